Context: an optimization exercise on an open-source flow, tuned for small area. The choices shown serve that exercise and are no tape-out recipe. RTL that was checked went through simulation tests only; none was proved equivalent to the original. Order is by start time. A run may have started before the one above it ended, and the first run may already hold edits. The series may have gaps, and a smaller design here may also do less where the tests do not look. For runs 2 to 5, only the layout was checked, not whether the RTL still works.

### flow/config.mk
export PLATFORM = sky130hd
export DESIGN_NAME = EF_TCC32_apb
export DESIGN_NICKNAME = EF_TCC32_apb
export VERILOG_FILES = /design/flow/design.v
export SDC_FILE = /design/flow/constraint.sdc
export NUM_CORES = 4
export LEC_CHECK = 0
export CAP_MARGIN = 20
export CORE_MARGIN = 2
export CORE_UTILIZATION = 40
export SLEW_MARGIN = 20
### flow/constraint.sdc
create_clock -name core_clock -period 10.0 [get_ports {PCLK}]
set_input_delay 2.0000 -clock core_clock [delete_from_list [all_inputs] [get_ports {PCLK}]]
set_output_delay 2.0000 -clock core_clock [all_outputs]
set_load 0.01 [all_outputs]
### flow/design.v
`timescale          1ns/1ns
`default_nettype    none
module EF_TCC32 (		
    input   wire            clk,
    input   wire	        rst_n,
    input	wire	        ctr_in,
    input   wire [31:0]     period,
    input   wire [31:0]     ctr_match,
    output  reg  [31:0]     tmr,
    output  reg  [31:0]     cp_count,
    input   wire [ 3:0]     clk_src,
    output  wire	        to_flag,
    output  wire            match_flag,
    input	wire	        tmr_en,
    input	wire	        one_shot,
    input	wire	        up,
    input   wire            cp_en,
    input   wire [1:0]      cp_event,
    output  wire            cp_flag,
    input   wire            en
);
    wire            ctr_clk;
    reg			    stop;
    reg			    pwm_out;
    assign to_flag = up ? (tmr == period) : (tmr == 32'b0);
    reg	ctr_in_sync [1:0];
    always @(posedge clk) begin
        ctr_in_sync[0] <= ctr_in;
        ctr_in_sync[1] <= ctr_in_sync[0];
    end
    assign ctr_clk = ctr_in_sync[1];
    reg [7:0] pre;
    always @(posedge clk or negedge rst_n)
        if(!rst_n)
            pre <= 8'd0;
        else
            if(en)
                pre <= pre + 1'd1;
    wire        tmr_clk;
    wire        tmr_clk_src;
    assign tmr_clk_src =    (clk_src[3] == 1'b0)    ? pre[clk_src[2:0]] :
                            (clk_src == 4'd9)       ? ctr_clk           : 1'b1;
    reg         tmr_clk_src_delayed;
    always @(posedge clk or negedge rst_n)
        if(!rst_n)
            tmr_clk_src_delayed <= 1'b0;
        else
            tmr_clk_src_delayed <= tmr_clk_src;
    assign tmr_clk =    (clk_src == 4'd8)   ? 1'b1 : ~tmr_clk_src_delayed & tmr_clk_src;
    always @ (posedge clk or negedge rst_n) begin
        if(!rst_n)
            tmr <= 32'b0;
        else
            if(~tmr_en)
                tmr <= up ? 32'b0 : period;
            else if(to_flag)
                tmr <= up ? 32'b0 : period;
            else if(~stop & tmr_clk)
                tmr <= up ? (tmr + 32'b1) : (tmr - 32'b1);
    end
    always @ (posedge clk or negedge rst_n)
        if(!rst_n)
            stop <= 1'b0;
        else if(~tmr_en)
            stop <= 1'b0;
        else if(to_flag & one_shot)
            stop <= 1'b1;
    reg [31:0]  cp_ctr;
    reg         cp_counting;
    wire        cp_pos, cp_neg;
    reg         ctr_in_sync_delayed;
    always @(posedge clk)
        ctr_in_sync_delayed <= ctr_in_sync[1];
    assign cp_pos = ~ctr_in_sync_delayed & ctr_in_sync[1];
    assign cp_neg = ctr_in_sync_delayed & ~ctr_in_sync[1];
    always @(posedge clk or negedge rst_n)
        if(!rst_n)
            cp_counting <= 1'b0;
        else if(!cp_en)
            cp_counting <= 1'b0;
        else if(cp_event[0] & cp_pos) 
            cp_counting <= ~cp_counting;
        else if(cp_event[1] & cp_neg)
            cp_counting <= ~cp_counting;
    always @(posedge clk or negedge rst_n)
        if(!rst_n)
            cp_ctr <= 32'd0;
        else if(!cp_counting)
            cp_ctr <= 32'd0;
        else if(tmr_clk)
            cp_ctr <= cp_ctr + 1'b1;
    reg cp_counting_delayed;
    always @(posedge clk or negedge rst_n)
        if(!rst_n)
            cp_counting_delayed <= 1'b0;
        else
            cp_counting_delayed <= cp_counting;
    assign cp_flag = cp_counting_delayed & ~cp_counting;
    always @(posedge clk or negedge rst_n)
    if(!rst_n)
        cp_count <= 32'd0;
    else if(cp_flag) 
        cp_count <= cp_ctr;
    reg     match;
    wire    ctr_mode = (clk_src == 4'd9);
    always @(posedge clk or negedge rst_n)
    if(!rst_n)
        match <= 1'b0;    
    else
        if(tmr == ctr_match && ctr_mode == 1'b1)
            match <= 1'b1;
        else
            match <= 1'b0;
    reg match_delayed;
    always @(posedge clk or negedge rst_n)
        if(!rst_n)
            match_delayed <= 1'b0;
        else
            match_delayed <= match;
    assign match_flag = match & ~match_delayed;
endmodule
`timescale			1ns/1ns
`default_nettype	none
module EF_TCC32_apb (
	input	wire 		ext_clk,
	input	wire 		PCLK,
	input	wire 		PRESETn,
	input	wire [31:0]	PADDR,
	input	wire 		PWRITE,
	input	wire 		PSEL,
	input	wire 		PENABLE,
	input	wire [31:0]	PWDATA,
	output	wire [31:0]	PRDATA,
	output	wire 		PREADY,
	output	wire 		irq
);
	localparam[15:0] TIMER_REG_ADDR = 16'h0000;
	localparam[15:0] PERIOD_REG_ADDR = 16'h0004;
	localparam[15:0] COUNTER_REG_ADDR = 16'h0008;
	localparam[15:0] COUNTER_MATCH_REG_ADDR = 16'h000c;
	localparam[15:0] CONTROL_REG_ADDR = 16'h0010;
	localparam[15:0] ICR_REG_ADDR = 16'h0f00;
	localparam[15:0] RIS_REG_ADDR = 16'h0f04;
	localparam[15:0] IM_REG_ADDR = 16'h0f08;
	localparam[15:0] MIS_REG_ADDR = 16'h0f0c;
	reg	[31:0]	PERIOD_REG;
	reg	[31:0]	COUNTER_MATCH_REG;
	reg	[31:0]	CONTROL_REG;
	reg	[2:0]	RIS_REG;
	reg	[2:0]	ICR_REG;
	reg	[2:0]	IM_REG;
	wire[31:0]	tmr;
	wire[31:0]	TIMER_REG	= tmr;
	wire[31:0]	period	= PERIOD_REG[31:0];
	wire[31:0]	cp_count;
	wire[31:0]	COUNTER_REG	= cp_count;
	wire[31:0]	ctr_match	= COUNTER_MATCH_REG[31:0];
	wire		en	= CONTROL_REG[0:0];
	wire		tmr_en	= CONTROL_REG[1:1];
	wire		cp_en	= CONTROL_REG[3:3];
	wire[3:0]	clk_src	= CONTROL_REG[11:8];
	wire		up	= CONTROL_REG[16:16];
	wire		one_shot	= CONTROL_REG[17:17];
	wire[1:0]	cp_event	= CONTROL_REG[25:24];
	wire		to_flag;
	wire		_TO_FLAG_	= to_flag;
	wire		cp_flag;
	wire		_CP_FLAG_	= cp_flag;
	wire		match_flag;
	wire		_MATCH_FLAG_	= match_flag;
	wire[2:0]	MIS_REG	= RIS_REG & IM_REG;
	wire		ctr_in	= ext_clk;
	wire		apb_valid	= PSEL & PENABLE;
	wire		apb_we	= PWRITE & apb_valid;
	wire		apb_re	= ~PWRITE & apb_valid;
	wire		_clk_	= PCLK;
	wire		_rst_	= ~PRESETn;
	EF_TCC32 inst_to_wrap (
		.clk(_clk_),
		.rst_n(~_rst_),
		.ctr_in(ctr_in),
		.period(period),
		.ctr_match(ctr_match),
		.tmr(tmr),
		.cp_count(cp_count),
		.clk_src(clk_src),
		.to_flag(to_flag),
		.match_flag(match_flag),
		.tmr_en(tmr_en),
		.one_shot(one_shot),
		.up(up),
		.cp_en(cp_en),
		.cp_event(cp_event),
		.cp_flag(cp_flag),
		.en(en)
	);
	always @(posedge PCLK or negedge PRESETn) if(~PRESETn) PERIOD_REG <= 0; else if(apb_we & (PADDR[15:0]==PERIOD_REG_ADDR)) PERIOD_REG <= PWDATA[32-1:0];
	always @(posedge PCLK or negedge PRESETn) if(~PRESETn) COUNTER_MATCH_REG <= 0; else if(apb_we & (PADDR[15:0]==COUNTER_MATCH_REG_ADDR)) COUNTER_MATCH_REG <= PWDATA[32-1:0];
	always @(posedge PCLK or negedge PRESETn) if(~PRESETn) CONTROL_REG <= 0; else if(apb_we & (PADDR[15:0]==CONTROL_REG_ADDR)) CONTROL_REG <= PWDATA[32-1:0];
	always @(posedge PCLK or negedge PRESETn) if(~PRESETn) IM_REG <= 0; else if(apb_we & (PADDR[15:0]==IM_REG_ADDR)) IM_REG <= PWDATA[3-1:0];
	always @(posedge PCLK or negedge PRESETn) if(~PRESETn) ICR_REG <= 3'b0; else if(apb_we & (PADDR[15:0]==ICR_REG_ADDR)) ICR_REG <= PWDATA[3-1:0]; else ICR_REG <= 3'd0;
	always @(posedge PCLK or negedge PRESETn)
		if(~PRESETn) RIS_REG <= 3'd0;
		else begin
			if(_TO_FLAG_) RIS_REG[0] <= 1'b1; else if(ICR_REG[0]) RIS_REG[0] <= 1'b0;
			if(_CP_FLAG_) RIS_REG[1] <= 1'b1; else if(ICR_REG[1]) RIS_REG[1] <= 1'b0;
			if(_MATCH_FLAG_) RIS_REG[2] <= 1'b1; else if(ICR_REG[2]) RIS_REG[2] <= 1'b0;
		end
	assign irq = |MIS_REG;
	assign	PRDATA = 
			(PADDR[15:0] == PERIOD_REG_ADDR) ? PERIOD_REG :
			(PADDR[15:0] == COUNTER_MATCH_REG_ADDR) ? COUNTER_MATCH_REG :
			(PADDR[15:0] == CONTROL_REG_ADDR) ? CONTROL_REG :
			(PADDR[15:0] == RIS_REG_ADDR) ? RIS_REG :
			(PADDR[15:0] == ICR_REG_ADDR) ? ICR_REG :
			(PADDR[15:0] == IM_REG_ADDR) ? IM_REG :
			(PADDR[15:0] == TIMER_REG_ADDR) ? TIMER_REG :
			(PADDR[15:0] == COUNTER_REG_ADDR) ? COUNTER_REG :
			(PADDR[15:0] == MIS_REG_ADDR) ? MIS_REG :
			32'hDEADBEEF;
	assign PREADY = 1'b1;
endmodule
### flow/run.sh
#!/bin/bash
# synth_recipe.tcl (not shown) runs the flow's synth.tcl, then flattens the netlist and writes it again
# the make line also repeats each setting of config.mk as NAME=value (left out here)
make -C /OpenROAD-flow-scripts/flow DESIGN_CONFIG=/design/flow/config.mk WORK_HOME=/design/flow/orfs CLKGATE_MAP_FILE= SYNTH_SCRIPT=/design/flow/synth_recipe.tcl finish
==> metrics.md, run 1 <==
| Metric | Value |
|---|---|
| Crit Path Max Fanout | 34 |
| Slew margin rel. | 24.8% |
| Most used DFF post-synth | dfrtp_1 |
| Synthesis-stage register bit count | around 220 |
| HP Class | register to register |
| Final #Nets | approximately 1400 |
| Total die area | 33000 um2 |
| Port bufs | 86 |
| H-Tree Depth | 1 |
| Ports | around 100 |
| Vias post-DR | ~10000 |
| Die Span Y | between 150 and 200 um |
| Critical path arrival | about 6.2 ns |
| Drt first pass iters | 5 |
| Top layer in use | met4 |
| Count leader, synth | dfrtp_1 |
| Top cells by count, synth | dfrtp_1, mux2_2, o21ai_0 |
| Kind of critical path | input port to primary output |
| Post-synth EDFFs | 0 |
| DRT iter0 DRCs | ~600 |
| Status | timing/DRC/antenna clean |
| Gr usage total | a little over a fifth |
| Slew Limit Fails | 0 |
| Cell taking the most area after synthesis | dfrtp_1 |
| Antenna diode count | 0 |
| Synthesized netlist net count | between 1000 and 1500 |
| Cell Rows | 65 |
| Final period utilization | between 80% and 90% |
| Cts bufs inserted | 23 |
| Crit path largest cell delay | around 0.86 ns |
| Fin worst setup slack | approximately 1.9 ns |
| Pre-CTS setup slack | approximately 2 ns |
| Clock transition at path regs | about 0.060 ns |
| Avg WL per Cell | 20.6 um |
| Setup_tns | 0 ns |
| CTS tree | done |
| Critical path required time | about 8.0 ns |
| Highest clock rate | about 120 MHz |
| GRT Residual Overflow | 0 |
| Vias in the first global route | 9759 |
| Async set-or-reset flop fraction in the synthesized netlist | between 90% and 100% |
| MaxCap Viol Count | 0 |
| Slowest CP cell | nand2b_1 |
| Antenna viol nets, final | 0 |
| WL met3 | roughly 1.5 mm |
| # setup viols final | 0 |
| Synthesized cell area | ~13000 um2 |
| Largest cells by area after synthesis | dfrtp_1, mux2_2, xnor2_1 |
| Post-CTS Setup Bufs | 0 |
| Startpoint Class | input port |
| Synthesized instance count | between 1000 and 1500 |
| Area of the core | between 30000 and 40000 um2 |
| DP Wirelength | ~25 mm |
| Initial Util | about 40% |
| First-pass GRT wire length | about 57 mm |
| Largest net degree at the start of global routing | 140 |
| Top cell by count, worst path | o21ai_0 |
| Post-DR vias/cell | 5.67 |
| Root Buffer | clkbuf_16 |
| Clk buf depth | 3 |
| Synth unique cells | between 60 and 70 |
| Setup crit end kind | primary output |
| Routed wl met2 | 16.3 mm |
| Die width | 182 um |
| Cts hold-fix bufs | 0 |
| Post_cts resized | 0 |
| Clock latency on the worst-skew pair | 0.53 ns |
| Synth warn | 3 |
| Endpoints failing hold | 0 |
| Layout cells sized above 1 | roughly 15% |
| Antenna violations before repair | 0 |
| RSZ-0062 raised after global routing | false |
| Final RePlAce weighted congestion | roughly 0.85 |
| Post-synthesis sequential area ratio | 43.1% |
| Syn-to-layout area delta | 16.0% |
| Final WL | 36.2 mm |
| Least-Margin Pin Slew | 1.13 ns |
| Worst path cell trace | clkdlybuf4s50_1, nor4_2, nand2_1, nor2_1, and4_1, buf_4, or2_2, nand2b_1, o21ai_0, o21ai_0, o21ai_0, clkdlybuf4s50_1 |
| Finished Layout Cells | roughly 1800 |
| Syn_area_per_cell | 9.80 um2 |
| Area share of the largest cell type after synthesis | 42.6% |
| Residual DRC count | 0 |
| Dpl cells | about 1700 |
| Skew final | approximately 0.028 ns |
| Clock period minus worst slack | ~8.1 ns |
| Metal1 wirelength | 17.0 mm |
| CTS sink count | approximately 220 |
registers in the layout, indices dropped and copies added, names as in the netlist, 8 cells and up:
signal and flops:
inst_to_wrap.cp_ctr 32, inst_to_wrap.cp_count 32, PERIOD_REG 32, inst_to_wrap.pre 8, COUNTER_MATCH_REG 32, CONTROL_REG 32
inst_to_wrap.tmr 32
per-stage QoR:
stage / hold slack (ns) / utilization (%) / area [um2]
detailed placement: 0.323 / 44.2 / 13800
finish: 0.334 / 46.8 / 14700
global route: 0.352 / 46.8 / 14700
CTS: 0.337 / 46.7 / 14600
global placement: 0.312 / 44.2 / 13800
floorplan: 0.310 / - / 12600
cells by family after synthesis:
kind of cell / count (synthesis) / share of synthesized area (%)
buffers and inverters: 88 / 2.84
multiplexers: 144 / 12.9
adder cells (fa/ha/maj): 33 / 3.33
AND/OR/NAND/NOR: 394 / 15.4
other: 1 / 0.0297
XOR/XNOR: 126 / 8.73
flip-flops: 218 / 43.1
AO/OA/AOI/OAI: 285 / 13.8
final cells by class:
class	instances	area, um2
Fill cell	2917	16700
Multi-Input combinational cell	983	6870
Sequential cell	218	5440
Timing Repair Buffer	101	998
Clock buffer	32	679
Tap cell	402	503
Clock inverter	9	98.8
Inverter	17	63.8
worst paths after layout:
path                                                   from                          end  slack [ns]  cells after the start
worst min-delay path            inst_to_wrap.ctr_in_sync[0]  inst_to_wrap.ctr_in_sync[1]        0.33                      0
worst max-delay path                              PADDR[13]                   PRDATA[31]        1.85                     12
worst min register to register  inst_to_wrap.ctr_in_sync[0]  inst_to_wrap.ctr_in_sync[1]        0.33                      0
max in group asynchronous                           PRESETn    inst_to_wrap.cp_count[28]        6.81                      3
min in group asynchronous                           PRESETn          inst_to_wrap.pre[1]        1.41                      1
worst max register to register              CONTROL_REG[16]         inst_to_wrap.tmr[31]        5.67                     13
critical path: cells and delay by family:
kind            cells  cell delay, ns
buf+inv             3            1.38
simple gates        6            2.23
compound gates      3            0.54
cell usage in the layout, fill, tap and decap left out, types with 16 or more instances in the layout:
cell type	n
a21oi_1	69
a21o_1	21
a22oi_1	20
nor4_1	17
nand2_1	94
o21ai_0	100
dfrtp_1	215
nand4_1	24
xnor2_1	92
xor2_1	34
ha_1	32
mux2_2	130
nor2_1	80
and2_1	32
clkdlybuf4s50_1	85
nor3_1	36
clkbuf_16	23
inv_1	16
nand3_1	56
routing by layer:
layer,up-vias,global-route usage (%)
li1,4752,-
met1,4928,31.3
met2,242,34.2
met3,64,2.39
met4,0,8.65
met5,-,0
Power of run 1 is not shown: the default activity estimate is doubtful for this run.
==> run 2, diff against run 1 <==
==> flow/design.v (replaced) <==
`timescale          1ns/1ns
`default_nettype    none
module EF_TCC32 (
    input   wire            clk,
    input   wire            rst_n,
    input   wire            ctr_in,
    input   wire [31:0]     period,
    input   wire [31:0]     ctr_match,
    output  reg  [31:0]     tmr,
    output  reg  [31:0]     cp_count,
    input   wire [ 3:0]     clk_src,
    output  wire            to_flag,
    output  wire            match_flag,
    input   wire            tmr_en,
    input   wire            one_shot,
    input   wire            up,
    input   wire            cp_en,
    input   wire [1:0]      cp_event,
    output  wire            cp_flag,
    input   wire            en
);
    reg ctr_in_sync0, ctr_in_sync1, ctr_in_sync_delayed;
    always @(posedge clk) begin
        ctr_in_sync0        <= ctr_in;
        ctr_in_sync1        <= ctr_in_sync0;
        ctr_in_sync_delayed <= ctr_in_sync1;
    end
    reg [7:0] pre;
    wire [8:0] pre_c;
    assign pre_c[0] = en;
    genvar gi;
    generate for (gi = 0; gi < 8; gi = gi + 1) begin : g_pre
        assign pre_c[gi+1] = pre_c[gi] & pre[gi];
    end endgenerate
    always @(posedge clk)
        pre <= (pre ^ pre_c[7:0]) & {8{rst_n}};
    wire ctr_mode    = (clk_src == 4'd9);
    wire tmr_clk_src = ~clk_src[3] ? pre[clk_src[2:0]] :
                       ctr_mode    ? ctr_in_sync1      : 1'b1;
    reg tmr_clk_src_delayed;
    always @(posedge clk)
        tmr_clk_src_delayed <= tmr_clk_src;
    wire tmr_clk = (clk_src == 4'd8) | (~tmr_clk_src_delayed & tmr_clk_src);
    reg stop;
    assign to_flag = up ? (tmr == period) : (tmr == 32'b0);
    wire        tmr_cnt = ~stop & tmr_clk;
    wire [31:0] tmr_y   = up ? tmr : ~tmr;
    wire [32:0] tmr_t;
    assign tmr_t[0] = tmr_cnt;
    generate for (gi = 0; gi < 32; gi = gi + 1) begin : g_tmr
        assign tmr_t[gi+1] = tmr_t[gi] & tmr_y[gi];
    end endgenerate
    wire reload = ~tmr_en | to_flag;
    always @(posedge clk)
        tmr <= reload ? (period & {32{~up}}) : (tmr ^ tmr_t[31:0]);
    always @(posedge clk)
        if (~tmr_en)
            stop <= 1'b0;
        else if (to_flag & one_shot)
            stop <= 1'b1;
    reg [31:0] cp_ctr;
    reg        cp_counting, cp_counting_delayed;
    wire cp_pos = ~ctr_in_sync_delayed &  ctr_in_sync1;
    wire cp_neg =  ctr_in_sync_delayed & ~ctr_in_sync1;
    always @(posedge clk)
        if (!cp_en)
            cp_counting <= 1'b0;
        else if ((cp_event[0] & cp_pos) | (cp_event[1] & cp_neg))
            cp_counting <= ~cp_counting;
    wire [32:0] cp_t;
    assign cp_t[0] = tmr_clk;
    generate for (gi = 0; gi < 32; gi = gi + 1) begin : g_cp
        assign cp_t[gi+1] = cp_t[gi] & cp_ctr[gi];
    end endgenerate
    always @(posedge clk)
        cp_ctr <= (cp_ctr ^ cp_t[31:0]) & {32{cp_counting & rst_n}};
    always @(posedge clk)
        cp_counting_delayed <= cp_counting;
    assign cp_flag = cp_counting_delayed & ~cp_counting;
    always @(posedge clk)
        if (cp_flag | ~rst_n)
            cp_count <= cp_ctr;
    reg match, match_delayed;
    always @(posedge clk) begin
        match         <= (tmr == ctr_match) & ctr_mode;
        match_delayed <= match;
    end
    assign match_flag = match & ~match_delayed;
endmodule
`timescale			1ns/1ns
`default_nettype	none
module EF_TCC32_apb (
	input	wire 		ext_clk,
	input	wire 		PCLK,
	input	wire 		PRESETn,
	input	wire [31:0]	PADDR,
	input	wire 		PWRITE,
	input	wire 		PSEL,
	input	wire 		PENABLE,
	input	wire [31:0]	PWDATA,
	output	wire [31:0]	PRDATA,
	output	wire 		PREADY,
	output	wire 		irq
);
	localparam[15:0] TIMER_REG_ADDR = 16'h0000;
	localparam[15:0] PERIOD_REG_ADDR = 16'h0004;
	localparam[15:0] COUNTER_REG_ADDR = 16'h0008;
	localparam[15:0] COUNTER_MATCH_REG_ADDR = 16'h000c;
	localparam[15:0] CONTROL_REG_ADDR = 16'h0010;
	localparam[15:0] ICR_REG_ADDR = 16'h0f00;
	localparam[15:0] RIS_REG_ADDR = 16'h0f04;
	localparam[15:0] IM_REG_ADDR = 16'h0f08;
	localparam[15:0] MIS_REG_ADDR = 16'h0f0c;
	reg	[31:0]	PERIOD_REG;
	reg	[31:0]	COUNTER_MATCH_REG;
	reg	[31:0]	CONTROL_REG;
	reg	[2:0]	IM_REG;
	reg	[2:0]	RIS_REG;
	reg		irq_pend;
	wire[31:0]	tmr;
	wire[31:0]	cp_count;
	wire		to_flag, cp_flag, match_flag;
	wire[2:0]	flags	= {match_flag, cp_flag, to_flag};
	wire		apb_we	= PWRITE & PSEL & PENABLE;
	wire[15:0]	addr	= PADDR[15:0];
	EF_TCC32 inst_to_wrap (
		.clk(PCLK),
		.rst_n(PRESETn),
		.ctr_in(ext_clk),
		.period(PERIOD_REG),
		.ctr_match(COUNTER_MATCH_REG),
		.tmr(tmr),
		.cp_count(cp_count),
		.clk_src(CONTROL_REG[11:8]),
		.to_flag(to_flag),
		.match_flag(match_flag),
		.tmr_en(CONTROL_REG[1]),
		.one_shot(CONTROL_REG[17]),
		.up(CONTROL_REG[16]),
		.cp_en(CONTROL_REG[3]),
		.cp_event(CONTROL_REG[25:24]),
		.cp_flag(cp_flag),
		.en(CONTROL_REG[0])
	);
	wire[31:0]	wdata	= PWDATA & {32{PRESETn}};
	always @(posedge PCLK) if((apb_we & (addr==PERIOD_REG_ADDR)) | ~PRESETn) PERIOD_REG <= wdata;
	always @(posedge PCLK) if((apb_we & (addr==COUNTER_MATCH_REG_ADDR)) | ~PRESETn) COUNTER_MATCH_REG <= wdata;
	always @(posedge PCLK) if((apb_we & (addr==CONTROL_REG_ADDR)) | ~PRESETn) CONTROL_REG <= wdata;
	always @(posedge PCLK) if((apb_we & (addr==IM_REG_ADDR)) | ~PRESETn) IM_REG <= wdata[2:0];
	wire[2:0]	icr	= (apb_we & (addr==ICR_REG_ADDR)) ? PWDATA[2:0] : 3'd0;
	wire[2:0]	ris_set	= flags | RIS_REG;
	always @(posedge PCLK or negedge PRESETn)
		if(~PRESETn) begin
			RIS_REG  <= 3'd0;
			irq_pend <= 1'b0;
		end else begin
			RIS_REG  <= ris_set & ~icr;
			irq_pend <= |(ris_set & icr & IM_REG);
		end
	wire[2:0]	MIS_REG	= RIS_REG & IM_REG;
	assign irq = (|MIS_REG) | irq_pend;
	assign	PRDATA =
			(addr == PERIOD_REG_ADDR) ? PERIOD_REG :
			(addr == COUNTER_MATCH_REG_ADDR) ? COUNTER_MATCH_REG :
			(addr == CONTROL_REG_ADDR) ? CONTROL_REG :
			(addr == RIS_REG_ADDR) ? {29'd0, RIS_REG} :
			(addr == ICR_REG_ADDR) ? 32'd0 :
			(addr == IM_REG_ADDR) ? {29'd0, IM_REG} :
			(addr == TIMER_REG_ADDR) ? tmr :
			(addr == COUNTER_REG_ADDR) ? cp_count :
			(addr == MIS_REG_ADDR) ? {29'd0, MIS_REG} :
			32'hDEADBEEF;
	assign PREADY = 1'b1;
endmodule
==> run 2 against run 1 <==
Synthesized cell count down 23%. Critical path depth increased by 26. Setup slack better by 0.25 ns. Via count decreased by 21%. Sequential cell count is 2 lower. Cell count fell by 21%. Non-clock buffer count fell by 2. Core utilization increased by 0.30 points. Worst hold slack gained 0.0032 ns. Area after synthesis fell by 14%.
==> metrics.md, run 2 <==
| Metric | Value |
|---|---|
| Status | timing/DRC/antenna clean |
| Slew Limit Fails | 0 |
| Least-Margin Pin Slew | 1.11 ns |
| Cell taking the most area after synthesis | edfxtp_1 |
| MaxCap Viol Count | 0 |
| Avg WL per Cell | roughly 22 um |
| Synth warn | 2 |
| FF/Latch Area | around 5700 um2 |
| RSZ-0062 raised after global routing | false |
| Clk buf depth | 3 |
| Cell Rows | 60 |
| HP Class | register to register |
| Post-synthesis sequential area ratio | 52.2% |
| Highest clock rate | 127 MHz |
| Setup crit end kind | register |
| GRT Residual Overflow | 0 |
| Clock latency on the worst-skew pair | between 0.5 and 0.6 ns |
| Post-DR vias/cell | 5.70 |
| Final period utilization | about four fifths |
| Largest cells by area after synthesis | edfxtp_1, dfxtp_1, xnor2_1 |
| R2R cell count | 38 |
| Hold Path Sink | inst_to_wrap.ctr_in_sync1 |
| Startpoint Class | register |
| Ports | approximately 100 |
| Most used DFF post-synth | edfxtp_1 |
| Multi-input logic area | around 4800 um2 |
| Top cells by count, synth | edfxtp_1, a21oi_1, dfxtp_1 |
| Skew final | 0.00718 ns |
| # setup viols final | 0 |
| Clock transition at path regs | 0.06 ns |
| Vias in the first global route | 7572 |
| Die width | roughly 170 um |
| Crit path largest cell delay | slightly below 0.7 ns |
| Clock period minus worst slack | between 7 and 8 ns |
| First-pass GRT wire length | 45.9 mm |
| Antenna viol nets, final | 0 |
| CTS tree | done |
| Post_cts resized | 0 |
| Die Span Y | 169 um |
| Final #Nets | ~1100 |
| Synthesis-stage register bit count | ~220 |
| Reg2Reg Setup Slack | roughly 2.1 ns |
| Setup_tns | 0 ns |
| Cts hold-fix bufs | 0 |
| CTS sink count | about 220 |
| Critical path arrival | around 8.3 ns |
| Critical path required time | around 10 ns |
| Slew margin rel. | 26.1% |
| Synth unique cells | 56 |
| Layout fillers | about 2400 |
| Drt first pass iters | 5 |
| Antenna diode count | 0 |
| Top cell by count, worst path | ha_1 |
| Async set-or-reset flop fraction in the synthesized netlist | under 10% |
| Crit Path Max Fanout | 9 |
| Commonest non-fill, non-tap cell in the layout | edfxtp_1 |
| Post-synth EDFFs | approximately 130 |
| Worst reg2reg path startpoint | CONTROL_REG[8] |
| Endpoints failing hold | 0 |
| Slowest CP cell | edfxtp_1 |
| Post-CTS Setup Bufs | 0 |
| Synthesized netlist net count | 1100 |
| Most frequent cells in the layout | edfxtp_1, clkdlybuf4s50_1, a21oi_1, dfxtp_1, xnor2_1 |
| Area share of the largest cell type after synthesis | 36.3% |
| Port bufs | 86 |
| Synthesized cell area | ~11000 um2 |
| Total die area | between 20000 and 30000 um2 |
| Final RePlAce weighted congestion | 0.873 |
| Residual DRC count | 0 |
| Syn-to-layout area delta | 16.6% |
| Initial Util | about two fifths |
| Hold path depth | 0 |
| Hold Crit Start | inst_to_wrap.ctr_in_sync0 |
| Cts bufs inserted | 23 |
| Gr usage total | between 20% and 30% |
| Vias post-DR | between 7000 and 8000 |
| R2R Path End | inst_to_wrap.cp_ctr[31] |
| Antenna violations before repair | 0 |
| Area of the core | around 27000 um2 |
| Root Buffer | clkbuf_16 |
| Syn_area_per_cell | 10.9 um2 |
| Kind of critical path | register to register |
| Count leader, synth | edfxtp_1 |
| DRT iter0 DRCs | 692 |
| H-Tree Depth | 1 |
| Final WL | 30.2 mm |
| DP Wirelength | approximately 21 mm |
| Synthesized instance count | between 900 and 1000 |
| Layout cells sized above 1 | 6.89% |
| Largest net degree at the start of global routing | slightly above 80 |
==> run 2: changes by cell type after synthesis, sizes merged, moves of 33 or more <==
cell | before | now
and3 | 8 | 41
nand2 | 95 | 62
edfxtp | 0 | 131
nor2 | 81 | 36
dfxtp | 3 | 81
mux2 | 130 | 0
o21ai | 114 | 8
nand3 | 56 | 19
dfrtp | 215 | 4
==> run 2: worst max path at each step <==
stage	from	to	slack, ns	cells past startpoint
6_report	CONTROL_REG[8]	inst_to_wrap.cp_ctr[31]	2.10	38
5_1_grt	CONTROL_REG[8]	inst_to_wrap.cp_ctr[31]	1.74	38
4_1_cts	PADDR[7]	PRDATA[10]	1.95	8
3_5_place_dp	PADDR[7]	PRDATA[10]	1.96	8
3_3_place_gp	PADDR[7]	PRDATA[10]	1.99	8
2_1_floorplan	CONTROL_REG[8]	inst_to_wrap.cp_ctr[31]	3.03	39
==> run 2: worst max-delay path: cells and delay by family (launching register included) <==
kind / cells / cell delay, ns
compound gates: 3 / 0.52
mux: 1 / 0.25
fa+ha+maj: 31 / 5.75
flops: 1 / 0.69
simple gates: 2 / 0.41
xor+xnor: 1 / 0.15
==> run 2: area by class of cell <==
cell class,count,share of cell area (%)
multi-input cells,679,38.1
flip-flops and latches,216,44.8
well taps,341,3.38
clock inverters,8,0.545
clock buffers,33,5.26
inverters,10,0.297
repair buffers,99,7.61
==> run 2: cells by family (layout without fill, tap and decap cells) <==
| kind of cell | Yosys count | count (layout) | share of synthesized area, % |
|---|---|---|---|
| flip-flops | 216 | 216 | 52.2 |
| buffers and inverters | 97 | 150 | 3.78 |
| AND/OR/NAND/NOR | 301 | 301 | 15.4 |
| adder cells (fa/ha/maj) | 38 | 38 | 4.39 |
| multiplexers | 41 | 41 | 3.91 |
| XOR/XNOR | 109 | 109 | 8.82 |
| AO/OA/AOI/OAI | 189 | 189 | 11.5 |
| other | 1 | 1 | 0.0346 |
==> run 2: metrics by stage <==
step	instances	hold slack [ns]	utilization (%)	instance area [um2]	worst slack, ns
2_1_floorplan	992	0.310	-	10800	3.03
3_3_place_gp	1344	0.316	44.3	11900	1.99
3_5_place_dp	1344	0.324	44.3	11900	1.96
4_1_cts	1385	0.338	47.1	12600	1.95
5_1_grt	1386	0.345	47.1	12600	1.74
6_report	1386	0.337	47.1	12600	2.10
==> run 2: layer usage <==
layer | GRT usage (%) | wire length [um] | up-vias
li1 | - | - | 3725
met1 | 29.2 | 13400 | 3931
met2 | 35.4 | 14700 | 211
met3 | 2.41 | 1450 | 38
met4 | 5.06 | 581 | 0
met5 | 0 | 0 | -
Power of run 2 is not shown: the default activity estimate is doubtful for this run.
==> run 3, diff against run 2 <==
--- a/flow/config.mk
+++ b/flow/config.mk
@@ -8,4 +8,5 @@
 export CAP_MARGIN = 20
 export CORE_MARGIN = 2
-export CORE_UTILIZATION = 40
+export CORE_UTILIZATION = 60
+export CTS_BUF_LIST = sky130_fd_sc_hd__clkbuf_2 sky130_fd_sc_hd__clkbuf_4 sky130_fd_sc_hd__clkbuf_8
 export SLEW_MARGIN = 20
==> run 3 against run 2 <==
Routed wire length down 0.57%. Sequential share of layout area up 0.30 points. Global-route usage up 9.9 points. Non-clock buffer count up 2. Synthesized cell count unchanged. Clock-buffer cell count up 27. First-iteration DRC count up 35%. Register-to-register slack worse by 0.17 ns. Worst hold slack worse by 0.012 ns. Clock skew up 0.026 ns. Highest routed layer unchanged. Critical path depth unchanged. Via count up 3.3%.
==> metrics.md, run 3 <==
| Metric | Value |
|---|---|
| Vias in the first global route | 8080 |
| Endpoints failing hold | 0 |
| Cell Rows | 49 |
| Drt first pass iters | 7 |
| Top cells by count, synth | edfxtp_1, a21oi_1, dfxtp_1 |
| MaxCap Viol Count | 0 |
| Clock transition at path regs | ~0.06 ns |
| Synthesized cell area | 10800 um2 |
| Post-synthesis sequential area ratio | a little over half |
| RSZ-0062 raised after global routing | false |
| Antenna viol nets, final | 0 |
| Final Cell Area | approximately 13000 um2 |
| Clk buf depth | 3 |
| HP Class | register to register |
| Initial Util | just over 60% |
| Root Buffer | clkbuf_8 |
| R2R cell count | 38 |
| Area of the core | ~18000 um2 |
| Largest net degree at the start of global routing | just over 80 |
| Die width | between 100 and 150 um |
| Area share of fa/ha/maj cells after synthesis | between 4 and 5% |
| Area share of the largest cell type after synthesis | between 30% and 40% |
| First-pass GRT wire length | about 46 mm |
| Layout fillers | roughly 1400 |
| DRT iter0 DRCs | about 930 |
| Slew Limit Fails | 0 |
| Post-DR vias/cell | ~6.3 |
| Hold Crit Start | inst_to_wrap.ctr_in_sync0 |
| Die Span Y | roughly 140 um |
| Fin Hold WS | 0.325 ns |
| H-Tree Depth | 2 |
| Setup crit end kind | register |
| Cts bufs inserted | 36 |
| R2R Path End | inst_to_wrap.cp_ctr[31] |
| Clock latency on the worst-skew pair | 0.54 ns |
| Cts hold-fix bufs | 0 |
| Cell taking the most area after synthesis | edfxtp_1 |
| Total die area | approximately 19000 um2 |
| Syn-to-layout area delta | 15.8% |
| # setup viols final | 0 |
| Slowest CP cell | edfxtp_1 |
| Placed cell areas | between 10000 and 15000 um2 |
| Crit. Startpoint | CONTROL_REG[8] |
| Layout cells sized above 1 | just under 10% |
| Async set-or-reset flop fraction in the synthesized netlist | 1.85% |
| Count leader, synth | edfxtp_1 |
| Most frequent cells in the layout | edfxtp_1, clkdlybuf4s50_1, a21oi_1, dfxtp_1, xnor2_1 |
| Reg2Reg Setup Slack | ~1.9 ns |
| Post_cts resized | 0 |
| DP Wirelength | roughly 21 mm |
| Port bufs | 86 |
| Startpoint Class | register |
| Post-synth EDFFs | 131 |
| Synthesized instance count | roughly 990 |
| Critical path arrival | about 8.5 ns |
| Setup_tns | 0 ns |
| Top cell by count, worst path | ha_1 |
| Final RePlAce weighted congestion | around 0.86 |
| Synthesized netlist net count | between 1000 and 1500 |
| Crit Path Max Fanout | 9 |
| CTS sink count | 216 |
| Avg WL per Cell | around 23 um |
| GRT Residual Overflow | 0 |
| Largest cells by area after synthesis | edfxtp_1, dfxtp_1, xnor2_1 |
| Final period utilization | between 80% and 90% |
| Clock period minus worst slack | 8.07 ns |
| Ports | around 100 |
| Most used DFF post-synth | edfxtp_1 |
| Critical path required time | between 10 and 15 ns |
| Final #Nets | 1152 |
| Synth unique cells | 56 |
| Post-Synth Simple-Gate Area | 15.4% |
| Fin worst setup slack | 1.93 ns |
| Gr usage total | a little under a third |
| Post-synthesis compound-gate area fraction | a little under an eighth |
| Pre-CTS setup slack | 1.93 ns |
| Final WL | between 20 and 30 mm |
| Vias post-DR | ~8200 |
| Crit path largest cell delay | roughly 0.70 ns |
| Synth warn | 2 |
| Syn_area_per_cell | 10.9 um2 |
| Synth Area in XOR/XNOR | under 10% |
| Hold path depth | 0 |
| Skew final | between 0.03 and 0.04 ns |
| Synthesis-stage register bit count | 216 |
| Commonest non-fill, non-tap cell in the layout | edfxtp_1 |
| Post-CTS Setup Bufs | 0 |
| Largest family of logic cells by synthesized area | simple AND/OR/NAND/NOR gates |
| Kind of critical path | register to register |
| CTS tree | done |
| Worst reg2reg path startpoint | CONTROL_REG[8] |
| Antenna violations before repair | 0 |
| Slew margin rel. | between 20% and 30% |
| Residual DRC count | 0 |
| Antenna diode count | 0 |
| Least-Margin Pin Slew | between 1 and 1.5 ns |
| Multiplexer share of the synthesized area | a little under 4% |
| Status | timing/DRC/antenna clean |
| Hold Path Sink | inst_to_wrap.ctr_in_sync1 |
| Highest clock rate | ~120 MHz |
## run 3: per-layer routing
metal	part of all wire [%]	global-route usage, %
met1	42	42.9
met2	46	47.7
met3	8.9	7.24
met4	3.3	11.9
met5	0	0
## run 3: stage by stage
stage / utilization (%) / std cells
6_report: 70.3 / 1301
5_1_grt: 70.3 / 1301
4_1_cts: 70.3 / 1300
3_5_place_dp: 66.0 / 1234
3_3_place_gp: 65.7 / 1231
2_1_floorplan: - / 992
## run 3: worst max-delay path by stage
stage	slack, ns	cells after the start	endpoint
floorplan	3.03	39	inst_to_wrap.cp_ctr[31]
global route	1.49	38	inst_to_wrap.cp_ctr[31]
global placement	2.09	8	PRDATA[21]
finish	1.93	38	inst_to_wrap.cp_ctr[31]
CTS	1.89	38	inst_to_wrap.cp_ctr[31]
detailed placement	1.93	38	inst_to_wrap.cp_ctr[31]
## run 3: cell type report
cell class              count  area, um2  area share, %
clock inverters             6       35.0          0.279
flip-flops and latches    216       5660           45.1
multi-input cells         679       4800           38.3
well taps                 229        287           2.28
clock buffers              60        726           5.79
inverters                  10       37.5          0.299
repair buffers            101       1000           8.00
## run 3: kinds of logic after synthesis
kind of cell / after synthesis
DFF: 216
AOI/OAI and AO/OA: 189
xor gates and xnor gates: 109
other: 1
muxes: 41
adders and majority gates: 38
buffers and inverters: 97
and+or+nand+nor: 301
## run 3: worst max-delay path: cells and delay by family (launching register included)
family | cells | cell delay [ns]
muxes | 1 | 0.47
DFF | 1 | 0.70
and+or+nand+nor | 3 | 0.47
adders and majority gates | 31 | 5.82
xor gates and xnor gates | 1 | 0.15
AOI/OAI and AO/OA | 2 | 0.34
Power of run 3 is not shown: the default activity estimate is doubtful for this run.
==> run 4, diff against run 3 <==
--- a/flow/config.mk
+++ b/flow/config.mk
@@ -8,5 +8,5 @@
 export CAP_MARGIN = 20
 export CORE_MARGIN = 2
-export CORE_UTILIZATION = 60
-export CTS_BUF_LIST = sky130_fd_sc_hd__clkbuf_2 sky130_fd_sc_hd__clkbuf_4 sky130_fd_sc_hd__clkbuf_8
+export CORE_UTILIZATION = 40
+export CTS_BUF_LIST = sky130_fd_sc_hd__clkbuf_4
 export SLEW_MARGIN = 20
==> run 4 against run 3 <==
Highest routed layer unchanged. Synthesized cell count unchanged. Area after synthesis unchanged. Register-to-register slack better by 0.13 ns. Global-route usage decreased by 9.5 points. Still clean. Critical path depth did not move. Largest cell class unchanged. Critical path type unchanged. Core utilization down 23 points. Clock skew shrank 0.00080 ns.
==> metrics.md, run 4 <==
| Metric | Value |
|---|---|
| Status | timing/DRC/antenna clean |
| Multi-input logic area | between 4000 and 5000 um2 |
| Total die area | approximately 28000 um2 |
| Syn_area_per_cell | 10.9 um2 |
| Kind of critical path | register to register |
| Clock latency on the worst-skew pair | just under 0.7 ns |
| GRT Residual Overflow | 0 |
| DRT iter0 DRCs | approximately 540 |
| Fin Hold WS | 0.337 ns |
| CTS tree | done |
| Post-synth EDFFs | roughly 130 |
| Post_cts resized | 0 |
| Synthesized netlist net count | 1100 |
| Skew final | around 0.032 ns |
| Final WL | 30.7 mm |
| Critical path arrival | approximately 8.5 ns |
| Layout fillers | 2498 |
| Most used DFF post-synth | edfxtp_1 |
| Drt first pass iters | 5 |
| Vias in the first global route | 7897 |
| Routed wl met2 | about 15 mm |
| Area share of the largest cell type after synthesis | 36.3% |
| Final period utilization | about four fifths |
| Top layer in use | met4 |
| Cts hold-fix bufs | 0 |
| Largest net degree at the start of global routing | 82 |
| Area of the core | around 27000 um2 |
| Clk buf depth | 3 |
| WL met3 | approximately 1.5 mm |
| Synthesized instance count | between 900 and 1000 |
| Ports | ~100 |
| Commonest non-fill, non-tap cell in the layout | edfxtp_1 |
| Cell taking the most area after synthesis | edfxtp_1 |
| Largest cells by area after synthesis | edfxtp_1, dfxtp_1, xnor2_1 |
| Final Cell Area | roughly 13000 um2 |
| Clock transition at path regs | 0.07 ns |
| Post-synthesis sequential area ratio | 52.2% |
| Setup_tns | 0 ns |
| CTS sink count | ~220 |
| Placed cell areas | roughly 12000 um2 |
| H-Tree Depth | 2 |
| Synth warn | 2 |
| Synth unique cells | 56 |
| Critical path buffers and inverters | 0 |
| # setup viols final | 0 |
| Synthesis-stage register bit count | roughly 220 |
| Root Buffer | clkbuf_4 |
| Post-CTS Setup Bufs | 0 |
| Setup crit end kind | register |
| Post-DR vias/cell | between 5 and 6 |
| Port bufs | between 80 and 90 |
| HP Class | register to register |
| RSZ-0062 raised after global routing | false |
| Final RePlAce weighted congestion | roughly 0.87 |
| Least-Margin Pin Slew | 1.11 ns |
| Critical path required time | 10.57 ns |
| Final #Nets | between 1000 and 1500 |
| Synthesized cell area | about 11000 um2 |
| DP Wirelength | 20.9 mm |
| Startpoint Class | register |
| Residual DRC count | 0 |
| Slew Limit Fails | 0 |
| MaxCap Viol Count | 0 |
| Slew margin rel. | roughly 26% |
| Antenna violations before repair | 1 |
| Avg WL per Cell | approximately 21 um |
| Slowest CP cell | edfxtp_1 |
| Clock period minus worst slack | approximately 8 ns |
| Endpoints failing hold | 0 |
| Top cells by count, synth | edfxtp_1, a21oi_1, dfxtp_1 |
| CP top delay family | adder cells |
| Vias post-DR | a little over 8000 |
| Initial Util | 40.4% |
| Crit Path Max Fanout | 9 |
| Die width | 169 um |
| Metal1 wirelength | about 14 mm |
| Top cell by count, worst path | ha_1 |
| Count leader, synth | edfxtp_1 |
| Gr usage total | 21.4% |
| Syn-to-layout area delta | 16.7% |
| First-pass GRT wire length | about 47 mm |
| Antenna viol nets, final | 0 |
| Highest clock rate | between 100 and 150 MHz |
| Cts bufs inserted | 55 |
| Most frequent cells in the layout | edfxtp_1, clkbuf_4, clkdlybuf4s50_1, a21oi_1, dfxtp_1 |
| FF/Latch Area | roughly 5700 um2 |
| Layout cells sized above 1 | a little under an eighth |
| Cell Rows | 60 |
| Async set-or-reset flop fraction in the synthesized netlist | 1.85% |
| Die Span Y | 169 um |
| Crit path largest cell delay | ~0.70 ns |
[run 4: changes by cell type in the layout (fill, tap and decap cells not counted), moves of 2 or more]
cell and delta:
clkbuf_8 -44, clkinv_1 +11, o21ai_4 +2, clkbuf_4 +74, clkinv_4 +2, o21ai_2 -2
clkinv_2 -4
[run 4: layout make-up]
| class | count | share of cell area, % |
|---|---|---|
| flip-flops and latches | 216 | 44.7 |
| multi-input cells | 679 | 38.1 |
| repair buffers | 99 | 7.60 |
| clock buffers | 90 | 5.35 |
| well taps | 341 | 3.38 |
| clock inverters | 14 | 0.525 |
| inverters | 10 | 0.297 |
| diodes | 1 | 0.0198 |
[run 4: per-layer routing]
metal | track usage [%] | up-vias
met5 | 0 | -
met4 | 6.93 | 0
met1 | 29.0 | 4031
li1 | - | 3835
met2 | 35.3 | 283
met3 | 3.23 | 59
[run 4: worst paths after layout]
| check | slack [ns] | startpoint | end | cells past startpoint |
|---|---|---|---|---|
| max | 2.06 | CONTROL_REG[8] | inst_to_wrap.cp_ctr[31] | 38 |
| min in group asynchronous | 1.48 | PRESETn | RIS_REG[1] | 2 |
| min | 0.34 | inst_to_wrap.ctr_in_sync0 | inst_to_wrap.ctr_in_sync1 | 0 |
| max in group asynchronous | 8.05 | PRESETn | RIS_REG[2] | 2 |
| max reg2reg | 2.06 | CONTROL_REG[8] | inst_to_wrap.cp_ctr[31] | 38 |
| min reg2reg | 0.34 | inst_to_wrap.ctr_in_sync0 | inst_to_wrap.ctr_in_sync1 | 0 |
[run 4: cell families (layout without fill, tap and decap cells)]
group | after synthesis | in the layout | share of synthesized area, %
xor+xnor | 109 | 109 | 8.82
fa+ha+maj | 38 | 38 | 4.39
other cells | 1 | 2 | 0.0346
mux | 41 | 41 | 3.91
simple gates | 301 | 301 | 15.4
flops | 216 | 216 | 52.2
buf+inv | 97 | 213 | 3.78
compound gates | 189 | 189 | 11.5
[run 4: through the flow]
step | setup WS (ns) | instances | util (%)
2_1_floorplan | 3.03 | 992 | -
3_3_place_gp | 1.99 | 1344 | 44.3
3_5_place_dp | 1.96 | 1344 | 44.3
4_1_cts | 1.95 | 1448 | 47.1
5_1_grt | 1.73 | 1450 | 47.2
6_report | 2.06 | 1450 | 47.2
Power of run 4 is not shown: the default activity estimate is doubtful for this run.
==> run 5, diff against run 4 <==
--- a/flow/config.mk
+++ b/flow/config.mk
@@ -8,5 +8,7 @@
 export CAP_MARGIN = 20
 export CORE_MARGIN = 2
-export CORE_UTILIZATION = 40
-export CTS_BUF_LIST = sky130_fd_sc_hd__clkbuf_4
+export CORE_UTILIZATION = 60
+export CTS_BUF_LIST = sky130_fd_sc_hd__clkbuf_8
+export CTS_CLUSTER_DIAMETER = 50
+export CTS_CLUSTER_SIZE = 15
 export SLEW_MARGIN = 20
==> run 5 against run 4 <==
Clock skew down 0.012 ns. Critical path depth unchanged. Sequential cell count unchanged. Cell count down 12%.
==> metrics.md, run 5 <==
| Metric | Value |
|---|---|
| Status | timing/DRC/antenna clean |
| Drt first pass iters | 5 |
| RSZ-0062 raised after global routing | false |
| Cts bufs inserted | 24 |
| # setup viols final | 0 |
| H-Tree Depth | 1 |
| Die width | roughly 140 um |
| Async set-or-reset flop fraction in the synthesized netlist | between 1.5 and 2% |
| Syn-to-layout area delta | 13.8% |
| R2R cell count | 38 |
| Met3 Usage GRT | approximately 6.3% |
| Clock transition at path regs | ~0.09 ns |
| Critical path buffers and inverters | 0 |
| Clock period minus worst slack | between 8 and 9 ns |
| Cts hold-fix bufs | 0 |
| Count leader, synth | edfxtp_1 |
| Die Span Y | 138 um |
| Synthesis-stage register bit count | 216 |
| Avg WL per Cell | 23.3 um |
| Setup crit end kind | register |
| Crit path largest cell delay | 0.69 ns |
| Highest clock rate | 125 MHz |
| Post-CTS Setup Bufs | 0 |
| Slowest CP cell | edfxtp_1 |
| Final WL | between 20 and 30 mm |
| Largest net degree at the start of global routing | 82 |
| Slew margin rel. | 23.2% |
| Endpoints failing hold | 0 |
| Hold path depth | 0 |
| Least-Margin Pin Slew | roughly 1.1 ns |
| Top cell by count, worst path | ha_1 |
| Cell Rows | 49 |
| CP top delay family | adder cells |
| Slew Limit Fails | 0 |
| CTS tree | done |
| MaxCap Viol Count | 0 |
| Top cells by count, synth | edfxtp_1, a21oi_1, dfxtp_1 |
| Area share of the largest cell type after synthesis | 36.3% |
| Ports | 104 |
| Syn_area_per_cell | approximately 11 um2 |
| Antenna violations before repair | 0 |
| Synthesized cell area | around 11000 um2 |
| Startpoint Class | register |
| Critical path required time | between 10 and 15 ns |
| R2R Path End | inst_to_wrap.cp_ctr[31] |
| Antenna diode count | 0 |
| Fin util | 69.1% |
| Synthesized instance count | a little under 1000 |
| Synth warn | 2 |
| Port bufs | 86 |
| Final #Nets | 1139 |
| Vias post-DR | 8077 |
| Hold Path Sink | inst_to_wrap.ctr_in_sync1 |
| Residual DRC count | 0 |
| HP Class | register to register |
| Commonest non-fill, non-tap cell in the layout | edfxtp_1 |
| Worst reg2reg path startpoint | CONTROL_REG[8] |
| Layout cells sized above 1 | 7.53% |
| DP Wirelength | 20.9 mm |
| Post-synth EDFFs | around 130 |
| Met2 usage | 48.5% |
| CTS sink count | about 220 |
| Reg2Reg Setup Slack | 1.98 ns |
| Final RePlAce weighted congestion | 0.865 |
| Kind of critical path | register to register |
| Most used DFF post-synth | edfxtp_1 |
| Most frequent cells in the layout | edfxtp_1, clkdlybuf4s50_1, a21oi_1, dfxtp_1, xnor2_1 |
| First-pass GRT wire length | 45.9 mm |
| Root Buffer | clkbuf_8 |
| Area of the core | about 18000 um2 |
| Synth unique cells | 56 |
| Met1 usage | a little over two fifths |
| Post-synthesis sequential area ratio | 52.2% |
| Top Usage Layer GRT | met2 |
| Initial Util | approximately three fifths |
| Fin Hold WS | ~0.33 ns |
| Cell taking the most area after synthesis | edfxtp_1 |
| Critical path arrival | about 8.5 ns |
| Skew final | around 0.020 ns |
| Total die area | about 19000 um2 |
| Post-DR vias/cell | ~6.3 |
| Largest cells by area after synthesis | edfxtp_1, dfxtp_1, xnor2_1 |
| Post_cts resized | 0 |
| Crit Path Max Fanout | 9 |
| Crit. Startpoint | CONTROL_REG[8] |
| Final period utilization | around 80% |
| DRT iter0 DRCs | around 830 |
| Antenna viol nets, final | 0 |
| Setup_tns | 0 ns |
| Gr usage total | a little under a third |
| Hold Crit Start | inst_to_wrap.ctr_in_sync0 |
| Synthesized netlist net count | 1100 |
| GRT Residual Overflow | 0 |
| Vias in the first global route | 8004 |
| Clk buf depth | 3 |
| Clock latency on the worst-skew pair | between 0.5 and 0.6 ns |
-- run 5: cell counts after synthesis --
Identical to the previous run, type by type.
-- run 5: area by class of cell --
class | instances | area, um2
repair buffers | 100 | 996
inverters | 10 | 37.5
well taps | 229 | 287
clock buffers | 24 | 330
clock inverters | 20 | 224
fillers | 1381 | 5510
multi-input cells | 679 | 4800
flip-flops and latches | 216 | 5660
-- run 5: through the flow --
step           area (um2)  setup WS (ns)  instances
3_3_place_gp        11700           2.09       1231
3_5_place_dp        11800           1.93       1234
4_1_cts             12300           1.92       1278
6_report            12300           1.98       1278
2_1_floorplan       10800           3.03        992
5_1_grt             12300           1.48       1278
-- run 5: worst register-to-register path, delay by kind of cell (launching register included) --
| family | cells | cell delay, ns |
|---|---|---|
| fa+ha+maj | 31 | 5.81 |
| xor+xnor | 1 | 0.15 |
| flops | 1 | 0.69 |
| mux | 1 | 0.46 |
| simple gates | 3 | 0.47 |
| compound gates | 2 | 0.34 |
-- run 5: how the worst max path moves through the flow --
stage	endpoint	slack [ns]	cells after the start
finish	inst_to_wrap.cp_ctr[31]	1.98	38
global route	inst_to_wrap.cp_ctr[31]	1.48	38
CTS	inst_to_wrap.cp_ctr[31]	1.92	38
detailed placement	inst_to_wrap.cp_ctr[31]	1.93	38
global placement	PRDATA[21]	2.09	8
floorplan	inst_to_wrap.cp_ctr[31]	3.03	39
-- run 5: cells by family (layout without fill, tap and decap cells) --
group	count (synthesis)	after routing	synth area share, %
adders and majority gates	38	38	4.39
muxes	41	41	3.91
buffers and inverters	97	154	3.78
xor gates and xnor gates	109	109	8.82
other	1	1	0.0346
DFF	216	216	52.2
and+or+nand+nor	301	301	15.4
AOI/OAI and AO/OA	189	189	11.5
-- run 5: per-layer routing --
metal / up-vias / part of all wire (%)
li1: 3722 / -
met2: 375 / 47
met4: 0 / 3.4
met1: 3913 / 42
met3: 67 / 8.4
met5: - / 0
Power of run 5 is not shown: the default activity estimate is doubtful for this run.
==> run 6, diff against run 5 <==
--- a/flow/design.v
+++ b/flow/design.v
@@ -1,4 +1,82 @@
 `timescale          1ns/1ns
 `default_nettype    none
+module tcc_inv   (input wire a, output wire y); assign y = ~a; endmodule
+module tcc_nand2 (input wire a, b, output wire y); assign y = ~(a & b); endmodule
+module tcc_nor2  (input wire a, b, output wire y); assign y = ~(a | b); endmodule
+module tcc_nor2b (input wire a, bn, output wire y); assign y = ~a & bn; endmodule
+module tcc_xor2  (input wire a, b, output wire y); assign y = a ^ b; endmodule
+module tcc_xnor2 (input wire a, b, output wire y); assign y = ~(a ^ b); endmodule
+module tcc_nor4  (input wire a, b, c, d, output wire y); assign y = ~(a | b | c | d); endmodule
+module tcc_nand4 (input wire a, b, c, d, output wire y); assign y = ~(a & b & c & d); endmodule
+module tcc_a22o  (input wire a1, a2, b1, b2, output wire y); assign y = (a1 & a2) | (b1 & b2); endmodule
+module tcc_eq32 (input wire [31:0] a, input wire [31:0] b, output wire y);
+    wire [31:0] d;
+    wire [7:0]  g;
+    wire [1:0]  h;
+    genvar i;
+    generate for (i = 0; i < 32; i = i + 1) begin : g_x
+        tcc_xor2 u (.a(a[i]), .b(b[i]), .y(d[i]));
+    end endgenerate
+    generate for (i = 0; i < 8; i = i + 1) begin : g_o
+        tcc_nor4 u (.a(d[4*i]), .b(d[4*i+1]), .c(d[4*i+2]), .d(d[4*i+3]), .y(g[i]));
+    end endgenerate
+    tcc_nand4 u_h0 (.a(g[0]), .b(g[1]), .c(g[2]), .d(g[3]), .y(h[0]));
+    tcc_nand4 u_h1 (.a(g[4]), .b(g[5]), .c(g[6]), .d(g[7]), .y(h[1]));
+    tcc_nor2  u_y  (.a(h[0]), .b(h[1]), .y(y));
+endmodule
+module tcc_zero32 (input wire [31:0] a, output wire y);
+    wire [7:0]  g;
+    wire [1:0]  h;
+    genvar i;
+    generate for (i = 0; i < 8; i = i + 1) begin : g_o
+        tcc_nor4 u (.a(a[4*i]), .b(a[4*i+1]), .c(a[4*i+2]), .d(a[4*i+3]), .y(g[i]));
+    end endgenerate
+    tcc_nand4 u_h0 (.a(g[0]), .b(g[1]), .c(g[2]), .d(g[3]), .y(h[0]));
+    tcc_nand4 u_h1 (.a(g[4]), .b(g[5]), .c(g[6]), .d(g[7]), .y(h[1]));
+    tcc_nor2  u_y  (.a(h[0]), .b(h[1]), .y(y));
+endmodule
+module tcc_tmr_next (
+    input  wire        cnt, up, r0, r1,
+    input  wire [31:0] q, p,
+    output wire [31:0] d
+);
+    wire [32:0] c;       
+    wire [31:0] x;
+    assign c[0] = cnt;
+    genvar i;
+    generate for (i = 0; i < 32; i = i + 1) begin : g_b
+        wire y;
+        if (i % 2 == 0) begin : g_e
+            tcc_xnor2 u_y (.a(q[i]), .b(up),   .y(y));       
+            tcc_nand2 u_c (.a(c[i]), .b(y),    .y(c[i+1]));
+            tcc_xor2  u_x (.a(q[i]), .b(c[i]), .y(x[i]));
+        end else begin : g_o
+            tcc_xor2  u_y (.a(q[i]), .b(up),   .y(y));       
+            tcc_nor2  u_c (.a(c[i]), .b(y),    .y(c[i+1]));
+            tcc_xnor2 u_x (.a(q[i]), .b(c[i]), .y(x[i]));
+        end
+        tcc_a22o u_d (.a1(r0), .a2(x[i]), .b1(r1), .b2(p[i]), .y(d[i]));
+    end endgenerate
+endmodule
+module tcc_ctr_next (
+    input  wire        cnt, nkeep,
+    input  wire [31:0] q,
+    output wire [31:0] d
+);
+    wire [32:0] c;       
+    wire [31:0] xn;
+    assign c[0] = cnt;
+    genvar i;
+    generate for (i = 0; i < 32; i = i + 1) begin : g_b
+        if (i % 2 == 0) begin : g_e
+            tcc_nand2 u_c (.a(c[i]), .b(q[i]), .y(c[i+1]));
+            tcc_xnor2 u_x (.a(q[i]), .b(c[i]), .y(xn[i]));
+        end else begin : g_o
+            tcc_nor2b u_c (.a(c[i]), .bn(q[i]), .y(c[i+1]));
+            tcc_xor2  u_x (.a(q[i]), .b(c[i]), .y(xn[i]));
+        end
+        tcc_nor2 u_d (.a(nkeep), .b(xn[i]), .y(d[i]));
+    end endgenerate
+endmodule
 module EF_TCC32 (
     input   wire            clk,
@@ -27,12 +105,9 @@
     end
     reg [7:0] pre;
-    wire [8:0] pre_c;
-    assign pre_c[0] = en;
-    genvar gi;
-    generate for (gi = 0; gi < 8; gi = gi + 1) begin : g_pre
-        assign pre_c[gi+1] = pre_c[gi] & pre[gi];
-    end endgenerate
-    always @(posedge clk)
-        pre <= (pre ^ pre_c[7:0]) & {8{rst_n}};
+    always @(posedge clk)
+        if (!rst_n)
+            pre <= 8'd0;
+        else if (en)
+            pre <= pre + 1'd1;
     wire ctr_mode    = (clk_src == 4'd9);
     wire tmr_clk_src = ~clk_src[3] ? pre[clk_src[2:0]] :
@@ -42,16 +117,17 @@
         tmr_clk_src_delayed <= tmr_clk_src;
     wire tmr_clk = (clk_src == 4'd8) | (~tmr_clk_src_delayed & tmr_clk_src);
-    reg stop;
-    assign to_flag = up ? (tmr == period) : (tmr == 32'b0);
-    wire        tmr_cnt = ~stop & tmr_clk;
-    wire [31:0] tmr_y   = up ? tmr : ~tmr;
-    wire [32:0] tmr_t;
-    assign tmr_t[0] = tmr_cnt;
-    generate for (gi = 0; gi < 32; gi = gi + 1) begin : g_tmr
-        assign tmr_t[gi+1] = tmr_t[gi] & tmr_y[gi];
-    end endgenerate
-    wire reload = ~tmr_en | to_flag;
-    always @(posedge clk)
-        tmr <= reload ? (period & {32{~up}}) : (tmr ^ tmr_t[31:0]);
+    reg  stop;
+    wire eq_period, tmr_zero;
+    tcc_eq32   u_eq_period (.a(tmr), .b(period), .y(eq_period));
+    tcc_zero32 u_tmr_zero  (.a(tmr), .y(tmr_zero));
+    assign to_flag = up ? eq_period : tmr_zero;
+    wire        reload = ~tmr_en | to_flag;
+    wire [31:0] tmr_d;
+    tcc_tmr_next u_tmr_next (
+        .cnt(~stop & tmr_clk), .up(up), .r0(~reload), .r1(reload & ~up),
+        .q(tmr), .p(period), .d(tmr_d)
+    );
+    always @(posedge clk)
+        tmr <= tmr_d;
     always @(posedge clk)
         if (~tmr_en)
@@ -68,11 +144,10 @@
         else if ((cp_event[0] & cp_pos) | (cp_event[1] & cp_neg))
             cp_counting <= ~cp_counting;
-    wire [32:0] cp_t;
-    assign cp_t[0] = tmr_clk;
-    generate for (gi = 0; gi < 32; gi = gi + 1) begin : g_cp
-        assign cp_t[gi+1] = cp_t[gi] & cp_ctr[gi];
-    end endgenerate
-    always @(posedge clk)
-        cp_ctr <= (cp_ctr ^ cp_t[31:0]) & {32{cp_counting & rst_n}};
+    wire [31:0] cp_ctr_d;
+    tcc_ctr_next u_ctr_next (
+        .cnt(tmr_clk), .nkeep(~(cp_counting & rst_n)), .q(cp_ctr), .d(cp_ctr_d)
+    );
+    always @(posedge clk)
+        cp_ctr <= cp_ctr_d;
     always @(posedge clk)
         cp_counting_delayed <= cp_counting;
@@ -81,7 +156,9 @@
         if (cp_flag | ~rst_n)
             cp_count <= cp_ctr;
+    wire eq_match;
+    tcc_eq32 u_eq_match (.a(tmr), .b(ctr_match), .y(eq_match));
     reg match, match_delayed;
     always @(posedge clk) begin
-        match         <= (tmr == ctr_match) & ctr_mode;
+        match         <= eq_match & ctr_mode;
         match_delayed <= match;
     end
@@ -90,4 +167,33 @@
 `timescale			1ns/1ns
 `default_nettype	none
+module tcc_a22oi  (input wire a1, a2, b1, b2, output wire y); assign y = ~((a1 & a2) | (b1 & b2)); endmodule
+module tcc_a222oi (input wire a1, a2, b1, b2, c1, c2, output wire y); assign y = ~((a1 & a2) | (b1 & b2) | (c1 & c2)); endmodule
+module tcc_nand3  (input wire a, b, c, output wire y); assign y = ~(a & b & c); endmodule
+module tcc_nand4b (input wire a, b, c, d, output wire y); assign y = ~(a & b & c & d); endmodule
+module tcc_rd_bit #(parameter K = 1'b0) (
+    input wire sel_t, sel_p, sel_c, sel_m, sel_k, nsel_d,
+    input wire t, p, c, m, k,
+    output wire y
+);
+    wire n0, n1;
+    tcc_a222oi u_0 (.a1(sel_t), .a2(t), .b1(sel_p), .b2(p), .c1(sel_c), .c2(c), .y(n0));
+    tcc_a22oi  u_1 (.a1(sel_m), .a2(m), .b1(sel_k), .b2(k), .y(n1));
+    generate if (K) begin : g_k
+        tcc_nand3 u_y (.a(n0), .b(n1), .c(nsel_d), .y(y));
+    end else begin : g_z
+        tcc_nand2 u_y (.a(n0), .b(n1), .y(y));
+    end endgenerate
+endmodule
+module tcc_rd_bit_lo (
+    input wire sel_t, sel_p, sel_c, sel_m, sel_k, nsel_d, sel_r, sel_i, sel_s,
+    input wire t, p, c, m, k, r, i, s,
+    output wire y
+);
+    wire n0, n1, n2;
+    tcc_a222oi u_0 (.a1(sel_t), .a2(t), .b1(sel_p), .b2(p), .c1(sel_c), .c2(c), .y(n0));
+    tcc_a22oi  u_1 (.a1(sel_m), .a2(m), .b1(sel_k), .b2(k), .y(n1));
+    tcc_a222oi u_2 (.a1(sel_r), .a2(r), .b1(sel_i), .b2(i), .c1(sel_s), .c2(s), .y(n2));
+    tcc_nand4b u_y (.a(n0), .b(n1), .c(n2), .d(nsel_d), .y(y));
+endmodule
 module EF_TCC32_apb (
 	input	wire 		ext_clk,
@@ -112,4 +218,5 @@
 	localparam[15:0] IM_REG_ADDR = 16'h0f08;
 	localparam[15:0] MIS_REG_ADDR = 16'h0f0c;
+	localparam[31:0] DEFAULT_READ = 32'hDEADBEEF;
 	reg	[31:0]	PERIOD_REG;
 	reg	[31:0]	COUNTER_MATCH_REG;
@@ -160,15 +267,34 @@
 	wire[2:0]	MIS_REG	= RIS_REG & IM_REG;
 	assign irq = (|MIS_REG) | irq_pend;
-	assign	PRDATA =
-			(addr == PERIOD_REG_ADDR) ? PERIOD_REG :
-			(addr == COUNTER_MATCH_REG_ADDR) ? COUNTER_MATCH_REG :
-			(addr == CONTROL_REG_ADDR) ? CONTROL_REG :
-			(addr == RIS_REG_ADDR) ? {29'd0, RIS_REG} :
-			(addr == ICR_REG_ADDR) ? 32'd0 :
-			(addr == IM_REG_ADDR) ? {29'd0, IM_REG} :
-			(addr == TIMER_REG_ADDR) ? tmr :
-			(addr == COUNTER_REG_ADDR) ? cp_count :
-			(addr == MIS_REG_ADDR) ? {29'd0, MIS_REG} :
-			32'hDEADBEEF;
+	wire sel_t = (addr == TIMER_REG_ADDR);
+	wire sel_p = (addr == PERIOD_REG_ADDR);
+	wire sel_c = (addr == COUNTER_REG_ADDR);
+	wire sel_m = (addr == COUNTER_MATCH_REG_ADDR);
+	wire sel_k = (addr == CONTROL_REG_ADDR);
+	wire sel_i = (addr == ICR_REG_ADDR);
+	wire sel_r = (addr == RIS_REG_ADDR);
+	wire sel_n = (addr == IM_REG_ADDR);
+	wire sel_s = (addr == MIS_REG_ADDR);
+	wire nsel_d = sel_t | sel_p | sel_c | sel_m | sel_k | sel_i | sel_r | sel_n | sel_s;
+	genvar gi;
+	generate for (gi = 0; gi < 32; gi = gi + 1) begin : g_rd
+		if (gi < 3) begin : g_lo
+			tcc_rd_bit_lo u (
+				.sel_t(sel_t), .sel_p(sel_p), .sel_c(sel_c), .sel_m(sel_m), .sel_k(sel_k),
+				.nsel_d(nsel_d), .sel_r(sel_r), .sel_i(sel_n), .sel_s(sel_s),
+				.t(tmr[gi]), .p(PERIOD_REG[gi]), .c(cp_count[gi]), .m(COUNTER_MATCH_REG[gi]),
+				.k(CONTROL_REG[gi]), .r(RIS_REG[gi]), .i(IM_REG[gi]), .s(MIS_REG[gi]),
+				.y(PRDATA[gi])
+			);
+		end else begin : g_hi
+			tcc_rd_bit #(.K(DEFAULT_READ[gi])) u (
+				.sel_t(sel_t), .sel_p(sel_p), .sel_c(sel_c), .sel_m(sel_m), .sel_k(sel_k),
+				.nsel_d(nsel_d),
+				.t(tmr[gi]), .p(PERIOD_REG[gi]), .c(cp_count[gi]), .m(COUNTER_MATCH_REG[gi]),
+				.k(CONTROL_REG[gi]),
+				.y(PRDATA[gi])
+			);
+		end
+	end endgenerate
 	assign PREADY = 1'b1;
 endmodule
--- a/flow/config.mk
+++ b/flow/config.mk
@@ -8,7 +8,6 @@
 export CAP_MARGIN = 20
 export CORE_MARGIN = 2
-export CORE_UTILIZATION = 60
-export CTS_BUF_LIST = sky130_fd_sc_hd__clkbuf_8
-export CTS_CLUSTER_DIAMETER = 50
-export CTS_CLUSTER_SIZE = 15
+export CORE_UTILIZATION = 40
 export SLEW_MARGIN = 20
+export SYNTH_HIERARCHICAL = 1
+export SYNTH_MINIMUM_KEEP_SIZE = 0
==> run 6 against run 5 <==
Clock-buffer cell count up 14. Register-to-register slack better by 1.7 ns. Critical path type is now input port to primary output. Critical endpoint is now PRDATA[25]. Area after synthesis down 7.3%.
==> metrics.md, run 6 <==
| Metric | Value |
|---|---|
| Status | timing/DRC/antenna clean |
| Drt first pass iters | 7 |
| Crit Path Max Fanout | 14 |
| Post-CTS Setup Bufs | 0 |
| # setup viols final | 0 |
| Die Span Y | approximately 160 um |
| Endpoints failing hold | 0 |
| Final WL | approximately 25 mm |
| CTS tree | done |
| Final Cell Area | around 12000 um2 |
| RSZ-0062 raised after global routing | false |
| Post-synth EDFFs | around 130 |
| Vias in the first global route | 6652 |
| Antenna viol nets, final | 0 |
| Layout cells sized above 1 | between 10% and 20% |
| Post_cts resized | 0 |
| Synthesized cell area | approximately 10000 um2 |
| Largest net degree at the start of global routing | between 40 and 50 |
| Synthesized instance count | between 700 and 800 |
| Residual DRC count | 0 |
| MaxCap Viol Count | 0 |
| Highest clock rate | 132 MHz |
| CTS sink count | 216 |
| Area of the core | 24500 um2 |
| Vias post-DR | roughly 6700 |
| Setup_tns | 0 ns |
| Clock latency on the worst-skew pair | 0.51 ns |
| Synthesized netlist net count | between 800 and 900 |
| Critical path required time | roughly 8 ns |
| GRT Residual Overflow | 0 |
| Setup crit end kind | primary output |
| H-Tree Depth | 1 |
| Syn-to-layout area delta | 21.9% |
| Final RePlAce weighted congestion | 0.771 |
| Clock transition at path regs | roughly 0.06 ns |
| Kind of critical path | input port to primary output |
| Slowest CP cell | nor3_2 |
| Critical path buffers and inverters | 3 |
| Cts hold-fix bufs | 0 |
| Post-synthesis sequential area ratio | about 56% |
| Slew Limit Fails | 0 |
| Post-DR vias/cell | between 5 and 6 |
| Least-Margin Pin Slew | around 1.0 ns |
| Synth warn | 8 |
| Port bufs | 86 |
| DRT iter0 DRCs | about 580 |
| Clock period minus worst slack | 7.57 ns |
| Synthesis-stage register bit count | 216 |
| Slew margin rel. | 33.0% |
| Antenna violations before repair | 0 |
| CP top delay family | simple AND/OR/NAND/NOR gates |
| Top cells by count, synth | edfxtp_1, xor2_1, dfxtp_1 |
| Most used DFF post-synth | edfxtp_1 |
| Avg WL per Cell | between 15 and 20 um |
| Largest cells by area after synthesis | edfxtp_1, dfxtp_1, xor2_1 |
| Skew final | around 0.012 ns |
| Final #Nets | between 900 and 1000 |
| Area share of the largest cell type after synthesis | 39.2% |
| Initial Util | 41.1% |
| Syn_area_per_cell | roughly 13 um2 |
| Total die area | 26400 um2 |
| Worst path cell trace | clkdlybuf4s50_1, nor4_1, nand3_1, nor3_2, buf_4, a22oi_2, nand3_1, clkdlybuf4s50_1 |
| Cell Rows | 57 |
| Cts bufs inserted | 24 |
| Most frequent cells in the layout | edfxtp_1, xor2_1, clkdlybuf4s50_1, dfxtp_1, nor2_1 |
| Async set-or-reset flop fraction in the synthesized netlist | between 1.5 and 2% |
| Antenna diode count | 0 |
| Gr usage total | approximately a fifth |
| Ports | around 100 |
| Clk buf depth | 3 |
| HP Class | register to register |
| Critical path arrival | between 5 and 6 ns |
| Die width | roughly 160 um |
| Cell taking the most area after synthesis | edfxtp_1 |
| DP Wirelength | 15.4 mm |
| Commonest non-fill, non-tap cell in the layout | edfxtp_1 |
| Placed cell areas | around 11000 um2 |
| Root Buffer | clkbuf_16 |
| Synth unique cells | between 50 and 60 |
| Count leader, synth | edfxtp_1 |
| Crit path largest cell delay | roughly 0.98 ns |
| Final period utilization | around 76% |
| First-pass GRT wire length | about 38 mm |
| Layout fillers | roughly 2200 |
| Startpoint Class | input port |
## run 6: stage by stage
stage | instances | hold slack (ns) | setup WS [ns] | util, %
after CTS | 1246 | 0.357 | 2.36 | 50.0
after detailed placement | 1202 | 0.342 | 2.36 | 46.8
final | 1246 | 0.351 | 2.43 | 50.0
after global routing | 1246 | 0.361 | 2.15 | 50.0
after floorplan | 784 | 0.310 | 1.71 | -
after global placement | 1202 | 0.334 | 2.45 | 46.8
## run 6: routing by layer
layer  up-vias  part of all wire [%]  global-route usage, %
met5         -                     0                      0
met4         0                   1.7                   3.66
met3        37                   5.3                   2.72
met2       190                    47                   30.7
met1      3276                    46                   26.3
li1       3209                     -                      -
## run 6: final cells by class
class                   instances  area, um2  share of cell area, %
repair buffers                101        968                   7.91
flip-flops and latches        216       5660                   46.2
well taps                     324        405                   3.31
multi-input cells             554       4390                   35.8
clock inverters                 6       52.6                  0.429
clock buffers                  38        744                   6.08
inverters                       7       26.3                  0.215
## run 6: final timing paths
check,startpoint,end,slack (ns),cells after the start
min in group asynchronous,PRESETn,RIS_REG[1],1.55,2
max reg2reg,CONTROL_REG[8],inst_to_wrap.tmr[31],3.63,36
max,PADDR[7],PRDATA[25],2.43,8
min reg2reg,inst_to_wrap.match,inst_to_wrap.match_delayed,0.35,0
min,inst_to_wrap.match,inst_to_wrap.match_delayed,0.35,0
max in group asynchronous,PRESETn,RIS_REG[2],8.11,2
## run 6: cells by family (layout without fill, tap and decap cells)
logic type | after synthesis | in the layout | share of synthesized area (%)
AO/OA/AOI/OAI | 126 | 126 | 12.3
XOR/XNOR | 163 | 163 | 14.2
adder cells (fa/ha/maj) | 1 | 1 | 0.125
buffers and inverters | 14 | 152 | 0.660
flip-flops | 216 | 216 | 56.3
multiplexers | 6 | 6 | 0.635
other | 1 | 1 | 0.0373
AND/OR/NAND/NOR | 257 | 257 | 15.7
## run 6: Yosys stat by module, one instance, submodules excluded, a selection
module	area, um2	times used	cells inside
tcc_nor2b	13.8	15	1
tcc_a22o	8.76	32	1
tcc_nand4b	6.26	3	1
tcc_nor4	12.5	24	1
tcc_a222oi	10.0	35	1
tcc_xor2	8.76	111	1
tcc_a22oi	12.5	32	1
tcc_nand3	5.00	21	1
Power of run 6 is not shown: the default activity estimate is doubtful for this run.
==> run 7, diff against run 6 <==
==> flow/flow/run.sh (new file) <==
#!/bin/bash
# Standard ORFS layout (standard.sh), with two changes to how the
# layout is made:
#  - port buffers use the smallest buffer cell (buf_1) instead of ORFS's pick
#  - after global routing, non-critical gates are downsized (RECOVER_POWER)
# The make output goes to flow_make.log; ORFS's own per-step logs stay under
# orfs/logs/.
set -euo pipefail
bash standard.sh \
  "BUFFER_PORTS_ARGS=-buffer_cell sky130_fd_sc_hd__buf_1" \
  "RECOVER_POWER=100" \
  finish > flow_make.log 2>&1
==> flow/standard.sh (new file) <==
#!/bin/bash
# synth_recipe.tcl (not shown) runs the flow's synth.tcl, then flattens the netlist and writes it again
# the make line also repeats each setting of config.mk as NAME=value (left out here)
make -C /OpenROAD-flow-scripts/flow DESIGN_CONFIG=/design/flow/config.mk WORK_HOME=/design/flow/orfs CLKGATE_MAP_FILE= SYNTH_SCRIPT=/design/flow/synth_recipe.tcl "${@:-finish}"
--- a/flow/config.mk
+++ b/flow/config.mk
@@ -9,4 +9,7 @@
 export CORE_MARGIN = 2
 export CORE_UTILIZATION = 40
+export CTS_BUF_LIST = sky130_fd_sc_hd__clkbuf_8
+export CTS_CLUSTER_DIAMETER = 50
+export CTS_CLUSTER_SIZE = 15
 export SLEW_MARGIN = 20
 export SYNTH_HIERARCHICAL = 1
removed: flow/run.sh
==> run 7 against run 6 <==
Now fails the layout checks on max-capacitance violations, max-slew violations. Routed wire length is 2.3% lower. Critical path depth did not move. Core utilization down 3.7 points. Maximum frequency shrank 4.6%. Non-clock buffer count did not move. Die area unchanged. Synthesized cell count stayed put. Register-to-register slack worse by 0.24 ns.
==> metrics.md, run 7 <==
| Metric | Value |
|---|---|
| Antenna violations before repair | 0 |
| Finished Layout Cells | 1248 |
| Post-synthesis sequential area ratio | a little under three fifths |
| Gr usage total | a little under a fifth |
| Async set-or-reset flop fraction in the synthesized netlist | under 10% |
| Clock latency on the worst-skew pair | between 0.5 and 0.6 ns |
| Syn_area_per_cell | between 10 and 15 um2 |
| Worst reg2reg path startpoint | CONTROL_REG[8] |
| Layout cells sized above 1 | 13.3% |
| Status | failed layout checks |
| Hold path depth | 0 |
| Synthesis-stage register bit count | 216 |
| Cell taking the most area after synthesis | edfxtp_1 |
| Hold Crit Start | inst_to_wrap.ctr_in_sync0 |
| Cell Rows | between 50 and 60 |
| R2R cell count | 36 |
| Reg2Reg Setup Slack | between 3 and 4 ns |
| CTS tree | done |
| Setup_tns | 0 ns |
| Root Buffer | clkbuf_8 |
| Vias post-DR | 6690 |
| H-Tree Depth | 1 |
| Total die area | about 26000 um2 |
| Area share of the largest cell type after synthesis | around 39% |
| Synth unique cells | 51 |
| Clock transition at path regs | ~0.090 ns |
| Synthesized cell area | about 10000 um2 |
| DP Wirelength | approximately 15 mm |
| MaxCap Viol Count | 7 |
| Count leader, synth | edfxtp_1 |
| Clk buf depth | 3 |
| Placed cell areas | approximately 11000 um2 |
| Ports | about 100 |
| Clock period minus worst slack | just under 8 ns |
| Startpoint Class | input port |
| Antenna diode count | 0 |
| Most used DFF post-synth | edfxtp_1 |
| GRT Residual Overflow | 0 |
| Post_cts resized | 0 |
| Cts hold-fix bufs | 0 |
| Die Span Y | 162 um |
| Largest net degree at the start of global routing | 44 |
| Crit Path Max Fanout | 32 |
| CTS sink count | about 220 |
| Post-CTS Setup Bufs | 0 |
| Vias in the first global route | roughly 6600 |
| Setup crit end kind | primary output |
| Hold Path Sink | inst_to_wrap.ctr_in_sync1 |
| Drt first pass iters | 5 |
| RSZ-0062 raised after global routing | false |
| # setup viols final | 0 |
| Least-Margin Pin Slew | approximately 2.8 ns |
| Skew final | 0.0227 ns |
| Avg WL per Cell | between 15 and 20 um |
| Slew margin rel. | -84.7% |
| Synth warn | 8 |
| Die width | 162 um |
| Initial Util | between 40% and 50% |
| Endpoints failing hold | 0 |
| DRT iter0 DRCs | between 400 and 500 |
| HP Class | register to register |
| Commonest non-fill, non-tap cell in the layout | edfxtp_1 |
| Syn-to-layout area delta | 12.7% |
| Final WL | between 20 and 25 mm |
| Highest clock rate | 126 MHz |
| Fin util | roughly 46% |
| Kind of critical path | input port to primary output |
| Final Cell Area | between 10000 and 15000 um2 |
| Dpl cells | about 1200 |
| Residual DRC count | 0 |
| Synthesized instance count | just under 800 |
| Antenna viol nets, final | 0 |
| Most frequent cells in the layout | edfxtp_1, xor2_1, buf_1, dfxtp_1, nor2_1 |
| Final RePlAce weighted congestion | between 0.7 and 0.8 |
| R2R Path End | inst_to_wrap.cp_ctr[31] |
| Critical path required time | 8.00 ns |
| Area of the core | 24500 um2 |
| Cts bufs inserted | 25 |
| Slew Limit Fails | 243 |
| Synthesized netlist net count | 855 |
| Post-DR vias/cell | 5.36 |
| Final period utilization | ~80% |
| Critical path arrival | roughly 5.9 ns |
| SO Faults | max-capacitance violations, max-slew violations |
| First-pass GRT wire length | 37.5 mm |
| Top cells by count, synth | edfxtp_1, xor2_1, dfxtp_1 |
| Post-synth EDFFs | 131 |
| Largest cells by area after synthesis | edfxtp_1, dfxtp_1, xor2_1 |
| Port bufs | between 80 and 90 |
| Final #Nets | 976 |
[run 7: Yosys stat by module, one instance, submodules excluded, excerpt]
module | cell area, um2 | times used | flip-flops and latches | cells
tcc_nand3 | 5.00 | 21 | 0 | 1
tcc_nand4 | 6.26 | 6 | 0 | 1
tcc_nand4b | 6.26 | 3 | 0 | 1
tcc_nor2 | 3.75 | 50 | 0 | 1
tcc_nor4 | 12.5 | 24 | 0 | 1
tcc_xor2 | 8.76 | 111 | 0 | 1
[run 7: routing by layer]
| metal | vias up | routed length, um | GRT usage, % | share of wire (%) |
|---|---|---|---|---|
| met2 | 132 | 11500 | 31.1 | 48 |
| met1 | 3310 | 11200 | 24.9 | 46 |
| li1 | 3218 | - | - | - |
| met5 | - | 0 | 0 | 0 |
| met3 | 30 | 1020 | 2.42 | 4.2 |
| met4 | 0 | 388 | 3.98 | 1.6 |
[run 7: metrics by stage]
step | hold slack (ns) | setup slack (ns)
after global placement | 0.344 | 3.66
after floorplan | 0.310 | 1.71
after detailed placement | 0.344 | 3.60
after global routing | 0.356 | 1.67
after CTS | 0.347 | 3.59
final | 0.348 | 2.06
[run 7: worst max path at each step]
stage	startpoint	endpoint	slack, ns	cells past startpoint
5_1_grt	PADDR[7]	PRDATA[11]	1.67	8
3_5_place_dp	PADDR[7]	PRDATA[3]	3.60	8
2_1_floorplan	PADDR[8]	PRDATA[0]	1.71	5
4_1_cts	PADDR[7]	PRDATA[3]	3.59	8
3_3_place_gp	CONTROL_REG[8]	inst_to_wrap.tmr[31]	3.66	36
6_report	PADDR[7]	PRDATA[11]	2.06	8
[run 7: kinds of logic after synthesis]
family | synth area share, %
simple gates | 15.7
flops | 56.3
xor+xnor | 14.2
compound gates | 12.3
buf+inv | 0.660
mux | 0.635
fa+ha+maj | 0.125
other cells | 0.0373
[run 7: area by class of cell]
| class | instances | area (um2) |
|---|---|---|
| well taps | 324 | 405 |
| clock inverters | 20 | 224 |
| flip-flops and latches | 216 | 5660 |
| multi-input cells | 554 | 4250 |
| inverters | 7 | 26.3 |
| clock buffers | 26 | 358 |
| fillers | 2316 | 13100 |
| repair buffers | 101 | 403 |
[run 7: worst max-delay path, cell delays in order]
cell and delay [ns]:
buf_1 0.07, nor4_1 0.35, nand3_1 0.50, nor3_2 0.28, clkbuf_1 1.99, a22oi_1 0.32, nand3_1 0.25, buf_1 0.17
Power of run 7 is not shown: the default activity estimate is doubtful for this run.
==> run 8, diff against run 7 <==
==> flow/run.sh (new file) <==
#!/bin/bash
# synth_recipe.tcl (not shown) runs the flow's synth.tcl, then flattens the netlist and writes it again
# the make line also repeats each setting of config.mk as NAME=value (left out here)
make -C /OpenROAD-flow-scripts/flow DESIGN_CONFIG=/design/flow/config.mk WORK_HOME=/design/flow/orfs CLKGATE_MAP_FILE= SYNTH_SCRIPT=/design/flow/synth_recipe.tcl finish
removed: flow/flow/run.sh
removed: flow/standard.sh
==> run 8 against run 7 <==
The run now finishes clean. Critical path depth unchanged. Synthesized cell count unchanged. Maximum frequency is 4.1% higher. Via count rose by 0.66%. Register-to-register slack better by 0.21 ns. Non-clock buffer count unchanged. Area after synthesis unchanged. Clock-buffer cell count is 1 higher. First-iteration DRC count is 15% higher. Routed wire length increased by 2.1%. Core utilization rose by 3.2 points. Highest routed layer unchanged.
==> metrics.md, run 8 <==
| Metric | Value |
|---|---|
| CTS sink count | 216 |
| Status | timing/DRC/antenna clean |
| Clock transition at path regs | around 0.080 ns |
| Commonest non-fill, non-tap cell in the layout | edfxtp_1 |
| Final period utilization | 76.3% |
| Total die area | 26400 um2 |
| DP Wirelength | approximately 15 mm |
| Pre-CTS setup slack | between 2 and 2.5 ns |
| Ports | between 100 and 150 |
| Synth unique cells | 51 |
| Fin worst setup slack | about 2.4 ns |
| Cell taking the most area after synthesis | edfxtp_1 |
| Vias in the first global route | between 6000 and 7000 |
| Root Buffer | clkbuf_8 |
| Final RePlAce weighted congestion | just under 0.8 |
| Post-CTS Setup Bufs | 0 |
| Area share of the largest cell type after synthesis | roughly 39% |
| Port bufs | 86 |
| Worst path cell trace | clkdlybuf4s50_1, nor4_1, nand3_1, nor3_2, buf_4, a22oi_2, nand3_1, clkdlybuf4s50_1 |
| CTS tree | done |
| Highest clock rate | around 130 MHz |
| Synthesis-stage register bit count | 216 |
| Async set-or-reset flop fraction in the synthesized netlist | between 1.5 and 2% |
| Kind of critical path | input port to primary output |
| Cts bufs inserted | 26 |
| Post_cts resized | 0 |
| Antenna diode count | 0 |
| Slew margin rel. | between 20% and 30% |
| CP top delay family | simple AND/OR/NAND/NOR gates |
| Least-Margin Pin Slew | roughly 1.0 ns |
| Most used DFF post-synth | edfxtp_1 |
| DRT iter0 DRCs | ~560 |
| Cts hold-fix bufs | 0 |
| Largest cells by area after synthesis | edfxtp_1, dfxtp_1, xor2_1 |
| Largest net degree at the start of global routing | 44 |
| Die Span Y | ~160 um |
| Synthesized cell area | roughly 10000 um2 |
| Post-synthesis sequential area ratio | between 50% and 60% |
| Skew final | 0.0252 ns |
| Area of the core | roughly 24000 um2 |
| Startpoint Class | input port |
| Clock period minus worst slack | approximately 7.6 ns |
| Setup_tns | 0 ns |
| Syn_area_per_cell | ~13 um2 |
| Most frequent cells in the layout | edfxtp_1, xor2_1, clkdlybuf4s50_1, dfxtp_1, nor2_1 |
| First-pass GRT wire length | 38.4 mm |
| Final #Nets | between 900 and 1000 |
| Critical path arrival | between 5 and 6 ns |
| RSZ-0062 raised after global routing | false |
| Antenna violations before repair | 0 |
| Clk buf depth | 3 |
| MaxCap Viol Count | 0 |
| Die width | around 160 um |
| # setup viols final | 0 |
| Count leader, synth | edfxtp_1 |
| Layout cells sized above 1 | ~17% |
| Antenna viol nets, final | 0 |
| Synthesized instance count | approximately 780 |
| Synth warn | 8 |
| Layout fillers | between 2000 and 2500 |
| Syn-to-layout area delta | 20.5% |
| Critical path required time | 8.00 ns |
| Top cells by count, synth | edfxtp_1, xor2_1, dfxtp_1 |
| Residual DRC count | 0 |
| Clock latency on the worst-skew pair | approximately 0.56 ns |
| Drt first pass iters | 6 |
| HP Class | register to register |
| GRT Residual Overflow | 0 |
| Post-synth EDFFs | 131 |
| Avg WL per Cell | between 15 and 20 um |
| Endpoints failing hold | 0 |
| Critical path buffers and inverters | 3 |
| Post-DR vias/cell | 5.39 |
| Vias post-DR | just under 7000 |
| Initial Util | between 40 and 50% |
| Cell Rows | 57 |
| Setup crit end kind | primary output |
| Fin Hold WS | approximately 0.35 ns |
| Gr usage total | 18.7% |
| H-Tree Depth | 1 |
| Slowest CP cell | nor3_2 |
| Slew Limit Fails | 0 |
| Crit path largest cell delay | 1.02 ns |
| Final WL | approximately 25 mm |
| Synthesized netlist net count | 855 |
| Crit Path Max Fanout | 14 |
-- run 8: layer usage --
layer	wire, um	track usage [%]	vias up
met3	1280	2.57	32
met5	0	0	-
met1	11300	26.3	3299
met2	11700	31.1	189
li1	-	-	3214
met4	372	4.06	0
-- run 8: path summary, 6_finish.rpt --
kind / startpoint / endpoint / slack, ns / cells after the start
worst min-delay path: inst_to_wrap.ctr_in_sync0 / inst_to_wrap.ctr_in_sync1 / 0.35 / 0
min in group asynchronous: PRESETn / RIS_REG[1] / 1.50 / 2
worst max-delay path: PADDR[7] / PRDATA[25] / 2.37 / 8
worst max register to register: CONTROL_REG[8] / inst_to_wrap.tmr[31] / 3.60 / 36
worst min register to register: inst_to_wrap.ctr_in_sync0 / inst_to_wrap.ctr_in_sync1 / 0.35 / 0
max in group asynchronous: PRESETn / RIS_REG[2] / 8.14 / 2
-- run 8: cell type report --
cell class              instances  area [um2]  share of cell area [%]
clock buffers                  27         372                    3.07
clock inverters                21         290                    2.40
inverters                       7        26.3                   0.217
multi-input cells             554        4390                    36.2
flip-flops and latches        216        5660                    46.7
well taps                     324         405                    3.35
repair buffers                101         968                    8.00
-- run 8: cell families (layout without fill, tap and decap cells) --
group	after synthesis	count (layout)	synth area share (%)
compound gates	126	126	12.3
xor+xnor	163	163	14.2
fa+ha+maj	1	1	0.125
buf+inv	14	156	0.660
flops	216	216	56.3
mux	6	6	0.635
other cells	1	1	0.0373
simple gates	257	257	15.7
-- run 8: stage by stage --
stage | utilization, % | instance area (um2) | instances
final | 49.5 | 12100 | 1250
after global routing | 49.5 | 12100 | 1250
after CTS | 49.5 | 12100 | 1250
after detailed placement | 46.8 | 11400 | 1202
after global placement | 46.8 | 11400 | 1202
after floorplan | - | 10000 | 784
-- run 8: worst register-to-register path: cells and delay by family, from the launching register on --
family,cells,cell delay (ns)
AOI/OAI and AO/OA,3,0.84
xor gates and xnor gates,1,0.13
DFF,1,0.54
muxes,1,0.17
and+or+nand+nor,31,4.63
-- run 8: modules after synthesis, one instance, submodules excluded, a selection --
module,cells,times used,flip-flops and latches,area [um2]
tcc_nor2,1,50,0,3.75
tcc_a222oi,1,35,0,10.0
tcc_xor2,1,111,0,8.76
tcc_xnor2,1,48,0,8.76
tcc_a22oi,1,32,0,12.5
tcc_nor2b,1,15,0,13.8
tcc_nor4,1,24,0,12.5
tcc_nand2,1,40,0,3.75
tcc_nand4b,1,3,0,6.26
Power of run 8 is not shown: the default activity estimate is doubtful for this run.
==> run 9, diff against run 8 <==
==> flow/flow/run.sh (new file) <==
#!/bin/bash
# Standard ORFS layout (standard.sh) with two changes to how the
# layout is made:
#  - after synthesis, combinational cells that ABC sized up are set back to
#    their smallest size (flow/downsize.py); the resizer sizes up again where
#    slew, capacitance or timing need it
#  - port buffers use the smallest buffer cell (buf_1)
# Each step's output goes to its own log in this folder; ORFS's own per-step
# logs stay under orfs/logs/.
set -euo pipefail
RES=orfs/results/${FLOW_PLATFORM}/EF_TCC32_apb/base
LIB=${FLOW_HOME}/platforms/${FLOW_PLATFORM}/lib/sky130_fd_sc_hd__tt_025C_1v80.lib
bash standard.sh "$PWD/$RES/1_2_yosys.v" > flow_synth.log 2>&1
python3 flow/downsize.py "$LIB" "$RES/1_2_yosys.v" > flow_downsize.log 2>&1
bash standard.sh \
  "BUFFER_PORTS_ARGS=-buffer_cell sky130_fd_sc_hd__buf_1" \
  finish > flow_make.log 2>&1
==> flow/flow/downsize.py (new file) <==
#!/usr/bin/env python3
"""Replace every combinational cell in a Yosys netlist by the smallest-area
cell of the same family (same function and pins, e.g. nor4_2 -> nor4_1).
Flip-flops, buffers and inverters are left as they are. The placer's
repair_design and repair_timing size cells up again where slew, capacitance
or timing need it.  usage: downsize.py LIB NETLIST"""
import re, sys
lib, net = sys.argv[1], sys.argv[2]
area = {}
for c in re.split(r'\n\s*cell\s*\(', open(lib).read())[1:]:
    n = re.match(r'\s*"?(\w+)', c).group(1)
    m = re.search(r'area\s*:\s*([\d.]+)', c)
    if m:
        area[n] = float(m.group(1))
fam = {}
for n, a in area.items():
    m = re.match(r'(sky130_fd_sc_hd__\w+?)_(\d+)$', n)
    if m:
        fam.setdefault(m.group(1), []).append((a, int(m.group(2)), n))
skip = re.compile(r'__(e?s?df|dl|buf|clkbuf|inv|clkinv|bufinv|clkdly|dlygate|dlymetal|conb|tap|fill|decap|lpflow|probe|diode|macro)')
best = {}
for f, v in fam.items():
    if skip.search(f + '_'):
        continue
    v.sort()
    for a, d, n in v:
        best[n] = v[0][2]
s = open(net).read()
cnt = [0]
def rep(m):
    n = m.group(1)
    b = best.get(n, n)
    if b != n:
        cnt[0] += 1
    return b + m.group(2)
s = re.sub(r'\b(sky130_fd_sc_hd__\w+)(\s+\S+\s*\()', rep, s)
open(net, 'w').write(s)
print('downsized', cnt[0], 'cells')
==> flow/standard.sh (new file) <==
#!/bin/bash
# synth_recipe.tcl (not shown) runs the flow's synth.tcl, then flattens the netlist and writes it again
# the make line also repeats each setting of config.mk as NAME=value (left out here)
make -C /OpenROAD-flow-scripts/flow DESIGN_CONFIG=/design/flow/config.mk WORK_HOME=/design/flow/orfs CLKGATE_MAP_FILE= SYNTH_SCRIPT=/design/flow/synth_recipe.tcl "${@:-finish}"
removed: flow/run.sh
==> run 9 against run 8 <==
Still clean. Cell area is 9.6% lower. Die area is 4.4% lower. Sequential share of layout area is 4.9 points higher. Sequential cell count stayed put. Area after synthesis is 4.6% lower. Register-to-register slack worse by 0.52 ns. Global-route usage hardly changed. Synthesized cell count stayed put. Clock skew is 0.0021 ns higher. Critical path type is now register to register. Critical endpoint is now inst_to_wrap.cp_ctr[31].
==> metrics.md, run 9 <==
| Metric | Value |
|---|---|
| Status | timing/DRC/antenna clean |
| Initial Util | 40.8% |
| Post-CTS Setup Bufs | 0 |
| Post-DR vias/cell | ~5.4 |
| Final RePlAce weighted congestion | a little under 0.8 |
| CTS sink count | 216 |
| Startpoint Class | register |
| Port bufs | 86 |
| Most frequent cells in the layout | edfxtp_1, xor2_1, buf_1, dfxtp_1, nor2_1 |
| Slew margin rel. | about 27% |
| Syn-to-layout area delta | 14.2% |
| Setup crit end kind | register |
| Vias in the first global route | between 6000 and 7000 |
| Die width | ~160 um |
| Top cell by count, worst path | nand2_1 |
| Final #Nets | roughly 980 |
| Die Span Y | about 160 um |
| Synthesized netlist net count | 855 |
| Cell Rows | 56 |
| Highest clock rate | about 140 MHz |
| Cts bufs inserted | 25 |
| Critical path arrival | between 7 and 8 ns |
| Clock latency on the worst-skew pair | 0.57 ns |
| Critical path required time | between 10 and 15 ns |
| Final period utilization | between 60% and 70% |
| Synthesized instance count | 784 |
| Syn_area_per_cell | ~12 um2 |
| Area of the core | between 20000 and 25000 um2 |
| Total die area | roughly 25000 um2 |
| CTS tree | done |
| # setup viols final | 0 |
| MaxCap Viol Count | 0 |
| Least-Margin Pin Slew | 1.09 ns |
| Clk buf depth | 3 |
| Fin worst setup slack | 3.08 ns |
| DRT iter0 DRCs | about 700 |
| Commonest non-fill, non-tap cell in the layout | edfxtp_1 |
| DP Wirelength | ~15 mm |
| RSZ-0062 raised after global routing | false |
| Clock period minus worst slack | between 6 and 7 ns |
| Antenna diode count | 0 |
| Synth warn | 8 |
| Kind of critical path | register to register |
| Endpoints failing hold | 0 |
| Root Buffer | clkbuf_8 |
| Drt first pass iters | 8 |
| Crit path largest cell delay | around 0.53 ns |
| Slowest CP cell | edfxtp_1 |
| HP Class | register to register |
| Antenna viol nets, final | 0 |
| Clock transition at path regs | ~0.09 ns |
| Avg WL per Cell | 19.3 um |
| Pre-CTS setup slack | ~3.2 ns |
| Layout cells sized above 1 | between 7 and 8% |
| GRT Residual Overflow | 0 |
| Setup_tns | 0 ns |
| Fin Hold WS | roughly 0.33 ns |
| Skew final | 0.0272 ns |
| Residual DRC count | 0 |
| Final WL | ~24 mm |
| Antenna violations before repair | 0 |
| Crit Path Max Fanout | 7 |
| First-pass GRT wire length | between 30 and 40 mm |
| Synthesized cell area | about 9600 um2 |
| Cts hold-fix bufs | 0 |
| Largest net degree at the start of global routing | between 40 and 50 |
| Post_cts resized | 0 |
| H-Tree Depth | 1 |
| Vias post-DR | 6711 |
| Ports | between 100 and 150 |
| Gr usage total | about a fifth |
| Slew Limit Fails | 0 |
[run 9: worst paths after layout]
path,startpoint,endpoint,cells after the start,slack (ns)
worst max-delay path,CONTROL_REG[8],inst_to_wrap.cp_ctr[31],36,3.08
worst min-delay path,inst_to_wrap.ctr_in_sync0,inst_to_wrap.ctr_in_sync1,0,0.33
worst max register to register,CONTROL_REG[8],inst_to_wrap.cp_ctr[31],36,3.08
worst min register to register,inst_to_wrap.ctr_in_sync0,inst_to_wrap.ctr_in_sync1,0,0.33
max in group asynchronous,PRESETn,RIS_REG[1],2,8.12
min in group asynchronous,PRESETn,RIS_REG[2],2,1.53
[run 9: routing by layer]
layer | part of all wire, % | vias to the layer above | global-route usage [%]
met5 | 0 | - | 0
met4 | 1.6 | 0 | 5.09
met3 | 5.6 | 26 | 2.93
met2 | 46 | 195 | 29.8
met1 | 47 | 3273 | 26.7
li1 | - | 3217 | -
[run 9: area by class of cell]
class | instances | area, um2
Fill cell | 2205 | 12500
Sequential cell | 216 | 5660
Multi-Input combinational cell | 554 | 3920
Timing Repair Buffer | 101 | 437
Tap cell | 319 | 399
Clock buffer | 26 | 358
Clock inverter | 20 | 153
Inverter | 7 | 26.3
[run 9: critical path: cells and delay by family (launching register included)]
family / cells / cell delay (ns)
xor gates and xnor gates: 1 / 0.16
muxes: 1 / 0.17
DFF: 1 / 0.53
AOI/OAI and AO/OA: 2 / 0.77
and+or+nand+nor: 32 / 5.19
[run 9: per-stage QoR]
| stage | instances | cell area (um2) | util (%) |
|---|---|---|---|
| 2_1_floorplan | 784 | 9590 | - |
| 3_3_place_gp | 1197 | 10400 | 44.5 |
| 3_5_place_dp | 1197 | 10400 | 44.5 |
| 4_1_cts | 1243 | 10900 | 46.6 |
| 5_1_grt | 1243 | 10900 | 46.6 |
| 6_report | 1243 | 10900 | 46.6 |
Power of run 9 is not shown: the default activity estimate is doubtful for this run.
==> run 10, diff against run 9 <==
--- a/flow/config.mk
+++ b/flow/config.mk
@@ -8,8 +8,8 @@
 export CAP_MARGIN = 20
 export CORE_MARGIN = 2
-export CORE_UTILIZATION = 40
+export CORE_UTILIZATION = 60
 export CTS_BUF_LIST = sky130_fd_sc_hd__clkbuf_8
-export CTS_CLUSTER_DIAMETER = 50
-export CTS_CLUSTER_SIZE = 15
+export CTS_CLUSTER_DIAMETER = 60
+export CTS_CLUSTER_SIZE = 20
 export SLEW_MARGIN = 20
 export SYNTH_HIERARCHICAL = 1
==> run 10 against run 9 <==
Setup slack worse by 0.13 ns. Largest cell class unchanged. First-iteration DRC count down 19%. Non-clock buffer count unchanged. Sequential cell count stayed put. Area after synthesis stayed put. Clock skew shrank 0.0020 ns. Still clean. Clock-buffer cell count fell by 7. Register-to-register slack lost 0.13 ns.
==> metrics.md, run 10 <==
| Metric | Value |
|---|---|
| Root Buffer | clkbuf_8 |
| Antenna diode count | 0 |
| # setup viols final | 0 |
| DP Wirelength | between 10 and 15 mm |
| Fin util | between 60% and 70% |
| Vias post-DR | roughly 6800 |
| Cts bufs inserted | 16 |
| FF/Latch Area | roughly 5700 um2 |
| Area of the core | 15800 um2 |
| Crit path largest cell delay | 0.54 ns |
| Critical path required time | approximately 10 ns |
| CTS tree | done |
| Final RePlAce weighted congestion | around 0.85 |
| Residual DRC count | 0 |
| Gr usage total | ~28% |
| MaxCap Viol Count | 0 |
| Largest net degree at the start of global routing | between 40 and 50 |
| HP Class | register to register |
| Skew final | 0.0252 ns |
| Commonest non-fill, non-tap cell in the layout | edfxtp_1 |
| Critical path buffers and inverters | 0 |
| Least-Margin Pin Slew | approximately 1.1 ns |
| Setup_tns | 0 ns |
| Clock latency on the worst-skew pair | approximately 0.52 ns |
| CP top delay family | simple AND/OR/NAND/NOR gates |
| Crit Path Max Fanout | 7 |
| Reg2Reg Setup Slack | 2.95 ns |
| Final WL | 23.6 mm |
| Most frequent cells in the layout | edfxtp_1, xor2_1, buf_1, dfxtp_1, nor2_1 |
| Post-DR vias/cell | 6.06 |
| Setup crit end kind | register |
| Slew Limit Fails | 0 |
| Multi-input logic area | between 3000 and 4000 um2 |
| Post_cts resized | 0 |
| Layout cells sized above 1 | under 10% |
| Startpoint Class | register |
| CTS sink count | 216 |
| Ports | ~100 |
| Critical path arrival | between 7 and 8 ns |
| H-Tree Depth | 1 |
| Status | timing/DRC/antenna clean |
| Layout fillers | about 1300 |
| RSZ-0062 raised after global routing | false |
| GRT Residual Overflow | 0 |
| R2R Path End | inst_to_wrap.cp_ctr[31] |
| Die Span Y | roughly 130 um |
| DRT iter0 DRCs | approximately 570 |
| Synthesized netlist net count | roughly 860 |
| Drt first pass iters | 8 |
| Worst reg2reg path startpoint | CONTROL_REG[8] |
| Final period utilization | approximately 70% |
| Synthesized instance count | roughly 800 |
| Synth warn | 8 |
| Port bufs | 86 |
| Highest clock rate | 142 MHz |
| Syn-to-layout area delta | 11.6% |
| Cts hold-fix bufs | 0 |
| Antenna violations before repair | 0 |
| Final #Nets | around 970 |
| Kind of critical path | register to register |
| Slowest CP cell | edfxtp_1 |
| Endpoints failing hold | 0 |
| Syn_area_per_cell | roughly 12 um2 |
| Antenna viol nets, final | 0 |
| Die width | approximately 130 um |
| Initial Util | 60.8% |
| Vias in the first global route | ~7000 |
| Avg WL per Cell | roughly 21 um |
| Cell Rows | 46 |
| Slew margin rel. | 27.5% |
| Clk buf depth | 3 |
| Total die area | between 15000 and 20000 um2 |
| Clock period minus worst slack | a little over 7 ns |
| Fin Hold WS | approximately 0.35 ns |
| Clock transition at path regs | between 0.1 and 0.15 ns |
| R2R cell count | 36 |
| Post-CTS Setup Bufs | 0 |
| Top cell by count, worst path | nand2_1 |
| Hold Crit Start | inst_to_wrap.ctr_in_sync0 |
| Synthesized cell area | 9590 um2 |
| Hold Path Sink | inst_to_wrap.ctr_in_sync1 |
| First-pass GRT wire length | between 30 and 40 mm |
| Hold path depth | 0 |
[run 10: cell count changes in the layout (fill, tap and decap cells not counted), moves of 2 or more]
| cell | previous run | this run |
|---|---|---|
| bufinv_16 | 0 | 2 |
| clkbuf_8 | 26 | 19 |
| clkinv_4 | 5 | 0 |
| clkinvlp_4 | 3 | 1 |
| inv_6 | 5 | 0 |
[run 10: layout make-up]
class                           instances  share of cell area, %
Multi-Input combinational cell        554                   36.8
Sequential cell                       216                   52.9
Tap cell                              216                   2.53
Timing Repair Buffer                  101                   4.08
Inverter                                7                  0.246
Clock buffer                           19                   2.45
Clock inverter                          9                   1.05
[run 10: worst max-delay path by stage]
stage | start | endpoint | slack [ns] | depth (start not counted)
after floorplan | PADDR[8] | PRDATA[0] | 2.89 | 5
after global placement | PADDR[7] | PRDATA[3] | 3.10 | 8
after detailed placement | CONTROL_REG[8] | inst_to_wrap.cp_ctr[31] | 2.94 | 36
after CTS | CONTROL_REG[8] | inst_to_wrap.cp_ctr[31] | 2.87 | 36
after global routing | CONTROL_REG[8] | inst_to_wrap.cp_ctr[31] | 2.32 | 36
final | CONTROL_REG[8] | inst_to_wrap.cp_ctr[31] | 2.95 | 36
[run 10: per-stage QoR]
stage | instance area, um2 | instances | setup slack (ns)
final | 10700 | 1122 | 2.95
after detailed placement | 10300 | 1094 | 2.94
after global placement | 10300 | 1094 | 3.10
after CTS | 10700 | 1122 | 2.87
after floorplan | 9590 | 784 | 2.89
after global routing | 10700 | 1122 | 2.32
[run 10: metal layers]
layer | GRT usage [%] | part of all wire (%) | up-vias
met1 | 36.1 | 41 | 3339
met4 | 9.57 | 2.7 | 0
met2 | 49.4 | 50 | 233
met3 | 3.50 | 5.9 | 49
li1 | - | - | 3180
met5 | 0 | 0 | -
Power of run 10 is not shown: the default activity estimate is doubtful for this run.
==> run 11, diff against run 10 <==
--- a/flow/flow/run.sh
+++ b/flow/flow/run.sh
@@ -6,4 +6,5 @@
 #    slew, capacitance or timing need it
 #  - port buffers use the smallest buffer cell (buf_1)
+#  - clock tree: clkbuf_8 buffers, small sink clusters, no dummy load cells
 # Each step's output goes to its own log in this folder; ORFS's own per-step
 # logs stay under orfs/logs/.
@@ -15,3 +16,4 @@
 bash standard.sh \
   "BUFFER_PORTS_ARGS=-buffer_cell sky130_fd_sc_hd__buf_1" \
+  "CTS_ARGS=-sink_clustering_enable -repair_clock_nets -dont_use_dummy_load -buf_list sky130_fd_sc_hd__clkbuf_8 -sink_clustering_size 15 -sink_clustering_max_diameter 50" \
   finish > flow_make.log 2>&1
--- a/flow/config.mk
+++ b/flow/config.mk
@@ -8,8 +8,5 @@
 export CAP_MARGIN = 20
 export CORE_MARGIN = 2
-export CORE_UTILIZATION = 60
-export CTS_BUF_LIST = sky130_fd_sc_hd__clkbuf_8
-export CTS_CLUSTER_DIAMETER = 60
-export CTS_CLUSTER_SIZE = 20
+export CORE_UTILIZATION = 40
 export SLEW_MARGIN = 20
 export SYNTH_HIERARCHICAL = 1
==> run 11 against run 10 <==
First-iteration DRC count is 19% higher. Non-clock buffer count unchanged. Sequential cell count unchanged. Maximum frequency grew 2.9%. Core utilization decreased by 22 points. Setup slack improved by 0.20 ns. Clock-buffer cell count up 6. Cell area is 0.81% higher. Cell count increased by 8.9%. Area after synthesis is the same. Critical path type unchanged.
==> metrics.md, run 11 <==
| Metric | Value |
|---|---|
| Drt first pass iters | 7 |
| GRT Residual Overflow | 0 |
| Fin util | 45.9% |
| MaxCap Viol Count | 0 |
| Vias in the first global route | 6701 |
| Antenna violations before repair | 0 |
| Final WL | approximately 24 mm |
| Total die area | ~25000 um2 |
| Top cell by count, worst path | nand2_1 |
| H-Tree Depth | 1 |
| Kind of critical path | register to register |
| Cts bufs inserted | 25 |
| # setup viols final | 0 |
| CTS tree | done |
| Commonest non-fill, non-tap cell in the layout | edfxtp_1 |
| Post-CTS Setup Bufs | 0 |
| Startpoint Class | register |
| Syn_area_per_cell | about 12 um2 |
| Least-Margin Pin Slew | about 1.1 ns |
| Avg WL per Cell | 19.6 um |
| Status | timing/DRC/antenna clean |
| DRT iter0 DRCs | 678 |
| Endpoints failing hold | 0 |
| Critical path arrival | approximately 7.3 ns |
| Layout cells sized above 1 | 5.76% |
| Critical path required time | 10.43 ns |
| RSZ-0062 raised after global routing | false |
| Final period utilization | approximately two thirds |
| Highest clock rate | 146 MHz |
| Reg2Reg Setup Slack | 3.15 ns |
| Die Span Y | 159 um |
| Gr usage total | a little under a fifth |
| Synthesized instance count | 784 |
| Slew Limit Fails | 0 |
| Clock period minus worst slack | between 6 and 7 ns |
| Crit Path Max Fanout | 7 |
| Slew margin rel. | between 20% and 30% |
| Synthesized netlist net count | approximately 860 |
| Skew final | between 0.08 and 0.09 ns |
| Post-DR vias/cell | roughly 5.5 |
| Synthesized cell area | about 9600 um2 |
| First-pass GRT wire length | ~37 mm |
| Clk buf depth | 3 |
| Most frequent cells in the layout | edfxtp_1, xor2_1, buf_1, dfxtp_1, nor2_1 |
| Crit path largest cell delay | approximately 0.52 ns |
| CTS sink count | about 220 |
| Syn-to-layout area delta | 12.5% |
| Vias post-DR | about 6700 |
| Port bufs | 86 |
| Final #Nets | ~980 |
| Area of the core | approximately 23000 um2 |
| Setup_tns | 0 ns |
| Initial Util | between 40% and 50% |
| Root Buffer | clkbuf_8 |
| Setup crit end kind | register |
| Slowest CP cell | edfxtp_1 |
| Clock transition at path regs | approximately 0.08 ns |
| DP Wirelength | ~15 mm |
| Clock latency on the worst-skew pair | 0.57 ns |
| Residual DRC count | 0 |
| Antenna viol nets, final | 0 |
| Antenna diode count | 0 |
| Final RePlAce weighted congestion | just under 0.8 |
| Ports | 104 |
| Synth warn | 8 |
| Largest net degree at the start of global routing | between 40 and 50 |
| HP Class | register to register |
| Post_cts resized | 0 |
| Cts hold-fix bufs | 0 |
| Die width | roughly 160 um |
| Cell Rows | 56 |
run 11: final timing paths:
path                                                start                   endpoint  cells after the start
worst min register to register  inst_to_wrap.ctr_in_sync0  inst_to_wrap.ctr_in_sync1                      0
worst max-delay path                       CONTROL_REG[8]    inst_to_wrap.cp_ctr[31]                     36
worst max register to register             CONTROL_REG[8]    inst_to_wrap.cp_ctr[31]                     36
max in group asynchronous                         PRESETn                   irq_pend                      2
worst min-delay path            inst_to_wrap.ctr_in_sync0  inst_to_wrap.ctr_in_sync1                      0
min in group asynchronous                         PRESETn                 RIS_REG[2]                      2
run 11: metal layers:
layer / wire length, um / share of wire [%] / GRT usage (%) / vias up
li1: - / - / - / 3185
met1: 11100 / 46 / 26.7 / 3277
met2: 11100 / 46 / 29.9 / 199
met3: 1290 / 5.4 / 2.80 / 28
met4: 410 / 1.7 / 5.30 / 0
met5: 0 / 0 / 0 / -
run 11: cell type report:
type	count	area (um2)
Clock buffer	25	344
Fill cell	2218	12700
Timing Repair Buffer	101	437
Inverter	7	26.3
Multi-Input combinational cell	554	3920
Sequential cell	216	5660
Tap cell	319	399
run 11: critical path: cells and delay by family (launching register included):
kind	cells	cell delay, ns
AO/OA/AOI/OAI	2	0.76
AND/OR/NAND/NOR	32	5.17
multiplexers	1	0.17
XOR/XNOR	1	0.17
flip-flops	1	0.52
run 11: metrics by stage:
stage          cells  cell area, um2  hold slack (ns)  worst slack [ns]
5_1_grt         1222           10800            0.333              2.27
2_1_floorplan    784            9590            0.310              2.89
4_1_cts         1222           10800            0.330              3.18
3_5_place_dp    1197           10400            0.314              3.18
3_3_place_gp    1197           10400            0.310              3.24
6_report        1222           10800            0.327              3.15
Power of run 11 is not shown: the default activity estimate is doubtful for this run.
==> run 12, diff against run 11 <==
--- a/flow/flow/run.sh
+++ b/flow/flow/run.sh
@@ -16,4 +16,4 @@
 bash standard.sh \
   "BUFFER_PORTS_ARGS=-buffer_cell sky130_fd_sc_hd__buf_1" \
-  "CTS_ARGS=-sink_clustering_enable -repair_clock_nets -dont_use_dummy_load -buf_list sky130_fd_sc_hd__clkbuf_8 -sink_clustering_size 15 -sink_clustering_max_diameter 50" \
+  "CTS_ARGS=-sink_clustering_enable -repair_clock_nets -dont_use_dummy_load -buf_list sky130_fd_sc_hd__clkbuf_8 -sink_clustering_size 18 -sink_clustering_max_diameter 50" \
   finish > flow_make.log 2>&1
--- a/flow/config.mk
+++ b/flow/config.mk
@@ -8,5 +8,5 @@
 export CAP_MARGIN = 20
 export CORE_MARGIN = 2
-export CORE_UTILIZATION = 40
+export CORE_UTILIZATION = 60
 export SLEW_MARGIN = 20
 export SYNTH_HIERARCHICAL = 1
==> run 12 against run 11 <==
Still clean. Cell count down 8.7%. Non-clock buffer count is the same. Sequential cell count is the same. Cell area decreased by 1.5%. Area after synthesis unchanged. Worst hold slack gained 0.0051 ns. Critical path type unchanged. Largest cell class unchanged. Highest routed layer unchanged.
==> metrics.md, run 12 <==
| Metric | Value |
|---|---|
| Setup crit end kind | register |
| Multi-input logic area | between 3000 and 4000 um2 |
| Antenna diode count | 0 |
| Drt first pass iters | 8 |
| First-pass GRT wire length | ~36 mm |
| Placed cell areas | between 10000 and 15000 um2 |
| Final Cell Area | roughly 11000 um2 |
| Crit Path Max Fanout | 7 |
| Clk buf depth | 3 |
| Gr usage total | 27.8% |
| Avg WL per Cell | between 20 and 25 um |
| Crit path largest cell delay | approximately 0.54 ns |
| Syn_area_per_cell | between 10 and 15 um2 |
| CP top delay family | simple AND/OR/NAND/NOR gates |
| DRT iter0 DRCs | 580 |
| Synthesized instance count | just under 800 |
| # setup viols final | 0 |
| Root Buffer | clkbuf_8 |
| Least-Margin Pin Slew | about 1.1 ns |
| Post-CTS Setup Bufs | 0 |
| Critical path required time | ~10 ns |
| Crit. Startpoint | CONTROL_REG[8] |
| Antenna violations before repair | 0 |
| Clock period minus worst slack | a little over 7 ns |
| Vias post-DR | approximately 6800 |
| Ports | roughly 100 |
| RSZ-0062 raised after global routing | false |
| DP Wirelength | approximately 15 mm |
| Pre-CTS setup slack | 2.94 ns |
| Area of the core | 15800 um2 |
| Clock transition at path regs | 0.09 ns |
| Worst reg2reg path startpoint | CONTROL_REG[8] |
| Most frequent cells in the layout | edfxtp_1, xor2_1, buf_1, dfxtp_1, nor2_1 |
| Final #Nets | 973 |
| Largest net degree at the start of global routing | 44 |
| FF/Latch Area | approximately 5700 um2 |
| R2R Path End | inst_to_wrap.cp_ctr[31] |
| Setup_tns | 0 ns |
| Critical path arrival | 7.46 ns |
| Post_cts resized | 0 |
| Clock latency on the worst-skew pair | between 0.5 and 0.6 ns |
| CTS sink count | about 220 |
| Cell Rows | 46 |
| GRT Residual Overflow | 0 |
| Residual DRC count | 0 |
| Antenna viol nets, final | 0 |
| Final RePlAce weighted congestion | 0.847 |
| Synthesized netlist net count | around 860 |
| Vias in the first global route | a little under 7000 |
| Critical path buffers and inverters | 0 |
| Slew margin rel. | a little over a quarter |
| Crit path depth | 36 |
| Fin worst setup slack | between 2 and 3 ns |
| Port bufs | 86 |
| MaxCap Viol Count | 0 |
| Kind of critical path | register to register |
| Post-DR vias/cell | slightly above 6 |
| R2R cell count | 36 |
| Endpoints failing hold | 0 |
| Highest clock rate | 142 MHz |
| Cts bufs inserted | 22 |
| Top cell by count, worst path | nand2_1 |
| Commonest non-fill, non-tap cell in the layout | edfxtp_1 |
| Die width | between 100 and 150 um |
| Layout fillers | roughly 1300 |
| Cts hold-fix bufs | 0 |
| Status | timing/DRC/antenna clean |
| Syn-to-layout area delta | 10.8% |
| Startpoint Class | register |
| Reg2Reg Setup Slack | around 3.0 ns |
| Final period utilization | 70.4% |
| Final WL | ~24 mm |
| CTS tree | done |
| Crit path capture | inst_to_wrap.cp_ctr[31] |
| Slowest CP cell | edfxtp_1 |
| Layout cells sized above 1 | roughly 5.4% |
| Total die area | between 15000 and 20000 um2 |
| Synth warn | 8 |
| Initial Util | between 60% and 70% |
| Skew final | approximately 0.064 ns |
| HP Class | register to register |
| Die Span Y | between 100 and 150 um |
| Synthesized cell area | 9590 um2 |
| Slew Limit Fails | 0 |
| Fin Hold WS | between 0.3 and 0.4 ns |
| H-Tree Depth | 1 |
run 12: through the flow:
stage | std cells | utilization [%]
after detailed placement | 1094 | 65.4
after global routing | 1116 | 67.4
after floorplan | 784 | -
final | 1116 | 67.4
after global placement | 1094 | 65.4
after CTS | 1116 | 67.4
run 12: how the worst min path moves through the flow:
stage                                    from                        end  slack (ns)  cells after the start
CTS                 inst_to_wrap.ctr_in_sync0  inst_to_wrap.ctr_in_sync1        0.34                      0
detailed placement  inst_to_wrap.ctr_in_sync0  inst_to_wrap.ctr_in_sync1        0.33                      0
floorplan           inst_to_wrap.ctr_in_sync0  inst_to_wrap.ctr_in_sync1        0.31                      0
global placement    inst_to_wrap.ctr_in_sync0  inst_to_wrap.ctr_in_sync1        0.31                      0
finish              inst_to_wrap.ctr_in_sync0  inst_to_wrap.ctr_in_sync1        0.33                      0
global route        inst_to_wrap.ctr_in_sync0  inst_to_wrap.ctr_in_sync1        0.35                      0
run 12: per-layer routing:
| metal | GRT usage [%] | vias to the layer above | wire (um) |
|---|---|---|---|
| met1 | 35.9 | 3354 | 9930 |
| met3 | 3.66 | 50 | 1150 |
| met2 | 49.1 | 247 | 11800 |
| met5 | 0 | - | 0 |
| li1 | - | 3187 | - |
| met4 | 9.01 | 0 | 668 |
run 12: area by class of cell:
class	instances	share of cell area, %
flip-flops and latches	216	53.2
well taps	216	2.54
multi-input cells	554	37.0
clock buffers	22	2.85
repair buffers	101	4.11
inverters	7	0.247
Power of run 12 is not shown: the default activity estimate is doubtful for this run.
==> run 13, diff against run 12 <==
--- a/flow/flow/run.sh
+++ b/flow/flow/run.sh
@@ -16,4 +16,4 @@
 bash standard.sh \
   "BUFFER_PORTS_ARGS=-buffer_cell sky130_fd_sc_hd__buf_1" \
-  "CTS_ARGS=-sink_clustering_enable -repair_clock_nets -dont_use_dummy_load -buf_list sky130_fd_sc_hd__clkbuf_8 -sink_clustering_size 18 -sink_clustering_max_diameter 50" \
+  "CTS_ARGS=-sink_clustering_enable -repair_clock_nets -dont_use_dummy_load -buf_list sky130_fd_sc_hd__clkbuf_8 -sink_clustering_size 20 -sink_clustering_max_diameter 60" \
   finish > flow_make.log 2>&1
--- a/flow/config.mk
+++ b/flow/config.mk
@@ -6,8 +6,8 @@
 export NUM_CORES = 4
 export LEC_CHECK = 0
-export CAP_MARGIN = 20
+export CAP_MARGIN = 10
 export CORE_MARGIN = 2
-export CORE_UTILIZATION = 60
-export SLEW_MARGIN = 20
+export CORE_UTILIZATION = 40
+export SLEW_MARGIN = 10
 export SYNTH_HIERARCHICAL = 1
 export SYNTH_MINIMUM_KEEP_SIZE = 0
==> run 13 against run 12 <==
Synthesized cell count is the same. Non-clock buffer count unchanged. Critical endpoint unchanged. Still clean on timing, DRC and antenna. Via count shrank 2.7%. Clock skew grew 0.019 ns. Highest routed layer unchanged.
==> metrics.md, run 13 <==
| Metric | Value |
|---|---|
| Status | timing/DRC/antenna clean |
| Syn-to-layout area delta | 11.6% |
| Layout cells sized above 1 | slightly above 5% |
| Layout fillers | 2235 |
| Startpoint Class | register |
| Ports | between 100 and 150 |
| Gr usage total | about a fifth |
| Crit Path Max Fanout | 7 |
| Die Span Y | ~160 um |
| CTS tree | done |
| Kind of critical path | register to register |
| Setup_tns | 0 ns |
| Residual DRC count | 0 |
| Fin Hold WS | approximately 0.33 ns |
| Post-CTS Setup Bufs | 0 |
| H-Tree Depth | 1 |
| Root Buffer | clkbuf_8 |
| Avg WL per Cell | 19.5 um |
| Synthesized cell area | roughly 9600 um2 |
| DRT iter0 DRCs | 720 |
| # setup viols final | 0 |
| FF/Latch Area | roughly 5700 um2 |
| HP Class | register to register |
| Post_cts resized | 0 |
| MaxCap Viol Count | 0 |
| Area of the core | 23500 um2 |
| Drt first pass iters | 5 |
| Synthesized instance count | 784 |
| Endpoints failing hold | 0 |
| Initial Util | 40.8% |
| Vias post-DR | around 6700 |
| Synthesized netlist net count | between 800 and 900 |
| Multi-input logic area | 3920 um2 |
| Highest clock rate | approximately 150 MHz |
| Final #Nets | 970 |
| CTS sink count | around 220 |
| Top cell by count, worst path | nand2_1 |
| Cell Rows | 56 |
| Commonest non-fill, non-tap cell in the layout | edfxtp_1 |
| Slowest CP cell | edfxtp_1 |
| Slew margin rel. | 26.7% |
| Clock latency on the worst-skew pair | roughly 0.55 ns |
| Antenna diode count | 0 |
| Least-Margin Pin Slew | between 1 and 1.5 ns |
| Clock transition at path regs | 0.12 ns |
| Die width | around 160 um |
| DP Wirelength | approximately 15 mm |
| Syn_area_per_cell | 12.2 um2 |
| Synth warn | 8 |
| Clock period minus worst slack | 6.89 ns |
| GRT Residual Overflow | 0 |
| Port bufs | 86 |
| Critical path required time | ~10 ns |
| Critical path arrival | 7.28 ns |
| Vias in the first global route | ~6600 |
| Clk buf depth | 3 |
| Skew final | roughly 0.082 ns |
| Final WL | 23.7 mm |
| Cts hold-fix bufs | 0 |
| Setup crit end kind | register |
| Post-DR vias/cell | 5.47 |
| RSZ-0062 raised after global routing | false |
| Most frequent cells in the layout | edfxtp_1, xor2_1, buf_1, dfxtp_1, nor2_1 |
| Final RePlAce weighted congestion | 0.784 |
| Total die area | roughly 25000 um2 |
| Antenna viol nets, final | 0 |
| Final period utilization | 68.9% |
| Cts bufs inserted | 19 |
| Crit path largest cell delay | 0.54 ns |
| First-pass GRT wire length | between 30 and 40 mm |
| Slew Limit Fails | 0 |
| Antenna violations before repair | 0 |
| Largest net degree at the start of global routing | 44 |
[run 13: changes by cell type in the layout (fill, tap and decap cells not counted)]
cell	previous run	this run
a21oi_2	0	1
a21oi_4	1	0
clkbuf_8	22	19
nor2_2	1	2
nor2_4	1	0
[run 13: per-layer routing]
layer	vias up	track usage, %	routed length, um
li1	3169	-	-
met1	3242	26.7	10900
met2	210	29.9	11000
met3	30	2.32	1320
met4	0	5.21	446
met5	-	0	0
[run 13: path summary, 6_finish.rpt]
| kind | slack [ns] | cells after the start | endpoint | start |
|---|---|---|---|---|
| max reg2reg | 3.11 | 36 | inst_to_wrap.cp_ctr[31] | CONTROL_REG[8] |
| min reg2reg | 0.33 | 0 | inst_to_wrap.ctr_in_sync1 | inst_to_wrap.ctr_in_sync0 |
| min in group asynchronous | 1.56 | 2 | RIS_REG[2] | PRESETn |
| max | 3.11 | 36 | inst_to_wrap.cp_ctr[31] | CONTROL_REG[8] |
| min | 0.33 | 0 | inst_to_wrap.ctr_in_sync1 | inst_to_wrap.ctr_in_sync0 |
| max in group asynchronous | 8.07 | 2 | irq_pend | PRESETn |
[run 13: per-stage QoR]
| step | cell area, um2 | std cells | setup slack (ns) | util [%] |
|---|---|---|---|---|
| after global routing | 10700 | 1216 | 2.19 | 45.6 |
| final | 10700 | 1216 | 3.11 | 45.6 |
| after detailed placement | 10400 | 1197 | 3.18 | 44.5 |
| after floorplan | 9590 | 784 | 2.89 | - |
| after global placement | 10400 | 1197 | 3.24 | 44.5 |
| after CTS | 10700 | 1216 | 3.13 | 45.6 |
[run 13: layout make-up]
class,instances,share of cell area [%]
tap,319,3.73
multi-input combinational,554,36.6
sequential,216,52.9
timing repair buffer,101,4.08
clock buffer,19,2.44
inverter,7,0.246
[run 13: worst max-delay path, delay by kind of cell, from the launching register on]
family                    cells  cell delay [ns]
DFF                           1             0.54
xor gates and xnor gates      1             0.17
and+or+nand+nor              32             5.15
AOI/OAI and AO/OA             2             0.76
muxes                         1             0.17
Power of run 13 is not shown: the default activity estimate is doubtful for this run.
==> run 14, diff against run 13 <==
--- a/flow/flow/run.sh
+++ b/flow/flow/run.sh
@@ -6,5 +6,5 @@
 #    slew, capacitance or timing need it
 #  - port buffers use the smallest buffer cell (buf_1)
-#  - clock tree: clkbuf_8 buffers, small sink clusters, no dummy load cells
+#  - clock tree: clkbuf_4 buffers, small sink clusters, no dummy load cells
 # Each step's output goes to its own log in this folder; ORFS's own per-step
 # logs stay under orfs/logs/.
@@ -16,4 +16,4 @@
 bash standard.sh \
   "BUFFER_PORTS_ARGS=-buffer_cell sky130_fd_sc_hd__buf_1" \
-  "CTS_ARGS=-sink_clustering_enable -repair_clock_nets -dont_use_dummy_load -buf_list sky130_fd_sc_hd__clkbuf_8 -sink_clustering_size 20 -sink_clustering_max_diameter 60" \
+  "CTS_ARGS=-sink_clustering_enable -repair_clock_nets -dont_use_dummy_load -buf_list sky130_fd_sc_hd__clkbuf_4 -sink_clustering_size 10 -sink_clustering_max_diameter 40" \
   finish > flow_make.log 2>&1
--- a/flow/config.mk
+++ b/flow/config.mk
@@ -6,8 +6,9 @@
 export NUM_CORES = 4
 export LEC_CHECK = 0
-export CAP_MARGIN = 10
+export CAP_MARGIN = 20
 export CORE_MARGIN = 2
 export CORE_UTILIZATION = 40
-export SLEW_MARGIN = 10
+export GPL_TIMING_DRIVEN = 0
+export SLEW_MARGIN = 20
 export SYNTH_HIERARCHICAL = 1
 export SYNTH_MINIMUM_KEEP_SIZE = 0
==> run 14 against run 13 <==
Still clean. Routed wire length is 2.1% higher. Maximum frequency decreased by 0.48%. Critical path depth grew 1. Cell area is 3.1% higher. Setup slack worse by 0.033 ns. Synthesized cell count stayed put. First-iteration DRC count is 21% lower. Clock-buffer cell count up 15. Die area stayed put. Non-clock buffer count rose by 33. Sequential share of layout area fell by 1.6 points. Sequential cell count is the same. Critical path type unchanged. Largest cell class unchanged.
==> metrics.md, run 14 <==
| Metric | Value |
|---|---|
| Slew Limit Fails | 0 |
| Synthesized cell area | ~9600 um2 |
| MaxCap Viol Count | 0 |
| Skew final | 0.0670 ns |
| Critical path arrival | approximately 7.4 ns |
| Top layer in use | met4 |
| Post_cts resized | 0 |
| Status | timing/DRC/antenna clean |
| Endpoints failing hold | 0 |
| Synthesized instance count | between 700 and 800 |
| Final WL | around 24 mm |
| First-pass GRT wire length | 38.1 mm |
| Clock transition at path regs | roughly 0.090 ns |
| WL met3 | 1.38 mm |
| Clock period minus worst slack | 6.92 ns |
| Syn_area_per_cell | around 12 um2 |
| CTS sink count | around 220 |
| Metal1 wirelength | between 10 and 15 mm |
| Post-CTS Setup Bufs | 0 |
| R2R cell count | 37 |
| Port bufs | 86 |
| HP Class | register to register |
| Critical path required time | approximately 10 ns |
| Top cell by count, worst path | nand2_1 |
| Cts hold-fix bufs | 0 |
| Cell Rows | 56 |
| Worst reg2reg path startpoint | CONTROL_REG[8] |
| Commonest non-fill, non-tap cell in the layout | edfxtp_1 |
| Slowest CP cell | o32ai_1 |
| Highest clock rate | between 100 and 150 MHz |
| Antenna violations before repair | 1 |
| Initial Util | about two fifths |
| Clk buf depth | 3 |
| Final #Nets | ~1000 |
| H-Tree Depth | 2 |
| Crit. Startpoint | CONTROL_REG[8] |
| Most frequent cells in the layout | edfxtp_1, xor2_1, buf_1, dfxtp_1, nor2_1 |
| Hold Path Sink | inst_to_wrap.match_delayed |
| Avg WL per Cell | about 19 um |
| Final RePlAce weighted congestion | 0.794 |
| R2R Path End | inst_to_wrap.cp_ctr[31] |
| Die Span Y | approximately 160 um |
| Setup crit end kind | register |
| Placed cell areas | 10800 um2 |
| Least-Margin Pin Slew | 0.895 ns |
| Crit path largest cell delay | roughly 0.5 ns |
| Drt first pass iters | 5 |
| Area of the core | approximately 23000 um2 |
| Syn-to-layout area delta | 15.1% |
| Residual DRC count | 0 |
| Vias post-DR | between 6000 and 7000 |
| Synthesized netlist net count | between 800 and 900 |
| Ports | roughly 100 |
| Gr usage total | between 10% and 20% |
| Root Buffer | clkbuf_4 |
| Slew margin rel. | 40.3% |
| Clock latency on the worst-skew pair | 0.62 ns |
| Die width | 159 um |
| Largest net degree at the start of global routing | 33 |
| CTS tree | done |
| Hold Crit Start | inst_to_wrap.match |
| Kind of critical path | register to register |
| GRT Residual Overflow | 0 |
| # setup viols final | 0 |
| Crit Path Max Fanout | 6 |
| Post-DR vias/cell | between 5 and 6 |
| DP Wirelength | approximately 18 mm |
| Reg2Reg Setup Slack | just over 3 ns |
| Routed wl met2 | 11.3 mm |
| Vias in the first global route | 7008 |
| Hold path depth | 0 |
| Final period utilization | 69.2% |
| Final Cell Area | around 11000 um2 |
| Layout cells sized above 1 | 9.74% |
| Cts bufs inserted | 34 |
| Antenna viol nets, final | 0 |
| Fin util | 47.0% |
| Synth warn | 8 |
| Total die area | 25200 um2 |
| Startpoint Class | register |
| RSZ-0062 raised after global routing | false |
| DRT iter0 DRCs | ~570 |
-- run 14: cell count changes in the layout (fill, tap and decap cells not counted), moves of 2 or more --
cell and delta:
clkbuf_4 +34, clkbuf_8 -19, buf_2 +17, buf_6 +7, buf_16 +3, buf_8 +3
clkbuf_1 +3, nor2_2 -2, nor2_4 +2
-- run 14: per-stage QoR --
step	TNS (ns)	cells	worst slack [ns]	hold WS, ns
finish	0	1265	3.08	0.325
global route	0	1265	2.32	0.331
CTS	0	1264	3.15	0.327
detailed placement	0	1230	3.16	0.318
global placement	-0.470	1189	-0.0193	0.310
floorplan	0	784	2.89	0.310
-- run 14: worst max-delay path, delay by kind of cell (launching register included) --
kind | cells | cell delay, ns
AND/OR/NAND/NOR | 32 | 5.12
AO/OA/AOI/OAI | 2 | 0.87
flip-flops | 1 | 0.43
buffers and inverters | 1 | 0.16
XOR/XNOR | 1 | 0.15
multiplexers | 1 | 0.11
-- run 14: layout make-up --
cell class	instances	area, um2
timing repair buffer	127	711
fill	2193	12400
sequential	216	5660
buffer	7	40.0
multi-input combinational	554	3940
clock buffer	34	255
inverter	7	26.3
antenna	1	2.50
tap	319	399
-- run 14: routing by layer --
metal	global-route usage, %	vias to the layer above
met1	26.2	3270
li1	-	3293
met3	3.66	36
met5	0	-
met2	31.0	207
met4	5.92	0
-- run 14: how the worst max path moves through the flow --
stage                                    endpoint  slack (ns)  depth (start not counted)
after global placement            CONTROL_REG[12]       -0.02                          4
after detailed placement  inst_to_wrap.cp_ctr[31]        3.16                         37
final                     inst_to_wrap.cp_ctr[31]        3.08                         37
after CTS                 inst_to_wrap.cp_ctr[31]        3.15                         37
after floorplan                         PRDATA[0]        2.89                          5
after global routing      inst_to_wrap.cp_ctr[31]        2.32                         37
Power of run 14 is not shown: the default activity estimate is doubtful for this run.
==> run 15, diff against run 14 <==
--- a/flow/config.mk
+++ b/flow/config.mk
@@ -9,5 +9,4 @@
 export CORE_MARGIN = 2
 export CORE_UTILIZATION = 40
-export GPL_TIMING_DRIVEN = 0
 export SLEW_MARGIN = 20
 export SYNTH_HIERARCHICAL = 1
==> run 15 against run 14 <==
Critical endpoint unchanged. Still clean on timing, DRC and antenna. Routed wire length decreased by 1.6%. Sequential cell count unchanged. Critical path depth decreased by 1. Highest routed layer unchanged. Register-to-register slack improved by 0.05 ns.
==> metrics.md, run 15 <==
| Metric | Value |
|---|---|
| Status | timing/DRC/antenna clean |
| Fin util | 45.5% |
| Final #Nets | just under 1000 |
| Most frequent cells in the layout | edfxtp_1, xor2_1, buf_1, dfxtp_1, nor2_1 |
| Skew final | roughly 0.1 ns |
| Area of the core | 23500 um2 |
| Post-CTS Setup Bufs | 0 |
| Synth warn | 8 |
| CTS tree | done |
| Post_cts resized | 0 |
| Reg2Reg Setup Slack | around 3.1 ns |
| Die width | between 150 and 200 um |
| Syn-to-layout area delta | 11.4% |
| # setup viols final | 0 |
| Clk buf depth | 3 |
| Initial Util | between 40 and 50% |
| Antenna violations before repair | 1 |
| WL met3 | around 1.3 mm |
| Ports | approximately 100 |
| Crit Path Max Fanout | 7 |
| Clock latency on the worst-skew pair | around 0.70 ns |
| Routed wl met2 | between 10 and 15 mm |
| First-pass GRT wire length | 37.3 mm |
| GRT Residual Overflow | 0 |
| Endpoints failing hold | 0 |
| Slew margin rel. | 27.0% |
| Crit path largest cell delay | between 0.5 and 0.6 ns |
| Multi-input logic area | 3920 um2 |
| DP Wirelength | 14.9 mm |
| Cts bufs inserted | 31 |
| Kind of critical path | register to register |
| Setup_tns | 0 ns |
| H-Tree Depth | 1 |
| Critical path arrival | between 7 and 8 ns |
| Largest net degree at the start of global routing | 44 |
| Final RePlAce weighted congestion | 0.784 |
| CTS sink count | ~220 |
| Final period utilization | about two thirds |
| Vias in the first global route | 6712 |
| Final WL | roughly 24 mm |
| Avg WL per Cell | roughly 19 um |
| Top cell by count, worst path | nand2_1 |
| Layout cells sized above 1 | about 6.4% |
| Final Cell Area | about 11000 um2 |
| Least-Margin Pin Slew | roughly 1.1 ns |
| Slew Limit Fails | 0 |
| Gr usage total | 18.7% |
| Cts hold-fix bufs | 0 |
| Clock period minus worst slack | just under 7 ns |
| Hold Crit Start | inst_to_wrap.match |
| Worst reg2reg path startpoint | CONTROL_REG[8] |
| Top layer in use | met4 |
| Hold path depth | 0 |
| DRT iter0 DRCs | approximately 630 |
| Total die area | between 20000 and 30000 um2 |
| Highest clock rate | approximately 150 MHz |
| FF/Latch Area | around 5700 um2 |
| Die Span Y | approximately 160 um |
| Placed cell areas | around 10000 um2 |
| Layout fillers | roughly 2300 |
| Antenna viol nets, final | 0 |
| R2R Path End | inst_to_wrap.cp_ctr[31] |
| Synthesized netlist net count | approximately 860 |
| Residual DRC count | 0 |
| Dpl cells | 1197 |
| Post-DR vias/cell | 5.47 |
| Finished Layout Cells | around 1200 |
| Slowest CP cell | edfxtp_1 |
| Hold Path Sink | inst_to_wrap.match_delayed |
| Port bufs | 86 |
| MaxCap Viol Count | 0 |
| Synthesized cell area | between 9000 and 10000 um2 |
| Cell Rows | 56 |
| Drt first pass iters | 6 |
| Clock transition at path regs | ~0.10 ns |
| Commonest non-fill, non-tap cell in the layout | edfxtp_1 |
| Startpoint Class | register |
| RSZ-0062 raised after global routing | false |
| Critical path required time | 10.55 ns |
| Root Buffer | clkbuf_4 |
| R2R cell count | 36 |
| Metal1 wirelength | between 10 and 15 mm |
| Vias post-DR | just under 7000 |
| HP Class | register to register |
| Synthesized instance count | 784 |
| Syn_area_per_cell | around 12 um2 |
| Setup crit end kind | register |
## run 15: how the worst max path moves through the flow
stage / startpoint / to / slack [ns]
2_1_floorplan: PADDR[8] / PRDATA[0] / 2.89
3_3_place_gp: CONTROL_REG[8] / inst_to_wrap.cp_ctr[31] / 3.24
3_5_place_dp: CONTROL_REG[8] / inst_to_wrap.cp_ctr[31] / 3.18
4_1_cts: CONTROL_REG[8] / inst_to_wrap.cp_ctr[31] / 3.12
5_1_grt: CONTROL_REG[8] / inst_to_wrap.cp_ctr[31] / 2.22
6_report: CONTROL_REG[8] / inst_to_wrap.cp_ctr[31] / 3.14
## run 15: critical path: cells and delay by family, from the launching register on
family,cells,cell delay [ns]
AO/OA/AOI/OAI,2,0.76
XOR/XNOR,1,0.16
flip-flops,1,0.54
multiplexers,1,0.17
AND/OR/NAND/NOR,32,5.16
## run 15: area by class of cell
cell class | instances | area share [%]
Antenna cell | 2 | 0.0469
Clock buffer | 31 | 2.18
Inverter | 7 | 0.246
Multi-Input combinational cell | 554 | 36.7
Sequential cell | 216 | 53.0
Tap cell | 319 | 3.74
Timing Repair Buffer | 101 | 4.09
## run 15: per-stage QoR
step / setup WS [ns] / hold slack (ns)
finish: 3.14 / 0.321
global placement: 3.24 / 0.310
CTS: 3.12 / 0.326
global route: 2.22 / 0.320
detailed placement: 3.18 / 0.314
floorplan: 2.89 / 0.310
## run 15: routing by layer
layer / vias to the layer above / track usage [%]
met5: - / 0
met4: 0 / 5.42
met3: 27 / 2.66
met2: 203 / 29.9
met1: 3282 / 26.6
li1: 3212 / -
Power of run 15 is not shown: the default activity estimate is doubtful for this run.
==> run 16, diff against run 15 <==
--- a/flow/design.v
+++ b/flow/design.v
@@ -59,14 +59,14 @@
     end endgenerate
 endmodule
-module tcc_ctr_next (
-    input  wire        cnt, nkeep,
-    input  wire [31:0] q,
-    output wire [31:0] d
+module tcc_ctr_next #(parameter W = 32) (
+    input  wire         cnt, nkeep,
+    input  wire [W-1:0] q,
+    output wire [W-1:0] d
 );
-    wire [32:0] c;       
-    wire [31:0] xn;
+    wire [W:0]   c;      
+    wire [W-1:0] xn;
     assign c[0] = cnt;
     genvar i;
-    generate for (i = 0; i < 32; i = i + 1) begin : g_b
+    generate for (i = 0; i < W; i = i + 1) begin : g_b
         if (i % 2 == 0) begin : g_e
             tcc_nand2 u_c (.a(c[i]), .b(q[i]), .y(c[i+1]));
@@ -104,10 +104,9 @@
         ctr_in_sync_delayed <= ctr_in_sync1;
     end
-    reg [7:0] pre;
+    reg  [7:0] pre;
+    wire [7:0] pre_d;
+    tcc_ctr_next #(.W(8)) u_pre_next (.cnt(en), .nkeep(~rst_n), .q(pre), .d(pre_d));
     always @(posedge clk)
-        if (!rst_n)
-            pre <= 8'd0;
-        else if (en)
-            pre <= pre + 1'd1;
+        pre <= pre_d;
     wire ctr_mode    = (clk_src == 4'd9);
     wire tmr_clk_src = ~clk_src[3] ? pre[clk_src[2:0]] :
@@ -196,4 +195,23 @@
     tcc_nand4b u_y (.a(n0), .b(n1), .c(n2), .d(nsel_d), .y(y));
 endmodule
+module tcc_apb_dec (
+    input  wire [15:0] a,
+    output wire sel_t, sel_p, sel_c, sel_m, sel_k, sel_i, sel_r, sel_n, sel_s, nsel_d
+);
+    wire zz   = ~|{a[15:12], a[7:5], a[1:0]};
+    wire base = zz & ~|a[11:8];              
+    wire fb   = zz & (&a[11:8]) & ~a[4];     
+    wire b0   = base & ~a[4];
+    assign sel_t = b0 & ~a[3] & ~a[2];
+    assign sel_p = b0 & ~a[3] &  a[2];
+    assign sel_c = b0 &  a[3] & ~a[2];
+    assign sel_m = b0 &  a[3] &  a[2];
+    assign sel_k = base & a[4] & ~a[3] & ~a[2];
+    assign sel_i = fb & ~a[3] & ~a[2];
+    assign sel_r = fb & ~a[3] &  a[2];
+    assign sel_n = fb &  a[3] & ~a[2];
+    assign sel_s = fb &  a[3] &  a[2];
+    assign nsel_d = b0 | sel_k | fb;
+endmodule
 module EF_TCC32_apb (
 	input	wire 		ext_clk,
@@ -250,10 +268,15 @@
 		.en(CONTROL_REG[0])
 	);
+	wire sel_t, sel_p, sel_c, sel_m, sel_k, sel_i, sel_r, sel_n, sel_s, nsel_d;
+	tcc_apb_dec u_dec (
+		.a(addr), .sel_t(sel_t), .sel_p(sel_p), .sel_c(sel_c), .sel_m(sel_m), .sel_k(sel_k),
+		.sel_i(sel_i), .sel_r(sel_r), .sel_n(sel_n), .sel_s(sel_s), .nsel_d(nsel_d)
+	);
 	wire[31:0]	wdata	= PWDATA & {32{PRESETn}};
-	always @(posedge PCLK) if((apb_we & (addr==PERIOD_REG_ADDR)) | ~PRESETn) PERIOD_REG <= wdata;
-	always @(posedge PCLK) if((apb_we & (addr==COUNTER_MATCH_REG_ADDR)) | ~PRESETn) COUNTER_MATCH_REG <= wdata;
-	always @(posedge PCLK) if((apb_we & (addr==CONTROL_REG_ADDR)) | ~PRESETn) CONTROL_REG <= wdata;
-	always @(posedge PCLK) if((apb_we & (addr==IM_REG_ADDR)) | ~PRESETn) IM_REG <= wdata[2:0];
-	wire[2:0]	icr	= (apb_we & (addr==ICR_REG_ADDR)) ? PWDATA[2:0] : 3'd0;
+	always @(posedge PCLK) if((apb_we & sel_p) | ~PRESETn) PERIOD_REG <= wdata;
+	always @(posedge PCLK) if((apb_we & sel_m) | ~PRESETn) COUNTER_MATCH_REG <= wdata;
+	always @(posedge PCLK) if((apb_we & sel_k) | ~PRESETn) CONTROL_REG <= wdata;
+	always @(posedge PCLK) if((apb_we & sel_n) | ~PRESETn) IM_REG <= wdata[2:0];
+	wire[2:0]	icr	= (apb_we & sel_i) ? PWDATA[2:0] : 3'd0;
 	wire[2:0]	ris_set	= flags | RIS_REG;
 	always @(posedge PCLK or negedge PRESETn)
@@ -267,14 +290,4 @@
 	wire[2:0]	MIS_REG	= RIS_REG & IM_REG;
 	assign irq = (|MIS_REG) | irq_pend;
-	wire sel_t = (addr == TIMER_REG_ADDR);
-	wire sel_p = (addr == PERIOD_REG_ADDR);
-	wire sel_c = (addr == COUNTER_REG_ADDR);
-	wire sel_m = (addr == COUNTER_MATCH_REG_ADDR);
-	wire sel_k = (addr == CONTROL_REG_ADDR);
-	wire sel_i = (addr == ICR_REG_ADDR);
-	wire sel_r = (addr == RIS_REG_ADDR);
-	wire sel_n = (addr == IM_REG_ADDR);
-	wire sel_s = (addr == MIS_REG_ADDR);
-	wire nsel_d = sel_t | sel_p | sel_c | sel_m | sel_k | sel_i | sel_r | sel_n | sel_s;
 	genvar gi;
 	generate for (gi = 0; gi < 32; gi = gi + 1) begin : g_rd
--- a/flow/config.mk
+++ b/flow/config.mk
@@ -8,5 +8,5 @@
 export CAP_MARGIN = 20
 export CORE_MARGIN = 2
-export CORE_UTILIZATION = 40
+export CORE_UTILIZATION = 60
 export SLEW_MARGIN = 20
 export SYNTH_HIERARCHICAL = 1
==> run 16 against run 15 <==
Still clean. Clock skew down 0.030 ns. Synthesized cell count down 0.26%. Register-to-register slack worse by 0.34 ns. Setup slack worse by 0.34 ns. First-iteration DRC count up 8.0%. Cell area down 1.4%. Die area down 33%. Area after synthesis down 0.35%. Clock-buffer cell count unchanged. Via count up 1.3%. Largest cell class unchanged.
==> metrics.md, run 16 <==
| Metric | Value |
|---|---|
| First-pass GRT wire length | 35.2 mm |
| Setup crit end kind | register |
| Area of the core | between 15000 and 20000 um2 |
| Synthesized cell area | roughly 9600 um2 |
| RSZ-0062 raised after global routing | false |
| Vias in the first global route | about 6600 |
| Die Span Y | 130 um |
| Antenna violations before repair | 1 |
| Critical path arrival | roughly 7.8 ns |
| Post-DR vias/cell | between 6 and 7 |
| Residual DRC count | 0 |
| Hold path depth | 0 |
| Highest clock rate | roughly 140 MHz |
| Kind of critical path | register to register |
| Crit path largest cell delay | approximately 0.57 ns |
| Avg WL per Cell | a little over 20 um |
| Layout fillers | ~1200 |
| Drt first pass iters | 7 |
| Final period utilization | 72.1% |
| CP top delay family | simple AND/OR/NAND/NOR gates |
| Most frequent cells in the layout | edfxtp_1, xor2_1, buf_1, dfxtp_1, nor2_1 |
| Syn-to-layout area delta | 10.2% |
| Startpoint Class | register |
| Cts hold-fix bufs | 0 |
| Syn_area_per_cell | between 10 and 15 um2 |
| Critical path buffers and inverters | 0 |
| Endpoints failing hold | 0 |
| Cell Rows | between 40 and 50 |
| Slew Limit Fails | 0 |
| Top cell by count, worst path | nand2_1 |
| # setup viols final | 0 |
| Layout cells sized above 1 | between 6 and 7% |
| DRT iter0 DRCs | between 600 and 700 |
| Vias post-DR | roughly 6800 |
| Status | timing/DRC/antenna clean |
| Crit path depth | 36 |
| Clock latency on the worst-skew pair | about 0.69 ns |
| Clock period minus worst slack | roughly 7.2 ns |
| Synth warn | 8 |
| Port bufs | 86 |
| Final #Nets | 980 |
| Ports | approximately 100 |
| Initial Util | between 60% and 70% |
| Final RePlAce weighted congestion | 0.844 |
| Crit Path Max Fanout | 7 |
| MaxCap Viol Count | 0 |
| Post-CTS Setup Bufs | 0 |
| Largest net degree at the start of global routing | 34 |
| Total die area | about 17000 um2 |
| R2R cell count | 36 |
| Skew final | approximately 0.07 ns |
| Least-Margin Pin Slew | roughly 0.98 ns |
| CTS tree | done |
| Slew margin rel. | around a third |
| Setup_tns | 0 ns |
| Synthesized netlist net count | 852 |
| Antenna viol nets, final | 0 |
| Gr usage total | a little over a quarter |
| Clk buf depth | 3 |
| Final WL | roughly 23 mm |
| Post_cts resized | 0 |
| Cts bufs inserted | 31 |
| Clock transition at path regs | 0.09 ns |
| Synthesized instance count | 782 |
| Commonest non-fill, non-tap cell in the layout | edfxtp_1 |
| HP Class | register to register |
| GRT Residual Overflow | 0 |
| H-Tree Depth | 1 |
| Root Buffer | clkbuf_4 |
| Die width | roughly 130 um |
| CTS sink count | roughly 220 |
| Critical path required time | around 11 ns |
| Slowest CP cell | edfxtp_1 |
| DP Wirelength | 14.7 mm |
## run 16: final timing paths
check | slack, ns | end | start
worst min-delay path | 0.37 | inst_to_wrap.ctr_in_sync1 | inst_to_wrap.ctr_in_sync0
worst min register to register | 0.37 | inst_to_wrap.ctr_in_sync1 | inst_to_wrap.ctr_in_sync0
worst max-delay path | 2.79 | inst_to_wrap.cp_ctr[31] | CONTROL_REG[8]
min in group asynchronous | 1.34 | RIS_REG[0] | PRESETn
worst max register to register | 2.79 | inst_to_wrap.cp_ctr[31] | CONTROL_REG[8]
max in group asynchronous | 8.25 | irq_pend | PRESETn
## run 16: final cells by class
cell class | instances | area (um2) | share of cell area (%)
clock buffer | 31 | 233 | 2.21
multi-input combinational | 550 | 3890 | 37.0
sequential | 216 | 5660 | 53.7
tap | 216 | 270 | 2.57
inverter | 10 | 37.5 | 0.357
antenna | 1 | 2.50 | 0.0238
timing repair buffer | 101 | 437 | 4.15
## run 16: stage by stage
step	util (%)	setup WS [ns]	instances	hold WS, ns	cell area (um2)
6_report	67.0	2.79	1125	0.369	10500
5_1_grt	67.0	2.13	1125	0.394	10500
4_1_cts	67.0	2.92	1124	0.371	10500
3_5_place_dp	65.5	2.98	1093	0.315	10300
3_3_place_gp	65.5	3.16	1093	0.310	10300
2_1_floorplan	-	2.64	782	0.310	9550
## run 16: worst register-to-register path, delay by kind of cell (launching register included)
family	cells	cell delay [ns]
mux	1	0.20
compound gates	2	0.77
simple gates	32	5.39
flops	1	0.57
xor+xnor	1	0.16
## run 16: layer usage
layer  share of wire, %  track usage [%]
met5                  0                0
met4                2.6             7.72
met2                 46             43.0
met1                 43             39.4
met3                8.3             4.59
Power of run 16 is not shown: the default activity estimate is doubtful for this run.
==> run 17, diff against run 16 <==
--- a/flow/config.mk
+++ b/flow/config.mk
@@ -8,5 +8,5 @@
 export CAP_MARGIN = 20
 export CORE_MARGIN = 2
-export CORE_UTILIZATION = 60
+export CORE_UTILIZATION = 70
 export SLEW_MARGIN = 20
 export SYNTH_HIERARCHICAL = 1
==> run 17 against run 16 <==
Sequential cell count is the same. Maximum frequency is 0.21% lower. Die area down 14%. Still clean on timing, DRC and antenna.
==> metrics.md, run 17 <==
| Metric | Value |
|---|---|
| Skew final | about 0.058 ns |
| Synth warn | 8 |
| RSZ-0062 raised after global routing | false |
| Clock period minus worst slack | just over 7 ns |
| Cts hold-fix bufs | 0 |
| Gr usage total | around 31% |
| Slew margin rel. | 34.9% |
| Avg WL per Cell | approximately 21 um |
| MaxCap Viol Count | 0 |
| Clock transition at path regs | around 0.10 ns |
| Clk buf depth | 3 |
| Final RePlAce weighted congestion | 0.835 |
| Root Buffer | clkbuf_4 |
| Antenna violations before repair | 0 |
| Die width | roughly 120 um |
| Final WL | 22.5 mm |
| Antenna viol nets, final | 0 |
| Commonest non-fill, non-tap cell in the layout | edfxtp_1 |
| Endpoints failing hold | 0 |
| Crit Path Max Fanout | 7 |
| Critical path arrival | a little under 8 ns |
| Synthesized cell area | between 9000 and 10000 um2 |
| Setup_tns | 0 ns |
| Most frequent cells in the layout | edfxtp_1, xor2_1, buf_1, dfxtp_1, nor2_1 |
| Largest net degree at the start of global routing | between 40 and 50 |
| DP Wirelength | 14.3 mm |
| CTS sink count | between 200 and 250 |
| First-pass GRT wire length | 35.1 mm |
| Top cell by count, worst path | nand2_1 |
| Ports | between 100 and 150 |
| Layout cells sized above 1 | 6.39% |
| Startpoint Class | register |
| Final #Nets | 980 |
| GRT Residual Overflow | 0 |
| Kind of critical path | register to register |
| Syn-to-layout area delta | 9.64% |
| Antenna diode count | 0 |
| Highest clock rate | between 100 and 150 MHz |
| Placed cell areas | 10200 um2 |
| Die Span Y | ~120 um |
| HP Class | register to register |
| Clock latency on the worst-skew pair | approximately 0.67 ns |
| Status | timing/DRC/antenna clean |
| Crit path largest cell delay | ~0.54 ns |
| Final period utilization | about 72% |
| H-Tree Depth | 1 |
| Dpl cells | ~1100 |
| Cell Rows | 42 |
| Drt first pass iters | 5 |
| Fin Hold WS | between 0.3 and 0.4 ns |
| Synthesized instance count | between 700 and 800 |
| Residual DRC count | 0 |
| Area of the core | ~13000 um2 |
| DRT iter0 DRCs | 740 |
| Vias post-DR | just under 7000 |
| Finished Layout Cells | ~1100 |
| # setup viols final | 0 |
| Post_cts resized | 0 |
| Total die area | between 10000 and 15000 um2 |
| Cts bufs inserted | 31 |
| Port bufs | 86 |
| Slew Limit Fails | 0 |
| Initial Util | 71.8% |
| Setup crit end kind | register |
| Slowest CP cell | edfxtp_1 |
| Synthesized netlist net count | 852 |
| Final Cell Area | around 10000 um2 |
| Vias in the first global route | between 6000 and 7000 |
| Least-Margin Pin Slew | a little under 1 ns |
| Syn_area_per_cell | about 12 um2 |
| Post-CTS Setup Bufs | 0 |
| Critical path required time | between 10 and 15 ns |
| CTS tree | done |
| Post-DR vias/cell | around 6.3 |
==> run 17: path summary, 6_finish.rpt <==
check                                          start                        end  slack, ns  depth (start not counted)
setup reg to reg                      CONTROL_REG[8]    inst_to_wrap.cp_ctr[31]       2.78                         36
hold / removal             inst_to_wrap.ctr_in_sync0  inst_to_wrap.ctr_in_sync1       0.35                          0
min in group asynchronous                    PRESETn                 RIS_REG[1]       1.40                          2
hold reg to reg            inst_to_wrap.ctr_in_sync0  inst_to_wrap.ctr_in_sync1       0.35                          0
setup / recovery                      CONTROL_REG[8]    inst_to_wrap.cp_ctr[31]       2.78                         36
max in group asynchronous                    PRESETn                   irq_pend       8.18                          2
==> run 17: worst max-delay path, delay by kind of cell (launching register included) <==
family / cells / cell delay (ns)
XOR/XNOR: 1 / 0.19
multiplexers: 1 / 0.19
AO/OA/AOI/OAI: 2 / 0.76
AND/OR/NAND/NOR: 32 / 5.47
flip-flops: 1 / 0.54
==> run 17: final cells by class <==
type                    count  area, um2
flip-flops and latches    216       5660
multi-input cells         550       3890
fillers                   872       2820
repair buffers            101        437
clock buffers              31        233
well taps                 176        220
inverters                  10       37.5
==> run 17: per-stage QoR <==
step | setup slack (ns) | util (%)
5_1_grt | 2.07 | 78.8
2_1_floorplan | 2.64 | -
3_5_place_dp | 2.85 | 77.0
6_report | 2.78 | 78.8
4_1_cts | 2.85 | 78.8
3_3_place_gp | 3.22 | 77.0
==> run 17: routing by layer <==
metal,vias up,GRT usage [%],wire length [um]
met5,-,0,0
met2,373,51.0,10600
met4,0,8.79,396
met1,3282,43.7,9340
met3,43,5.19,2220
li1,3173,-,-
Power of run 17 is not shown: the default activity estimate is doubtful for this run.
==> run 18, diff against run 17 <==
--- a/flow/flow/run.sh
+++ b/flow/flow/run.sh
@@ -16,4 +16,4 @@
 bash standard.sh \
   "BUFFER_PORTS_ARGS=-buffer_cell sky130_fd_sc_hd__buf_1" \
-  "CTS_ARGS=-sink_clustering_enable -repair_clock_nets -dont_use_dummy_load -buf_list sky130_fd_sc_hd__clkbuf_4 -sink_clustering_size 10 -sink_clustering_max_diameter 40" \
+  "CTS_ARGS=-sink_clustering_enable -repair_clock_nets -dont_use_dummy_load -buf_list sky130_fd_sc_hd__clkbuf_4 -sink_clustering_size 10 -sink_clustering_max_diameter 30" \
   finish > flow_make.log 2>&1
--- a/flow/config.mk
+++ b/flow/config.mk
@@ -8,5 +8,5 @@
 export CAP_MARGIN = 20
 export CORE_MARGIN = 2
-export CORE_UTILIZATION = 70
+export CORE_UTILIZATION = 40
 export SLEW_MARGIN = 20
 export SYNTH_HIERARCHICAL = 1
==> run 18 against run 17 <==
Core utilization is 33 points lower. Cell count grew 14%. Die area grew 72%. Area after synthesis stayed put. Critical path depth did not move. Global-route usage decreased by 12 points. Cell area grew 2.7%. Clock skew up 0.027 ns.
==> metrics.md, run 18 <==
| Metric | Value |
|---|---|
| Clock latency on the worst-skew pair | 0.66 ns |
| Endpoints failing hold | 0 |
| Root Buffer | clkbuf_4 |
| Kind of critical path | register to register |
| Synthesized netlist net count | 852 |
| Critical path arrival | a little over 7 ns |
| Multi-input logic area | about 4000 um2 |
| DRT iter0 DRCs | between 400 and 500 |
| Most frequent cells in the layout | edfxtp_1, xor2_1, buf_1, dfxtp_1, nor2_1 |
| H-Tree Depth | 2 |
| Final period utilization | approximately two thirds |
| Largest net degree at the start of global routing | between 40 and 50 |
| Crit Path Max Fanout | 7 |
| Layout cells sized above 1 | 7.62% |
| CTS sink count | 216 |
| Least-Margin Pin Slew | 0.954 ns |
| GRT Residual Overflow | 0 |
| Highest clock rate | roughly 150 MHz |
| HP Class | register to register |
| Critical path required time | 10.54 ns |
| RSZ-0062 raised after global routing | false |
| Setup_tns | 0 ns |
| Final #Nets | 991 |
| Top cell by count, worst path | nand2_1 |
| MaxCap Viol Count | 0 |
| Clock transition at path regs | 0.08 ns |
| First-pass GRT wire length | about 36 mm |
| FF/Latch Area | about 5700 um2 |
| Avg WL per Cell | roughly 19 um |
| Cts bufs inserted | 44 |
| Setup crit end kind | register |
| CTS tree | done |
| Drt first pass iters | 6 |
| Slew margin rel. | between 30% and 40% |
| Post-DR vias/cell | 5.35 |
| Startpoint Class | register |
| DP Wirelength | between 10 and 15 mm |
| Layout fillers | about 2200 |
| Residual DRC count | 0 |
| Syn_area_per_cell | ~12 um2 |
| Vias in the first global route | 6546 |
| Clk buf depth | 3 |
| Ports | around 100 |
| # setup viols final | 0 |
| Die Span Y | 159 um |
| Antenna violations before repair | 1 |
| Crit path largest cell delay | between 0.5 and 0.6 ns |
| Post_cts resized | 0 |
| Cell Rows | 56 |
| Skew final | 0.0844 ns |
| Post-CTS Setup Bufs | 0 |
| Port bufs | 86 |
| Syn-to-layout area delta | 12.5% |
| Synth warn | 8 |
| Gr usage total | between 10% and 20% |
| Commonest non-fill, non-tap cell in the layout | edfxtp_1 |
| Slowest CP cell | edfxtp_1 |
| Antenna viol nets, final | 0 |
| Cts hold-fix bufs | 0 |
| Initial Util | 40.7% |
| Clock period minus worst slack | between 6 and 7 ns |
| Total die area | 25100 um2 |
| Die width | 159 um |
| Status | timing/DRC/antenna clean |
| Final WL | approximately 23 mm |
| Final RePlAce weighted congestion | 0.773 |
| Vias post-DR | around 6600 |
| Slew Limit Fails | 0 |
| Synthesized cell area | 9550 um2 |
| Synthesized instance count | 782 |
| Area of the core | between 20000 and 25000 um2 |
run 18: routing by layer:
layer	wire length (um)	global-route usage [%]	share of wire, %
met2	10300	29.6	44
met3	1510	3.51	6.5
met5	0	0	0
met1	11000	26.4	47
met4	387	5.79	1.7
run 18: path summary, 6_finish.rpt:
check                                     startpoint                   endpoint  slack, ns  cells after the start
max in group asynchronous                    PRESETn                   irq_pend       8.16                      2
setup / recovery                      CONTROL_REG[8]    inst_to_wrap.cp_ctr[31]       3.26                     36
min in group asynchronous                    PRESETn                 RIS_REG[2]       1.46                      2
setup reg to reg                      CONTROL_REG[8]    inst_to_wrap.cp_ctr[31]       3.26                     36
hold / removal             inst_to_wrap.ctr_in_sync0  inst_to_wrap.ctr_in_sync1       0.31                      0
hold reg to reg            inst_to_wrap.ctr_in_sync0  inst_to_wrap.ctr_in_sync1       0.31                      0
run 18: through the flow:
stage	utilization (%)	cell area (um2)	setup WS, ns	hold WS, ns	cells
global placement	44.4	10400	3.22	0.313	1194
finish	45.8	10800	3.26	0.305	1239
global route	45.8	10800	2.46	0.326	1239
detailed placement	44.4	10400	3.23	0.315	1194
floorplan	-	9550	2.64	0.310	782
CTS	45.8	10700	3.18	0.304	1238
run 18: critical path: cells and delay by family, from the launching register on:
kind                      cells  cell delay (ns)
and+or+nand+nor              32             5.05
AOI/OAI and AO/OA             2             0.75
DFF                           1             0.54
muxes                         1             0.17
xor gates and xnor gates      1             0.15
run 18: cell type report:
| type | count | share of cell area [%] |
|---|---|---|
| Multi-Input combinational cell | 550 | 36.3 |
| Clock buffer | 44 | 3.07 |
| Tap cell | 319 | 3.71 |
| Timing Repair Buffer | 99 | 3.92 |
| Inverter | 10 | 0.349 |
| Antenna cell | 1 | 0.0233 |
| Sequential cell | 216 | 52.6 |
Power of run 18 is not shown: the default activity estimate is doubtful for this run.
==> run 19, diff against run 18 <==
--- a/flow/flow/run.sh
+++ b/flow/flow/run.sh
@@ -16,4 +16,4 @@
 bash standard.sh \
   "BUFFER_PORTS_ARGS=-buffer_cell sky130_fd_sc_hd__buf_1" \
-  "CTS_ARGS=-sink_clustering_enable -repair_clock_nets -dont_use_dummy_load -buf_list sky130_fd_sc_hd__clkbuf_4 -sink_clustering_size 10 -sink_clustering_max_diameter 30" \
+  "CTS_ARGS=-sink_clustering_enable -repair_clock_nets -dont_use_dummy_load -buf_list sky130_fd_sc_hd__clkbuf_2 -sink_clustering_size 6 -sink_clustering_max_diameter 30" \
   finish > flow_make.log 2>&1
==> run 19 against run 18 <==
Still clean on timing, DRC and antenna. First-iteration DRC count rose by 3.9%. Synthesized cell count did not move. Cell count rose by 0.48%. Critical path depth did not move. Clock skew fell by 0.0077 ns. Worst hold slack improved by 0.00070 ns. Setup slack got worse by 0.028 ns. Critical endpoint unchanged. Largest cell class unchanged.
==> metrics.md, run 19 <==
| Metric | Value |
|---|---|
| Crit path largest cell delay | ~0.54 ns |
| CTS tree | done |
| Ports | roughly 100 |
| Vias in the first global route | 6636 |
| DRT iter0 DRCs | between 500 and 600 |
| Final RePlAce weighted congestion | around 0.77 |
| Commonest non-fill, non-tap cell in the layout | edfxtp_1 |
| Post-DR vias/cell | 5.36 |
| Layout fillers | ~2200 |
| Cts hold-fix bufs | 0 |
| MaxCap Viol Count | 0 |
| Syn_area_per_cell | ~12 um2 |
| # setup viols final | 0 |
| HP Class | register to register |
| Antenna violations before repair | 1 |
| Layout cells sized above 1 | approximately 8.2% |
| CTS sink count | ~220 |
| Clock period minus worst slack | between 6 and 7 ns |
| Critical path arrival | around 7.5 ns |
| Setup_tns | 0 ns |
| Most frequent cells in the layout | edfxtp_1, xor2_1, buf_1, dfxtp_1, nor2_1 |
| Port bufs | 86 |
| Synthesized cell area | between 9000 and 10000 um2 |
| Final period utilization | roughly two thirds |
| Kind of critical path | register to register |
| Final WL | approximately 23 mm |
| Startpoint Class | register |
| Skew final | 0.0767 ns |
| Cts bufs inserted | 50 |
| Post_cts resized | 0 |
| Die Span Y | around 160 um |
| Largest net degree at the start of global routing | 44 |
| Status | timing/DRC/antenna clean |
| Post-CTS Setup Bufs | 0 |
| Endpoints failing hold | 0 |
| Clock transition at path regs | between 0.1 and 0.15 ns |
| Avg WL per Cell | roughly 19 um |
| Least-Margin Pin Slew | a little under 1 ns |
| Critical path required time | roughly 11 ns |
| H-Tree Depth | 2 |
| Die width | approximately 160 um |
| Vias post-DR | around 6700 |
| DP Wirelength | between 10 and 15 mm |
| Clk buf depth | 3 |
| Area of the core | between 20000 and 25000 um2 |
| Final #Nets | between 900 and 1000 |
| Slew margin rel. | roughly a third |
| Synth warn | 8 |
| RSZ-0062 raised after global routing | false |
| Slowest CP cell | edfxtp_1 |
| Dpl cells | ~1200 |
| Crit Path Max Fanout | 7 |
| Finished Layout Cells | between 1000 and 1500 |
| Clock latency on the worst-skew pair | 0.78 ns |
| GRT Residual Overflow | 0 |
| Residual DRC count | 0 |
| Drt first pass iters | 8 |
| Highest clock rate | roughly 150 MHz |
| Top cell by count, worst path | nand2_1 |
| Antenna viol nets, final | 0 |
| Slew Limit Fails | 0 |
| Syn-to-layout area delta | 11.7% |
| Cell Rows | 56 |
| Gr usage total | a little under a fifth |
| Synthesized instance count | 782 |
| First-pass GRT wire length | between 30 and 40 mm |
| Synthesized netlist net count | 852 |
| Root Buffer | clkbuf_2 |
| Initial Util | between 40% and 50% |
| Setup crit end kind | register |
| Total die area | around 25000 um2 |
run 19: metrics by stage:
stage	utilization, %	hold slack (ns)	setup WS [ns]	area, um2
after global placement	44.4	0.313	3.22	10400
after detailed placement	44.4	0.315	3.23	10400
after floorplan	-	0.310	2.64	9550
after CTS	45.4	0.304	3.22	10700
after global routing	45.5	0.326	2.51	10700
final	45.5	0.306	3.24	10700
run 19: routing by layer:
| layer | track usage [%] | wire length, um | up-vias |
|---|---|---|---|
| met4 | 6.56 | 460 | 0 |
| met3 | 3.51 | 1560 | 43 |
| met1 | 26.3 | 11000 | 3181 |
| li1 | - | - | 3209 |
| met5 | 0 | 0 | - |
| met2 | 29.7 | 10400 | 238 |
run 19: worst paths after layout:
check                                            end  cells past startpoint  slack (ns)                       from
hold / removal             inst_to_wrap.ctr_in_sync1                      0        0.31  inst_to_wrap.ctr_in_sync0
hold reg to reg            inst_to_wrap.ctr_in_sync1                      0        0.31  inst_to_wrap.ctr_in_sync0
max in group asynchronous                   irq_pend                      2        8.28                    PRESETn
setup / recovery             inst_to_wrap.cp_ctr[31]                     36        3.24             CONTROL_REG[8]
setup reg to reg             inst_to_wrap.cp_ctr[31]                     36        3.24             CONTROL_REG[8]
min in group asynchronous                 RIS_REG[2]                      2        1.34                    PRESETn
run 19: worst max-delay path, delay by kind of cell (launching register included):
kind	cells	cell delay, ns
flip-flops	1	0.54
AND/OR/NAND/NOR	32	5.11
AO/OA/AOI/OAI	2	0.75
multiplexers	1	0.17
XOR/XNOR	1	0.16
run 19: final cells by class:
| cell class | count | area [um2] | share of cell area (%) |
|---|---|---|---|
| flip-flops and latches | 216 | 5660 | 53.0 |
| repair buffers | 99 | 422 | 3.95 |
| inverters | 10 | 37.5 | 0.352 |
| multi-input cells | 550 | 3900 | 36.6 |
| well taps | 319 | 399 | 3.74 |
| clock buffers | 50 | 250 | 2.35 |
| diodes | 1 | 2.50 | 0.0235 |
Power of run 19 is not shown: the default activity estimate is doubtful for this run.
==> run 20, diff against run 19 <==
--- a/flow/flow/run.sh
+++ b/flow/flow/run.sh
@@ -16,4 +16,4 @@
 bash standard.sh \
   "BUFFER_PORTS_ARGS=-buffer_cell sky130_fd_sc_hd__buf_1" \
-  "CTS_ARGS=-sink_clustering_enable -repair_clock_nets -dont_use_dummy_load -buf_list sky130_fd_sc_hd__clkbuf_2 -sink_clustering_size 6 -sink_clustering_max_diameter 30" \
+  "CTS_ARGS=-sink_clustering_enable -repair_clock_nets -dont_use_dummy_load -buf_list sky130_fd_sc_hd__clkbuf_4 -sink_clustering_size 10 -sink_clustering_max_diameter 40" \
   finish > flow_make.log 2>&1
==> run 20 against run 19 <==
Clock skew decreased by 0.010 ns. Sequential cell count unchanged. Die area unchanged. Routed wire length decreased by 1.2%. Sequential share of layout area increased by 0.087 points. Cell area decreased by 0.16%. Critical path depth unchanged. Cell count decreased by 1.5%. Maximum frequency increased by 0.46%. Area after synthesis unchanged. Synthesized cell count unchanged. Critical endpoint unchanged.
==> metrics.md, run 20 <==
| Metric | Value |
|---|---|
| R2R cell count | 36 |
| Syn-to-layout area delta | 11.5% |
| Skew final | around 0.066 ns |
| Cts bufs inserted | 31 |
| Most frequent cells in the layout | edfxtp_1, xor2_1, buf_1, dfxtp_1, nor2_1 |
| Top cell by count, worst path | nand2_1 |
| Synthesized cell area | 9550 um2 |
| Top layer in use | met4 |
| Die width | ~160 um |
| Final RePlAce weighted congestion | approximately 0.77 |
| Clk buf depth | 3 |
| Antenna viol nets, final | 0 |
| Slew Limit Fails | 0 |
| Worst reg2reg path startpoint | CONTROL_REG[8] |
| Antenna violations before repair | 1 |
| Area of the core | between 20000 and 25000 um2 |
| Clock latency on the worst-skew pair | ~0.7 ns |
| Clock period minus worst slack | ~6.7 ns |
| Least-Margin Pin Slew | 0.944 ns |
| WL met3 | between 1.5 and 2 mm |
| Syn_area_per_cell | approximately 12 um2 |
| Synth warn | 8 |
| Initial Util | 40.7% |
| Crit path capture | inst_to_wrap.cp_ctr[31] |
| Setup crit end kind | register |
| CTS sink count | about 220 |
| Crit Path Max Fanout | 7 |
| Crit path depth | 36 |
| H-Tree Depth | 1 |
| Vias post-DR | around 6600 |
| Final WL | roughly 23 mm |
| Final period utilization | 67.3% |
| Reg2Reg Setup Slack | 3.27 ns |
| CP top delay family | simple AND/OR/NAND/NOR gates |
| RSZ-0062 raised after global routing | false |
| Startpoint Class | register |
| Endpoints failing hold | 0 |
| Kind of critical path | register to register |
| CTS tree | done |
| Final #Nets | around 980 |
| Routed wl met2 | 10.3 mm |
| First-pass GRT wire length | about 36 mm |
| Post-DR vias/cell | approximately 5.4 |
| Clock transition at path regs | approximately 0.1 ns |
| Largest net degree at the start of global routing | 44 |
| Crit. Startpoint | CONTROL_REG[8] |
| Metal1 wirelength | 11.0 mm |
| Avg WL per Cell | about 19 um |
| Critical path buffers and inverters | 0 |
| Commonest non-fill, non-tap cell in the layout | edfxtp_1 |
| DRT iter0 DRCs | 493 |
| Cell Rows | 56 |
| Synthesized instance count | roughly 780 |
| Synthesized netlist net count | ~850 |
| GRT Residual Overflow | 0 |
| Vias in the first global route | between 6000 and 7000 |
| Gr usage total | between 10% and 20% |
| DP Wirelength | around 15 mm |
| Post_cts resized | 0 |
| Critical path required time | about 11 ns |
| Die Span Y | between 150 and 200 um |
| Post-CTS Setup Bufs | 0 |
| Setup_tns | 0 ns |
| Ports | between 100 and 150 |
| Slowest CP cell | edfxtp_1 |
| Port bufs | 86 |
| Total die area | ~25000 um2 |
| MaxCap Viol Count | 0 |
| Drt first pass iters | 6 |
| Status | timing/DRC/antenna clean |
| Cts hold-fix bufs | 0 |
| Highest clock rate | about 150 MHz |
| # setup viols final | 0 |
| Layout cells sized above 1 | 6.29% |
| Root Buffer | clkbuf_4 |
| Crit path largest cell delay | approximately 0.53 ns |
| R2R Path End | inst_to_wrap.cp_ctr[31] |
| Residual DRC count | 0 |
| Critical path arrival | between 7 and 8 ns |
| HP Class | register to register |
| Slew margin rel. | between 30 and 40% |
-- run 20: how the worst min path moves through the flow --
stage                     depth (start not counted)  slack (ns)                       from                         to
after floorplan                                   0        0.31  inst_to_wrap.ctr_in_sync0  inst_to_wrap.ctr_in_sync1
after CTS                                         0        0.32  inst_to_wrap.ctr_in_sync0  inst_to_wrap.ctr_in_sync1
after global placement                            0        0.31  inst_to_wrap.ctr_in_sync0  inst_to_wrap.ctr_in_sync1
after global routing                              0        0.35  inst_to_wrap.ctr_in_sync0  inst_to_wrap.ctr_in_sync1
final                                             0        0.32  inst_to_wrap.ctr_in_sync0  inst_to_wrap.ctr_in_sync1
after detailed placement                          0        0.32  inst_to_wrap.ctr_in_sync0  inst_to_wrap.ctr_in_sync1
-- run 20: worst register-to-register path: cells and delay by family (launching register included) --
| family | cells | cell delay [ns] |
|---|---|---|
| XOR/XNOR | 1 | 0.16 |
| AND/OR/NAND/NOR | 32 | 5.10 |
| multiplexers | 1 | 0.17 |
| AO/OA/AOI/OAI | 2 | 0.75 |
| flip-flops | 1 | 0.53 |
-- run 20: cell type report --
class	count	area, um2
multi-input cells	550	3900
fillers	2224	12800
repair buffers	99	422
clock buffers	31	233
inverters	10	37.5
diodes	1	2.50
well taps	319	399
flip-flops and latches	216	5660
-- run 20: per-layer routing --
layer,vias up,GRT usage (%)
met5,-,0
met4,0,4.50
met3,29,2.59
met2,216,29.6
met1,3147,26.6
li1,3171,-
-- run 20: through the flow --
| stage | area, um2 | worst slack, ns | hold WS (ns) | utilization [%] | instances |
|---|---|---|---|---|---|
| 6_report | 10700 | 3.27 | 0.316 | 45.4 | 1226 |
| 5_1_grt | 10700 | 2.48 | 0.348 | 45.4 | 1226 |
| 4_1_cts | 10700 | 3.21 | 0.319 | 45.4 | 1225 |
| 3_5_place_dp | 10400 | 3.23 | 0.315 | 44.4 | 1194 |
| 3_3_place_gp | 10400 | 3.22 | 0.313 | 44.4 | 1194 |
| 2_1_floorplan | 9550 | 2.64 | 0.310 | - | 782 |
Power of run 20 is not shown: the default activity estimate is doubtful for this run.
==> run 21, diff against run 20 <==
--- a/flow/flow/run.sh
+++ b/flow/flow/run.sh
@@ -16,4 +16,4 @@
 bash standard.sh \
   "BUFFER_PORTS_ARGS=-buffer_cell sky130_fd_sc_hd__buf_1" \
-  "CTS_ARGS=-sink_clustering_enable -repair_clock_nets -dont_use_dummy_load -buf_list sky130_fd_sc_hd__clkbuf_4 -sink_clustering_size 10 -sink_clustering_max_diameter 40" \
+  "CTS_ARGS=-sink_clustering_enable -repair_clock_nets -dont_use_dummy_load -buf_list sky130_fd_sc_hd__clkbuf_4 -sink_clustering_size 12 -sink_clustering_max_diameter 35" \
   finish > flow_make.log 2>&1
==> run 21 against run 20 <==
Sequential share of layout area down 0.22 points. Maximum frequency rose by 0.89%. Non-clock buffer count is the same. Critical path depth did not move. Highest routed layer unchanged.
==> metrics.md, run 21 <==
| Metric | Value |
|---|---|
| Status | timing/DRC/antenna clean |
| Hold path depth | 0 |
| Least-Margin Pin Slew | approximately 0.96 ns |
| Clock latency on the worst-skew pair | ~0.66 ns |
| Syn-to-layout area delta | 12.0% |
| R2R Path End | inst_to_wrap.cp_ctr[31] |
| Fin worst setup slack | roughly 3.3 ns |
| Syn_area_per_cell | 12.2 um2 |
| Crit Path Max Fanout | 7 |
| Hold Crit Start | inst_to_wrap.ctr_in_sync0 |
| FF/Latch Area | between 5000 and 6000 um2 |
| Antenna viol nets, final | 0 |
| Synthesized instance count | between 700 and 800 |
| Residual DRC count | 0 |
| DP Wirelength | ~15 mm |
| Slowest CP cell | edfxtp_1 |
| H-Tree Depth | 2 |
| Final #Nets | between 900 and 1000 |
| Layout cells sized above 1 | 6.91% |
| Endpoints failing hold | 0 |
| Clock transition at path regs | approximately 0.1 ns |
| Ports | approximately 100 |
| Clk buf depth | 3 |
| Clock period minus worst slack | ~6.7 ns |
| Startpoint Class | register |
| Highest clock rate | 150 MHz |
| Avg WL per Cell | between 15 and 20 um |
| Largest net degree at the start of global routing | 44 |
| Pre-CTS setup slack | 3.23 ns |
| CP top delay family | simple AND/OR/NAND/NOR gates |
| HP Class | register to register |
| Multi-input logic area | just under 4000 um2 |
| Synthesized netlist net count | between 800 and 900 |
| Die Span Y | between 150 and 200 um |
| Final WL | around 23 mm |
| Port bufs | 86 |
| Final period utilization | 66.7% |
| Root Buffer | clkbuf_4 |
| Drt first pass iters | 5 |
| Total die area | 25100 um2 |
| Cts bufs inserted | 37 |
| Synth warn | 8 |
| Critical path required time | 10.54 ns |
| Fin Hold WS | roughly 0.28 ns |
| DRT iter0 DRCs | ~530 |
| RSZ-0062 raised after global routing | false |
| Top cell by count, worst path | nand2_1 |
| # setup viols final | 0 |
| Layout fillers | about 2200 |
| Commonest non-fill, non-tap cell in the layout | edfxtp_1 |
| Reg2Reg Setup Slack | roughly 3.3 ns |
| MaxCap Viol Count | 0 |
| Setup crit end kind | register |
| Vias in the first global route | between 6000 and 7000 |
| Final RePlAce weighted congestion | between 0.7 and 0.8 |
| First-pass GRT wire length | ~36 mm |
| Hold Path Sink | inst_to_wrap.ctr_in_sync1 |
| Cts hold-fix bufs | 0 |
| Synthesized cell area | 9550 um2 |
| Post_cts resized | 0 |
| Most frequent cells in the layout | edfxtp_1, xor2_1, buf_1, dfxtp_1, nor2_1 |
| Worst reg2reg path startpoint | CONTROL_REG[8] |
| R2R cell count | 36 |
| Initial Util | 40.7% |
| Slew margin rel. | 36.3% |
| Crit path largest cell delay | approximately 0.54 ns |
| Gr usage total | between 10% and 20% |
| Skew final | between 0.1 and 0.15 ns |
| Kind of critical path | register to register |
| CTS sink count | approximately 220 |
| Slew Limit Fails | 0 |
| Antenna violations before repair | 1 |
| Critical path arrival | between 7 and 8 ns |
| GRT Residual Overflow | 0 |
| CTS tree | done |
| Die width | approximately 160 um |
| Critical path buffers and inverters | 0 |
| Post-CTS Setup Bufs | 0 |
| Cell Rows | 56 |
| Setup_tns | 0 ns |
| Post-DR vias/cell | about 5.3 |
| Area of the core | approximately 23000 um2 |
| Vias post-DR | 6579 |
==> run 21: cell types whose count changed in the layout (fill, tap and decap cells not counted) <==
cell      previous run  this run
clkbuf_4            31        37
==> run 21: cell type report <==
| type | count | share of cell area (%) |
|---|---|---|
| well taps | 319 | 3.73 |
| inverters | 10 | 0.351 |
| clock buffers | 37 | 2.60 |
| flip-flops and latches | 216 | 52.9 |
| multi-input cells | 550 | 36.5 |
| repair buffers | 99 | 3.94 |
| diodes | 1 | 0.0234 |
==> run 21: metal layers <==
metal / share of wire [%] / vias up / wire (um) / global-route usage [%]
met5: 0 / - / 0 / 0
met4: 1.5 / 0 / 355 / 4.89
met3: 6.8 / 31 / 1570 / 3.65
met2: 44 / 214 / 10300 / 29.6
met1: 47 / 3147 / 10900 / 26.4
li1: - / 3187 / - / -
==> run 21: worst max-delay path by stage <==
stage / start / end / slack, ns / cells past startpoint
detailed placement: CONTROL_REG[8] / inst_to_wrap.cp_ctr[31] / 3.23 / 36
global route: CONTROL_REG[8] / inst_to_wrap.cp_ctr[31] / 2.54 / 36
global placement: PADDR[7] / PRDATA[5] / 3.22 / 8
CTS: CONTROL_REG[8] / inst_to_wrap.cp_ctr[31] / 3.28 / 36
finish: CONTROL_REG[8] / inst_to_wrap.cp_ctr[31] / 3.33 / 36
floorplan: PADDR[6] / CONTROL_REG[0] / 2.64 / 5
==> run 21: through the flow <==
step | cells | area, um2 | utilization [%]
6_report | 1232 | 10700 | 45.6
5_1_grt | 1232 | 10700 | 45.6
4_1_cts | 1231 | 10700 | 45.6
3_5_place_dp | 1194 | 10400 | 44.4
3_3_place_gp | 1194 | 10400 | 44.4
2_1_floorplan | 782 | 9550 | -
Power of run 21 is not shown: the default activity estimate is doubtful for this run.
==> run 22, diff against run 21 <==
--- a/flow/flow/run.sh
+++ b/flow/flow/run.sh
@@ -16,4 +16,4 @@
 bash standard.sh \
   "BUFFER_PORTS_ARGS=-buffer_cell sky130_fd_sc_hd__buf_1" \
-  "CTS_ARGS=-sink_clustering_enable -repair_clock_nets -dont_use_dummy_load -buf_list sky130_fd_sc_hd__clkbuf_4 -sink_clustering_size 12 -sink_clustering_max_diameter 35" \
+  "CTS_ARGS=-sink_clustering_enable -repair_clock_nets -dont_use_dummy_load -buf_list sky130_fd_sc_hd__clkbuf_4 -sink_clustering_size 11 -sink_clustering_max_diameter 40" \
   finish > flow_make.log 2>&1
==> run 22 against run 21 <==
Critical path depth is the same. First-iteration DRC count down 13%. Die area stayed put. Routed wire length barely moved. Area after synthesis unchanged. Cell count decreased by 0.49%. Sequential share of layout area rose by 0.22 points. Largest cell class unchanged. Synthesized cell count is the same. Core utilization is 0.19 points lower. Via count down 0.24%. Register-to-register slack about the same. Global-route usage shrank 0.27 points.
==> metrics.md, run 22 <==
| Metric | Value |
|---|---|
| Synth warn | 8 |
| RSZ-0062 raised after global routing | false |
| Synthesized instance count | a little under 800 |
| Skew final | between 0.1 and 0.15 ns |
| Clock period minus worst slack | 6.69 ns |
| CTS tree | done |
| Die Span Y | between 150 and 200 um |
| Startpoint Class | register |
| Most frequent cells in the layout | edfxtp_1, xor2_1, buf_1, dfxtp_1, nor2_1 |
| Setup crit end kind | register |
| Crit. Startpoint | CONTROL_REG[8] |
| Largest net degree at the start of global routing | 44 |
| HP Class | register to register |
| Syn-to-layout area delta | 11.5% |
| Critical path required time | approximately 11 ns |
| Post-DR vias/cell | ~5.4 |
| GRT Residual Overflow | 0 |
| Die width | roughly 160 um |
| Vias in the first global route | approximately 6400 |
| Clk buf depth | 3 |
| Synthesized cell area | between 9000 and 10000 um2 |
| Clock latency on the worst-skew pair | 0.71 ns |
| Setup_tns | 0 ns |
| Cell Rows | 56 |
| Fin worst setup slack | roughly 3.3 ns |
| Post_cts resized | 0 |
| Critical path arrival | around 7.3 ns |
| DRT iter0 DRCs | 464 |
| Post-CTS Setup Bufs | 0 |
| Layout cells sized above 1 | under 10% |
| CTS sink count | 216 |
| Syn_area_per_cell | 12.2 um2 |
| Clock transition at path regs | between 0.1 and 0.15 ns |
| Cts hold-fix bufs | 0 |
| Worst reg2reg path startpoint | CONTROL_REG[8] |
| R2R Path End | inst_to_wrap.cp_ctr[31] |
| Reg2Reg Setup Slack | 3.31 ns |
| Antenna violations before repair | 1 |
| Residual DRC count | 0 |
| DP Wirelength | 14.8 mm |
| Initial Util | 40.7% |
| First-pass GRT wire length | between 30 and 40 mm |
| Crit path largest cell delay | 0.53 ns |
| Final #Nets | 978 |
| Port bufs | 86 |
| Gr usage total | between 10% and 20% |
| Final RePlAce weighted congestion | 0.773 |
| Antenna viol nets, final | 0 |
| H-Tree Depth | 1 |
| Total die area | roughly 25000 um2 |
| Least-Margin Pin Slew | approximately 0.94 ns |
| R2R cell count | 36 |
| Commonest non-fill, non-tap cell in the layout | edfxtp_1 |
| Avg WL per Cell | between 15 and 20 um |
| Highest clock rate | ~150 MHz |
| Synthesized netlist net count | around 850 |
| Root Buffer | clkbuf_4 |
| Crit Path Max Fanout | 7 |
| Pre-CTS setup slack | roughly 3.2 ns |
| Ports | 104 |
| Final period utilization | between 60 and 70% |
| Cts bufs inserted | 31 |
| Final WL | approximately 23 mm |
| Slew Limit Fails | 0 |
| Area of the core | approximately 23000 um2 |
| MaxCap Viol Count | 0 |
| Kind of critical path | register to register |
| Drt first pass iters | 7 |
| Top cell by count, worst path | nand2_1 |
| # setup viols final | 0 |
| Crit path capture | inst_to_wrap.cp_ctr[31] |
| Vias post-DR | ~6600 |
| Slowest CP cell | edfxtp_1 |
| Endpoints failing hold | 0 |
| Status | timing/DRC/antenna clean |
| Slew margin rel. | 37.4% |
-- run 22: worst min-delay path by stage --
stage / from / endpoint / slack (ns) / depth (start not counted)
floorplan: inst_to_wrap.ctr_in_sync0 / inst_to_wrap.ctr_in_sync1 / 0.31 / 0
global placement: inst_to_wrap.ctr_in_sync0 / inst_to_wrap.ctr_in_sync1 / 0.31 / 0
detailed placement: inst_to_wrap.ctr_in_sync0 / inst_to_wrap.ctr_in_sync1 / 0.32 / 0
CTS: inst_to_wrap.ctr_in_sync0 / inst_to_wrap.ctr_in_sync1 / 0.30 / 0
global route: inst_to_wrap.ctr_in_sync0 / inst_to_wrap.ctr_in_sync1 / 0.33 / 0
finish: inst_to_wrap.ctr_in_sync0 / inst_to_wrap.ctr_in_sync1 / 0.30 / 0
-- run 22: cell type report --
class | count | area (um2)
Fill cell | 2221 | 12800
Timing Repair Buffer | 99 | 422
Sequential cell | 216 | 5660
Clock buffer | 31 | 233
Inverter | 10 | 37.5
Tap cell | 319 | 399
Multi-Input combinational cell | 550 | 3900
Antenna cell | 1 | 2.50
-- run 22: metal layers --
metal / track usage (%) / up-vias / share of wire (%)
li1: - / 3173 / -
met1: 26.7 / 3133 / 47
met2: 29.5 / 232 / 45
met3: 2.75 / 25 / 7.0
met4: 3.99 / 0 / 1.2
met5: 0 / - / 0
-- run 22: through the flow --
step                      area [um2]  util (%)  cells  hold WS [ns]
final                          10700      45.4   1226         0.301
after global routing           10700      45.4   1226         0.329
after CTS                      10700      45.4   1225         0.303
after detailed placement       10400      44.4   1194         0.315
after global placement         10400      44.4   1194         0.313
after floorplan                 9550         -    782         0.310
-- run 22: critical path, delay by kind of cell (launching register included) --
| family | cells | cell delay, ns |
|---|---|---|
| AND/OR/NAND/NOR | 32 | 5.10 |
| flip-flops | 1 | 0.53 |
| multiplexers | 1 | 0.17 |
| XOR/XNOR | 1 | 0.16 |
| AO/OA/AOI/OAI | 2 | 0.76 |
Power of run 22 is not shown: the default activity estimate is doubtful for this run.

port drivers added, routing unchanged:
How much do the figures lean on ideal ports? The routed layouts below were timed once more, with nothing changed but the port constraints.
Step 1 (the two cells are an assumption about what drives the block):
set clk [get_ports {PCLK}]
set_driving_cell -lib_cell sky130_fd_sc_hd__clkbuf_16 $clk
set_driving_cell -lib_cell sky130_fd_sc_hd__buf_2 [delete_from_list [all_inputs] $clk]
Step 2 adds t to the input delays and takes it off the output delays; t is the mean of the earliest and latest rising clock arrival at the registers after step 1. Input paths then give back, and output paths get back, about the clock's delay inside the block.
Slacks: no drivers / after step 1 / after step 2; pairs: no drivers / after step 1.
| run | t (ns) | setup slack, ns | clock arrival spread, ns |
|---|---|---|---|
| run 1 | 0.559 | 1.850 / 1.830 / 1.830 | 0.029 / 0.029 |
| run 2 | 0.554 | 2.095 / 2.084 / 2.084 | 0.009 / 0.008 |
| run 3 | 0.571 | 1.926 / 1.926 / 1.926 | 0.034 / 0.033 |
| run 4 | 0.709 | 2.060 / 2.060 / 2.060 | 0.033 / 0.032 |
| run 5 | 0.599 | 1.977 / 1.977 / 1.977 | 0.021 / 0.020 |
| run 6 | 0.553 | 2.425 / 2.404 / 2.404 | 0.012 / 0.012 |
| run 7 | 0.595 | 2.060 / 2.040 / 2.040 | 0.023 / 0.023 |
| run 8 | 0.593 | 2.374 / 2.352 / 2.352 | 0.025 / 0.025 |
| run 9 | 0.599 | 3.081 / 3.081 / 3.081 | 0.027 / 0.027 |
| run 10 | 0.548 | 2.949 / 2.949 / 2.949 | 0.025 / 0.025 |
| run 11 | 0.568 | 3.149 / 3.149 / 3.149 | 0.087 / 0.087 |
| run 12 | 0.557 | 2.961 / 2.961 / 2.961 | 0.064 / 0.064 |
| run 13 | 0.545 | 3.115 / 3.115 / 3.115 | 0.083 / 0.083 |
| run 14 | 0.623 | 3.082 / 3.082 / 3.082 | 0.067 / 0.067 |
| run 15 | 0.688 | 3.136 / 3.136 / 3.136 | 0.100 / 0.100 |
| run 16 | 0.689 | 2.793 / 2.793 / 2.793 | 0.070 / 0.070 |
| run 17 | 0.680 | 2.778 / 2.778 / 2.778 | 0.058 / 0.058 |
| run 18 | 0.661 | 3.263 / 3.263 / 3.263 | 0.085 / 0.084 |
| run 19 | 0.780 | 3.235 / 3.235 / 3.235 | 0.077 / 0.077 |
| run 20 | 0.688 | 3.266 / 3.266 / 3.266 | 0.066 / 0.067 |
| run 21 | 0.637 | 3.326 / 3.326 / 3.326 | 0.117 / 0.117 |
| run 22 | 0.693 | 3.312 / 3.312 / 3.312 | 0.116 / 0.117 |
The setup slack of run 8, which loses most, moves by -0.022 ns with the drivers and by -0.022 ns with both steps.
